This is an optimization exercise on Yosys and OpenROAD, whose aim is small area, not a production implementation. At most, simulation tests tie the RTL to the original design; equivalence was not proved. Order is by start time. A run may have started before the one above it ended, and the first run may already hold edits. Not every run is shown, and edits may drop behaviour that the tests do not exercise. Function not checked in runs 7, 9 and 12: the RTL went through the layout flow alone. The clock port is modelled as an ideal driver, which makes a skipped or thinned clock tree look cheaper than it is; a real chip needs a root buffer or a tree. Power and IR drop assume default switching activity.

--- flow/run.sh ---
#!/bin/bash
# synth_recipe.tcl (not shown) runs the flow's synth.tcl, then flattens the netlist and writes it again
# the make line also repeats each setting of config.mk as NAME=value (left out here)
make -C /OpenROAD-flow-scripts/flow DESIGN_CONFIG=/design/flow/config.mk WORK_HOME=/design/flow/orfs CLKGATE_MAP_FILE= SYNTH_SCRIPT=/design/flow/synth_recipe.tcl finish
--- flow/config.mk ---
export PLATFORM = sky130hd
export DESIGN_NAME = top
export DESIGN_NICKNAME = top
export VERILOG_FILES = /design/flow/design.v
export SDC_FILE = /design/flow/constraint.sdc
export NUM_CORES = 4
export LEC_CHECK = 0
export ABC_AREA = 1
export CAP_MARGIN = 20
export CORE_MARGIN = 2
export CORE_UTILIZATION = 40
export SLEW_MARGIN = 20
--- flow/constraint.sdc ---
create_clock -name core_clock -period 5.0 [get_ports {pclk}]
set_input_delay 1.0000 -clock core_clock [delete_from_list [all_inputs] [get_ports {pclk}]]
set_output_delay 1.0000 -clock core_clock [all_outputs]
set_load 0.01 [all_outputs]
--- flow/design.v ---
module top
  (
    input               pclk,
    input               presetn,
    input   [31:0]      paddr,
    input   [31:0]      pwdata,
    input               psel,
    input               pwrite,
    input               penable,
    output  [31:0]      prdata
  );
  localparam [31:0] RV1 = 32'h5A5A_5555;
  localparam [31:0] RV2 = 32'h1234_9876;
  localparam [31:0] RV3 = 32'hA5A5_0000;
  localparam [31:0] RV4 = 32'h0000_FFFF;
  reg [3:0]  cntrl;
  reg [31:0] reg1, reg2, reg3, reg4;
  reg        rst1, rst2, rst3, rst4;
  reg [4:0]  sel;
  wire base_ok = ~|paddr[31:5] & ~|paddr[1:0];
  wire [4:0] hit;
  assign hit[0] = base_ok & (paddr[4:2] == 3'd0);
  assign hit[1] = base_ok & (paddr[4:2] == 3'd1);
  assign hit[2] = base_ok & (paddr[4:2] == 3'd2);
  assign hit[3] = base_ok & (paddr[4:2] == 3'd3);
  assign hit[4] = base_ok & (paddr[4:2] == 3'd4);
  wire wr = psel & penable & pwrite;
  always @(posedge pclk) begin
    sel <= hit;
    if (!presetn)
      cntrl <= 4'h0;
    else if (wr & hit[0])
      cntrl <= pwdata[3:0];
    if (wr & hit[1]) reg1 <= pwdata;
    if (wr & hit[2]) reg2 <= pwdata;
    if (wr & hit[3]) reg3 <= pwdata;
    if (wr & hit[4]) reg4 <= pwdata;
    if (!presetn) begin
      rst1 <= 1'b1; rst2 <= 1'b1; rst3 <= 1'b1; rst4 <= 1'b1;
    end else begin
      if (wr & hit[1]) rst1 <= 1'b0;
      if (wr & hit[2]) rst2 <= 1'b0;
      if (wr & hit[3]) rst3 <= 1'b0;
      if (wr & hit[4]) rst4 <= 1'b0;
    end
  end
  wire [31:0] v1 = rst1 ? RV1 : reg1;
  wire [31:0] v2 = rst2 ? RV2 : reg2;
  wire [31:0] v3 = rst3 ? RV3 : reg3;
  wire [31:0] v4 = rst4 ? RV4 : reg4;
  assign prdata = ({32{sel[0]}} & {28'h0, cntrl})
                | ({32{sel[1]}} & v1)
                | ({32{sel[2]}} & v2)
                | ({32{sel[3]}} & v3)
                | ({32{sel[4]}} & v4);
endmodule
==> flow_summary.toml, run 1 <==
[yosys]
synth_fa_ha_area_frac = 0
yosys.area.top_type = "edfxtp_1"
synthXorXnorAreaFrac = 0
synth_area_leaders = "edfxtp_1 (71%), nand2_1 (7.0%), dfxtp_1 (4.8%)"
yosys.area_share.simple = 0.155
synth-compound-area-share = 0.0522
synthCells = 423
synth.avg_cell_area_um2 = 12.8
seq_area_frac_synth = 0.760
synthesis.nets = 492
ys_types = 23
synth-seq-cells = 141
yosysWarningCount = 1
synth.cell_area_um2 = 5400
async_flop_share = 0
synth.mux.area_fraction = 0
synth_edf_count = 128
synth_top_family_by_area = "simple AND/OR/NAND/NOR gates"
yosys_most_used_dff = "edfxtp_1"
yosysTopAreaCellShare = 0.712

[critical_path]
cp_slowest_cell = "nor2_2"
path_class = "reg -> out"
critPathBufInv = 2
cp.arrival_ns = 2.75
r2r_end = "rst4$_SDFFE_PN1P_"
crit_required_ns = 4.00
cp-endpoint = "prdata[3]"
cp_top_family = "simple AND/OR/NAND/NOR gates"
critPathLaunchType = "register"
critPathMaxFanout = 19
cp-end-kind = "primary output"
startpoint = "sel[2]$_DFF_P_"
crit_chain = "inv_2 > nor2_2 > a221oi_1 > nand3_1 > clkdlybuf4s50_1"
crit_cells = 5
regToRegStartpoint = "rst4$_SDFFE_PN1P_"
reg2reg_depth = 2
ff2ff_setup_slack_ns = 3.92
cpPeakStageDelay_ns = 0.74

[route]
avgRoutedWirePerCell_um = 17.3
wl_um = 12500
final_antenna_net_count = 0
drt_iter0_drc = 286
vias = 3599
post-route-drc-count = 0
dr.pass1.iters = 4
vias_per_cell = 4.98
wl_met2_um = 6410
met1_length_um = 5330
top_layer = "met4"
wl_met3_um = 666

[timing]
hold_viol_final = 0
setup-tns-final_ns = 0
setup_viol = 0
fmax_mhz = 266
period_share = 0.751
rsz0062_at_grt = "no"
period_minus_slack_ns = 3.75
worst_slew_pin_slew_ns = 0.968
drv_slew = 0
slew-limit-headroom = 0.354
skew_ns = 0

[layout]
final_common_cell = "edfxtp_1"
layout-drive-gt1-share = 0.0969
mostFrequentLayoutCells = "edfxtp_1 (128), nand2_1 (100), clkdlybuf4s50_1 (100)"
antenna_cells = 0
fin_nets = 603
fill_cells = 1096
fin_cells = 723
synthToLayoutAreaGrowth_pct = 33.7

[pwr]
p_seq_frac = 0.491
p_comb_frac = 0.030
power_density_nw_per_um2 = 363
power.leakage_nw = 2.46
internal-power_mw = 2.12
swShare = 0.189
netSwitchingPower_mw = 0.496
power_frac_clock = 0.479
irDropWorstVdd_uv = 226

[placed_design]
port_buffers = 100
dp.cells = 691
gp_congestion = 0.777
dpl.hpwl_um = 8230

[floorplanning]
die_w_um = 120
die_y_um = 120
core_um2 = 13200
start_util = 0.409
die-area_um2 = 14400
ios = 101
rows = 42

[global_route]
grtUsageTotal = 0.181
grt_max_degree = 23
overflow = 0
grt_pass1_vias = 3602
grt_pass1_wl_um = 19500
antenna_found_initial = 0

[cts]
cts_tree = "built"
clock_latency_ns = 0.40
cts_buffers = 17
clockRootBuffer = "clkbuf_16"
post_cts_resized = 0
clk_pin_slew_ns = 0.06
ctsHoldBuffers = 0
h-tree-depth = 4
cts_setup_buffers = 0
cts.sinks = 141
clock_path_buffers = 2

[hold_path]
worstHoldStart = "cntrl[1]$_SDFFE_PN0P_"
min_path_type = "reg -> reg"

[job]
max_cap_violations = 0

[run_status]
status = "timing/DRC/antenna clean"
==> power groups by stage <==
| stage | clock [mW] | combinational [mW] | sequential, mW |
|---|---|---|---|
| 2_1_floorplan | 0 | 0.00982 | 1.31 |
| 3_3_place_gp | 0 | 0.0780 | 1.31 |
| 3_5_place_dp | 0 | 0.0796 | 1.31 |
| 4_1_cts | 1.27 | 0.0799 | 1.28 |
| 5_1_grt | 1.32 | 0.0853 | 1.28 |
| 6_report | 1.25 | 0.0795 | 1.28 |
==> sequential cells by signal (all words and copies together) (netlist names), 4 cells and up <==
| name | cells |
|---|---|
| reg1 | 32 |
| reg3 | 32 |
| reg4 | 32 |
| sel | 5 |
| reg2 | 32 |
| cntrl | 4 |
==> logic make-up after synthesis <==
kind of cell	after synthesis
buf+inv	42
simple gates	186
flops	141
compound gates	54
==> synthesized netlist by cell type (3+ instances only) <==
| master | instances |
|---|---|
| edfxtp_1 | 128 |
| nand2_1 | 100 |
| o21ai_0 | 38 |
| nand4_1 | 34 |
| nor2_1 | 34 |
| inv_1 | 20 |
| dfxtp_1 | 13 |
| o21ai_1 | 12 |
| clkbuf_1 | 9 |
| buf_2 | 6 |
| nand3_1 | 6 |
| inv_2 | 5 |
| a221oi_1 | 3 |
| nor2_2 | 3 |
| nor3_1 | 3 |
==> final cells by class <==
cell class / instances / area, um2 / share of cell area
Sequential cell: 141 / 4100 / 0.569
Tap cell: 176 / 220 / 0.0305
Clock inverter: 13 / 166 / 0.0231
Inverter: 26 / 97.6 / 0.0135
Multi-Input combinational cell: 240 / 1130 / 0.157
Timing Repair Buffer: 108 / 1060 / 0.147
Clock buffer: 19 / 433 / 0.0600
==> worst reg2reg max path, cell delays in order (launching register included) <==
cell and delay [ns]:
dfxtp_1 0.82, nand2_1 0.11, nand2_1 0.09
==> worst min path at each step <==
stage,to,cells past startpoint
floorplan,cntrl[3]$_SDFFE_PN0P_,4
global placement,cntrl[1]$_SDFFE_PN0P_,4
detailed placement,cntrl[0]$_SDFFE_PN0P_,4
CTS,cntrl[0]$_SDFFE_PN0P_,4
global route,cntrl[1]$_SDFFE_PN0P_,4
finish,cntrl[1]$_SDFFE_PN0P_,4
==> metrics by stage <==
| stage | hold WS, ns | setup WS, ns | total power [mW] | area (um2) | util |
|---|---|---|---|---|---|
| CTS | 0.516 | 1.14 | 2.64 | 7210 | 0.547 |
| global placement | 0.500 | 1.51 | 1.39 | 6620 | 0.502 |
| global route | 0.553 | 1.04 | 2.69 | 7210 | 0.547 |
| floorplan | 0.486 | 0.683 | 1.32 | 5400 | - |
| finish | 0.514 | 1.25 | 2.62 | 7210 | 0.547 |
| detailed placement | 0.504 | 1.48 | 1.39 | 6620 | 0.502 |
==> layer usage <==
metal / vias up / GRT usage
met5: - / 0
met4: 0 / 0.0522
met3: 12 / 0.0452
met2: 91 / 0.306
met1: 1754 / 0.232
li1: 1742 / -
==> run 2, diff against run 1 <==
==> flow/flow/run.sh (new file) <==
#!/bin/bash
# Standard ORFS layout, with two changes: ports are buffered with the
# smallest buffer, and CTS inserts no dummy loads and uses small buffers.
set -euo pipefail
export BUFFER_PORTS_ARGS="-buffer_cell sky130_fd_sc_hd__buf_1"
export CTS_ARGS="-sink_clustering_enable -repair_clock_nets -dont_use_dummy_load -buf_list sky130_fd_sc_hd__clkbuf_4"
bash standard.sh "BUFFER_PORTS_ARGS=$BUFFER_PORTS_ARGS" "CTS_ARGS=$CTS_ARGS" finish > standard_flow.log 2>&1
==> flow/standard.sh (new file) <==
#!/bin/bash
# synth_recipe.tcl (not shown) runs the flow's synth.tcl, then flattens the netlist and writes it again
# the make line also repeats each setting of config.mk as NAME=value (left out here)
make -C /OpenROAD-flow-scripts/flow DESIGN_CONFIG=/design/flow/config.mk WORK_HOME=/design/flow/orfs CLKGATE_MAP_FILE= SYNTH_SCRIPT=/design/flow/synth_recipe.tcl "${@:-finish}"
removed: flow/run.sh
==> run 2 against run 1 <==
Combinational power down 46%. First-iteration DRC count increased by 0.70%. Cell count shrank 2.4%. Die area did not move. Largest cell class unchanged. Fmax grew 4.5%. Critical path depth is 1 higher. Still clean. Non-clock buffer count fell by 2. Register-to-register slack better by 0.02 ns. Via count down 1.8%. Routed wire length decreased by 5.2%. Critical path type unchanged. Power fell by 31%. Critical endpoint is now prdata[17].
==> flow_summary.toml, run 2 <==
[run_status]
status = "timing/DRC/antenna clean"

[yosys]
synth_edf_count = 128
synth.avg_cell_area_um2 = 12.8
yosysWarningCount = 1
synth.cell_area_um2 = 5400
yosys-top-cells-count = "edfxtp_1 (128), nand2_1 (100), o21ai_0 (38)"
synthesis.nets = 492
synth_area_leaders = "edfxtp_1 (71%), nand2_1 (7.0%), dfxtp_1 (4.8%)"
yosys_most_used_dff = "edfxtp_1"
synth-seq-cells = 141
seq_area_frac_synth = 0.760
synthCells = 423
ys_types = 23
async_flop_share = 0
yosysMostFrequentCell = "edfxtp_1"
yosys.area.top_type = "edfxtp_1"
yosysTopAreaCellShare = 0.712

[cts]
h-tree-depth = 4
cts.sinks = 141
clock_path_buffers = 2
cts_tree = "built"
cts_buffers = 17
cts_setup_buffers = 0
clockRootBuffer = "clkbuf_4"
clock_latency_ns = 0.50
ctsHoldBuffers = 0
post_cts_resized = 0
clk_pin_slew_ns = 0.10

[critical_path]
cp-end-kind = "primary output"
path_class = "reg -> out"
cp.arrival_ns = 2.59
critPathMaxFanout = 15
critPathLaunchType = "register"
crit_required_ns = 4.00

[route]
dr.pass1.iters = 5
wl_um = 11900
vias = 3534
post-route-drc-count = 0
vias_per_cell = 5.01
final_antenna_net_count = 0
drt_iter0_drc = 288
avgRoutedWirePerCell_um = 16.8

[global_route]
overflow = 0
grt_pass1_vias = 3587
grt_pass1_wl_um = 18700
antenna_found_initial = 0
grtUsageTotal = 0.173
grt_max_degree = 33

[timing]
skew_ns = 0
hold_viol_final = 0
worst_slew_pin_slew_ns = 0.900
hold_slack_ns = 0.521
rsz0062_at_grt = "no"
fmax_mhz = 278
setup_viol = 0
slew-limit-headroom = 0.399
setup-tns-final_ns = 0
drv_slew = 0
period_share = 0.719
period_minus_slack_ns = 3.59

[floorplanning]
ios = 101
die_w_um = 120
core_um2 = 13200
die-area_um2 = 14400
die_y_um = 120
start_util = 0.409
rows = 42

[pwr]
power_frac_clock = 0.266
power_density_nw_per_um2 = 295
internal-power_mw = 1.45
irDropWorstVdd_uv = 133
p_comb_frac = 0.024
power_mw = 1.80
p_seq_frac = 0.710
power.leakage_nw = 2.00
netSwitchingPower_mw = 0.352
swShare = 0.195

[layout]
layout-drive-gt1-share = 0.0717
synthToLayoutAreaGrowth_pct = 13.2
design_area_um2 = 6110
fin_nets = 601
final_common_cell = "edfxtp_1"
antenna_cells = 0
fill_cells = 1250
multi_input_area_um2 = 1140
mostFrequentLayoutCells = "edfxtp_1 (128), nand2_1 (100), buf_1 (100)"
seq_area_um2 = 4100

[placed_design]
port_buffers = 100
dpl_cell_area_um2 = 5980
gp_congestion = 0.826
dpl.hpwl_um = 7410

[job]
max_cap_violations = 0

[hold_path]
min_path_type = "reg -> reg"
-- run 2: cell counts after synthesis --
No cell type changed its count.
-- run 2: final timing paths --
kind / startpoint / endpoint / slack, ns / cells past startpoint
worst max-delay path: sel[4]$_DFF_P_ / prdata[17] / 1.41 / 6
worst min-delay path: cntrl[3]$_SDFFE_PN0P_ / cntrl[3]$_SDFFE_PN0P_ / 0.52 / 4
worst max register to register: rst4$_SDFFE_PN1P_ / rst4$_SDFFE_PN1P_ / 3.94 / 2
worst min register to register: cntrl[3]$_SDFFE_PN0P_ / cntrl[3]$_SDFFE_PN0P_ / 0.52 / 4
-- run 2: kinds of logic (layout without fill, tap and decap cells) --
family | after synthesis | in the layout | synth area share
AOI/OAI and AO/OA | 54 | 54 | 0.0522
DFF | 141 | 141 | 0.760
and+or+nand+nor | 186 | 186 | 0.155
buffers and inverters | 42 | 149 | 0.0320
-- run 2: worst max-delay path: stages, from the launching register on --
cell and delay [ns]:
dfxtp_1 0.76, inv_2 0.09, nor2_1 0.62, buf_4 0.31
nand2_1 0.07, nand4_1 0.09, buf_1 0.16
-- run 2: layout make-up --
| cell class | count | area share |
|---|---|---|
| Sequential cell | 141 | 0.672 |
| Multi-Input combinational cell | 240 | 0.186 |
| Timing Repair Buffer | 106 | 0.0688 |
| Tap cell | 176 | 0.0361 |
| Clock buffer | 17 | 0.0209 |
| Inverter | 26 | 0.0160 |
-- run 2: power groups by stage --
stage / sequential (mW) / combinational [mW] / clock, mW
6_report: 1.28 / 0.0431 / 0.479
2_1_floorplan: 1.31 / 0.00982 / 0
3_3_place_gp: 1.31 / 0.0408 / 0
3_5_place_dp: 1.31 / 0.0432 / 0
5_1_grt: 1.28 / 0.0491 / 0.541
4_1_cts: 1.28 / 0.0434 / 0.493
-- run 2: per-layer routing --
layer	track usage	wire (um)	share of wire	vias up
met5	0	0	0	-
met4	0.0537	37	0.0031	0
met3	0.0437	732	0.062	2
met2	0.281	5800	0.49	103
met1	0.231	5290	0.45	1703
li1	-	-	-	1726
-- run 2: per-stage QoR --
step                setup slack (ns)  instances   util
floorplan                      0.683        423      -
global placement                1.95        689  0.453
detailed placement              1.94        689  0.453
CTS                             1.41        706  0.463
global route                    1.19        706  0.463
finish                          1.41        706  0.463
==> run 3, diff against run 2 <==
==> flow/flow/run.sh (replaced) <==
#!/bin/bash
# Standard ORFS layout with three changes: ABC maps for area with flow/area.abc
# (registers untouched), ports are buffered with the smallest buffer, and CTS
# inserts no dummy loads and uses small buffers.
set -euo pipefail
export AREA_ABC_SCRIPT="$PWD/flow/area.abc"
export BUFFER_PORTS_ARGS="-buffer_cell sky130_fd_sc_hd__buf_1"
export CTS_ARGS="-sink_clustering_enable -repair_clock_nets -dont_use_dummy_load -buf_list sky130_fd_sc_hd__clkbuf_4"
bash standard.sh "SYNTH_SCRIPT=$PWD/flow/synth.tcl" "BUFFER_PORTS_ARGS=$BUFFER_PORTS_ARGS" "CTS_ARGS=$CTS_ARGS" finish > standard_flow.log 2>&1
==> flow/flow/area.abc (new file) <==
strash
&get -n
&dch
&nf -R 1000
&put
mfs2
strash
&get -n
&dch
&nf -R 1000
&put
==> flow/flow/synth.tcl (new file) <==
proc synth {args} { yosys synth -nofsm -noshare {*}$args }
# Same as synth_recipe.tcl, except that ABC maps with flow/area.abc.
proc abc {args} {
  set i [lsearch -exact $args -script]
  if { $i >= 0 } {
    set args [lreplace $args [expr {$i + 1}] [expr {$i + 1}] $::env(AREA_ABC_SCRIPT)]
  }
  yosys abc {*}$args
}
source $::env(SCRIPTS_DIR)/synth.tcl
# left out here: clear keep_hierarchy, flatten, clean up, hide names made inside functions, write 1_2_yosys.v
==> run 3 against run 2 <==
Clock skew unchanged. Count of clock-buffer cells in the layout did not move. Clock power barely moved. Routed wire length fell by 2.8%. Final area fell by 3.1%. Hold slack better by 0.030 ns. Flip-flop and latch count unchanged. Utilization rose by 0.97 points. Cell count decreased by 12%. Synthesized cell count decreased by 24%. Area after synthesis shrank 5.9%. Non-clock buffer count rose by 4. Critical path type unchanged.
==> flow_summary.toml, run 3 <==
[cts]
clk_pin_slew_ns = 0.09
h-tree-depth = 4
cts_setup_buffers = 0
ctsHoldBuffers = 0
post_cts_resized = 0
cts_tree = "built"
clock_latency_ns = 0.50
clock_path_buffers = 2
clockRootBuffer = "clkbuf_4"
cts.sinks = 141
cts_buffers = 17

[floorplanning]
die_y_um = 117
die-area_um2 = 13600
ios = 101
core_um2 = 12500
start_util = 0.406
die_w_um = 117
rows = 41

[yosys]
synth.cell_area_um2 = 5080
async_flop_share = 0
yosysMostFrequentCell = "edfxtp_1"
yosysWarningCount = 1
synth-seq-cells = 141
seq_area_frac_synth = 0.808
yosys.area.top_type = "edfxtp_1"
synthesis.nets = 392
yosys-top-cells-count = "edfxtp_1 (128), o21ai_0 (61), nand2_1 (32)"
yosys_most_used_dff = "edfxtp_1"
yosysTopAreaCellShare = 0.757
ys_types = 16
synth_area_leaders = "edfxtp_1 (76%), o21ai_0 (6.0%), dfxtp_1 (5.1%)"
synth.avg_cell_area_um2 = 15.7
synthCells = 323
synth_edf_count = 128

[critical_path]
cp_slowest_cell = "nor2b_2"
critPathMaxFanout = 19
crit_chain = "nor2b_2 > a222oi_1 > nand2_1 > buf_1"
cpPeakStageDelay_ns = 0.92
crit_required_ns = 4.00
critPathLaunchType = "register"
reg2reg_depth = 2
cp_top_family = "simple AND/OR/NAND/NOR gates"
path_class = "reg -> out"
regToRegStartpoint = "rst4$_SDFFE_PN1P_"
critPathBufInv = 1
cp-end-kind = "primary output"
r2r_end = "rst4$_SDFFE_PN1P_"
ff2ff_setup_slack_ns = 3.85
cp.arrival_ns = 2.66

[timing]
drv_slew = 0
period_minus_slack_ns = 3.66
period_share = 0.732
hold_viol_final = 0
fmax_mhz = 273
setup_slack_ns = 1.34
worst_slew_pin_slew_ns = 1.01
setup_viol = 0
slew-limit-headroom = 0.324
rsz0062_at_grt = "no"
skew_ns = 0
setup-tns-final_ns = 0

[global_route]
grt_pass1_vias = 3385
grt_max_degree = 23
grtUsageTotal = 0.182
overflow = 0
antenna_found_initial = 0
grt_pass1_wl_um = 17900

[placed_design]
dp.cells = 605
dpl_cell_area_um2 = 5790
gp_congestion = 0.777
dpl.hpwl_um = 7260
post-place-ws_ns = 1.46
port_buffers = 100

[layout]
mostFrequentLayoutCells = "edfxtp_1 (128), buf_1 (100), o21ai_0 (61)"
layout-drive-gt1-share = 0.0733
fin_nets = 521
synthToLayoutAreaGrowth_pct = 16.6
final_common_cell = "edfxtp_1"
antenna_cells = 0
fill_cells = 1156
design_area_um2 = 5920
fin_cells = 622

[pwr]
internal-power_mw = 1.45
p_seq_frac = 0.714
irDropWorstVdd_uv = 108
p_comb_frac = 0.020
netSwitchingPower_mw = 0.344
power.leakage_nw = 1.85
swShare = 0.192
power_density_nw_per_um2 = 303
power_mw = 1.79
power_frac_clock = 0.266

[route]
wl_um = 11500
drt_iter0_drc = 214
post-route-drc-count = 0
avgRoutedWirePerCell_um = 18.5
vias = 3275
final_antenna_net_count = 0
dr.pass1.iters = 5
vias_per_cell = 5.27

[hold_path]
min_delay_path_depth = 2
min_path_type = "reg -> reg"
min_to = "cntrl[2]$_SDFFE_PN0P_"
worstHoldStart = "cntrl[2]$_SDFFE_PN0P_"

[run_status]
status = "timing/DRC/antenna clean"

[job]
max_cap_violations = 0
run 3: cell count changes after synthesis, moves of 11 or more:
cell,change
inv_1,-20
nand4_1,-25
nand3_1,+11
a22oi_1,+15
nor2_1,-31
nand2_1,-68
o21ai_1,-12
o21ai_0,+23
run 3: logic make-up (layout without fill, tap and decap cells):
group                  count (synthesis)  after routing  synth area share
DFF                                  141            141             0.808
AOI/OAI and AO/OA                     91             91             0.107
and+or+nand+nor                       81             81            0.0774
buffers and inverters                 10            137           0.00740
run 3: worst reg2reg max path: stages (launching register included):
cell,delay [ns]
dfxtp_1,0.78
clkinv_1,0.13
o21ai_0,0.17
run 3: how the worst max path moves through the flow:
stage / startpoint / endpoint / slack, ns / cells after the start
after CTS: sel[2]$_DFF_P_ / prdata[17] / 1.23 / 4
after global routing: sel[2]$_DFF_P_ / prdata[17] / 1.10 / 4
after detailed placement: paddr[18] / reg4[29]$_DFFE_PP_ / 1.46 / 7
after floorplan: paddr[26] / reg3[0]$_DFFE_PP_ / 0.31 / 5
final: sel[2]$_DFF_P_ / prdata[17] / 1.34 / 4
after global placement: paddr[25] / reg4[3]$_DFFE_PP_ / 1.52 / 7
run 3: final cells by class:
type | instances | area [um2] | area share
Sequential cell | 141 | 4100 | 0.694
Multi-Input combinational cell | 172 | 982 | 0.166
Timing Repair Buffer | 110 | 450 | 0.0761
Tap cell | 172 | 215 | 0.0364
Clock buffer | 17 | 128 | 0.0216
Inverter | 10 | 37.5 | 0.00634
run 3: power groups by stage:
| stage | sequential, mW | clock, mW | combinational (mW) |
|---|---|---|---|
| floorplan | 1.31 | 0 | 0.00332 |
| global placement | 1.31 | 0 | 0.0348 |
| detailed placement | 1.31 | 0 | 0.0368 |
| CTS | 1.28 | 0.499 | 0.0369 |
| global route | 1.28 | 0.536 | 0.0419 |
| finish | 1.28 | 0.477 | 0.0366 |
run 3: metal layers:
| layer | up-vias | wire length (um) | track usage |
|---|---|---|---|
| li1 | 1547 | - | - |
| met1 | 1607 | 4920 | 0.226 |
| met2 | 115 | 5910 | 0.308 |
| met3 | 6 | 607 | 0.0488 |
| met4 | 0 | 88 | 0.0675 |
| met5 | - | 0 | 0 |
run 3: per-stage QoR:
stage / hold slack [ns] / utilization
6_report: 0.552 / 0.473
5_1_grt: 0.607 / 0.473
4_1_cts: 0.557 / 0.473
3_5_place_dp: 0.527 / 0.463
2_1_floorplan: 0.504 / -
3_3_place_gp: 0.520 / 0.463
==> run 4, diff against run 3 <==
--- a/flow/flow/run.sh
+++ b/flow/flow/run.sh
@@ -5,5 +5,5 @@
 set -euo pipefail
 export AREA_ABC_SCRIPT="$PWD/flow/area.abc"
 export BUFFER_PORTS_ARGS="-buffer_cell sky130_fd_sc_hd__buf_1"
-export CTS_ARGS="-sink_clustering_enable -repair_clock_nets -dont_use_dummy_load -buf_list sky130_fd_sc_hd__clkbuf_4"
+export CTS_ARGS="-sink_clustering_enable -repair_clock_nets -dont_use_dummy_load -buf_list sky130_fd_sc_hd__clkbuf_8 -sink_clustering_size 40 -sink_clustering_max_diameter 300"
 bash standard.sh "SYNTH_SCRIPT=$PWD/flow/synth.tcl" "BUFFER_PORTS_ARGS=$BUFFER_PORTS_ARGS" "CTS_ARGS=$CTS_ARGS" finish > standard_flow.log 2>&1
==> run 4 against run 3 <==
Global-route usage decreased by 0.10 points. Sequential power about the same. Worst setup slack got worse by 0.024 ns. Clock power increased by 35%. Highest routed layer unchanged. Area after synthesis unchanged. Hold slack got worse by 0.0047 ns. Count of clock-buffer cells in the layout unchanged. Final area increased by 1.8%. Combinational power about the same. Sequential share of layout area decreased by 1.2 points. Synthesized cell count unchanged. Utilization increased by 0.85 points.
==> flow_summary.toml, run 4 <==
[timing]
drv_slew = 0
hold_viol_final = 0
period_share = 0.736
fmax_mhz = 272
setup_viol = 0
rsz0062_at_grt = "no"
skew_ns = 0
worst_slew_pin_slew_ns = 1.12
setup-tns-final_ns = 0
period_minus_slack_ns = 3.68
setup_slack_ns = 1.32
hold_slack_ns = 0.547
slew-limit-headroom = 0.250

[route]
post-route-drc-count = 0
vias_per_cell = 5.31
drt_iter0_drc = 238
wl_um = 11700
dr.pass1.iters = 4
vias = 3304
avgRoutedWirePerCell_um = 18.8
final_antenna_net_count = 0

[global_route]
grt_max_degree = 23
grtUsageTotal = 0.181
grt_pass1_wl_um = 17800
grt_pass1_vias = 3387
antenna_found_initial = 0
overflow = 0

[floorplanning]
die_w_um = 117
die-area_um2 = 13600
core_um2 = 12500
die_y_um = 117
start_util = 0.406
ios = 101
rows = 41

[cts]
cts_setup_buffers = 0
post_cts_resized = 0
clock_latency_ns = 0.43
cts_tree = "built"
clockRootBuffer = "clkbuf_8"
ctsHoldBuffers = 0
clk_pin_slew_ns = 0.07
cts.sinks = 141
h-tree-depth = 4
clock_path_buffers = 2
cts_buffers = 17

[layout]
synthToLayoutAreaGrowth_pct = 18.7
fin_cells = 622
mostFrequentLayoutCells = "edfxtp_1 (128), buf_1 (100), o21ai_0 (61)"
design_area_um2 = 6020
post-route-util = 0.481
antenna_cells = 0
layout-drive-gt1-share = 0.0733
final_common_cell = "edfxtp_1"
fill_cells = 1138
fin_nets = 521

[hold_path]
min_path_type = "reg -> reg"

[placed_design]
dpl.hpwl_um = 7260
gp_congestion = 0.777
dpl_cell_area_um2 = 5790
port_buffers = 100
post-place-ws_ns = 1.46
dp.cells = 605

[run_status]
status = "timing/DRC/antenna clean"

[critical_path]
crit_required_ns = 4.00
path_class = "reg -> out"
cp-end-kind = "primary output"
critPathLaunchType = "register"
cpPeakStageDelay_ns = 0.99
crit_chain = "nor2b_2 > a222oi_1 > nand2_1 > buf_1"
cp_slowest_cell = "nor2b_2"
cp.arrival_ns = 2.68
critPathMaxFanout = 19

[yosys]
synthCells = 323
yosysMostFrequentCell = "edfxtp_1"
yosys-top-cells-count = "edfxtp_1 (128), o21ai_0 (61), nand2_1 (32)"
yosysWarningCount = 1
synthesis.nets = 392
yosys_most_used_dff = "edfxtp_1"
yosys.area.top_type = "edfxtp_1"
seq_area_frac_synth = 0.808
async_flop_share = 0
synth_edf_count = 128
synth.avg_cell_area_um2 = 15.7
synth_area_leaders = "edfxtp_1 (76%), o21ai_0 (6.0%), dfxtp_1 (5.1%)"
ys_types = 16
synth.cell_area_um2 = 5080
yosysTopAreaCellShare = 0.757
synth-seq-cells = 141

[pwr]
power.leakage_nw = 1.90
power_mw = 1.96
irDropWorstVdd_uv = 117
power_density_nw_per_um2 = 326

[job]
max_cap_violations = 0
[run 4: report_power, final]
part            switching, mW  internal, mW
clock network           0.344         0.299
registers      0.000000000139          1.28
logic                  0.0234        0.0134
total                   0.368          1.60
[run 4: path summary, 6_finish.rpt]
kind / slack, ns / cells after the start / startpoint / endpoint
worst min register to register: 0.55 / 2 / cntrl[0]$_SDFFE_PN0P_ / cntrl[0]$_SDFFE_PN0P_
worst min-delay path: 0.55 / 2 / cntrl[0]$_SDFFE_PN0P_ / cntrl[0]$_SDFFE_PN0P_
worst max-delay path: 1.32 / 4 / sel[2]$_DFF_P_ / prdata[17]
worst max register to register: 3.86 / 2 / rst1$_SDFFE_PN1P_ / rst1$_SDFFE_PN1P_
[run 4: worst max-delay path: cells and delay by family, from the launching register on]
kind / cells / cell delay (ns)
buffers and inverters: 1 / 0.16
flip-flops: 1 / 0.67
AND/OR/NAND/NOR: 2 / 1.13
AO/OA/AOI/OAI: 1 / 0.28
[run 4: routing by layer]
layer,vias up,share of wire,track usage
met5,-,0,0
met4,0,0.015,0.0682
met3,17,0.060,0.0472
met2,119,0.50,0.307
met1,1624,0.43,0.224
li1,1544,-,-
[run 4: final cells by class]
class                           instances  area, um2  area share
Multi-Input combinational cell        172        982       0.163
Clock buffer                           17        234      0.0388
Timing Repair Buffer                  110        450      0.0748
Inverter                               10       37.5     0.00623
Sequential cell                       141       4100       0.681
Tap cell                              172        215      0.0357
[run 4: cells by family (layout without fill, tap and decap cells)]
| kind of cell | after synthesis | after routing | share of synthesized area |
|---|---|---|---|
| and+or+nand+nor | 81 | 81 | 0.0774 |
| AOI/OAI and AO/OA | 91 | 91 | 0.107 |
| DFF | 141 | 141 | 0.808 |
| buffers and inverters | 10 | 137 | 0.00740 |
==> run 5, diff against run 4 <==
==> flow/flow/run.sh (replaced) <==
#!/bin/bash
# Standard ORFS layout with three changes: ABC maps for area with flow/area.abc
# (registers untouched), ports are buffered with the smallest buffer, and CTS
# inserts no dummy loads and uses small buffers.
set -euo pipefail
export AREA_ABC_SCRIPT="$PWD/flow/area.abc"
export BUFFER_PORTS_ARGS="-buffer_cell sky130_fd_sc_hd__buf_1"
export CTS_ARGS="-sink_clustering_enable -repair_clock_nets -dont_use_dummy_load -buf_list sky130_fd_sc_hd__clkbuf_4"
bash standard.sh "SYNTH_SCRIPT=$PWD/flow/synth.tcl" "BUFFER_PORTS_ARGS=$BUFFER_PORTS_ARGS" "CTS_ARGS=$CTS_ARGS" finish > standard_flow.log 2>&1
--- a/flow/config.mk
+++ b/flow/config.mk
@@ -8,5 +8,5 @@
 export ABC_AREA = 1
 export CAP_MARGIN = 20
 export CORE_MARGIN = 2
-export CORE_UTILIZATION = 40
+export CORE_UTILIZATION = 70
 export SLEW_MARGIN = 20
==> run 5 against run 4 <==
Sequential share of layout area rose by 2.2 points. Critical endpoint is now prdata[18]. Clock power down 27%. Clock skew did not move. Power decreased by 8.9%. Flip-flop and latch count unchanged. Highest routed layer unchanged. Critical path depth rose by 1. Fmax is 1.6% higher. Combinational power increased by 2%. Synthesized cell count did not move. Still clean on timing, DRC and antenna. Worst setup slack improved by 0.056 ns. Utilization grew 34 points.
==> flow_summary.toml, run 5 <==
[cts]
cts_setup_buffers = 0
clockRootBuffer = "clkbuf_4"
h-tree-depth = 4
cts.sinks = 141
post_cts_resized = 0
ctsHoldBuffers = 0
clock_path_buffers = 2
cts_buffers = 17
clk_pin_slew_ns = 0.08
cts_tree = "built"
clock_latency_ns = 0.47

[timing]
hold_viol_final = 0
period_minus_slack_ns = 3.63
setup_viol = 0
worst_slew_pin_slew_ns = 1.05
drv_slew = 0
setup-tns-final_ns = 0
setup_slack_ns = 1.37
slew-limit-headroom = 0.301
fmax_mhz = 276
skew_ns = 0
period_share = 0.725
rsz0062_at_grt = "no"

[critical_path]
crit_chain = "nor2b_1 > buf_4 > a22oi_1 > nand3_1 > buf_1"
reg2reg_depth = 2
ff2ff_setup_slack_ns = 3.87
cpPeakStageDelay_ns = 0.75
cp_slowest_cell = "nor2b_1"
crit_required_ns = 4.00
regToRegStartpoint = "rst4$_SDFFE_PN1P_"
cp-end-kind = "primary output"
critPathLaunchType = "register"
critPathMaxFanout = 17
cp.arrival_ns = 2.63
r2r_end = "rst4$_SDFFE_PN1P_"
path_class = "reg -> out"
cp-endpoint = "prdata[18]"
startpoint = "sel[4]$_DFF_P_"

[route]
wl_um = 10700
vias_per_cell = 6.19
post-route-drc-count = 0
vias = 3376
final_antenna_net_count = 0
dr.pass1.iters = 5
drt_iter0_drc = 373
avgRoutedWirePerCell_um = 19.6

[floorplanning]
start_util = 0.711
ios = 101
die-area_um2 = 7950
die_y_um = 89.2
die_w_um = 89.2
rows = 31
core_um2 = 7140

[layout]
mostFrequentLayoutCells = "edfxtp_1 (128), buf_1 (100), o21ai_0 (61)"
synthToLayoutAreaGrowth_pct = 15.0
final_common_cell = "edfxtp_1"
fill_cells = 397
post-route-util = 0.818
fin_nets = 517
antenna_cells = 0
layout-drive-gt1-share = 0.0628

[yosys]
synth.cell_area_um2 = 5080
yosys-top-cells-count = "edfxtp_1 (128), o21ai_0 (61), nand2_1 (32)"
synth-seq-cells = 141
synth_edf_count = 128
yosys.area.top_type = "edfxtp_1"
yosysMostFrequentCell = "edfxtp_1"
yosysTopAreaCellShare = 0.757
yosysWarningCount = 1
ys_types = 16
synthCells = 323
yosys_most_used_dff = "edfxtp_1"
synthesis.nets = 392
async_flop_share = 0
synth_area_leaders = "edfxtp_1 (76%), o21ai_0 (6.0%), dfxtp_1 (5.1%)"
synth.avg_cell_area_um2 = 15.7
seq_area_frac_synth = 0.808

[pwr]
power_density_nw_per_um2 = 307
power.leakage_nw = 1.84
irDropWorstVdd_uv = 201

[placed_design]
post-place-ws_ns = 1.36
gp_congestion = 0.830
port_buffers = 100
dpl.hpwl_um = 6800

[job]
max_cap_violations = 0

[global_route]
grt_pass1_vias = 3188
overflow = 0
antenna_found_initial = 0
grtUsageTotal = 0.284
grt_pass1_wl_um = 15800
grt_max_degree = 34

[hold_path]
min_path_type = "reg -> reg"

[run_status]
status = "timing/DRC/antenna clean"
[run 5: cell counts after synthesis]
No cell type changed its count.
[run 5: how the worst min path moves through the flow]
stage / start / to / slack, ns / depth (start not counted)
final: cntrl[3]$_SDFFE_PN0P_ / cntrl[3]$_SDFFE_PN0P_ / 0.55 / 2
after global routing: cntrl[3]$_SDFFE_PN0P_ / cntrl[3]$_SDFFE_PN0P_ / 0.59 / 2
after CTS: cntrl[3]$_SDFFE_PN0P_ / cntrl[3]$_SDFFE_PN0P_ / 0.55 / 2
after detailed placement: cntrl[3]$_SDFFE_PN0P_ / cntrl[3]$_SDFFE_PN0P_ / 0.54 / 2
after global placement: cntrl[0]$_SDFFE_PN0P_ / cntrl[0]$_SDFFE_PN0P_ / 0.52 / 2
after floorplan: cntrl[0]$_SDFFE_PN0P_ / cntrl[0]$_SDFFE_PN0P_ / 0.50 / 2
[run 5: where the power goes]
group | internal, mW | switching [mW] | leakage, nW
registers | 1.28 | 0.000000000132 | 1.25
clock network | 0.155 | 0.315 | 0.0782
logic | 0.0134 | 0.0240 | 0.506
[run 5: critical path: cells and delay by family, from the launching register on]
family                 cells  cell delay (ns)
and+or+nand+nor            2             0.86
DFF                        1             0.71
buffers and inverters      2             0.47
AOI/OAI and AO/OA          1             0.10
[run 5: through the flow]
step / hold slack [ns] / total power, mW / area [um2] / std cells
final: 0.552 / 1.79 / 5840 / 545
after global routing: 0.589 / 1.83 / 5840 / 545
after CTS: 0.551 / 1.80 / 5830 / 545
after detailed placement: 0.542 / 1.35 / 5700 / 528
after global placement: 0.521 / 1.34 / 5700 / 528
after floorplan: 0.504 / 1.31 / 5090 / 323
[run 5: cell families (layout without fill, tap and decap cells)]
| kind of cell | count (synthesis) | count (layout) | share of synthesized area |
|---|---|---|---|
| flops | 141 | 141 | 0.808 |
| simple gates | 81 | 81 | 0.0774 |
| compound gates | 91 | 91 | 0.107 |
| buf+inv | 10 | 133 | 0.00740 |
[run 5: area by class of cell]
type	instances	area [um2]	area share
inverter	10	37.5	0.00643
tap	99	124	0.0212
clock buffer	17	128	0.0219
timing repair buffer	106	458	0.0785
multi-input combinational	172	985	0.169
sequential	141	4100	0.703
[run 5: metal layers]
metal  share of wire  up-vias  global-route usage
met2            0.52      166               0.473
met3           0.073       14              0.0674
met4           0.012        0              0.0936
li1                -     1540                   -
met5               0        -                   0
met1            0.40     1656               0.375
==> run 6, diff against run 5 <==
--- a/flow/design.v
+++ b/flow/design.v
@@ -1,3 +1,39 @@
+module apb_rsel
+  (
+    input       [4:1]  sel,
+    input       [4:1]  rst,
+    output      [4:1]  a,
+    output      [15:0] pm
+  );
+  wire [4:1] b = sel & rst;
+  assign a = sel & ~rst;
+  genvar m;
+  generate
+    for (m = 0; m < 16; m = m + 1) begin : g_pm
+      assign pm[m] = |(b & m[3:0]);
+    end
+  endgenerate
+endmodule
+module apb_rbit
+  (
+    input  [4:1] a,
+    input  [4:1] r,
+    input        p,
+    output       y
+  );
+  assign y = |(a & r) | p;
+endmodule
+module apb_rbitc
+  (
+    input  [4:1] a,
+    input  [4:1] r,
+    input        p,
+    input        c,
+    input        cv,
+    output       y
+  );
+  assign y = |(a & r) | p | (c & cv);
+endmodule
 module top
   (
     input               pclk,
@@ -9,10 +45,6 @@
     input               penable,
     output  [31:0]      prdata
   );
-  localparam [31:0] RV1 = 32'h5A5A_5555;
-  localparam [31:0] RV2 = 32'h1234_9876;
-  localparam [31:0] RV3 = 32'hA5A5_0000;
-  localparam [31:0] RV4 = 32'h0000_FFFF;
   reg [3:0]  cntrl;
   reg [31:0] reg1, reg2, reg3, reg4;
   reg        rst1, rst2, rst3, rst4;
@@ -44,13 +76,25 @@
       if (wr & hit[4]) rst4 <= 1'b0;
     end
   end
-  wire [31:0] v1 = rst1 ? RV1 : reg1;
-  wire [31:0] v2 = rst2 ? RV2 : reg2;
-  wire [31:0] v3 = rst3 ? RV3 : reg3;
-  wire [31:0] v4 = rst4 ? RV4 : reg4;
-  assign prdata = ({32{sel[0]}} & {28'h0, cntrl})
-                | ({32{sel[1]}} & v1)
-                | ({32{sel[2]}} & v2)
-                | ({32{sel[3]}} & v3)
-                | ({32{sel[4]}} & v4);
+  localparam [31:0] RV1 = 32'h5A5A_5555;
+  localparam [31:0] RV2 = 32'h1234_9876;
+  localparam [31:0] RV3 = 32'hA5A5_0000;
+  localparam [31:0] RV4 = 32'h0000_FFFF;
+  wire [4:1]  a;
+  wire [15:0] pm;
+  apb_rsel u_rsel (.sel(sel[4:1]), .rst({rst4, rst3, rst2, rst1}), .a(a), .pm(pm));
+  wire [31:0] p;
+  genvar i;
+  generate
+    for (i = 0; i < 32; i = i + 1) begin : g_rd
+      assign p[i] = pm[{RV4[i], RV3[i], RV2[i], RV1[i]}];
+      if (i < 4) begin : g_c
+        apb_rbitc u_bit (.a(a), .r({reg4[i], reg3[i], reg2[i], reg1[i]}), .p(p[i]),
+                         .c(sel[0]), .cv(cntrl[i]), .y(prdata[i]));
+      end else begin : g_r
+        apb_rbit u_bit (.a(a), .r({reg4[i], reg3[i], reg2[i], reg1[i]}), .p(p[i]),
+                        .y(prdata[i]));
+      end
+    end
+  endgenerate
 endmodule
==> flow/flow/run.sh (replaced) <==
#!/bin/bash
# Standard ORFS layout with these changes: ABC maps for area with
# flow/area.abc (registers untouched), ports are buffered with the smallest
# buffer, CTS inserts no dummy loads and uses small buffers, and after CTS a
# clock buffer with slow sink slews is upsized (flow/post_cts.tcl).
set -euo pipefail
export AREA_ABC_SCRIPT="$PWD/flow/area.abc"
export BUFFER_PORTS_ARGS="-buffer_cell sky130_fd_sc_hd__buf_1"
export CTS_ARGS="-sink_clustering_enable -repair_clock_nets -dont_use_dummy_load -buf_list sky130_fd_sc_hd__clkbuf_4"
export POST_CTS_TCL="$PWD/flow/post_cts.tcl"
bash standard.sh "SYNTH_SCRIPT=$PWD/flow/synth.tcl" "BUFFER_PORTS_ARGS=$BUFFER_PORTS_ARGS" \
  "CTS_ARGS=$CTS_ARGS" "POST_CTS_TCL=$POST_CTS_TCL" finish > standard_flow.log 2>&1
==> flow/flow/post_cts.tcl (new file) <==
set_propagated_clock [all_clocks]
estimate_parasitics -placement
set n_up 0
foreach inst [get_cells clkbuf_*] {
  if { [get_property $inst ref_name] ne "sky130_fd_sc_hd__clkbuf_4" } { continue }
  set worst 0
  foreach out [get_pins -of_objects $inst -filter "direction==output"] {
    foreach p [get_pins -of_objects [get_nets -of_objects $out] -filter "direction==input"] {
      set s [get_property $p slew_max]
      if { $s > $worst } { set worst $s }
    }
  }
  if { $worst > 0.095 } {
    puts "post_cts: [get_full_name $inst] sink slew $worst, using clkbuf_8"
    replace_cell $inst sky130_fd_sc_hd__clkbuf_8
    incr n_up
  }
}
puts "post_cts: upsized $n_up clock buffers"
if { $n_up > 0 } {
  detailed_placement
  check_placement -verbose
}
--- a/flow/config.mk
+++ b/flow/config.mk
@@ -6,7 +6,9 @@
 export NUM_CORES = 4
 export LEC_CHECK = 0
 export ABC_AREA = 1
-export CAP_MARGIN = 20
+export CAP_MARGIN = 5
 export CORE_MARGIN = 2
-export CORE_UTILIZATION = 70
-export SLEW_MARGIN = 20
+export CORE_UTILIZATION = 40
+export GPL_TIMING_DRIVEN = 0
+export SLEW_MARGIN = 5
+export SYNTH_HIERARCHICAL = 1
==> run 6 against run 5 <==
Largest power group unchanged. Worst setup slack gained 0.36 ns. Clock skew did not move. Hold slack got worse by 0.041 ns. Die area grew 70%. Critical endpoint is now reg3[30]$_DFFE_PP_. Final area rose by 4.0%.
==> flow_summary.toml, run 6 <==
[timing]
skew_ns = 0
worst_slew_pin_slew_ns = 0.898
fmax_mhz = 306
drv_slew = 0
setup-tns-final_ns = 0
setup_slack_ns = 1.74
hold_viol_final = 0
period_share = 0.653
hold_slack_ns = 0.511
period_minus_slack_ns = 3.26
rsz0062_at_grt = "no"
slew-limit-headroom = 0.400
setup_viol = 0

[cts]
cts.sinks = 141
cts_tree = "built"
clock_latency_ns = 0.40
clk_pin_slew_ns = 0.07

[critical_path]
critPathLaunchType = "input port"
critPathBufInv = 3
cpPeakStageDelay_ns = 0.74
path_class = "in -> reg"
cp_top_family = "simple AND/OR/NAND/NOR gates"
cp.arrival_ns = 3.35
critPathMaxFanout = 10
crit_required_ns = 5.09
cp-end-kind = "register"
crit_chain = "buf_1 > nor4_1 > nand3_1 > nor4_1 > nand2_1 > nor3_2 > buf_6 > buf_6"
cp_slowest_cell = "nor3_2"

[floorplanning]
core_um2 = 12200
start_util = 0.414
die-area_um2 = 13500
ios = 101
die_w_um = 116
die_y_um = 116
rows = 40

[pwr]
internal-power_mw = 1.50
p_comb_frac = 0.019
swShare = 0.184
netSwitchingPower_mw = 0.340
p_seq_frac = 0.695
power.leakage_nw = 1.97
irDropWorstVdd_uv = 117
power_density_nw_per_um2 = 304
power_frac_clock = 0.285

[placed_design]
dpl_cell_area_um2 = 5900
gp_congestion = 0.727
dpl.hpwl_um = 7330
dp.cells = 586
port_buffers = 100
post-place-ws_ns = 1.28

[global_route]
grt_pass1_wl_um = 17100
overflow = 0
grt_pass1_vias = 3246
grt_max_degree = 33
grtUsageTotal = 0.176
antenna_found_initial = 0

[route]
wl_um = 11200
vias = 3225
final_antenna_net_count = 0
vias_per_cell = 5.35
dr.pass1.iters = 4
post-route-drc-count = 0
avgRoutedWirePerCell_um = 18.6
drt_iter0_drc = 250

[layout]
fill_cells = 1072
fin_cells = 603
antenna_cells = 0
layout-drive-gt1-share = 0.0874
synthToLayoutAreaGrowth_pct = 20.5
final_common_cell = "edfxtp_1"
design_area_um2 = 6070
mostFrequentLayoutCells = "edfxtp_1 (128), buf_1 (100), nand2_1 (37)"
fin_nets = 506

[yosys]
synth.cell_area_um2 = 5040
synthCells = 305
yosysWarningCount = 7
synthesis.nets = 374
synth.avg_cell_area_um2 = 16.5

[hold_path]
min_path_type = "reg -> reg"

[run_status]
status = "timing/DRC/antenna clean"

[job]
max_cap_violations = 0
## run 6: final timing paths
| kind | startpoint | to | slack [ns] | depth (start not counted) |
|---|---|---|---|---|
| setup / recovery | paddr[22] | reg3[30]$_DFFE_PP_ | 1.74 | 8 |
| hold / removal | rst1$_SDFFE_PN1P_ | rst1$_SDFFE_PN1P_ | 0.51 | 2 |
| setup reg to reg | rst2$_SDFFE_PN1P_ | rst2$_SDFFE_PN1P_ | 4.27 | 2 |
| hold reg to reg | rst1$_SDFFE_PN1P_ | rst1$_SDFFE_PN1P_ | 0.51 | 2 |
## run 6: worst register-to-register path, stage by stage (launching register included)
cell      delay [ns]
dfxtp_1         0.42
clkinv_1        0.08
o21ai_0         0.15
## run 6: final cells by class
cell class                 count  area, um2  area share
sequential                   141       4100       0.676
multi-input combinational    149        948       0.156
timing repair buffer         113        583      0.0961
tap                          168        210      0.0346
clock buffer                  17        165      0.0272
inverter                      15       56.3     0.00928
## run 6: through the flow
| step | util | power (mW) |
|---|---|---|
| after floorplan | - | 1.31 |
| after global placement | 0.463 | 1.34 |
| after detailed placement | 0.485 | 1.34 |
| after global routing | 0.499 | 1.92 |
| final | 0.499 | 1.84 |
## run 6: power by group through the flow
stage / Clock, mW / Combinational [mW] / Sequential [mW]
floorplan: 0 / 0.00332 / 1.31
global route: 0.595 / 0.0405 / 1.28
global placement: 0 / 0.0325 / 1.31
detailed placement: 0 / 0.0360 / 1.31
finish: 0.526 / 0.0358 / 1.28
## run 6: metal layers
layer | vias up | routed length (um) | GRT usage
li1 | 1509 | - | -
met1 | 1568 | 4770 | 0.229
met2 | 135 | 5560 | 0.285
met3 | 13 | 796 | 0.0545
met4 | 0 | 114 | 0.0532
met5 | - | 0 | 0
==> run 7, diff against run 6 <==
--- a/flow/design.v
+++ b/flow/design.v
@@ -2,17 +2,24 @@
   (
     input       [4:1]  sel,
     input       [4:1]  rst,
-    output      [4:1]  a,
+    output      [4:1]  an,
     output      [15:0] pm
   );
   wire [4:1] b = sel & rst;
-  assign a = sel & ~rst;
+  assign an = ~(sel & ~rst);
   genvar m;
   generate
     for (m = 0; m < 16; m = m + 1) begin : g_pm
       assign pm[m] = |(b & m[3:0]);
     end
   endgenerate
+endmodule
+module apb_inv
+  (
+    input  a,
+    output y
+  );
+  assign y = ~a;
 endmodule
 module apb_rbit
   (
@@ -57,32 +64,42 @@
   assign hit[3] = base_ok & (paddr[4:2] == 3'd3);
   assign hit[4] = base_ok & (paddr[4:2] == 3'd4);
   wire wr = psel & penable & pwrite;
+  wire [4:1] wen_n = ~({4{wr}} & hit[4:1]);
+  wire [4:1] we;
+  apb_inv u_we1 (.a(wen_n[1]), .y(we[1]));
+  apb_inv u_we2 (.a(wen_n[2]), .y(we[2]));
+  apb_inv u_we3 (.a(wen_n[3]), .y(we[3]));
+  apb_inv u_we4 (.a(wen_n[4]), .y(we[4]));
   always @(posedge pclk) begin
     sel <= hit;
     if (!presetn)
       cntrl <= 4'h0;
     else if (wr & hit[0])
       cntrl <= pwdata[3:0];
-    if (wr & hit[1]) reg1 <= pwdata;
-    if (wr & hit[2]) reg2 <= pwdata;
-    if (wr & hit[3]) reg3 <= pwdata;
-    if (wr & hit[4]) reg4 <= pwdata;
+    if (we[1]) reg1 <= pwdata;
+    if (we[2]) reg2 <= pwdata;
+    if (we[3]) reg3 <= pwdata;
+    if (we[4]) reg4 <= pwdata;
     if (!presetn) begin
       rst1 <= 1'b1; rst2 <= 1'b1; rst3 <= 1'b1; rst4 <= 1'b1;
     end else begin
-      if (wr & hit[1]) rst1 <= 1'b0;
-      if (wr & hit[2]) rst2 <= 1'b0;
-      if (wr & hit[3]) rst3 <= 1'b0;
-      if (wr & hit[4]) rst4 <= 1'b0;
+      if (we[1]) rst1 <= 1'b0;
+      if (we[2]) rst2 <= 1'b0;
+      if (we[3]) rst3 <= 1'b0;
+      if (we[4]) rst4 <= 1'b0;
     end
   end
   localparam [31:0] RV1 = 32'h5A5A_5555;
   localparam [31:0] RV2 = 32'h1234_9876;
   localparam [31:0] RV3 = 32'hA5A5_0000;
   localparam [31:0] RV4 = 32'h0000_FFFF;
-  wire [4:1]  a;
+  wire [4:1]  an, a;
   wire [15:0] pm;
-  apb_rsel u_rsel (.sel(sel[4:1]), .rst({rst4, rst3, rst2, rst1}), .a(a), .pm(pm));
+  apb_rsel u_rsel (.sel(sel[4:1]), .rst({rst4, rst3, rst2, rst1}), .an(an), .pm(pm));
+  apb_inv u_a1 (.a(an[1]), .y(a[1]));
+  apb_inv u_a2 (.a(an[2]), .y(a[2]));
+  apb_inv u_a3 (.a(an[3]), .y(a[3]));
+  apb_inv u_a4 (.a(an[4]), .y(a[4]));
   wire [31:0] p;
   genvar i;
   generate
--- a/flow/flow/post_cts.tcl
+++ b/flow/flow/post_cts.tcl
@@ -6,11 +6,12 @@
   set worst 0
   foreach out [get_pins -of_objects $inst -filter "direction==output"] {
     foreach p [get_pins -of_objects [get_nets -of_objects $out] -filter "direction==input"] {
+      if { [get_property $p is_register_clock] ne "1" } { continue }
       set s [get_property $p slew_max]
       if { $s > $worst } { set worst $s }
     }
   }
-  if { $worst > 0.095 } {
+  if { $worst > 0.108 } {
     puts "post_cts: [get_full_name $inst] sink slew $worst, using clkbuf_8"
     replace_cell $inst sky130_fd_sc_hd__clkbuf_8
     incr n_up
--- a/flow/config.mk
+++ b/flow/config.mk
@@ -6,9 +6,8 @@
 export NUM_CORES = 4
 export LEC_CHECK = 0
 export ABC_AREA = 1
-export CAP_MARGIN = 5
+export CAP_MARGIN = 20
 export CORE_MARGIN = 2
 export CORE_UTILIZATION = 40
-export GPL_TIMING_DRIVEN = 0
-export SLEW_MARGIN = 5
+export SLEW_MARGIN = 20
 export SYNTH_HIERARCHICAL = 1
==> run 7 against run 6 <==
Synthesized cell count rose by 2.3%. Count of clock-buffer cells in the layout did not move. Still clean on timing, DRC and antenna. Flip-flop and latch count did not move. Global-route usage fell by 0.43 points. Clock skew did not move. Routed wire length fell by 2.4%. Largest cell class unchanged. Clock power fell by 8.0%. Sequential power barely moved. Die area rose by 0.43%.
==> flow_summary.toml, run 7 <==
[critical_path]
crit_required_ns = 4.00
cpPeakStageDelay_ns = 0.52
cp-end-kind = "primary output"
cp_slowest_cell = "clkinv_1"
regToRegStartpoint = "cntrl[0]$_SDFFE_PN0P_"
startpoint = "rst1$_SDFFE_PN1P_"
cp.arrival_ns = 2.49
path_class = "reg -> out"
reg2reg_depth = 2
cp-endpoint = "prdata[25]"
ff2ff_setup_slack_ns = 4.33
critPathLaunchType = "register"
critPathMaxFanout = 17
r2r_end = "cntrl[0]$_SDFFE_PN0P_"
crit_chain = "nand2b_1 > clkinv_1 > buf_16 > a222oi_1 > nand2_1 > buf_1"

[layout]
mostFrequentLayoutCells = "edfxtp_1 (128), buf_1 (100), nand2_1 (42)"
fin_nets = 508
layout-drive-gt1-share = 0.0572
seq_area_um2 = 4100
synthToLayoutAreaGrowth_pct = 16.4
final_common_cell = "edfxtp_1"
antenna_cells = 0
fin_cells = 609
fill_cells = 1113
multi_input_area_um2 = 891

[timing]
setup-tns-final_ns = 0
hold_viol_final = 0
rsz0062_at_grt = "no"
drv_slew = 0
worst_slew_pin_slew_ns = 0.957
period_minus_slack_ns = 3.49
period_share = 0.698
skew_ns = 0
slew-limit-headroom = 0.358
fmax_mhz = 286
setup_viol = 0

[cts]
clk_pin_slew_ns = 0.08
cts.sinks = 141
cts_tree = "built"
clock_latency_ns = 0.50

[yosys]
synthCells = 312
synth.cell_area_um2 = 5060
synth.avg_cell_area_um2 = 16.2
yosysWarningCount = 7
synthesis.nets = 381

[placed_design]
dpl.hpwl_um = 6940
port_buffers = 100
gp_congestion = 0.703
dp.cells = 592

[run_status]
status = "timing/DRC/antenna clean"

[route]
vias_per_cell = 5.29
post-route-drc-count = 0
vias = 3224
avgRoutedWirePerCell_um = 18.0
final_antenna_net_count = 0
drt_iter0_drc = 297
dr.pass1.iters = 5
wl_um = 11000

[pwr]
p_seq_frac = 0.712
netSwitchingPower_mw = 0.332
internal-power_mw = 1.47
irDropWorstVdd_uv = 101
power_frac_clock = 0.269
power_density_nw_per_um2 = 305
p_comb_frac = 0.019
swShare = 0.185
power.leakage_nw = 1.97

[global_route]
grt_pass1_vias = 3286
grt_max_degree = 34
antenna_found_initial = 0
overflow = 0
grtUsageTotal = 0.171
grt_pass1_wl_um = 17100

[job]
max_cap_violations = 0

[floorplanning]
die_w_um = 116
rows = 41
start_util = 0.406
die_y_um = 116
ios = 101
core_um2 = 12500
die-area_um2 = 13600

[hold_path]
min_path_type = "reg -> reg"
[run 7: worst min path at each step]
stage | cells after the start | start | end | slack (ns)
3_5_place_dp | 2 | rst1$_SDFFE_PN1P_ | rst1$_SDFFE_PN1P_ | 0.47
5_1_grt | 2 | rst1$_SDFFE_PN1P_ | rst1$_SDFFE_PN1P_ | 0.53
3_3_place_gp | 2 | rst4$_SDFFE_PN1P_ | rst4$_SDFFE_PN1P_ | 0.46
6_report | 2 | rst1$_SDFFE_PN1P_ | rst1$_SDFFE_PN1P_ | 0.48
2_1_floorplan | 2 | rst1$_SDFFE_PN1P_ | rst1$_SDFFE_PN1P_ | 0.45
[run 7: final cells by class]
| class | instances | area share |
|---|---|---|
| flip-flops and latches | 141 | 0.697 |
| clock buffers | 17 | 0.0238 |
| inverters | 17 | 0.0108 |
| repair buffers | 108 | 0.0807 |
| well taps | 172 | 0.0365 |
| multi-input cells | 154 | 0.151 |
[run 7: per-stage QoR]
| step | setup WS, ns | hold WS [ns] | utilization | cell area [um2] | total power [mW] |
|---|---|---|---|---|---|
| after floorplan | 2.11 | 0.450 | - | 5060 | 1.31 |
| after global placement | 1.64 | 0.461 | 0.457 | 5690 | 1.34 |
| after detailed placement | 1.50 | 0.473 | 0.461 | 5750 | 1.34 |
| after global routing | 1.28 | 0.531 | 0.472 | 5890 | 1.88 |
| final | 1.51 | 0.480 | 0.472 | 5890 | 1.80 |
[run 7: layer usage]
metal	part of all wire	wire length, um	vias up	GRT usage
met3	0.066	726	6	0.0612
met1	0.45	4950	1586	0.228
met4	0.0071	78	0	0.0437
li1	-	-	1505	-
met2	0.48	5220	127	0.270
met5	0	0	-	0
[run 7: critical path, delay by kind of cell, from the launching register on]
family	cells	cell delay [ns]
buf+inv	3	1.05
flops	1	0.35
compound gates	1	0.35
simple gates	2	0.24
[run 7: power groups by stage]
stage | clock network, mW | registers (mW) | logic [mW]
after floorplan | 0 | 1.31 | 0.00213
after global placement | 0 | 1.31 | 0.0325
after detailed placement | 0 | 1.31 | 0.0339
after global routing | 0.557 | 1.28 | 0.0381
final | 0.484 | 1.28 | 0.0334
==> run 8, diff against run 7 <==
--- a/flow/design.v
+++ b/flow/design.v
@@ -2,24 +2,17 @@
   (
     input       [4:1]  sel,
     input       [4:1]  rst,
-    output      [4:1]  an,
+    output      [4:1]  a,
     output      [15:0] pm
   );
   wire [4:1] b = sel & rst;
-  assign an = ~(sel & ~rst);
+  assign a = sel & ~rst;
   genvar m;
   generate
     for (m = 0; m < 16; m = m + 1) begin : g_pm
       assign pm[m] = |(b & m[3:0]);
     end
   endgenerate
-endmodule
-module apb_inv
-  (
-    input  a,
-    output y
-  );
-  assign y = ~a;
 endmodule
 module apb_rbit
   (
@@ -64,42 +57,32 @@
   assign hit[3] = base_ok & (paddr[4:2] == 3'd3);
   assign hit[4] = base_ok & (paddr[4:2] == 3'd4);
   wire wr = psel & penable & pwrite;
-  wire [4:1] wen_n = ~({4{wr}} & hit[4:1]);
-  wire [4:1] we;
-  apb_inv u_we1 (.a(wen_n[1]), .y(we[1]));
-  apb_inv u_we2 (.a(wen_n[2]), .y(we[2]));
-  apb_inv u_we3 (.a(wen_n[3]), .y(we[3]));
-  apb_inv u_we4 (.a(wen_n[4]), .y(we[4]));
   always @(posedge pclk) begin
     sel <= hit;
     if (!presetn)
       cntrl <= 4'h0;
     else if (wr & hit[0])
       cntrl <= pwdata[3:0];
-    if (we[1]) reg1 <= pwdata;
-    if (we[2]) reg2 <= pwdata;
-    if (we[3]) reg3 <= pwdata;
-    if (we[4]) reg4 <= pwdata;
+    if (wr & hit[1]) reg1 <= pwdata;
+    if (wr & hit[2]) reg2 <= pwdata;
+    if (wr & hit[3]) reg3 <= pwdata;
+    if (wr & hit[4]) reg4 <= pwdata;
     if (!presetn) begin
       rst1 <= 1'b1; rst2 <= 1'b1; rst3 <= 1'b1; rst4 <= 1'b1;
     end else begin
-      if (we[1]) rst1 <= 1'b0;
-      if (we[2]) rst2 <= 1'b0;
-      if (we[3]) rst3 <= 1'b0;
-      if (we[4]) rst4 <= 1'b0;
+      if (wr & hit[1]) rst1 <= 1'b0;
+      if (wr & hit[2]) rst2 <= 1'b0;
+      if (wr & hit[3]) rst3 <= 1'b0;
+      if (wr & hit[4]) rst4 <= 1'b0;
     end
   end
   localparam [31:0] RV1 = 32'h5A5A_5555;
   localparam [31:0] RV2 = 32'h1234_9876;
   localparam [31:0] RV3 = 32'hA5A5_0000;
   localparam [31:0] RV4 = 32'h0000_FFFF;
-  wire [4:1]  an, a;
+  wire [4:1]  a;
   wire [15:0] pm;
-  apb_rsel u_rsel (.sel(sel[4:1]), .rst({rst4, rst3, rst2, rst1}), .an(an), .pm(pm));
-  apb_inv u_a1 (.a(an[1]), .y(a[1]));
-  apb_inv u_a2 (.a(an[2]), .y(a[2]));
-  apb_inv u_a3 (.a(an[3]), .y(a[3]));
-  apb_inv u_a4 (.a(an[4]), .y(a[4]));
+  apb_rsel u_rsel (.sel(sel[4:1]), .rst({rst4, rst3, rst2, rst1}), .a(a), .pm(pm));
   wire [31:0] p;
   genvar i;
   generate
--- a/flow/flow/post_cts.tcl
+++ b/flow/flow/post_cts.tcl
@@ -6,12 +6,11 @@
   set worst 0
   foreach out [get_pins -of_objects $inst -filter "direction==output"] {
     foreach p [get_pins -of_objects [get_nets -of_objects $out] -filter "direction==input"] {
-      if { [get_property $p is_register_clock] ne "1" } { continue }
       set s [get_property $p slew_max]
       if { $s > $worst } { set worst $s }
     }
   }
-  if { $worst > 0.108 } {
+  if { $worst > 0.095 } {
     puts "post_cts: [get_full_name $inst] sink slew $worst, using clkbuf_8"
     replace_cell $inst sky130_fd_sc_hd__clkbuf_8
     incr n_up
==> run 8 against run 7 <==
Non-clock buffer count unchanged. Register-to-register slack lost 0.02 ns. First-iteration DRC count is 8.1% lower. Utilization increased by 1.5 points. Count of clock-buffer cells in the layout unchanged. Flip-flop and latch count stayed put. Combinational power increased by about 10%. Cell count decreased by 1.8%. Power up 3.8%. Largest cell class unchanged. Sequential share of layout area shrank 0.41 points.
==> flow_summary.toml, run 8 <==
[floorplanning]
die_w_um = 116
core_um2 = 12200
ios = 101
rows = 40
start_util = 0.414
die-area_um2 = 13500
die_y_um = 116

[cts]
clock_latency_ns = 0.41
clk_pin_slew_ns = 0.09
cts.sinks = 141
cts_tree = "built"

[layout]
synthToLayoutAreaGrowth_pct = 17.6
final_common_cell = "edfxtp_1"
fill_cells = 1090
layout-drive-gt1-share = 0.0767
antenna_cells = 0
mostFrequentLayoutCells = "edfxtp_1 (128), buf_1 (100), nand2_1 (37)"
post-route-util = 0.487
fin_nets = 501

[route]
vias_per_cell = 5.27
wl_um = 10800
post-route-drc-count = 0
avgRoutedWirePerCell_um = 18.1
drt_iter0_drc = 273
final_antenna_net_count = 0
vias = 3154
dr.pass1.iters = 8

[yosys]
synth.cell_area_um2 = 5040
yosysWarningCount = 7
synthesis.nets = 374
synth.avg_cell_area_um2 = 16.5
synthCells = 305

[pwr]
p_comb_frac = 0.020
swShare = 0.186
power.leakage_nw = 1.92
power_frac_clock = 0.294
internal-power_mw = 1.52
p_seq_frac = 0.687
netSwitchingPower_mw = 0.346
power_density_nw_per_um2 = 315
irDropWorstVdd_uv = 132

[timing]
hold_viol_final = 0
period_share = 0.644
setup_viol = 0
drv_slew = 0
fmax_mhz = 311
rsz0062_at_grt = "no"
setup-tns-final_ns = 0
worst_slew_pin_slew_ns = 0.896
slew-limit-headroom = 0.398
period_minus_slack_ns = 3.22
setup_slack_ns = 1.78
skew_ns = 0

[critical_path]
regToRegStartpoint = "cntrl[2]$_SDFFE_PN0P_"
path_class = "reg -> out"
cp.arrival_ns = 2.22
critPathMaxFanout = 17
critPathLaunchType = "register"
crit_required_ns = 4.00
cp-end-kind = "primary output"
startpoint = "sel[2]$_DFF_P_"

[global_route]
grtUsageTotal = 0.171
grt_pass1_vias = 3171
grtUsageMet3 = 0.0524
use_met1 = 0.223
antenna_found_initial = 0
grt_pass1_wl_um = 16700
overflow = 0
grt_util_met2 = 0.274
grt_busiest_layer = "met2"
grt_max_degree = 34

[run_status]
status = "timing/DRC/antenna clean"

[placed_design]
post-place-ws_ns = 1.44
gp_congestion = 0.708
port_buffers = 100
dpl.hpwl_um = 6950

[job]
max_cap_violations = 0

[hold_path]
worstHoldStart = "rst3$_SDFFE_PN1P_"
min_path_type = "reg -> reg"
-- run 8: cell count changes in the layout (fill, tap and decap cells not counted), sizes merged, moves of 4 or more --
cell and delta:
nand2 -5, a21oi +4, nor2b +4, nor2 -7
and3 -4
-- run 8: final timing paths --
check	to	slack, ns	cells past startpoint
max	prdata[27]	1.78	5
min	rst3$_SDFFE_PN1P_	0.50	2
max reg2reg	cntrl[2]$_SDFFE_PN0P_	4.31	2
min reg2reg	rst3$_SDFFE_PN1P_	0.50	2
-- run 8: power by group through the flow --
| stage | sequential (mW) | clock [mW] | combinational (mW) |
|---|---|---|---|
| after detailed placement | 1.31 | 0 | 0.0375 |
| final | 1.28 | 0.548 | 0.0369 |
| after global placement | 1.31 | 0 | 0.0358 |
| after global routing | 1.28 | 0.616 | 0.0423 |
| after floorplan | 1.31 | 0 | 0.00332 |
-- run 8: stage by stage --
stage / hold slack, ns / cell area, um2 / std cells / total power, mW
floorplan: 0.455 / 5050 / 305 / 1.31
global placement: 0.475 / 5750 / 581 / 1.34
detailed placement: 0.484 / 5750 / 581 / 1.35
global route: 0.517 / 5920 / 598 / 1.94
finish: 0.498 / 5920 / 598 / 1.87
-- run 8: layout make-up --
class	instances	area (um2)	area share
tap	168	210	0.0355
timing repair buffer	108	448	0.0756
inverter	15	56.3	0.00950
multi-input combinational	149	928	0.157
sequential	141	4100	0.693
clock buffer	17	178	0.0300
-- run 8: layer usage --
metal	wire length [um]	part of all wire	up-vias
met5	0	0	-
met4	121	0.011	0
met3	918	0.085	11
met2	5240	0.49	152
met1	4520	0.42	1495
li1	-	-	1496
-- run 8: critical path, cell delays in order (launching register included) --
cell      delay, ns
dfxtp_1        0.33
nor2b_2        0.71
buf_4          0.37
a222oi_1       0.10
nand2_1        0.14
buf_1          0.16
==> run 9, diff against run 8 <==
--- a/flow/design.v
+++ b/flow/design.v
@@ -2,17 +2,24 @@
   (
     input       [4:1]  sel,
     input       [4:1]  rst,
-    output      [4:1]  a,
+    output      [4:1]  an,
     output      [15:0] pm
   );
   wire [4:1] b = sel & rst;
-  assign a = sel & ~rst;
+  assign an = ~(sel & ~rst);
   genvar m;
   generate
     for (m = 0; m < 16; m = m + 1) begin : g_pm
       assign pm[m] = |(b & m[3:0]);
     end
   endgenerate
+endmodule
+module apb_inv
+  (
+    input  a,
+    output y
+  );
+  assign y = ~a;
 endmodule
 module apb_rbit
   (
@@ -57,32 +64,42 @@
   assign hit[3] = base_ok & (paddr[4:2] == 3'd3);
   assign hit[4] = base_ok & (paddr[4:2] == 3'd4);
   wire wr = psel & penable & pwrite;
+  wire [4:1] wen_n = ~({4{wr}} & hit[4:1]);
+  wire [4:1] we;
+  apb_inv u_we1 (.a(wen_n[1]), .y(we[1]));
+  apb_inv u_we2 (.a(wen_n[2]), .y(we[2]));
+  apb_inv u_we3 (.a(wen_n[3]), .y(we[3]));
+  apb_inv u_we4 (.a(wen_n[4]), .y(we[4]));
   always @(posedge pclk) begin
     sel <= hit;
     if (!presetn)
       cntrl <= 4'h0;
     else if (wr & hit[0])
       cntrl <= pwdata[3:0];
-    if (wr & hit[1]) reg1 <= pwdata;
-    if (wr & hit[2]) reg2 <= pwdata;
-    if (wr & hit[3]) reg3 <= pwdata;
-    if (wr & hit[4]) reg4 <= pwdata;
+    if (we[1]) reg1 <= pwdata;
+    if (we[2]) reg2 <= pwdata;
+    if (we[3]) reg3 <= pwdata;
+    if (we[4]) reg4 <= pwdata;
     if (!presetn) begin
       rst1 <= 1'b1; rst2 <= 1'b1; rst3 <= 1'b1; rst4 <= 1'b1;
     end else begin
-      if (wr & hit[1]) rst1 <= 1'b0;
-      if (wr & hit[2]) rst2 <= 1'b0;
-      if (wr & hit[3]) rst3 <= 1'b0;
-      if (wr & hit[4]) rst4 <= 1'b0;
+      if (we[1]) rst1 <= 1'b0;
+      if (we[2]) rst2 <= 1'b0;
+      if (we[3]) rst3 <= 1'b0;
+      if (we[4]) rst4 <= 1'b0;
     end
   end
   localparam [31:0] RV1 = 32'h5A5A_5555;
   localparam [31:0] RV2 = 32'h1234_9876;
   localparam [31:0] RV3 = 32'hA5A5_0000;
   localparam [31:0] RV4 = 32'h0000_FFFF;
-  wire [4:1]  a;
+  wire [4:1]  an, a;
   wire [15:0] pm;
-  apb_rsel u_rsel (.sel(sel[4:1]), .rst({rst4, rst3, rst2, rst1}), .a(a), .pm(pm));
+  apb_rsel u_rsel (.sel(sel[4:1]), .rst({rst4, rst3, rst2, rst1}), .an(an), .pm(pm));
+  apb_inv u_a1 (.a(an[1]), .y(a[1]));
+  apb_inv u_a2 (.a(an[2]), .y(a[2]));
+  apb_inv u_a3 (.a(an[3]), .y(a[3]));
+  apb_inv u_a4 (.a(an[4]), .y(a[4]));
   wire [31:0] p;
   genvar i;
   generate
--- a/flow/flow/post_cts.tcl
+++ b/flow/flow/post_cts.tcl
@@ -6,11 +6,12 @@
   set worst 0
   foreach out [get_pins -of_objects $inst -filter "direction==output"] {
     foreach p [get_pins -of_objects [get_nets -of_objects $out] -filter "direction==input"] {
+      if { [get_property $p is_register_clock] ne "1" } { continue }
       set s [get_property $p slew_max]
       if { $s > $worst } { set worst $s }
     }
   }
-  if { $worst > 0.095 } {
+  if { $worst > 0.108 } {
     puts "post_cts: [get_full_name $inst] sink slew $worst, using clkbuf_8"
     replace_cell $inst sky130_fd_sc_hd__clkbuf_8
     incr n_up
==> flow/flow/synth.tcl (replaced) <==
proc synth {args} { yosys synth -nofsm -noshare {*}$args }
# Same as synth_recipe.tcl, except that ABC maps with flow/area.abc, and the
# inverters of apb_inv are sized up (below).
proc abc {args} {
  set i [lsearch -exact $args -script]
  if { $i >= 0 } {
    set args [lreplace $args [expr {$i + 1}] [expr {$i + 1}] $::env(AREA_ABC_SCRIPT)]
  }
  yosys abc {*}$args
}
source $::env(SCRIPTS_DIR)/synth.tcl
# The inverters of apb_inv drive a whole register's enables or read selects:
# give them the double-strength inverter, which has the same area.
chtype -set sky130_fd_sc_hd__inv_2 apb_inv/t:sky130_fd_sc_hd__clkinv_1 apb_inv/t:sky130_fd_sc_hd__inv_1
# left out here: clear keep_hierarchy, flatten, clean up, hide names made inside functions, write 1_2_yosys.v
==> run 9 against run 8 <==
Clock skew unchanged. Routed wire length up 1.3%. Sequential power about the same. Critical endpoint is now prdata[25]. Count of clock-buffer cells in the layout unchanged. Register-to-register slack about the same. Power down 3.2%. Critical path type unchanged. Flip-flop and latch count unchanged.
==> flow_summary.toml, run 9 <==
[critical_path]
cp.arrival_ns = 2.08
r2r_end = "cntrl[1]$_SDFFE_PN0P_"
ff2ff_setup_slack_ns = 4.30
startpoint = "rst1$_SDFFE_PN1P_"
cp-end-kind = "primary output"
path_class = "reg -> out"
crit_required_ns = 4.00
critPathMaxFanout = 32
regToRegStartpoint = "cntrl[1]$_SDFFE_PN0P_"
critPathLaunchType = "register"
reg2reg_depth = 2
cp-endpoint = "prdata[25]"

[floorplanning]
core_um2 = 12500
die_y_um = 116
rows = 41
die_w_um = 116
ios = 101
die-area_um2 = 13600
start_util = 0.406

[timing]
worst_slew_pin_slew_ns = 0.859
period_share = 0.617
setup_slack_ns = 1.92
setup_viol = 0
slew-limit-headroom = 0.426
drv_slew = 0
rsz0062_at_grt = "no"
period_minus_slack_ns = 3.08
hold_viol_final = 0
fmax_mhz = 324
setup-tns-final_ns = 0
skew_ns = 0

[yosys]
synth.cell_area_um2 = 5060
synthCells = 312
synthesis.nets = 381
synth.avg_cell_area_um2 = 16.2
yosysWarningCount = 7

[layout]
antenna_cells = 0
mostFrequentLayoutCells = "edfxtp_1 (128), buf_1 (100), nand2_1 (42)"
fin_cells = 601
fin_nets = 500
fill_cells = 1156
final_common_cell = "edfxtp_1"
synthToLayoutAreaGrowth_pct = 14.4
layout-drive-gt1-share = 0.0583

[route]
wl_um = 10900
vias = 3206
drt_iter0_drc = 239
avgRoutedWirePerCell_um = 18.2
post-route-drc-count = 0
vias_per_cell = 5.33
dr.pass1.iters = 5
final_antenna_net_count = 0

[cts]
cts_tree = "built"
cts.sinks = 141
clk_pin_slew_ns = 0.10
clock_latency_ns = 0.51

[global_route]
grt_max_degree = 34
grt_pass1_wl_um = 16700
overflow = 0
antenna_found_initial = 0
grt_pass1_vias = 3305
grtUsageTotal = 0.170

[pwr]
power.leakage_nw = 1.95
power_mw = 1.81
irDropWorstVdd_uv = 141
power_density_nw_per_um2 = 312

[placed_design]
gp_congestion = 0.703
post-place-ws_ns = 1.54
dpl.hpwl_um = 6400
port_buffers = 100
dp.cells = 584

[job]
max_cap_violations = 0

[hold_path]
min_path_type = "reg -> reg"

[run_status]
status = "timing/DRC/antenna clean"
[run 9: power by group]
| part | switching, mW | total, mW | internal (mW) |
|---|---|---|---|
| sequential | 0.0000000000483 | 1.28 | 1.28 |
| clock | 0.319 | 0.491 | 0.172 |
| combinational | 0.0206 | 0.0336 | 0.0130 |
| total | 0.340 | 1.81 | 1.47 |
[run 9: per-layer routing]
metal  global-route usage  vias to the layer above  routed length, um
met5                    0                        -                  0
met4               0.0500                        0                 68
met3               0.0550                        6                816
met2                0.282                      131               5350
met1                0.215                     1577               4700
li1                     -                     1492                  -
[run 9: critical path, stage by stage (launching register included)]
cell and delay, ns:
dfxtp_1 0.33, nand2b_1 0.15, inv_2 0.52, a222oi_1 0.24, nand2_1 0.15, buf_1 0.17
[run 9: area by class of cell]
class | count | area [um2] | share of cell area
repair buffers | 100 | 375 | 0.0648
multi-input cells | 154 | 891 | 0.154
flip-flops and latches | 141 | 4100 | 0.709
clock buffers | 17 | 140 | 0.0242
inverters | 17 | 63.8 | 0.0110
well taps | 172 | 215 | 0.0372
[run 9: worst min path at each step]
stage | end | startpoint | depth (start not counted)
detailed placement | rst1$_SDFFE_PN1P_ | rst1$_SDFFE_PN1P_ | 2
global placement | rst3$_SDFFE_PN1P_ | rst3$_SDFFE_PN1P_ | 2
finish | rst1$_SDFFE_PN1P_ | rst1$_SDFFE_PN1P_ | 2
global route | rst1$_SDFFE_PN1P_ | rst1$_SDFFE_PN1P_ | 2
floorplan | rst1$_SDFFE_PN1P_ | rst1$_SDFFE_PN1P_ | 2
[run 9: through the flow]
step	util	cell area, um2	hold slack [ns]
floorplan	-	5060	0.450
global placement	0.453	5650	0.459
detailed placement	0.453	5650	0.467
global route	0.464	5790	0.510
finish	0.464	5790	0.483
==> run 10, diff against run 9 <==
--- a/flow/design.v
+++ b/flow/design.v
@@ -20,6 +20,16 @@
     output y
   );
   assign y = ~a;
+endmodule
+module apb_hold
+  (
+    input  en,
+    input  en_n,
+    input  d,
+    input  q,
+    output y
+  );
+  assign y = (en & d) | (en_n & q);
 endmodule
 module apb_rbit
   (
@@ -70,16 +80,31 @@
   apb_inv u_we2 (.a(wen_n[2]), .y(we[2]));
   apb_inv u_we3 (.a(wen_n[3]), .y(we[3]));
   apb_inv u_we4 (.a(wen_n[4]), .y(we[4]));
+  wire [4:1] wn;
+  apb_inv u_wn1 (.a(we[1]), .y(wn[1]));
+  apb_inv u_wn2 (.a(we[2]), .y(wn[2]));
+  apb_inv u_wn3 (.a(we[3]), .y(wn[3]));
+  apb_inv u_wn4 (.a(we[4]), .y(wn[4]));
+  wire [31:0] nx1, nx2, nx3, nx4;
+  genvar j;
+  generate
+    for (j = 0; j < 32; j = j + 1) begin : g_wr
+      apb_hold u_h1 (.en(we[1]), .en_n(wn[1]), .d(pwdata[j]), .q(reg1[j]), .y(nx1[j]));
+      apb_hold u_h2 (.en(we[2]), .en_n(wn[2]), .d(pwdata[j]), .q(reg2[j]), .y(nx2[j]));
+      apb_hold u_h3 (.en(we[3]), .en_n(wn[3]), .d(pwdata[j]), .q(reg3[j]), .y(nx3[j]));
+      apb_hold u_h4 (.en(we[4]), .en_n(wn[4]), .d(pwdata[j]), .q(reg4[j]), .y(nx4[j]));
+    end
+  endgenerate
   always @(posedge pclk) begin
     sel <= hit;
     if (!presetn)
       cntrl <= 4'h0;
     else if (wr & hit[0])
       cntrl <= pwdata[3:0];
-    if (we[1]) reg1 <= pwdata;
-    if (we[2]) reg2 <= pwdata;
-    if (we[3]) reg3 <= pwdata;
-    if (we[4]) reg4 <= pwdata;
+    reg1 <= nx1;
+    reg2 <= nx2;
+    reg3 <= nx3;
+    reg4 <= nx4;
     if (!presetn) begin
       rst1 <= 1'b1; rst2 <= 1'b1; rst3 <= 1'b1; rst4 <= 1'b1;
     end else begin
==> run 10 against run 9 <==
Combinational power is 13% higher. Non-clock buffer count is 4 higher. Clock skew stayed put. Die area is 2.8% lower. Worst setup slack worse by 0.0033 ns. Routed wire length is 28% higher. First-iteration DRC count is 100% higher. Count of clock-buffer cells in the layout stayed put. Final area is 2.4% lower. Via count is 33% higher. Critical path type unchanged. Largest cell class unchanged.
==> flow_summary.toml, run 10 <==
[run_status]
status = "timing/DRC/antenna clean"

[layout]
fin_nets = 636
design_area_um2 = 5650
final_common_cell = "dfxtp_1"
layout-drive-gt1-share = 0.0584
post-route-util = 0.470
fill_cells = 1183
fin_cells = 712
antenna_cells = 0
synthToLayoutAreaGrowth_pct = 15.0
mostFrequentLayoutCells = "dfxtp_1 (141), a22o_1 (128), buf_1 (100)"

[global_route]
grt_max_degree = 35
grt_pass1_vias = 4194
grt_pass1_wl_um = 21900
overflow = 0
antenna_found_initial = 0
grtUsageTotal = 0.215

[critical_path]
critPathLaunchType = "register"
cp.arrival_ns = 2.09
reg2reg_depth = 2
crit_required_ns = 4.00
path_class = "reg -> out"
ff2ff_setup_slack_ns = 4.36
cp-end-kind = "primary output"
r2r_end = "cntrl[3]$_SDFFE_PN0P_"
critPathMaxFanout = 32
regToRegStartpoint = "cntrl[3]$_SDFFE_PN0P_"

[pwr]
power_mw = 1.68
power.leakage_nw = 2.26
power_density_nw_per_um2 = 297
irDropWorstVdd_uv = 108

[route]
vias_per_cell = 5.99
dr.pass1.iters = 5
drt_iter0_drc = 482
final_antenna_net_count = 0
vias = 4262
post-route-drc-count = 0
avgRoutedWirePerCell_um = 19.6
wl_um = 14000

[placed_design]
dp.cells = 695
dpl.hpwl_um = 8010
post-place-ws_ns = 1.48
gp_congestion = 0.717
dpl_cell_area_um2 = 5500
port_buffers = 100

[timing]
setup-tns-final_ns = 0
worst_slew_pin_slew_ns = 0.743
setup_viol = 0
slew-limit-headroom = 0.504
setup_slack_ns = 1.91
fmax_mhz = 324
hold_slack_ns = 0.476
skew_ns = 0
rsz0062_at_grt = "no"
hold_viol_final = 0
period_share = 0.617
period_minus_slack_ns = 3.09
drv_slew = 0

[hold_path]
worstHoldStart = "reg3[1]$_DFF_P_"
min_delay_path_depth = 1
min_path_type = "reg -> reg"
min_to = "reg3[1]$_DFF_P_"

[yosys]
yosysWarningCount = 7
synth.avg_cell_area_um2 = 11.1
synthesis.nets = 513
synthCells = 444
synth.cell_area_um2 = 4910

[cts]
cts.sinks = 141
cts_tree = "built"
clk_pin_slew_ns = 0.08
clock_latency_ns = 0.52

[floorplanning]
core_um2 = 12000
die_y_um = 115
ios = 101
die-area_um2 = 13200
rows = 40
die_w_um = 115
start_util = 0.409

[job]
max_cap_violations = 0
run 10: how the worst max path moves through the flow:
| stage | start | end |
|---|---|---|
| final | rst1$_SDFFE_PN1P_ | prdata[5] |
| after global routing | rst1$_SDFFE_PN1P_ | prdata[5] |
| after detailed placement | paddr[13] | reg3[8]$_DFF_P_ |
| after global placement | paddr[26] | reg3[23]$_DFF_P_ |
| after floorplan | paddr[26] | reg1[0]$_DFF_P_ |
run 10: cell type report:
cell class	instances	area, um2	area share
inverters	21	78.8	0.0140
well taps	147	184	0.0326
clock buffers	17	146	0.0259
repair buffers	104	405	0.0718
multi-input cells	282	2010	0.356
flip-flops and latches	141	2820	0.500
run 10: per-layer routing:
layer,vias up,track usage,share of wire
li1,2021,-,-
met1,2041,0.294,0.46
met2,189,0.341,0.46
met3,11,0.0559,0.072
met4,0,0.0562,0.010
met5,-,0,0
run 10: report_power, final:
part / leakage [nW] / internal [mW] / switching (mW)
sequential: 1.14 / 1.12 / 0.00000000114
combinational: 1.04 / 0.0143 / 0.0235
clock: 0.0860 / 0.180 / 0.337
total: 2.26 / 1.32 / 0.360
run 10: critical path, cell delays in order, from the launching register on:
cell and delay (ns):
dfxtp_1 0.33, nand2b_1 0.16, inv_2 0.53, a222oi_1 0.23, nand2_1 0.14, buf_1 0.17
==> run 11, diff against run 10 <==
--- a/flow/config.mk
+++ b/flow/config.mk
@@ -9,5 +9,6 @@
 export CAP_MARGIN = 20
 export CORE_MARGIN = 2
 export CORE_UTILIZATION = 40
+export GPL_TIMING_DRIVEN = 0
 export SLEW_MARGIN = 20
 export SYNTH_HIERARCHICAL = 1
==> run 11 against run 10 <==
Still clean on timing, DRC and antenna. Register-to-register slack about the same. Synthesized cell count unchanged. Sequential share of layout area increased by 0.38 points. Routed wire length increased by 5.1%. Largest power group unchanged. Highest routed layer unchanged.
==> flow_summary.toml, run 11 <==
[pwr]
swShare = 0.214
internal-power_mw = 1.30
power_frac_clock = 0.300
irDropWorstVdd_uv = 110
power_density_nw_per_um2 = 295
p_seq_frac = 0.678
netSwitchingPower_mw = 0.355
p_comb_frac = 0.022
power.leakage_nw = 2.23

[placed_design]
port_buffers = 100
gp_congestion = 0.732
dpl.hpwl_um = 8090
dp.cells = 691

[hold_path]
min_path_type = "reg -> reg"
min_delay_path_depth = 1

[layout]
fin_cells = 708
mostFrequentLayoutCells = "dfxtp_1 (141), a22o_1 (128), buf_1 (100)"
layout-drive-gt1-share = 0.0517
synthToLayoutAreaGrowth_pct = 14.1
fin_nets = 632
antenna_cells = 0
final_common_cell = "dfxtp_1"

[critical_path]
crit_chain = "buf_1 > nor4_1 > nand4_1 > nor4_1 > nor2b_1 > and3b_1 > nand2_1 > inv_2 > inv_2 > a22o_1"
cp_top_family = "simple AND/OR/NAND/NOR gates"
critPathLaunchType = "input port"
cp-end-kind = "register"
critPathMaxFanout = 34
cp.arrival_ns = 3.85
crit_required_ns = 5.38
critPathBufInv = 3
cpPeakStageDelay_ns = 0.59
crit_cells = 10
path_class = "in -> reg"
cp_slowest_cell = "inv_2"
reg2reg_depth = 2

[route]
avgRoutedWirePerCell_um = 20.7
drt_iter0_drc = 541
final_antenna_net_count = 0
post-route-drc-count = 0
vias = 4336
dr.pass1.iters = 8
vias_per_cell = 6.12
wl_um = 14700

[timing]
setup_viol = 0
worst_slew_pin_slew_ns = 0.811
hold_viol_final = 0
period_share = 0.693
rsz0062_at_grt = "no"
period_minus_slack_ns = 3.47
skew_ns = 0
slew-limit-headroom = 0.459
hold_slack_ns = 0.477
drv_slew = 0
setup-tns-final_ns = 0
fmax_mhz = 288

[cts]
cts.sinks = 141
clock_latency_ns = 0.51
clk_pin_slew_ns = 0.09
cts_tree = "built"

[yosys]
synthCells = 444
synth.avg_cell_area_um2 = 11.1
synth.cell_area_um2 = 4910
yosysWarningCount = 7
synthesis.nets = 513

[job]
max_cap_violations = 0

[floorplanning]
core_um2 = 12000
die_y_um = 115
die_w_um = 115
rows = 40
die-area_um2 = 13200
start_util = 0.409
ios = 101

[run_status]
status = "timing/DRC/antenna clean"

[global_route]
antenna_found_initial = 0
grt_max_degree = 35
grtUsageTotal = 0.228
overflow = 0
grt_pass1_wl_um = 22700
grt_pass1_vias = 4332
==> run 11: cell type report <==
class	instances	area, um2
repair buffers	100	375
clock buffers	17	134
inverters	21	78.8
multi-input cells	282	2010
well taps	147	184
fillers	1167	6400
flip-flops and latches	141	2820
==> run 11: layer usage <==
metal  GRT usage  share of wire
met1       0.296           0.45
met3      0.0611          0.075
met4      0.0578         0.0082
met2       0.379           0.46
met5           0              0
==> run 11: power by group through the flow <==
| stage | clock [mW] | sequential, mW | combinational [mW] |
|---|---|---|---|
| after floorplan | 0 | 1.15 | 0.00344 |
| after global placement | 0 | 1.15 | 0.0350 |
| after detailed placement | 0 | 1.15 | 0.0362 |
| after global routing | 0.564 | 1.12 | 0.0400 |
| final | 0.496 | 1.12 | 0.0366 |
==> run 11: through the flow <==
stage               instance area [um2]  power (mW)  utilization  setup WS (ns)
floorplan                          4910        1.15            -           2.02
finish                             5610        1.65        0.467           1.53
global route                       5610        1.73        0.467           1.33
global placement                   5470        1.18        0.456           1.08
detailed placement                 5470        1.18        0.456           1.02
==> run 11: final timing paths <==
path,startpoint,to,slack (ns)
hold / removal,reg4[21]$_DFF_P_,reg4[21]$_DFF_P_,0.48
hold reg to reg,reg4[21]$_DFF_P_,reg4[21]$_DFF_P_,0.48
setup reg to reg,cntrl[1]$_SDFFE_PN0P_,cntrl[1]$_SDFFE_PN0P_,4.37
setup / recovery,paddr[6],reg1[2]$_DFF_P_,1.53
==> run 11: worst register-to-register path: cells and delay by family (launching register included) <==
| kind | cells | cell delay, ns |
|---|---|---|
| compound gates | 1 | 0.16 |
| simple gates | 1 | 0.06 |
| flops | 1 | 0.31 |
==> run 12, diff against run 11 <==
--- a/flow/design.v
+++ b/flow/design.v
@@ -1,12 +1,12 @@
 module apb_rsel
   (
     input       [4:1]  sel,
-    input       [4:1]  rst,
+    input       [4:1]  vld,
     output      [4:1]  an,
     output      [15:0] pm
   );
-  wire [4:1] b = sel & rst;
-  assign an = ~(sel & ~rst);
+  wire [4:1] b = sel & ~vld;
+  assign an = ~(sel & vld);
   genvar m;
   generate
     for (m = 0; m < 16; m = m + 1) begin : g_pm
@@ -40,6 +40,33 @@
   );
   assign y = |(a & r) | p;
 endmodule
+module apb_aoi3
+  (
+    input  [3:1] a,
+    input  [3:1] r,
+    output yn
+  );
+  assign yn = ~|(a & r);
+endmodule
+module apb_aoi221
+  (
+    input  a4,
+    input  r4,
+    input  c,
+    input  cv,
+    input  p,
+    output yn
+  );
+  assign yn = ~((a4 & r4) | (c & cv) | p);
+endmodule
+module apb_nand2
+  (
+    input  a,
+    input  b,
+    output y
+  );
+  assign y = ~(a & b);
+endmodule
 module apb_rbitc
   (
     input  [4:1] a,
@@ -49,7 +76,10 @@
     input        cv,
     output       y
   );
-  assign y = |(a & r) | p | (c & cv);
+  wire n0, n1;
+  apb_aoi3   u_l (.a(a[3:1]), .r(r[3:1]), .yn(n0));
+  apb_aoi221 u_h (.a4(a[4]), .r4(r[4]), .c(c), .cv(cv), .p(p), .yn(n1));
+  apb_nand2  u_y (.a(n0), .b(n1), .y(y));
 endmodule
 module top
   (
@@ -64,7 +94,7 @@
   );
   reg [3:0]  cntrl;
   reg [31:0] reg1, reg2, reg3, reg4;
-  reg        rst1, rst2, rst3, rst4;
+  reg        vld1, vld2, vld3, vld4;
   reg [4:0]  sel;
   wire base_ok = ~|paddr[31:5] & ~|paddr[1:0];
   wire [4:0] hit;
@@ -85,6 +115,15 @@
   apb_inv u_wn2 (.a(we[2]), .y(wn[2]));
   apb_inv u_wn3 (.a(we[3]), .y(wn[3]));
   apb_inv u_wn4 (.a(we[4]), .y(wn[4]));
+  wire ce   = presetn & wr & hit[0];
+  wire ce_n = presetn & ~(wr & hit[0]);
+  wire [3:0] nxc;
+  genvar c;
+  generate
+    for (c = 0; c < 4; c = c + 1) begin : g_c
+      apb_hold u_hc (.en(ce), .en_n(ce_n), .d(pwdata[c]), .q(cntrl[c]), .y(nxc[c]));
+    end
+  endgenerate
   wire [31:0] nx1, nx2, nx3, nx4;
   genvar j;
   generate
@@ -97,22 +136,15 @@
   endgenerate
   always @(posedge pclk) begin
     sel <= hit;
-    if (!presetn)
-      cntrl <= 4'h0;
-    else if (wr & hit[0])
-      cntrl <= pwdata[3:0];
+    cntrl <= nxc;
     reg1 <= nx1;
     reg2 <= nx2;
     reg3 <= nx3;
     reg4 <= nx4;
-    if (!presetn) begin
-      rst1 <= 1'b1; rst2 <= 1'b1; rst3 <= 1'b1; rst4 <= 1'b1;
-    end else begin
-      if (we[1]) rst1 <= 1'b0;
-      if (we[2]) rst2 <= 1'b0;
-      if (we[3]) rst3 <= 1'b0;
-      if (we[4]) rst4 <= 1'b0;
-    end
+    vld1 <= presetn & (vld1 | we[1]);
+    vld2 <= presetn & (vld2 | we[2]);
+    vld3 <= presetn & (vld3 | we[3]);
+    vld4 <= presetn & (vld4 | we[4]);
   end
   localparam [31:0] RV1 = 32'h5A5A_5555;
   localparam [31:0] RV2 = 32'h1234_9876;
@@ -120,7 +152,7 @@
   localparam [31:0] RV4 = 32'h0000_FFFF;
   wire [4:1]  an, a;
   wire [15:0] pm;
-  apb_rsel u_rsel (.sel(sel[4:1]), .rst({rst4, rst3, rst2, rst1}), .an(an), .pm(pm));
+  apb_rsel u_rsel (.sel(sel[4:1]), .vld({vld4, vld3, vld2, vld1}), .an(an), .pm(pm));
   apb_inv u_a1 (.a(an[1]), .y(a[1]));
   apb_inv u_a2 (.a(an[2]), .y(a[2]));
   apb_inv u_a3 (.a(an[3]), .y(a[3]));
--- a/flow/config.mk
+++ b/flow/config.mk
@@ -8,7 +8,7 @@
 export ABC_AREA = 1
 export CAP_MARGIN = 20
 export CORE_MARGIN = 2
-export CORE_UTILIZATION = 40
+export CORE_UTILIZATION = 60
 export GPL_TIMING_DRIVEN = 0
 export SLEW_MARGIN = 20
 export SYNTH_HIERARCHICAL = 1
==> run 12 against run 11 <==
Clock power increased by 3%. Area after synthesis fell by 0.53%. Sequential share of layout area rose by 0.64 points. Worst setup slack better by 0.13 ns. Global-route usage increased by 7.9 points. Largest cell class unchanged. Largest power group unchanged. Highest routed layer unchanged.
==> flow_summary.toml, run 12 <==
[timing]
period_minus_slack_ns = 3.34
setup-tns-final_ns = 0
hold_viol_final = 0
fmax_mhz = 300
drv_slew = 0
worst_slew_pin_slew_ns = 0.773
skew_ns = 0
slew-limit-headroom = 0.484
setup_viol = 0
period_share = 0.668
rsz0062_at_grt = "no"

[route]
avgRoutedWirePerCell_um = 20.6
final_antenna_net_count = 0
post-route-drc-count = 0
vias = 4405
drt_iter0_drc = 472
dr.pass1.iters = 6
vias_per_cell = 6.76
wl_um = 13400

[pwr]
power.leakage_nw = 2.23
p_seq_frac = 0.672
power_density_nw_per_um2 = 301
internal-power_mw = 1.32
netSwitchingPower_mw = 0.353
power_frac_clock = 0.306
swShare = 0.211
p_comb_frac = 0.022
irDropWorstVdd_uv = 191

[cts]
cts_tree = "built"
clock_latency_ns = 0.52
clk_pin_slew_ns = 0.08
cts.sinks = 141

[global_route]
antenna_found_initial = 0
grtUsageTotal = 0.307
grt_pass1_wl_um = 21100
overflow = 0
grt_pass1_vias = 4316
grt_max_degree = 35

[run_status]
status = "timing/DRC/antenna clean"

[yosys]
synthesis.nets = 502
synth.avg_cell_area_um2 = 11.3
synth.cell_area_um2 = 4890
yosysWarningCount = 7
synthCells = 433

[floorplanning]
start_util = 0.626
die_y_um = 94.3
die_w_um = 94.3
core_um2 = 7810
die-area_um2 = 8880
rows = 32
ios = 101

[critical_path]
path_class = "in -> reg"
startpoint = "paddr[26]"
cp.arrival_ns = 3.73
crit_chain = "buf_1 > nor4_1 > nand3_1 > nor4_1 > nor2b_1 > and3b_1 > nand2_1 > inv_2 > inv_2 > a22o_1"
critPathMaxFanout = 34
regToRegStartpoint = "cntrl[1]$_DFF_P_"
cpPeakStageDelay_ns = 0.57
crit_required_ns = 5.39
critPathLaunchType = "input port"
critPathBufInv = 3
cp-end-kind = "register"
cp_top_family = "simple AND/OR/NAND/NOR gates"
cp_slowest_cell = "inv_2"

[layout]
fin_nets = 621
antenna_cells = 0
synthToLayoutAreaGrowth_pct = 13.3
layout-drive-gt1-share = 0.0527
mostFrequentLayoutCells = "dfxtp_1 (141), a22o_1 (132), buf_1 (100)"
post-route-util = 0.709
final_common_cell = "dfxtp_1"

[job]
max_cap_violations = 0

[placed_design]
port_buffers = 100
gp_congestion = 0.769
dpl.hpwl_um = 7500

[hold_path]
worstHoldStart = "reg2[7]$_DFF_P_"
min_path_type = "reg -> reg"
==> run 12: final cells by class <==
cell class                      instances  area (um2)
Multi-Input combinational cell        274        2000
Timing Repair Buffer                  100         375
Fill cell                             633        2270
Inverter                               18        67.6
Clock buffer                           17         146
Sequential cell                       141        2820
Tap cell                              102         128
==> run 12: layer usage <==
layer,GRT usage,part of all wire,vias to the layer above
li1,-,-,1987
met1,0.399,0.42,2153
met2,0.513,0.48,249
met3,0.0730,0.095,16
met4,0.0833,0.0085,0
met5,0,0,-
==> run 12: final timing paths <==
kind	endpoint	slack [ns]	cells past startpoint
max	reg1[31]$_DFF_P_	1.66	10
min	reg2[7]$_DFF_P_	0.47	1
max reg2reg	cntrl[1]$_DFF_P_	4.36	1
min reg2reg	reg2[7]$_DFF_P_	0.47	1
==> run 12: power groups by stage <==
| stage | Sequential (mW) | Clock [mW] | Combinational [mW] |
|---|---|---|---|
| floorplan | 1.15 | 0 | 0.00413 |
| global placement | 1.15 | 0 | 0.0339 |
| detailed placement | 1.15 | 0 | 0.0355 |
| global route | 1.12 | 0.561 | 0.0409 |
| finish | 1.12 | 0.511 | 0.0362 |
==> run 12: stage by stage <==
stage / setup WS (ns) / std cells / area (um2) / hold WS [ns] / power (mW)
2_1_floorplan: 2.04 / 433 / 4890 / 0.438 / 1.15
3_3_place_gp: 1.27 / 635 / 5390 / 0.451 / 1.18
3_5_place_dp: 1.19 / 635 / 5390 / 0.452 / 1.18
5_1_grt: 1.37 / 652 / 5540 / 0.486 / 1.72
6_report: 1.66 / 652 / 5540 / 0.475 / 1.67
==> run 13, diff against run 12 <==
==> flow/design.v (replaced) <==
module apb_inv (input a, output y);
  assign y = ~a;
endmodule
module apb_nand2 (input a, input b, output y);
  assign y = ~(a & b);
endmodule
module apb_aoi2 (input [1:0] a, input [1:0] r, output y);
  assign y = ~|(a & r);
endmodule
module apb_aoi3 (input [2:0] a, input [2:0] r, output y);
  assign y = ~|(a & r);
endmodule
module apb_o21ai (input a1, input a2, input b, output y);
  assign y = ~((a1 | a2) & b);
endmodule
module apb_o221ai (input a1, input a2, input b1, input b2, input c, output y);
  assign y = ~((a1 | a2) & (b1 | b2) & c);
endmodule
module apb_o22a (input a1, input a2, input b1, input b2, output y);
  assign y = (a1 | a2) & (b1 | b2);
endmodule
module apb_o211ai (input a1, input a2, input b, input c, output y);
  assign y = ~((a1 | a2) & b & c);
endmodule
module apb_hold (input en, input en_n, input d, input q, output y);
  assign y = (en & d) | (en_n & q);
endmodule
module apb_holdn (input en_b, input en_n, input d, input q, output y);
  assign y = (~en_b & ~d) | (en_n & q);
endmodule
module top
  (
    input               pclk,
    input               presetn,
    input   [31:0]      paddr,
    input   [31:0]      pwdata,
    input               psel,
    input               pwrite,
    input               penable,
    output  [31:0]      prdata
  );
  localparam [31:0] RV1 = 32'h5A5A_5555;
  localparam [31:0] RV2 = 32'h1234_9876;
  localparam [31:0] RV3 = 32'hA5A5_0000;
  localparam [31:0] RV4 = 32'h0000_FFFF;
  reg [3:0]  cntrl;
  reg [31:0] s1, s2, s3, s4;    
  reg [4:0]  selq_n;
  wire base_ok = ~|paddr[31:5] & ~|paddr[1:0];
  wire [4:0] hit;
  assign hit[0] = base_ok & (paddr[4:2] == 3'd0);
  assign hit[1] = base_ok & (paddr[4:2] == 3'd1);
  assign hit[2] = base_ok & (paddr[4:2] == 3'd2);
  assign hit[3] = base_ok & (paddr[4:2] == 3'd3);
  assign hit[4] = base_ok & (paddr[4:2] == 3'd4);
  wire wr = psel & penable & pwrite;
  wire [4:1] x_n = ~({4{wr & presetn}} & hit[4:1]);
  wire [4:1] h_n = ~({4{presetn}} & ~({4{wr}} & hit[4:1]));
  wire [4:1] en, en_b, en_n;
  wire [4:0] a, an;
  assign a[0] = ~selq_n[0];
  wire ce   = presetn & wr & hit[0];
  wire ce_n = presetn & ~(wr & hit[0]);
  wire [3:0]  nxc;
  wire [31:0] nx1, nx2, nx3, nx4;
  always @(posedge pclk) begin
    selq_n <= ~hit;
    cntrl  <= nxc;
    s1 <= nx1;
    s2 <= nx2;
    s3 <= nx3;
    s4 <= nx4;
  end
  apb_inv u_en1  (.a(x_n[1]), .y(en[1]));
  apb_inv u_enb1 (.a(en[1]), .y(en_b[1]));
  apb_inv u_enn1 (.a(h_n[1]), .y(en_n[1]));
  apb_inv u_a1   (.a(selq_n[1]), .y(a[1]));
  apb_inv u_an1  (.a(a[1]), .y(an[1]));
  apb_inv u_en2  (.a(x_n[2]), .y(en[2]));
  apb_inv u_enb2 (.a(en[2]), .y(en_b[2]));
  apb_inv u_enn2 (.a(h_n[2]), .y(en_n[2]));
  apb_inv u_a2   (.a(selq_n[2]), .y(a[2]));
  apb_inv u_an2  (.a(a[2]), .y(an[2]));
  apb_inv u_en3  (.a(x_n[3]), .y(en[3]));
  apb_inv u_enb3 (.a(en[3]), .y(en_b[3]));
  apb_inv u_enn3 (.a(h_n[3]), .y(en_n[3]));
  apb_inv u_a3   (.a(selq_n[3]), .y(a[3]));
  apb_inv u_an3  (.a(a[3]), .y(an[3]));
  apb_inv u_en4  (.a(x_n[4]), .y(en[4]));
  apb_inv u_enb4 (.a(en[4]), .y(en_b[4]));
  apb_inv u_enn4 (.a(h_n[4]), .y(en_n[4]));
  apb_inv u_a4   (.a(selq_n[4]), .y(a[4]));
  apb_inv u_an4  (.a(a[4]), .y(an[4]));
  assign an[0] = selq_n[0];
  apb_hold u_hc0 (.en(ce), .en_n(ce_n), .d(pwdata[0]), .q(cntrl[0]), .y(nxc[0]));
  apb_hold u_hc1 (.en(ce), .en_n(ce_n), .d(pwdata[1]), .q(cntrl[1]), .y(nxc[1]));
  apb_hold u_hc2 (.en(ce), .en_n(ce_n), .d(pwdata[2]), .q(cntrl[2]), .y(nxc[2]));
  apb_hold u_hc3 (.en(ce), .en_n(ce_n), .d(pwdata[3]), .q(cntrl[3]), .y(nxc[3]));
  apb_holdn u_h1_0 (.en_b(en_b[1]), .en_n(en_n[1]), .d(pwdata[0]), .q(s1[0]), .y(nx1[0]));
  apb_hold  u_h1_1 (.en(en[1]), .en_n(en_n[1]), .d(pwdata[1]), .q(s1[1]), .y(nx1[1]));
  apb_holdn u_h1_2 (.en_b(en_b[1]), .en_n(en_n[1]), .d(pwdata[2]), .q(s1[2]), .y(nx1[2]));
  apb_hold  u_h1_3 (.en(en[1]), .en_n(en_n[1]), .d(pwdata[3]), .q(s1[3]), .y(nx1[3]));
  apb_holdn u_h1_4 (.en_b(en_b[1]), .en_n(en_n[1]), .d(pwdata[4]), .q(s1[4]), .y(nx1[4]));
  apb_hold  u_h1_5 (.en(en[1]), .en_n(en_n[1]), .d(pwdata[5]), .q(s1[5]), .y(nx1[5]));
  apb_holdn u_h1_6 (.en_b(en_b[1]), .en_n(en_n[1]), .d(pwdata[6]), .q(s1[6]), .y(nx1[6]));
  apb_hold  u_h1_7 (.en(en[1]), .en_n(en_n[1]), .d(pwdata[7]), .q(s1[7]), .y(nx1[7]));
  apb_holdn u_h1_8 (.en_b(en_b[1]), .en_n(en_n[1]), .d(pwdata[8]), .q(s1[8]), .y(nx1[8]));
  apb_hold  u_h1_9 (.en(en[1]), .en_n(en_n[1]), .d(pwdata[9]), .q(s1[9]), .y(nx1[9]));
  apb_holdn u_h1_10 (.en_b(en_b[1]), .en_n(en_n[1]), .d(pwdata[10]), .q(s1[10]), .y(nx1[10]));
  apb_hold  u_h1_11 (.en(en[1]), .en_n(en_n[1]), .d(pwdata[11]), .q(s1[11]), .y(nx1[11]));
  apb_holdn u_h1_12 (.en_b(en_b[1]), .en_n(en_n[1]), .d(pwdata[12]), .q(s1[12]), .y(nx1[12]));
  apb_hold  u_h1_13 (.en(en[1]), .en_n(en_n[1]), .d(pwdata[13]), .q(s1[13]), .y(nx1[13]));
  apb_holdn u_h1_14 (.en_b(en_b[1]), .en_n(en_n[1]), .d(pwdata[14]), .q(s1[14]), .y(nx1[14]));
  apb_hold  u_h1_15 (.en(en[1]), .en_n(en_n[1]), .d(pwdata[15]), .q(s1[15]), .y(nx1[15]));
  apb_hold  u_h1_16 (.en(en[1]), .en_n(en_n[1]), .d(pwdata[16]), .q(s1[16]), .y(nx1[16]));
  apb_holdn u_h1_17 (.en_b(en_b[1]), .en_n(en_n[1]), .d(pwdata[17]), .q(s1[17]), .y(nx1[17]));
  apb_hold  u_h1_18 (.en(en[1]), .en_n(en_n[1]), .d(pwdata[18]), .q(s1[18]), .y(nx1[18]));
  apb_holdn u_h1_19 (.en_b(en_b[1]), .en_n(en_n[1]), .d(pwdata[19]), .q(s1[19]), .y(nx1[19]));
  apb_holdn u_h1_20 (.en_b(en_b[1]), .en_n(en_n[1]), .d(pwdata[20]), .q(s1[20]), .y(nx1[20]));
  apb_hold  u_h1_21 (.en(en[1]), .en_n(en_n[1]), .d(pwdata[21]), .q(s1[21]), .y(nx1[21]));
  apb_holdn u_h1_22 (.en_b(en_b[1]), .en_n(en_n[1]), .d(pwdata[22]), .q(s1[22]), .y(nx1[22]));
  apb_hold  u_h1_23 (.en(en[1]), .en_n(en_n[1]), .d(pwdata[23]), .q(s1[23]), .y(nx1[23]));
  apb_hold  u_h1_24 (.en(en[1]), .en_n(en_n[1]), .d(pwdata[24]), .q(s1[24]), .y(nx1[24]));
  apb_holdn u_h1_25 (.en_b(en_b[1]), .en_n(en_n[1]), .d(pwdata[25]), .q(s1[25]), .y(nx1[25]));
  apb_hold  u_h1_26 (.en(en[1]), .en_n(en_n[1]), .d(pwdata[26]), .q(s1[26]), .y(nx1[26]));
  apb_holdn u_h1_27 (.en_b(en_b[1]), .en_n(en_n[1]), .d(pwdata[27]), .q(s1[27]), .y(nx1[27]));
  apb_holdn u_h1_28 (.en_b(en_b[1]), .en_n(en_n[1]), .d(pwdata[28]), .q(s1[28]), .y(nx1[28]));
  apb_hold  u_h1_29 (.en(en[1]), .en_n(en_n[1]), .d(pwdata[29]), .q(s1[29]), .y(nx1[29]));
  apb_holdn u_h1_30 (.en_b(en_b[1]), .en_n(en_n[1]), .d(pwdata[30]), .q(s1[30]), .y(nx1[30]));
  apb_hold  u_h1_31 (.en(en[1]), .en_n(en_n[1]), .d(pwdata[31]), .q(s1[31]), .y(nx1[31]));
  apb_hold  u_h2_0 (.en(en[2]), .en_n(en_n[2]), .d(pwdata[0]), .q(s2[0]), .y(nx2[0]));
  apb_holdn u_h2_1 (.en_b(en_b[2]), .en_n(en_n[2]), .d(pwdata[1]), .q(s2[1]), .y(nx2[1]));
  apb_holdn u_h2_2 (.en_b(en_b[2]), .en_n(en_n[2]), .d(pwdata[2]), .q(s2[2]), .y(nx2[2]));
  apb_hold  u_h2_3 (.en(en[2]), .en_n(en_n[2]), .d(pwdata[3]), .q(s2[3]), .y(nx2[3]));
  apb_holdn u_h2_4 (.en_b(en_b[2]), .en_n(en_n[2]), .d(pwdata[4]), .q(s2[4]), .y(nx2[4]));
  apb_holdn u_h2_5 (.en_b(en_b[2]), .en_n(en_n[2]), .d(pwdata[5]), .q(s2[5]), .y(nx2[5]));
  apb_holdn u_h2_6 (.en_b(en_b[2]), .en_n(en_n[2]), .d(pwdata[6]), .q(s2[6]), .y(nx2[6]));
  apb_hold  u_h2_7 (.en(en[2]), .en_n(en_n[2]), .d(pwdata[7]), .q(s2[7]), .y(nx2[7]));
  apb_hold  u_h2_8 (.en(en[2]), .en_n(en_n[2]), .d(pwdata[8]), .q(s2[8]), .y(nx2[8]));
  apb_hold  u_h2_9 (.en(en[2]), .en_n(en_n[2]), .d(pwdata[9]), .q(s2[9]), .y(nx2[9]));
  apb_hold  u_h2_10 (.en(en[2]), .en_n(en_n[2]), .d(pwdata[10]), .q(s2[10]), .y(nx2[10]));
  apb_holdn u_h2_11 (.en_b(en_b[2]), .en_n(en_n[2]), .d(pwdata[11]), .q(s2[11]), .y(nx2[11]));
  apb_holdn u_h2_12 (.en_b(en_b[2]), .en_n(en_n[2]), .d(pwdata[12]), .q(s2[12]), .y(nx2[12]));
  apb_hold  u_h2_13 (.en(en[2]), .en_n(en_n[2]), .d(pwdata[13]), .q(s2[13]), .y(nx2[13]));
  apb_hold  u_h2_14 (.en(en[2]), .en_n(en_n[2]), .d(pwdata[14]), .q(s2[14]), .y(nx2[14]));
  apb_holdn u_h2_15 (.en_b(en_b[2]), .en_n(en_n[2]), .d(pwdata[15]), .q(s2[15]), .y(nx2[15]));
  apb_hold  u_h2_16 (.en(en[2]), .en_n(en_n[2]), .d(pwdata[16]), .q(s2[16]), .y(nx2[16]));
  apb_hold  u_h2_17 (.en(en[2]), .en_n(en_n[2]), .d(pwdata[17]), .q(s2[17]), .y(nx2[17]));
  apb_holdn u_h2_18 (.en_b(en_b[2]), .en_n(en_n[2]), .d(pwdata[18]), .q(s2[18]), .y(nx2[18]));
  apb_hold  u_h2_19 (.en(en[2]), .en_n(en_n[2]), .d(pwdata[19]), .q(s2[19]), .y(nx2[19]));
  apb_holdn u_h2_20 (.en_b(en_b[2]), .en_n(en_n[2]), .d(pwdata[20]), .q(s2[20]), .y(nx2[20]));
  apb_holdn u_h2_21 (.en_b(en_b[2]), .en_n(en_n[2]), .d(pwdata[21]), .q(s2[21]), .y(nx2[21]));
  apb_hold  u_h2_22 (.en(en[2]), .en_n(en_n[2]), .d(pwdata[22]), .q(s2[22]), .y(nx2[22]));
  apb_hold  u_h2_23 (.en(en[2]), .en_n(en_n[2]), .d(pwdata[23]), .q(s2[23]), .y(nx2[23]));
  apb_hold  u_h2_24 (.en(en[2]), .en_n(en_n[2]), .d(pwdata[24]), .q(s2[24]), .y(nx2[24]));
  apb_holdn u_h2_25 (.en_b(en_b[2]), .en_n(en_n[2]), .d(pwdata[25]), .q(s2[25]), .y(nx2[25]));
  apb_hold  u_h2_26 (.en(en[2]), .en_n(en_n[2]), .d(pwdata[26]), .q(s2[26]), .y(nx2[26]));
  apb_hold  u_h2_27 (.en(en[2]), .en_n(en_n[2]), .d(pwdata[27]), .q(s2[27]), .y(nx2[27]));
  apb_holdn u_h2_28 (.en_b(en_b[2]), .en_n(en_n[2]), .d(pwdata[28]), .q(s2[28]), .y(nx2[28]));
  apb_hold  u_h2_29 (.en(en[2]), .en_n(en_n[2]), .d(pwdata[29]), .q(s2[29]), .y(nx2[29]));
  apb_hold  u_h2_30 (.en(en[2]), .en_n(en_n[2]), .d(pwdata[30]), .q(s2[30]), .y(nx2[30]));
  apb_hold  u_h2_31 (.en(en[2]), .en_n(en_n[2]), .d(pwdata[31]), .q(s2[31]), .y(nx2[31]));
  apb_hold  u_h3_0 (.en(en[3]), .en_n(en_n[3]), .d(pwdata[0]), .q(s3[0]), .y(nx3[0]));
  apb_hold  u_h3_1 (.en(en[3]), .en_n(en_n[3]), .d(pwdata[1]), .q(s3[1]), .y(nx3[1]));
  apb_hold  u_h3_2 (.en(en[3]), .en_n(en_n[3]), .d(pwdata[2]), .q(s3[2]), .y(nx3[2]));
  apb_hold  u_h3_3 (.en(en[3]), .en_n(en_n[3]), .d(pwdata[3]), .q(s3[3]), .y(nx3[3]));
  apb_hold  u_h3_4 (.en(en[3]), .en_n(en_n[3]), .d(pwdata[4]), .q(s3[4]), .y(nx3[4]));
  apb_hold  u_h3_5 (.en(en[3]), .en_n(en_n[3]), .d(pwdata[5]), .q(s3[5]), .y(nx3[5]));
  apb_hold  u_h3_6 (.en(en[3]), .en_n(en_n[3]), .d(pwdata[6]), .q(s3[6]), .y(nx3[6]));
  apb_hold  u_h3_7 (.en(en[3]), .en_n(en_n[3]), .d(pwdata[7]), .q(s3[7]), .y(nx3[7]));
  apb_hold  u_h3_8 (.en(en[3]), .en_n(en_n[3]), .d(pwdata[8]), .q(s3[8]), .y(nx3[8]));
  apb_hold  u_h3_9 (.en(en[3]), .en_n(en_n[3]), .d(pwdata[9]), .q(s3[9]), .y(nx3[9]));
  apb_hold  u_h3_10 (.en(en[3]), .en_n(en_n[3]), .d(pwdata[10]), .q(s3[10]), .y(nx3[10]));
  apb_hold  u_h3_11 (.en(en[3]), .en_n(en_n[3]), .d(pwdata[11]), .q(s3[11]), .y(nx3[11]));
  apb_hold  u_h3_12 (.en(en[3]), .en_n(en_n[3]), .d(pwdata[12]), .q(s3[12]), .y(nx3[12]));
  apb_hold  u_h3_13 (.en(en[3]), .en_n(en_n[3]), .d(pwdata[13]), .q(s3[13]), .y(nx3[13]));
  apb_hold  u_h3_14 (.en(en[3]), .en_n(en_n[3]), .d(pwdata[14]), .q(s3[14]), .y(nx3[14]));
  apb_hold  u_h3_15 (.en(en[3]), .en_n(en_n[3]), .d(pwdata[15]), .q(s3[15]), .y(nx3[15]));
  apb_holdn u_h3_16 (.en_b(en_b[3]), .en_n(en_n[3]), .d(pwdata[16]), .q(s3[16]), .y(nx3[16]));
  apb_hold  u_h3_17 (.en(en[3]), .en_n(en_n[3]), .d(pwdata[17]), .q(s3[17]), .y(nx3[17]));
  apb_holdn u_h3_18 (.en_b(en_b[3]), .en_n(en_n[3]), .d(pwdata[18]), .q(s3[18]), .y(nx3[18]));
  apb_hold  u_h3_19 (.en(en[3]), .en_n(en_n[3]), .d(pwdata[19]), .q(s3[19]), .y(nx3[19]));
  apb_hold  u_h3_20 (.en(en[3]), .en_n(en_n[3]), .d(pwdata[20]), .q(s3[20]), .y(nx3[20]));
  apb_holdn u_h3_21 (.en_b(en_b[3]), .en_n(en_n[3]), .d(pwdata[21]), .q(s3[21]), .y(nx3[21]));
  apb_hold  u_h3_22 (.en(en[3]), .en_n(en_n[3]), .d(pwdata[22]), .q(s3[22]), .y(nx3[22]));
  apb_holdn u_h3_23 (.en_b(en_b[3]), .en_n(en_n[3]), .d(pwdata[23]), .q(s3[23]), .y(nx3[23]));
  apb_holdn u_h3_24 (.en_b(en_b[3]), .en_n(en_n[3]), .d(pwdata[24]), .q(s3[24]), .y(nx3[24]));
  apb_hold  u_h3_25 (.en(en[3]), .en_n(en_n[3]), .d(pwdata[25]), .q(s3[25]), .y(nx3[25]));
  apb_holdn u_h3_26 (.en_b(en_b[3]), .en_n(en_n[3]), .d(pwdata[26]), .q(s3[26]), .y(nx3[26]));
  apb_hold  u_h3_27 (.en(en[3]), .en_n(en_n[3]), .d(pwdata[27]), .q(s3[27]), .y(nx3[27]));
  apb_hold  u_h3_28 (.en(en[3]), .en_n(en_n[3]), .d(pwdata[28]), .q(s3[28]), .y(nx3[28]));
  apb_holdn u_h3_29 (.en_b(en_b[3]), .en_n(en_n[3]), .d(pwdata[29]), .q(s3[29]), .y(nx3[29]));
  apb_hold  u_h3_30 (.en(en[3]), .en_n(en_n[3]), .d(pwdata[30]), .q(s3[30]), .y(nx3[30]));
  apb_holdn u_h3_31 (.en_b(en_b[3]), .en_n(en_n[3]), .d(pwdata[31]), .q(s3[31]), .y(nx3[31]));
  apb_holdn u_h4_0 (.en_b(en_b[4]), .en_n(en_n[4]), .d(pwdata[0]), .q(s4[0]), .y(nx4[0]));
  apb_holdn u_h4_1 (.en_b(en_b[4]), .en_n(en_n[4]), .d(pwdata[1]), .q(s4[1]), .y(nx4[1]));
  apb_holdn u_h4_2 (.en_b(en_b[4]), .en_n(en_n[4]), .d(pwdata[2]), .q(s4[2]), .y(nx4[2]));
  apb_holdn u_h4_3 (.en_b(en_b[4]), .en_n(en_n[4]), .d(pwdata[3]), .q(s4[3]), .y(nx4[3]));
  apb_holdn u_h4_4 (.en_b(en_b[4]), .en_n(en_n[4]), .d(pwdata[4]), .q(s4[4]), .y(nx4[4]));
  apb_holdn u_h4_5 (.en_b(en_b[4]), .en_n(en_n[4]), .d(pwdata[5]), .q(s4[5]), .y(nx4[5]));
  apb_holdn u_h4_6 (.en_b(en_b[4]), .en_n(en_n[4]), .d(pwdata[6]), .q(s4[6]), .y(nx4[6]));
  apb_holdn u_h4_7 (.en_b(en_b[4]), .en_n(en_n[4]), .d(pwdata[7]), .q(s4[7]), .y(nx4[7]));
  apb_holdn u_h4_8 (.en_b(en_b[4]), .en_n(en_n[4]), .d(pwdata[8]), .q(s4[8]), .y(nx4[8]));
  apb_holdn u_h4_9 (.en_b(en_b[4]), .en_n(en_n[4]), .d(pwdata[9]), .q(s4[9]), .y(nx4[9]));
  apb_holdn u_h4_10 (.en_b(en_b[4]), .en_n(en_n[4]), .d(pwdata[10]), .q(s4[10]), .y(nx4[10]));
  apb_holdn u_h4_11 (.en_b(en_b[4]), .en_n(en_n[4]), .d(pwdata[11]), .q(s4[11]), .y(nx4[11]));
  apb_holdn u_h4_12 (.en_b(en_b[4]), .en_n(en_n[4]), .d(pwdata[12]), .q(s4[12]), .y(nx4[12]));
  apb_holdn u_h4_13 (.en_b(en_b[4]), .en_n(en_n[4]), .d(pwdata[13]), .q(s4[13]), .y(nx4[13]));
  apb_holdn u_h4_14 (.en_b(en_b[4]), .en_n(en_n[4]), .d(pwdata[14]), .q(s4[14]), .y(nx4[14]));
  apb_holdn u_h4_15 (.en_b(en_b[4]), .en_n(en_n[4]), .d(pwdata[15]), .q(s4[15]), .y(nx4[15]));
  apb_hold  u_h4_16 (.en(en[4]), .en_n(en_n[4]), .d(pwdata[16]), .q(s4[16]), .y(nx4[16]));
  apb_hold  u_h4_17 (.en(en[4]), .en_n(en_n[4]), .d(pwdata[17]), .q(s4[17]), .y(nx4[17]));
  apb_hold  u_h4_18 (.en(en[4]), .en_n(en_n[4]), .d(pwdata[18]), .q(s4[18]), .y(nx4[18]));
  apb_hold  u_h4_19 (.en(en[4]), .en_n(en_n[4]), .d(pwdata[19]), .q(s4[19]), .y(nx4[19]));
  apb_hold  u_h4_20 (.en(en[4]), .en_n(en_n[4]), .d(pwdata[20]), .q(s4[20]), .y(nx4[20]));
  apb_hold  u_h4_21 (.en(en[4]), .en_n(en_n[4]), .d(pwdata[21]), .q(s4[21]), .y(nx4[21]));
  apb_hold  u_h4_22 (.en(en[4]), .en_n(en_n[4]), .d(pwdata[22]), .q(s4[22]), .y(nx4[22]));
  apb_hold  u_h4_23 (.en(en[4]), .en_n(en_n[4]), .d(pwdata[23]), .q(s4[23]), .y(nx4[23]));
  apb_hold  u_h4_24 (.en(en[4]), .en_n(en_n[4]), .d(pwdata[24]), .q(s4[24]), .y(nx4[24]));
  apb_hold  u_h4_25 (.en(en[4]), .en_n(en_n[4]), .d(pwdata[25]), .q(s4[25]), .y(nx4[25]));
  apb_hold  u_h4_26 (.en(en[4]), .en_n(en_n[4]), .d(pwdata[26]), .q(s4[26]), .y(nx4[26]));
  apb_hold  u_h4_27 (.en(en[4]), .en_n(en_n[4]), .d(pwdata[27]), .q(s4[27]), .y(nx4[27]));
  apb_hold  u_h4_28 (.en(en[4]), .en_n(en_n[4]), .d(pwdata[28]), .q(s4[28]), .y(nx4[28]));
  apb_hold  u_h4_29 (.en(en[4]), .en_n(en_n[4]), .d(pwdata[29]), .q(s4[29]), .y(nx4[29]));
  apb_hold  u_h4_30 (.en(en[4]), .en_n(en_n[4]), .d(pwdata[30]), .q(s4[30]), .y(nx4[30]));
  apb_hold  u_h4_31 (.en(en[4]), .en_n(en_n[4]), .d(pwdata[31]), .q(s4[31]), .y(nx4[31]));
  wire r0p;
  apb_aoi3  u_r0p (.a({a[0], a[2], a[3]}), .r({cntrl[0], s2[0], s3[0]}), .y(r0p));
  apb_o221ai u_r0 (.a1(an[1]), .a2(s1[0]), .b1(an[4]), .b2(s4[0]), .c(r0p), .y(prdata[0]));
  wire r1p;
  apb_aoi3  u_r1p (.a({a[0], a[1], a[3]}), .r({cntrl[1], s1[1], s3[1]}), .y(r1p));
  apb_o221ai u_r1 (.a1(an[2]), .a2(s2[1]), .b1(an[4]), .b2(s4[1]), .c(r1p), .y(prdata[1]));
  wire r2p, r2m;
  apb_aoi2  u_r2p (.a({a[0], a[3]}), .r({cntrl[2], s3[2]}), .y(r2p));
  apb_o22a u_r2m (.a1(an[1]), .a2(s1[2]), .b1(an[2]), .b2(s2[2]), .y(r2m));
  apb_o211ai u_r2 (.a1(an[4]), .a2(s4[2]), .b(r2p), .c(r2m), .y(prdata[2]));
  wire r3p, r3q;
  apb_aoi3  u_r3p (.a({a[0], a[1], a[2]}), .r({cntrl[3], s1[3], s2[3]}), .y(r3p));
  apb_nand2 u_r3q (.a(a[3]), .b(s3[3]), .y(r3q));
  apb_o211ai u_r3 (.a1(an[4]), .a2(s4[3]), .b(r3p), .c(r3q), .y(prdata[3]));
  wire r4p, r4m;
  apb_nand2 u_r4p (.a(a[3]), .b(s3[4]), .y(r4p));
  apb_o22a u_r4m (.a1(an[1]), .a2(s1[4]), .b1(an[2]), .b2(s2[4]), .y(r4m));
  apb_o211ai u_r4 (.a1(an[4]), .a2(s4[4]), .b(r4p), .c(r4m), .y(prdata[4]));
  wire r5p;
  apb_aoi2  u_r5p (.a({a[1], a[3]}), .r({s1[5], s3[5]}), .y(r5p));
  apb_o221ai u_r5 (.a1(an[2]), .a2(s2[5]), .b1(an[4]), .b2(s4[5]), .c(r5p), .y(prdata[5]));
  wire r6p, r6m;
  apb_nand2 u_r6p (.a(a[3]), .b(s3[6]), .y(r6p));
  apb_o22a u_r6m (.a1(an[1]), .a2(s1[6]), .b1(an[2]), .b2(s2[6]), .y(r6m));
  apb_o211ai u_r6 (.a1(an[4]), .a2(s4[6]), .b(r6p), .c(r6m), .y(prdata[6]));
  wire r7p;
  apb_aoi3  u_r7p (.a({a[1], a[2], a[3]}), .r({s1[7], s2[7], s3[7]}), .y(r7p));
  apb_o21ai u_r7 (.a1(an[4]), .a2(s4[7]), .b(r7p), .y(prdata[7]));
  wire r8p;
  apb_aoi2  u_r8p (.a({a[2], a[3]}), .r({s2[8], s3[8]}), .y(r8p));
  apb_o221ai u_r8 (.a1(an[1]), .a2(s1[8]), .b1(an[4]), .b2(s4[8]), .c(r8p), .y(prdata[8]));
  wire r9p;
  apb_aoi3  u_r9p (.a({a[1], a[2], a[3]}), .r({s1[9], s2[9], s3[9]}), .y(r9p));
  apb_o21ai u_r9 (.a1(an[4]), .a2(s4[9]), .b(r9p), .y(prdata[9]));
  wire r10p;
  apb_aoi2  u_r10p (.a({a[2], a[3]}), .r({s2[10], s3[10]}), .y(r10p));
  apb_o221ai u_r10 (.a1(an[1]), .a2(s1[10]), .b1(an[4]), .b2(s4[10]), .c(r10p), .y(prdata[10]));
  wire r11p;
  apb_aoi2  u_r11p (.a({a[1], a[3]}), .r({s1[11], s3[11]}), .y(r11p));
  apb_o221ai u_r11 (.a1(an[2]), .a2(s2[11]), .b1(an[4]), .b2(s4[11]), .c(r11p), .y(prdata[11]));
  wire r12p, r12m;
  apb_nand2 u_r12p (.a(a[3]), .b(s3[12]), .y(r12p));
  apb_o22a u_r12m (.a1(an[1]), .a2(s1[12]), .b1(an[2]), .b2(s2[12]), .y(r12m));
  apb_o211ai u_r12 (.a1(an[4]), .a2(s4[12]), .b(r12p), .c(r12m), .y(prdata[12]));
  wire r13p;
  apb_aoi3  u_r13p (.a({a[1], a[2], a[3]}), .r({s1[13], s2[13], s3[13]}), .y(r13p));
  apb_o21ai u_r13 (.a1(an[4]), .a2(s4[13]), .b(r13p), .y(prdata[13]));
  wire r14p;
  apb_aoi2  u_r14p (.a({a[2], a[3]}), .r({s2[14], s3[14]}), .y(r14p));
  apb_o221ai u_r14 (.a1(an[1]), .a2(s1[14]), .b1(an[4]), .b2(s4[14]), .c(r14p), .y(prdata[14]));
  wire r15p;
  apb_aoi2  u_r15p (.a({a[1], a[3]}), .r({s1[15], s3[15]}), .y(r15p));
  apb_o221ai u_r15 (.a1(an[2]), .a2(s2[15]), .b1(an[4]), .b2(s4[15]), .c(r15p), .y(prdata[15]));
  wire r16p;
  apb_aoi3  u_r16p (.a({a[1], a[2], a[4]}), .r({s1[16], s2[16], s4[16]}), .y(r16p));
  apb_o21ai u_r16 (.a1(an[3]), .a2(s3[16]), .b(r16p), .y(prdata[16]));
  wire r17p;
  apb_aoi3  u_r17p (.a({a[2], a[3], a[4]}), .r({s2[17], s3[17], s4[17]}), .y(r17p));
  apb_o21ai u_r17 (.a1(an[1]), .a2(s1[17]), .b(r17p), .y(prdata[17]));
  wire r18p;
  apb_aoi2  u_r18p (.a({a[1], a[4]}), .r({s1[18], s4[18]}), .y(r18p));
  apb_o221ai u_r18 (.a1(an[2]), .a2(s2[18]), .b1(an[3]), .b2(s3[18]), .c(r18p), .y(prdata[18]));
  wire r19p;
  apb_aoi3  u_r19p (.a({a[2], a[3], a[4]}), .r({s2[19], s3[19], s4[19]}), .y(r19p));
  apb_o21ai u_r19 (.a1(an[1]), .a2(s1[19]), .b(r19p), .y(prdata[19]));
  wire r20p;
  apb_aoi2  u_r20p (.a({a[3], a[4]}), .r({s3[20], s4[20]}), .y(r20p));
  apb_o221ai u_r20 (.a1(an[1]), .a2(s1[20]), .b1(an[2]), .b2(s2[20]), .c(r20p), .y(prdata[20]));
  wire r21p;
  apb_aoi2  u_r21p (.a({a[1], a[4]}), .r({s1[21], s4[21]}), .y(r21p));
  apb_o221ai u_r21 (.a1(an[2]), .a2(s2[21]), .b1(an[3]), .b2(s3[21]), .c(r21p), .y(prdata[21]));
  wire r22p;
  apb_aoi3  u_r22p (.a({a[2], a[3], a[4]}), .r({s2[22], s3[22], s4[22]}), .y(r22p));
  apb_o21ai u_r22 (.a1(an[1]), .a2(s1[22]), .b(r22p), .y(prdata[22]));
  wire r23p;
  apb_aoi3  u_r23p (.a({a[1], a[2], a[4]}), .r({s1[23], s2[23], s4[23]}), .y(r23p));
  apb_o21ai u_r23 (.a1(an[3]), .a2(s3[23]), .b(r23p), .y(prdata[23]));
  wire r24p;
  apb_aoi3  u_r24p (.a({a[1], a[2], a[4]}), .r({s1[24], s2[24], s4[24]}), .y(r24p));
  apb_o21ai u_r24 (.a1(an[3]), .a2(s3[24]), .b(r24p), .y(prdata[24]));
  wire r25p;
  apb_aoi2  u_r25p (.a({a[3], a[4]}), .r({s3[25], s4[25]}), .y(r25p));
  apb_o221ai u_r25 (.a1(an[1]), .a2(s1[25]), .b1(an[2]), .b2(s2[25]), .c(r25p), .y(prdata[25]));
  wire r26p;
  apb_aoi3  u_r26p (.a({a[1], a[2], a[4]}), .r({s1[26], s2[26], s4[26]}), .y(r26p));
  apb_o21ai u_r26 (.a1(an[3]), .a2(s3[26]), .b(r26p), .y(prdata[26]));
  wire r27p;
  apb_aoi3  u_r27p (.a({a[2], a[3], a[4]}), .r({s2[27], s3[27], s4[27]}), .y(r27p));
  apb_o21ai u_r27 (.a1(an[1]), .a2(s1[27]), .b(r27p), .y(prdata[27]));
  wire r28p;
  apb_aoi2  u_r28p (.a({a[3], a[4]}), .r({s3[28], s4[28]}), .y(r28p));
  apb_o221ai u_r28 (.a1(an[1]), .a2(s1[28]), .b1(an[2]), .b2(s2[28]), .c(r28p), .y(prdata[28]));
  wire r29p;
  apb_aoi3  u_r29p (.a({a[1], a[2], a[4]}), .r({s1[29], s2[29], s4[29]}), .y(r29p));
  apb_o21ai u_r29 (.a1(an[3]), .a2(s3[29]), .b(r29p), .y(prdata[29]));
  wire r30p;
  apb_aoi3  u_r30p (.a({a[2], a[3], a[4]}), .r({s2[30], s3[30], s4[30]}), .y(r30p));
  apb_o21ai u_r30 (.a1(an[1]), .a2(s1[30]), .b(r30p), .y(prdata[30]));
  wire r31p;
  apb_aoi3  u_r31p (.a({a[1], a[2], a[4]}), .r({s1[31], s2[31], s4[31]}), .y(r31p));
  apb_o21ai u_r31 (.a1(an[3]), .a2(s3[31]), .b(r31p), .y(prdata[31]));
endmodule
--- a/flow/config.mk
+++ b/flow/config.mk
@@ -8,7 +8,7 @@
 export ABC_AREA = 1
 export CAP_MARGIN = 20
 export CORE_MARGIN = 2
-export CORE_UTILIZATION = 60
+export CORE_UTILIZATION = 40
 export GPL_TIMING_DRIVEN = 0
 export SLEW_MARGIN = 20
 export SYNTH_HIERARCHICAL = 1
==> run 13 against run 12 <==
Still clean on timing, DRC and antenna. Sequential power about the same. Critical path depth up 1. Non-clock buffer count did not move. Sequential share of layout area rose by 0.12 points. Hold slack worse by 0.024 ns. Die area up 41%. Fmax is 8.5% higher. Routed wire length is 0.59% lower. Highest routed layer unchanged.
==> flow_summary.toml, run 13 <==
[run_status]
status = "timing/DRC/antenna clean"

[pwr]
irDropWorstVdd_uv = 167
power.leakage_nw = 1.94
power_density_nw_per_um2 = 325

[yosys]
synthXorXnorAreaFrac = 0
synthCells = 441
yosys.area.top_type = "dfxtp_1"
seq_area_frac_synth = 0.587
yosys-top-cells-count = "dfxtp_1 (137), a22o_1 (79), o21ai_0 (71)"
yosysWarningCount = 7
yosys_most_used_dff = "dfxtp_1"
synth.cell_area_um2 = 4670
async_flop_share = 0
synth-seq-cells = 137
synthesis.nets = 510
synth-compound-area-share = 0.322
synth.avg_cell_area_um2 = 10.6
yosys.area_share.simple = 0.0734
yosysTopAreaCellShare = 0.587
yosysMostFrequentCell = "dfxtp_1"
ys_types = 19
synth_top_family_by_area = "compound AO/OA/AOI/OAI gates"
synth_edf_count = 0
synth.mux.area_fraction = 0
synth_area_leaders = "dfxtp_1 (59%), a22o_1 (15%), o21ai_0 (7.6%)"
synth_fa_ha_area_frac = 0

[route]
drt_iter0_drc = 424
dr.pass1.iters = 6
vias_per_cell = 5.86
final_antenna_net_count = 0
post-route-drc-count = 0
vias = 4115
avgRoutedWirePerCell_um = 19.0
wl_um = 13300

[layout]
layout-drive-gt1-share = 0.0663
multi_input_area_um2 = 1840
synthToLayoutAreaGrowth_pct = 14.9
mostFrequentLayoutCells = "dfxtp_1 (137), buf_1 (100), a22o_1 (79)"
seq_area_um2 = 2740
fin_nets = 629
fill_cells = 1103
final_common_cell = "dfxtp_1"

[floorplanning]
core_um2 = 11400
start_util = 0.409
die_w_um = 112
die-area_um2 = 12600
rows = 39
die_y_um = 112
ios = 101

[cts]
clk_pin_slew_ns = 0.08
cts_tree = "built"
cts.sinks = 137
clock_latency_ns = 0.49

[global_route]
overflow = 0
grt_max_degree = 33
grtUsageTotal = 0.217
grt_pass1_vias = 3997
grt_util_met2 = 0.346
grtUsageMet3 = 0.0529
grt_busiest_layer = "met2"
use_met1 = 0.301
antenna_found_initial = 1
grt_pass1_wl_um = 21100

[critical_path]
path_class = "in -> reg"
critPathLaunchType = "input port"
cp-end-kind = "register"
cp.arrival_ns = 3.48
crit_required_ns = 5.40
critPathMaxFanout = 20

[placed_design]
gp_congestion = 0.722
post-place-ws_ns = 1.42
port_buffers = 100
dpl.hpwl_um = 7760

[timing]
period_minus_slack_ns = 3.08
period_share = 0.615
hold_viol_final = 0
setup_slack_ns = 1.92
fmax_mhz = 325
hold_slack_ns = 0.451
setup_viol = 0
slew-limit-headroom = 0.511
skew_ns = 0
worst_slew_pin_slew_ns = 0.732
setup-tns-final_ns = 0
drv_slew = 0
rsz0062_at_grt = "no"

[job]
max_cap_violations = 0

[hold_path]
min_path_type = "reg -> reg"
run 13: cell type report:
class,count,share of cell area
sequential,137,0.511
multi-input combinational,282,0.344
timing repair buffer,100,0.0699
tap,143,0.0333
clock buffer,17,0.0261
inverter,22,0.0154
antenna,1,0.000466
run 13: worst max-delay path: stages:
cell and delay, ns:
buf_1 0.07, nor4_1 0.29, nand4_1 0.14, nor4_1 0.30, nor2b_1 0.28, nand3b_1 0.13
o21ai_0 0.27, nand2_1 0.10, inv_2 0.41, inv_2 0.25, o21ai_0 0.22
run 13: cell families after synthesis:
family | count (synthesis)
AO/OA/AOI/OAI | 202
buffers and inverters | 22
flip-flops | 137
AND/OR/NAND/NOR | 80
run 13: final timing paths:
kind	start	endpoint	cells after the start	slack, ns
hold reg to reg	s4[9]$_DFF_P_	s4[9]$_DFF_P_	2	0.45
hold / removal	s4[9]$_DFF_P_	s4[9]$_DFF_P_	2	0.45
setup reg to reg	s1[26]$_DFF_P_	s1[26]$_DFF_P_	1	4.39
setup / recovery	paddr[10]	s2[1]$_DFF_P_	11	1.92
run 13: metal layers:
metal  routed length, um  share of wire
met2                6280           0.47
met5                   0              0
met4                 106         0.0079
met3                 909          0.068
met1                6050           0.45
run 13: modules after synthesis (local to each module, per instance):
module | times used | cells inside | cell area, um2 | flops+latches
apb_o221ai | 13 | 1 | 8.76 | 0
apb_nand2 | 4 | 1 | 3.75 | 0
apb_o211ai | 5 | 1 | 7.51 | 0
apb_aoi3 | 17 | 1 | 10.0 | 0
apb_o21ai | 14 | 1 | 5.00 | 0
apb_hold | 79 | 1 | 8.76 | 0
apb_o22a | 4 | 1 | 8.76 | 0
apb_aoi2 | 12 | 1 | 7.51 | 0
apb_holdn | 53 | 2 | 8.76 | 0
apb_inv | 20 | 1 | 3.75 | 0
top | 1 | 167 | 2910 | 137
run 13: stage by stage:
step / power (mW) / std cells / area (um2) / utilization
finish: 1.74 / 702 / 5370 / 0.470
global route: 1.82 / 702 / 5370 / 0.470
detailed placement: 1.28 / 684 / 5220 / 0.457
global placement: 1.27 / 684 / 5220 / 0.457
floorplan: 1.22 / 441 / 4670 / -
run 13: where the power goes:
part / switching, mW / total [mW] / internal (mW)
logic: 0.0651 / 0.102 / 0.0369
registers: 0.0208 / 1.15 / 1.13
clock network: 0.315 / 0.487 / 0.172
total: 0.401 / 1.74 / 1.34
==> run 14, diff against run 13 <==
--- a/flow/design.v
+++ b/flow/design.v
@@ -25,6 +25,9 @@
 module apb_hold (input en, input en_n, input d, input q, output y);
   assign y = (en & d) | (en_n & q);
 endmodule
+module apb_holds (input en, input en_n, input rst, input d, input q, output y);
+  assign y = (en & d) | (en_n & q) | rst;
+endmodule
 module apb_holdn (input en_b, input en_n, input d, input q, output y);
   assign y = (~en_b & ~d) | (en_n & q);
 endmodule
@@ -54,9 +57,10 @@
   assign hit[3] = base_ok & (paddr[4:2] == 3'd3);
   assign hit[4] = base_ok & (paddr[4:2] == 3'd4);
   wire wr = psel & penable & pwrite;
-  wire [4:1] x_n = ~({4{wr & presetn}} & hit[4:1]);
+  wire [4:1] en_b = ~({4{wr & presetn}} & hit[4:1]);
+  wire rst = ~presetn;
   wire [4:1] h_n = ~({4{presetn}} & ~({4{wr}} & hit[4:1]));
-  wire [4:1] en, en_b, en_n;
+  wire [4:1] en, en_n;
   wire [4:0] a, an;
   assign a[0] = ~selq_n[0];
   wire ce   = presetn & wr & hit[0];
@@ -71,27 +75,19 @@
     s3 <= nx3;
     s4 <= nx4;
   end
-  apb_inv u_en1  (.a(x_n[1]), .y(en[1]));
-  apb_inv u_enb1 (.a(en[1]), .y(en_b[1]));
+  apb_inv u_en1  (.a(en_b[1]), .y(en[1]));
   apb_inv u_enn1 (.a(h_n[1]), .y(en_n[1]));
   apb_inv u_a1   (.a(selq_n[1]), .y(a[1]));
-  apb_inv u_an1  (.a(a[1]), .y(an[1]));
-  apb_inv u_en2  (.a(x_n[2]), .y(en[2]));
-  apb_inv u_enb2 (.a(en[2]), .y(en_b[2]));
+  apb_inv u_en2  (.a(en_b[2]), .y(en[2]));
   apb_inv u_enn2 (.a(h_n[2]), .y(en_n[2]));
   apb_inv u_a2   (.a(selq_n[2]), .y(a[2]));
-  apb_inv u_an2  (.a(a[2]), .y(an[2]));
-  apb_inv u_en3  (.a(x_n[3]), .y(en[3]));
-  apb_inv u_enb3 (.a(en[3]), .y(en_b[3]));
+  apb_inv u_en3  (.a(en_b[3]), .y(en[3]));
   apb_inv u_enn3 (.a(h_n[3]), .y(en_n[3]));
   apb_inv u_a3   (.a(selq_n[3]), .y(a[3]));
-  apb_inv u_an3  (.a(a[3]), .y(an[3]));
-  apb_inv u_en4  (.a(x_n[4]), .y(en[4]));
-  apb_inv u_enb4 (.a(en[4]), .y(en_b[4]));
+  apb_inv u_en4  (.a(en_b[4]), .y(en[4]));
   apb_inv u_enn4 (.a(h_n[4]), .y(en_n[4]));
   apb_inv u_a4   (.a(selq_n[4]), .y(a[4]));
-  apb_inv u_an4  (.a(a[4]), .y(an[4]));
-  assign an[0] = selq_n[0];
+  assign an = selq_n;
   apb_hold u_hc0 (.en(ce), .en_n(ce_n), .d(pwdata[0]), .q(cntrl[0]), .y(nxc[0]));
   apb_hold u_hc1 (.en(ce), .en_n(ce_n), .d(pwdata[1]), .q(cntrl[1]), .y(nxc[1]));
   apb_hold u_hc2 (.en(ce), .en_n(ce_n), .d(pwdata[2]), .q(cntrl[2]), .y(nxc[2]));
@@ -194,17 +190,17 @@
   apb_holdn u_h3_31 (.en_b(en_b[3]), .en_n(en_n[3]), .d(pwdata[31]), .q(s3[31]), .y(nx3[31]));
   apb_holdn u_h4_0 (.en_b(en_b[4]), .en_n(en_n[4]), .d(pwdata[0]), .q(s4[0]), .y(nx4[0]));
   apb_holdn u_h4_1 (.en_b(en_b[4]), .en_n(en_n[4]), .d(pwdata[1]), .q(s4[1]), .y(nx4[1]));
-  apb_holdn u_h4_2 (.en_b(en_b[4]), .en_n(en_n[4]), .d(pwdata[2]), .q(s4[2]), .y(nx4[2]));
+  apb_holds u_h4_2 (.en(en[4]), .en_n(en_n[4]), .rst(rst), .d(pwdata[2]), .q(s4[2]), .y(nx4[2]));
   apb_holdn u_h4_3 (.en_b(en_b[4]), .en_n(en_n[4]), .d(pwdata[3]), .q(s4[3]), .y(nx4[3]));
-  apb_holdn u_h4_4 (.en_b(en_b[4]), .en_n(en_n[4]), .d(pwdata[4]), .q(s4[4]), .y(nx4[4]));
+  apb_holds u_h4_4 (.en(en[4]), .en_n(en_n[4]), .rst(rst), .d(pwdata[4]), .q(s4[4]), .y(nx4[4]));
   apb_holdn u_h4_5 (.en_b(en_b[4]), .en_n(en_n[4]), .d(pwdata[5]), .q(s4[5]), .y(nx4[5]));
-  apb_holdn u_h4_6 (.en_b(en_b[4]), .en_n(en_n[4]), .d(pwdata[6]), .q(s4[6]), .y(nx4[6]));
+  apb_holds u_h4_6 (.en(en[4]), .en_n(en_n[4]), .rst(rst), .d(pwdata[6]), .q(s4[6]), .y(nx4[6]));
   apb_holdn u_h4_7 (.en_b(en_b[4]), .en_n(en_n[4]), .d(pwdata[7]), .q(s4[7]), .y(nx4[7]));
   apb_holdn u_h4_8 (.en_b(en_b[4]), .en_n(en_n[4]), .d(pwdata[8]), .q(s4[8]), .y(nx4[8]));
   apb_holdn u_h4_9 (.en_b(en_b[4]), .en_n(en_n[4]), .d(pwdata[9]), .q(s4[9]), .y(nx4[9]));
   apb_holdn u_h4_10 (.en_b(en_b[4]), .en_n(en_n[4]), .d(pwdata[10]), .q(s4[10]), .y(nx4[10]));
   apb_holdn u_h4_11 (.en_b(en_b[4]), .en_n(en_n[4]), .d(pwdata[11]), .q(s4[11]), .y(nx4[11]));
-  apb_holdn u_h4_12 (.en_b(en_b[4]), .en_n(en_n[4]), .d(pwdata[12]), .q(s4[12]), .y(nx4[12]));
+  apb_holds u_h4_12 (.en(en[4]), .en_n(en_n[4]), .rst(rst), .d(pwdata[12]), .q(s4[12]), .y(nx4[12]));
   apb_holdn u_h4_13 (.en_b(en_b[4]), .en_n(en_n[4]), .d(pwdata[13]), .q(s4[13]), .y(nx4[13]));
   apb_holdn u_h4_14 (.en_b(en_b[4]), .en_n(en_n[4]), .d(pwdata[14]), .q(s4[14]), .y(nx4[14]));
   apb_holdn u_h4_15 (.en_b(en_b[4]), .en_n(en_n[4]), .d(pwdata[15]), .q(s4[15]), .y(nx4[15]));
@@ -230,25 +226,22 @@
   wire r1p;
   apb_aoi3  u_r1p (.a({a[0], a[1], a[3]}), .r({cntrl[1], s1[1], s3[1]}), .y(r1p));
   apb_o221ai u_r1 (.a1(an[2]), .a2(s2[1]), .b1(an[4]), .b2(s4[1]), .c(r1p), .y(prdata[1]));
-  wire r2p, r2m;
-  apb_aoi2  u_r2p (.a({a[0], a[3]}), .r({cntrl[2], s3[2]}), .y(r2p));
-  apb_o22a u_r2m (.a1(an[1]), .a2(s1[2]), .b1(an[2]), .b2(s2[2]), .y(r2m));
-  apb_o211ai u_r2 (.a1(an[4]), .a2(s4[2]), .b(r2p), .c(r2m), .y(prdata[2]));
+  wire r2p;
+  apb_aoi3  u_r2p (.a({a[0], a[3], a[4]}), .r({cntrl[2], s3[2], s4[2]}), .y(r2p));
+  apb_o221ai u_r2 (.a1(an[1]), .a2(s1[2]), .b1(an[2]), .b2(s2[2]), .c(r2p), .y(prdata[2]));
   wire r3p, r3q;
   apb_aoi3  u_r3p (.a({a[0], a[1], a[2]}), .r({cntrl[3], s1[3], s2[3]}), .y(r3p));
   apb_nand2 u_r3q (.a(a[3]), .b(s3[3]), .y(r3q));
   apb_o211ai u_r3 (.a1(an[4]), .a2(s4[3]), .b(r3p), .c(r3q), .y(prdata[3]));
-  wire r4p, r4m;
-  apb_nand2 u_r4p (.a(a[3]), .b(s3[4]), .y(r4p));
-  apb_o22a u_r4m (.a1(an[1]), .a2(s1[4]), .b1(an[2]), .b2(s2[4]), .y(r4m));
-  apb_o211ai u_r4 (.a1(an[4]), .a2(s4[4]), .b(r4p), .c(r4m), .y(prdata[4]));
+  wire r4p;
+  apb_aoi2  u_r4p (.a({a[3], a[4]}), .r({s3[4], s4[4]}), .y(r4p));
+  apb_o221ai u_r4 (.a1(an[1]), .a2(s1[4]), .b1(an[2]), .b2(s2[4]), .c(r4p), .y(prdata[4]));
   wire r5p;
   apb_aoi2  u_r5p (.a({a[1], a[3]}), .r({s1[5], s3[5]}), .y(r5p));
   apb_o221ai u_r5 (.a1(an[2]), .a2(s2[5]), .b1(an[4]), .b2(s4[5]), .c(r5p), .y(prdata[5]));
-  wire r6p, r6m;
-  apb_nand2 u_r6p (.a(a[3]), .b(s3[6]), .y(r6p));
-  apb_o22a u_r6m (.a1(an[1]), .a2(s1[6]), .b1(an[2]), .b2(s2[6]), .y(r6m));
-  apb_o211ai u_r6 (.a1(an[4]), .a2(s4[6]), .b(r6p), .c(r6m), .y(prdata[6]));
+  wire r6p;
+  apb_aoi2  u_r6p (.a({a[3], a[4]}), .r({s3[6], s4[6]}), .y(r6p));
+  apb_o221ai u_r6 (.a1(an[1]), .a2(s1[6]), .b1(an[2]), .b2(s2[6]), .c(r6p), .y(prdata[6]));
   wire r7p;
   apb_aoi3  u_r7p (.a({a[1], a[2], a[3]}), .r({s1[7], s2[7], s3[7]}), .y(r7p));
   apb_o21ai u_r7 (.a1(an[4]), .a2(s4[7]), .b(r7p), .y(prdata[7]));
@@ -264,10 +257,9 @@
   wire r11p;
   apb_aoi2  u_r11p (.a({a[1], a[3]}), .r({s1[11], s3[11]}), .y(r11p));
   apb_o221ai u_r11 (.a1(an[2]), .a2(s2[11]), .b1(an[4]), .b2(s4[11]), .c(r11p), .y(prdata[11]));
-  wire r12p, r12m;
-  apb_nand2 u_r12p (.a(a[3]), .b(s3[12]), .y(r12p));
-  apb_o22a u_r12m (.a1(an[1]), .a2(s1[12]), .b1(an[2]), .b2(s2[12]), .y(r12m));
-  apb_o211ai u_r12 (.a1(an[4]), .a2(s4[12]), .b(r12p), .c(r12m), .y(prdata[12]));
+  wire r12p;
+  apb_aoi2  u_r12p (.a({a[3], a[4]}), .r({s3[12], s4[12]}), .y(r12p));
+  apb_o221ai u_r12 (.a1(an[1]), .a2(s1[12]), .b1(an[2]), .b2(s2[12]), .c(r12p), .y(prdata[12]));
   wire r13p;
   apb_aoi3  u_r13p (.a({a[1], a[2], a[3]}), .r({s1[13], s2[13], s3[13]}), .y(r13p));
   apb_o21ai u_r13 (.a1(an[4]), .a2(s4[13]), .b(r13p), .y(prdata[13]));
==> run 14 against run 13 <==
Still clean on timing, DRC and antenna. Area after synthesis decreased by 0.86%. Flip-flop and latch count unchanged. Hold slack got worse by 0.0012 ns. First-iteration DRC count decreased by 14%. Via count decreased by 0.51%. Combinational power decreased by 41%. Global-route usage decreased by 0.11 points. Largest power group unchanged.
==> flow_summary.toml, run 14 <==
[run_status]
status = "timing/DRC/antenna clean"

[cts]
cts.sinks = 137
clk_pin_slew_ns = 0.09
cts_tree = "built"
clock_latency_ns = 0.49

[yosys]
async_flop_share = 0
synthCells = 425
synth.cell_area_um2 = 4630
yosysWarningCount = 7
synth_edf_count = 0
yosysMostFrequentCell = "dfxtp_1"
yosysTopAreaCellShare = 0.592
synth.avg_cell_area_um2 = 10.9
synth-seq-cells = 137
synthesis.nets = 494
yosys.area.top_type = "dfxtp_1"
ys_types = 18
seq_area_frac_synth = 0.592
yosys-top-cells-count = "dfxtp_1 (137), a22o_1 (79), o21ai_0 (67)"
yosys_most_used_dff = "dfxtp_1"
synth_area_leaders = "dfxtp_1 (59%), a22o_1 (15%), o21ai_0 (7.2%)"

[route]
dr.pass1.iters = 8
post-route-drc-count = 0
vias = 4094
final_antenna_net_count = 0
vias_per_cell = 5.97
wl_um = 13400
drt_iter0_drc = 365
avgRoutedWirePerCell_um = 19.6

[floorplanning]
die-area_um2 = 12500
rows = 39
die_y_um = 112
start_util = 0.407
core_um2 = 11400
ios = 101
die_w_um = 112

[critical_path]
crit_chain = "inv_2 > a222oi_1 > o21ai_0 > buf_1"
r2r_end = "s4[2]$_DFF_P_"
cp.arrival_ns = 2.51
path_class = "reg -> out"
cp-end-kind = "primary output"
crit_required_ns = 4.00
cp_slowest_cell = "dfxtp_1"
cpPeakStageDelay_ns = 0.83
ff2ff_setup_slack_ns = 4.28
critPathLaunchType = "register"
reg2reg_depth = 1
regToRegStartpoint = "s4[2]$_DFF_P_"
critPathMaxFanout = 19

[timing]
rsz0062_at_grt = "no"
setup_viol = 0
hold_viol_final = 0
skew_ns = 0
period_share = 0.702
fmax_mhz = 285
period_minus_slack_ns = 3.51
slew-limit-headroom = 0.466
worst_slew_pin_slew_ns = 0.800
drv_slew = 0
setup-tns-final_ns = 0

[layout]
final_common_cell = "dfxtp_1"
layout-drive-gt1-share = 0.0535
mostFrequentLayoutCells = "dfxtp_1 (137), buf_1 (100), a22o_1 (79)"
fin_cells = 686
synthToLayoutAreaGrowth_pct = 15.2
post-route-util = 0.469
fin_nets = 613

[global_route]
overflow = 0
grt_pass1_wl_um = 21100
grtUsageTotal = 0.216
antenna_found_initial = 1
grt_pass1_vias = 3921
grt_max_degree = 33

[placed_design]
dp.cells = 668
gp_congestion = 0.741
port_buffers = 100
dpl.hpwl_um = 7990

[job]
max_cap_violations = 0

[hold_path]
min_path_type = "reg -> reg"
worstHoldStart = "s4[7]$_DFF_P_"
min_to = "s4[7]$_DFF_P_"
min_delay_path_depth = 2

[pwr]
power_mw = 1.66
irDropWorstVdd_uv = 131
power.leakage_nw = 1.89
power_density_nw_per_um2 = 312
## run 14: cell count changes in the layout (fill, tap and decap cells not counted), moves of 4 or more
cell,previous run,this run
nand2_1,60,51
o211ai_1,5,1
o221ai_1,13,17
a221o_1,0,4
o21ai_0,71,67
o22a_1,4,0
inv_2,20,12
## run 14: cell type report
| cell class | instances | area, um2 |
|---|---|---|
| Fill cell | 1093 | 6040 |
| Sequential cell | 137 | 2740 |
| Multi-Input combinational cell | 274 | 1830 |
| Timing Repair Buffer | 100 | 375 |
| Tap cell | 143 | 179 |
| Clock buffer | 17 | 146 |
| Inverter | 14 | 52.6 |
| Antenna cell | 1 | 2.50 |
## run 14: worst max path at each step
stage | startpoint | end | slack (ns) | depth (start not counted)
floorplan | paddr[14] | s2[0]$_DFF_P_ | 2.06 | 8
global placement | paddr[10] | s2[13]$_DFF_P_ | 1.21 | 9
detailed placement | paddr[18] | s2[0]$_DFF_P_ | 1.13 | 9
global route | selq_n[2]$_DFF_P_ | prdata[30] | 1.22 | 4
finish | selq_n[2]$_DFF_P_ | prdata[17] | 1.49 | 4
## run 14: kinds of logic after synthesis
| logic type | after synthesis | synth area share |
|---|---|---|
| compound gates | 200 | 0.326 |
| flops | 137 | 0.592 |
| buf+inv | 14 | 0.0114 |
| simple gates | 74 | 0.0703 |
## run 14: report_power, final
part           internal [mW]  switching [mW]  leakage [nW]
combinational         0.0162          0.0444         0.696
sequential              1.09         0.00135          1.10
clock                  0.181           0.330        0.0860
## run 14: per-stage QoR
step	instance area, um2	hold slack (ns)	setup slack, ns
5_1_grt	5330	0.487	1.22
2_1_floorplan	4630	0.420	2.06
6_report	5330	0.449	1.49
3_3_place_gp	5180	0.428	1.21
3_5_place_dp	5180	0.437	1.13
## run 14: modules after synthesis (local to each module, per instance)
| module | times used | cells inside |
|---|---|---|
| apb_hold | 79 | 1 |
| apb_aoi2 | 14 | 1 |
| apb_holds | 4 | 1 |
| apb_nand2 | 1 | 1 |
| apb_inv | 12 | 1 |
| apb_o211ai | 1 | 1 |
| apb_o21ai | 14 | 1 |
| apb_holdn | 49 | 2 |
| apb_o221ai | 17 | 1 |
| apb_aoi3 | 18 | 1 |
| top | 1 | 167 |
## run 14: critical path, delay by kind of cell (launching register included)
kind	cells	cell delay, ns
AO/OA/AOI/OAI	2	0.59
buffers and inverters	2	0.57
flip-flops	1	0.83
## run 14: routing by layer
metal,GRT usage,share of wire,up-vias
met4,0.0543,0.0082,0
met5,0,0,-
met2,0.340,0.47,185
met1,0.294,0.45,1968
li1,-,-,1935
met3,0.0626,0.076,6
==> run 15, diff against run 14 <==
--- a/flow/flow/run.sh
+++ b/flow/flow/run.sh
@@ -2,7 +2,7 @@
 # Standard ORFS layout with these changes: ABC maps for area with
 # flow/area.abc (registers untouched), ports are buffered with the smallest
 # buffer, CTS inserts no dummy loads and uses small buffers, and after CTS a
-# clock buffer with slow sink slews is upsized (flow/post_cts.tcl).
+# clock tree is rebuilt as a root and eight leaf buffers (flow/post_cts.tcl).
 set -euo pipefail
 export AREA_ABC_SCRIPT="$PWD/flow/area.abc"
 export BUFFER_PORTS_ARGS="-buffer_cell sky130_fd_sc_hd__buf_1"
==> flow/flow/clock_tree.tcl (new file) <==
# Replace the clock tree by a two-level tree: one root buffer fed by the
# clock port, driving NB leaf buffers, each driving the flops of one region.
proc rebuild_clock_tree { nc nr leaf_cell root_cell } {
  set block [ord::get_db_block]
  set clk_port_net [$block findNet pclk]
  # 1. Tear down the existing tree: every sink back onto the port net.
  set bufs {}
  foreach inst [$block getInsts] {
    if { [string match "sky130_fd_sc_hd__clkbuf_*" [[$inst getMaster] getName]] } { lappend bufs $inst }
  }
  foreach inst $bufs {
    set onet [[$inst findITerm X] getNet]
    foreach it [$onet getITerms] {
      if { [$it getInst] == $inst } continue
      $it disconnect
      $it connect $clk_port_net
    }
    odb::dbInst_destroy $inst
    odb::dbNet_destroy $onet
  }
  # 2. Sinks with their locations.
  set sinks {}
  foreach it [$clk_port_net getITerms] {
    set inst [$it getInst]
    set bb [$inst getBBox]
    lappend sinks [list [$inst getName]/[[$it getMTerm] getName] [expr {([$bb xMin]+[$bb xMax])/2}] [expr {([$bb yMin]+[$bb yMax])/2}]]
  }
  # 3. Regions: nc columns by x, each split into nr rows by y, equal counts.
  set groups {}
  set s [lsort -integer -index 1 $sinks]
  set L [llength $s]
  for {set c 0} {$c < $nc} {incr c} {
    set col [lsort -integer -index 2 [lrange $s [expr {$c*$L/$nc}] [expr {($c+1)*$L/$nc - 1}]]]
    set M [llength $col]
    for {set r 0} {$r < $nr} {incr r} {
      lappend groups [lrange $col [expr {$r*$M/$nr}] [expr {($r+1)*$M/$nr - 1}]]
    }
  }
  # 4. Leaf buffers at the centroid of their region.
  set i 0
  set leaves {}
  foreach g $groups {
    set sx 0; set sy 0; set pl {}
    foreach e $g { lassign $e p x y; set sx [expr {$sx+$x}]; set sy [expr {$sy+$y}]; lappend pl [get_pins $p] }
    set n [llength $g]
    set cx [expr {$sx/$n/1000.0}]; set cy [expr {$sy/$n/1000.0}]
    insert_buffer -buffer_cell $leaf_cell -net pclk -load_pins $pl -location [list $cx $cy] -buffer_name clkbuf_leaf_$i -net_name clknet_leaf_$i
    incr i
  }
  # 5. Root buffer at the centroid of the leaves, fed by the port.
  set sx 0; set sy 0
  foreach it [$clk_port_net getITerms] {
    set inst [$it getInst]
    lappend leaves [get_pins [$inst getName]/[[$it getMTerm] getName]]
    set bb [$inst getBBox]
    set sx [expr {$sx + ([$bb xMin]+[$bb xMax])/2}]; set sy [expr {$sy + ([$bb yMin]+[$bb yMax])/2}]
  }
  set n [llength $leaves]
  insert_buffer -buffer_cell $root_cell -net pclk -load_pins $leaves -location [list [expr {$sx/$n/1000.0}] [expr {$sy/$n/1000.0}]] -buffer_name clkbuf_root -net_name clknet_root
  foreach net [$block getNets] {
    if { [string match clknet_* [$net getName]] } { $net setSigType CLOCK }
  }
  $clk_port_net setSigType CLOCK
}
==> flow/flow/post_cts.tcl (replaced) <==
# After CTS: the clock tree is rebuilt as two levels, one root buffer fed by
# the clock port driving eight leaf buffers, each of which drives the
# flip-flops of one region of the core (flow/clock_tree.tcl). A leaf whose
# flip-flops see a slow clock edge is then swapped for a larger buffer.
source [file join [file dirname [info script]] clock_tree.tcl]
rebuild_clock_tree 2 4 sky130_fd_sc_hd__clkbuf_8 sky130_fd_sc_hd__clkbuf_4
detailed_placement
set_propagated_clock [all_clocks]
estimate_parasitics -placement
set n_up 0
foreach inst [get_cells clkbuf_leaf_*] {
  set worst 0
  foreach out [get_pins -of_objects $inst -filter "direction==output"] {
    foreach p [get_pins -of_objects [get_nets -of_objects $out] -filter "direction==input"] {
      if { [get_property $p is_register_clock] ne "1" } { continue }
      set s [get_property $p slew_max]
      if { $s > $worst } { set worst $s }
    }
  }
  puts "post_cts: [get_full_name $inst] sink slew $worst"
  if { $worst > 0.112 } {
    puts "post_cts: [get_full_name $inst] using clkbuf_16"
    replace_cell $inst sky130_fd_sc_hd__clkbuf_16
    incr n_up
  }
}
puts "post_cts: upsized $n_up clock buffers"
if { $n_up > 0 } {
  detailed_placement
  estimate_parasitics -placement
}
check_placement -verbose
report_clock_skew
==> run 15 against run 14 <==
Sequential power hardly changed. Critical path type unchanged. Final area is 0.54% lower. Via count is 3.8% higher. Flip-flop and latch count stayed put. Routed wire length is 1.6% higher. Synthesized cell count stayed put. Power is 2.6% lower. Global-route usage is 2.8 points higher. Sequential share of layout area is 0.28 points higher. Register-to-register slack worse by 0.02 ns. Die area stayed put. First-iteration DRC count is 85% higher.
==> flow_summary.toml, run 15 <==
[run_status]
status = "timing/DRC/antenna clean"

[route]
vias = 4249
avgRoutedWirePerCell_um = 20.1
vias_per_cell = 6.27
final_antenna_net_count = 0
wl_um = 13700
post-route-drc-count = 0
dr.pass1.iters = 12
drt_iter0_drc = 677

[timing]
setup_slack_ns = 1.49
slew-limit-headroom = 0.465
setup_viol = 0
setup-tns-final_ns = 0
drv_slew = 0
period_minus_slack_ns = 3.51
fmax_mhz = 285
hold_viol_final = 0
skew_ns = 0
period_share = 0.701
rsz0062_at_grt = "no"
worst_slew_pin_slew_ns = 0.801

[hold_path]
min_delay_path_depth = 2
min_path_type = "reg -> reg"

[cts]
clock_latency_ns = 0.47
cts.sinks = 137
clk_pin_slew_ns = 0.10

[pwr]
power_mw = 1.62
internal-power_mw = 1.26
power.leakage_nw = 1.86
netSwitchingPower_mw = 0.360
irDropWorstVdd_uv = 119
power_density_nw_per_um2 = 306
swShare = 0.222
p_comb_frac = 0.038
power_frac_clock = 0.288
p_seq_frac = 0.675

[critical_path]
cp-end-kind = "primary output"
path_class = "reg -> out"
critPathBufInv = 2
cpPeakStageDelay_ns = 0.85
crit_cells = 4
cp_top_family = "flip-flops"
cp.arrival_ns = 2.51
cp_slowest_cell = "dfxtp_1"
critPathLaunchType = "register"
crit_chain = "inv_2 > a222oi_1 > o21ai_0 > buf_1"
critPathMaxFanout = 19
crit_required_ns = 4.00
reg2reg_depth = 1

[global_route]
antenna_found_initial = 1
grt_pass1_wl_um = 20700
overflow = 0
grt_pass1_vias = 3878
grtUsageTotal = 0.244
grt_max_degree = 33

[yosys]
yosysMostFrequentCell = "dfxtp_1"
seq_area_frac_synth = 0.592
synth_edf_count = 0
synthCells = 425
yosys.area.top_type = "dfxtp_1"
synthesis.nets = 494
synth-seq-cells = 137
yosysWarningCount = 7
yosys_most_used_dff = "dfxtp_1"
ys_types = 18
yosys-top-cells-count = "dfxtp_1 (137), a22o_1 (79), o21ai_0 (67)"
yosysTopAreaCellShare = 0.592
synth.avg_cell_area_um2 = 10.9
synth.cell_area_um2 = 4630
async_flop_share = 0
synth_area_leaders = "dfxtp_1 (59%), a22o_1 (15%), o21ai_0 (7.2%)"

[placed_design]
post-place-ws_ns = 1.13
port_buffers = 100
dpl.hpwl_um = 7990
gp_congestion = 0.741
dp.cells = 668

[layout]
mostFrequentLayoutCells = "dfxtp_1 (137), buf_1 (100), a22o_1 (79)"
layout-drive-gt1-share = 0.0393
fin_nets = 605
final_common_cell = "dfxtp_1"
synthToLayoutAreaGrowth_pct = 14.6
fin_cells = 678

[floorplanning]
start_util = 0.407
die_y_um = 112
core_um2 = 11400
die_w_um = 112
ios = 101
die-area_um2 = 12500
rows = 39

[job]
max_cap_violations = 0
## run 15: logic make-up after synthesis
group | synth area share
AND/OR/NAND/NOR | 0.0703
AO/OA/AOI/OAI | 0.326
buffers and inverters | 0.0114
flip-flops | 0.592
## run 15: per-layer routing
| layer | track usage | part of all wire | wire (um) |
|---|---|---|---|
| met5 | 0 | 0 | 0 |
| met4 | 0.0922 | 0.018 | 252 |
| met3 | 0.0397 | 0.12 | 1630 |
| met2 | 0.365 | 0.46 | 6220 |
| met1 | 0.354 | 0.41 | 5550 |
## run 15: layout make-up, clock buffers not listed
class	instances	area, um2
inverter	14	52.6
antenna	1	2.50
sequential	137	2740
tap	143	179
multi-input combinational	274	1830
timing repair buffer	100	375
fill	1102	6070
## run 15: modules after synthesis (local to each module, per instance)
| module | times used | flops+latches | area (um2) |
|---|---|---|---|
| apb_o211ai | 1 | 0 | 7.51 |
| apb_inv | 12 | 0 | 3.75 |
| apb_holdn | 49 | 0 | 8.76 |
| apb_o221ai | 17 | 0 | 8.76 |
| apb_holds | 4 | 0 | 10.0 |
| apb_hold | 79 | 0 | 8.76 |
| apb_o21ai | 14 | 0 | 5.00 |
| apb_aoi2 | 14 | 0 | 7.51 |
| apb_aoi3 | 18 | 0 | 10.0 |
| top | 1 | 137 | 2910 |
| apb_nand2 | 1 | 0 | 3.75 |
## run 15: final timing paths
path	end	start	slack (ns)
max	prdata[30]	selq_n[2]$_DFF_P_	1.49
min	s4[7]$_DFF_P_	s4[7]$_DFF_P_	0.46
max reg2reg	s4[12]$_DFF_P_	s4[12]$_DFF_P_	4.26
min reg2reg	s4[7]$_DFF_P_	s4[7]$_DFF_P_	0.46
## run 15: per-stage QoR
step / utilization / cell area [um2] / hold WS, ns
2_1_floorplan: - / 4630 / 0.420
3_3_place_gp: 0.456 / 5180 / 0.428
3_5_place_dp: 0.456 / 5180 / 0.437
5_1_grt: 0.466 / 5300 / 0.490
6_report: 0.466 / 5300 / 0.459
## run 15: power by group through the flow
stage | Combinational, mW | Clock (mW) | Sequential, mW
after global placement | 0.0586 | 0 | 1.12
after detailed placement | 0.0603 | 0 | 1.12
after floorplan | 0.0175 | 0 | 1.12
final | 0.0609 | 0.466 | 1.09
after global routing | 0.0660 | 0.524 | 1.09
==> run 16, diff against run 15 <==
--- a/flow/flow/run.sh
+++ b/flow/flow/run.sh
@@ -1,8 +1,9 @@
 #!/bin/bash
 # Standard ORFS layout with these changes: ABC maps for area with
 # flow/area.abc (registers untouched), ports are buffered with the smallest
-# buffer, CTS inserts no dummy loads and uses small buffers, and after CTS a
-# clock tree is rebuilt as a root and eight leaf buffers (flow/post_cts.tcl).
+# buffer, and after CTS the clock tree is rebuilt as one root and eight leaf
+# buffers (flow/post_cts.tcl, flow/clock_tree.tcl). Each tool's output goes
+# to standard_flow.log here and to ORFS's own logs under orfs/logs.
 set -euo pipefail
 export AREA_ABC_SCRIPT="$PWD/flow/area.abc"
 export BUFFER_PORTS_ARGS="-buffer_cell sky130_fd_sc_hd__buf_1"
--- a/flow/config.mk
+++ b/flow/config.mk
@@ -7,6 +7,8 @@
 export LEC_CHECK = 0
 export ABC_AREA = 1
 export CAP_MARGIN = 20
+export CELL_PAD_IN_SITES_DETAIL_PLACEMENT = 1
+export CELL_PAD_IN_SITES_GLOBAL_PLACEMENT = 1
 export CORE_MARGIN = 2
 export CORE_UTILIZATION = 40
 export GPL_TIMING_DRIVEN = 0
==> run 16 against run 15 <==
Still clean. Fmax fell by 0.78%. Critical path depth unchanged. Routed wire length is 11% higher. Area after synthesis unchanged. Sequential power is essentially flat. Critical path type unchanged. Critical endpoint is now prdata[0]. Largest power group unchanged.
==> flow_summary.toml, run 16 <==
[run_status]
status = "timing/DRC/antenna clean"

[route]
avgRoutedWirePerCell_um = 22.3
wl_um = 15100
drt_iter0_drc = 666
final_antenna_net_count = 0
post-route-drc-count = 0
dr.pass1.iters = 8
vias_per_cell = 6.35
vias = 4299

[yosys]
yosysWarningCount = 7
synth.mux.area_fraction = 0
yosys.area_share.simple = 0.0703
synth-compound-area-share = 0.326
yosysMostFrequentCell = "dfxtp_1"
synth.avg_cell_area_um2 = 10.9
synth_edf_count = 0
synth_top_family_by_area = "compound AO/OA/AOI/OAI gates"
yosys-top-cells-count = "dfxtp_1 (137), a22o_1 (79), o21ai_0 (67)"
synth_fa_ha_area_frac = 0
yosysTopAreaCellShare = 0.592
yosys_most_used_dff = "dfxtp_1"
async_flop_share = 0
synthXorXnorAreaFrac = 0
synthCells = 425
seq_area_frac_synth = 0.592
synth-seq-cells = 137
synth_area_leaders = "dfxtp_1 (59%), a22o_1 (15%), o21ai_0 (7.2%)"
synth.cell_area_um2 = 4630
synthesis.nets = 494
yosys.area.top_type = "dfxtp_1"
ys_types = 18

[critical_path]
crit_required_ns = 4.00
startpoint = "selq_n[2]$_DFF_P_"
critPathLaunchType = "register"
regToRegStartpoint = "s4[4]$_DFF_P_"
cp.arrival_ns = 2.53
r2r_end = "s4[4]$_DFF_P_"
critPathMaxFanout = 19
cpPeakStageDelay_ns = 0.86
cp-endpoint = "prdata[0]"
ff2ff_setup_slack_ns = 4.29
path_class = "reg -> out"
reg2reg_depth = 1
cp-end-kind = "primary output"
crit_chain = "inv_2 > a222oi_1 > o221ai_1 > buf_1"
cp_slowest_cell = "dfxtp_1"

[global_route]
use_met1 = 0.383
grt_pass1_vias = 4466
grtUsageMet3 = 0.0370
grt_util_met2 = 0.448
grt_pass1_wl_um = 23800
antenna_found_initial = 0
grt_max_degree = 33
grtUsageTotal = 0.277
overflow = 0
grt_busiest_layer = "met2"

[layout]
layout-drive-gt1-share = 0.0393
synthToLayoutAreaGrowth_pct = 14.8
fin_nets = 605
fin_cells = 677
antenna_cells = 0
final_common_cell = "dfxtp_1"
mostFrequentLayoutCells = "dfxtp_1 (137), buf_1 (100), a22o_1 (79)"

[pwr]
netSwitchingPower_mw = 0.366
power_frac_clock = 0.297
p_seq_frac = 0.665
internal-power_mw = 1.28
swShare = 0.223
irDropWorstVdd_uv = 221
p_comb_frac = 0.038
power.leakage_nw = 1.87
power_density_nw_per_um2 = 310

[timing]
period_share = 0.707
worst_slew_pin_slew_ns = 0.813
setup-tns-final_ns = 0
hold_slack_ns = 0.463
rsz0062_at_grt = "no"
skew_ns = 0
drv_slew = 0
fmax_mhz = 283
hold_viol_final = 0
setup_viol = 0
slew-limit-headroom = 0.457
period_minus_slack_ns = 3.53

[floorplanning]
start_util = 0.407
rows = 39
core_um2 = 11400
die-area_um2 = 12500
die_w_um = 112
ios = 101
die_y_um = 112

[cts]
clock_latency_ns = 0.48
clk_pin_slew_ns = 0.10
cts.sinks = 137

[placed_design]
dp.cells = 668
gp_congestion = 0.726
dpl.hpwl_um = 8930
port_buffers = 100

[hold_path]
min_path_type = "reg -> reg"
worstHoldStart = "s4[3]$_DFF_P_"

[job]
max_cap_violations = 0
-- run 16: logic make-up after synthesis --
family          Yosys count
compound gates          200
flops                   137
simple gates             74
buf+inv                  14
-- run 16: how the worst min path moves through the flow --
stage                           endpoint  slack (ns)  depth (start not counted)
final                      s4[3]$_DFF_P_        0.46                          2
after global placement    s3[23]$_DFF_P_        0.43                          2
after detailed placement  s1[17]$_DFF_P_        0.44                          2
after global routing      s1[19]$_DFF_P_        0.49                          2
after floorplan           s1[17]$_DFF_P_        0.42                          2
-- run 16: per-stage QoR --
stage	power, mW	worst slack (ns)	utilization	cell area, um2
after detailed placement	1.18	1.14	0.456	5180
after global placement	1.18	1.25	0.456	5180
after floorplan	1.14	2.06	-	4630
final	1.64	1.47	0.467	5310
after global routing	1.71	1.26	0.467	5310
-- run 16: modules after synthesis, one instance, submodules excluded, excerpt --
module / cells inside / area (um2)
top: 167 / 2910
apb_aoi3: 1 / 10.0
apb_holds: 1 / 10.0
apb_holdn: 2 / 8.76
apb_hold: 1 / 8.76
apb_o211ai: 1 / 7.51
apb_o21ai: 1 / 5.00
apb_inv: 1 / 3.75
-- run 16: critical path: cells and delay by family (launching register included) --
| kind | cells | cell delay, ns |
|---|---|---|
| DFF | 1 | 0.86 |
| buffers and inverters | 2 | 0.60 |
| AOI/OAI and AO/OA | 2 | 0.58 |
-- run 16: final cells by class, clock buffers not listed --
cell class	count	area, um2
Sequential cell	137	2740
Multi-Input combinational cell	274	1830
Fill cell	1323	6060
Tap cell	143	179
Timing Repair Buffer	100	375
Inverter	14	52.6
-- run 16: power groups by stage --
stage / sequential [mW] / combinational, mW / clock (mW)
finish: 1.09 / 0.0622 / 0.489
global route: 1.09 / 0.0690 / 0.546
detailed placement: 1.12 / 0.0623 / 0
global placement: 1.12 / 0.0602 / 0
floorplan: 1.12 / 0.0175 / 0
-- run 16: per-layer routing --
layer	vias up	part of all wire
li1	1916	-
met1	2122	0.42
met2	237	0.48
met3	24	0.080
met4	0	0.021
met5	-	0
==> run 17, diff against run 16 <==
--- a/flow/config.mk
+++ b/flow/config.mk
@@ -7,8 +7,6 @@
 export LEC_CHECK = 0
 export ABC_AREA = 1
 export CAP_MARGIN = 20
-export CELL_PAD_IN_SITES_DETAIL_PLACEMENT = 1
-export CELL_PAD_IN_SITES_GLOBAL_PLACEMENT = 1
 export CORE_MARGIN = 2
 export CORE_UTILIZATION = 40
 export GPL_TIMING_DRIVEN = 0
==> run 17 against run 16 <==
Fmax is 0.79% higher. Global-route usage down 3.3 points. Hold slack got worse by 0.0039 ns. Synthesized cell count stayed put. Register-to-register slack got worse by 0.03 ns. Routed wire length is 9.5% lower. Clock power is 4.7% lower. Power shrank 1.4%. Highest routed layer unchanged.
==> flow_summary.toml, run 17 <==
[yosys]
async_flop_share = 0
synth_area_leaders = "dfxtp_1 (59%), a22o_1 (15%), o21ai_0 (7.2%)"
synth-seq-cells = 137
synth.mux.area_fraction = 0
synthesis.nets = 494
synth.cell_area_um2 = 4630
yosys-top-cells-count = "dfxtp_1 (137), a22o_1 (79), o21ai_0 (67)"
seq_area_frac_synth = 0.592
synth.avg_cell_area_um2 = 10.9
yosysWarningCount = 7
yosys.area_share.simple = 0.0703
yosys_most_used_dff = "dfxtp_1"
synth_top_family_by_area = "compound AO/OA/AOI/OAI gates"
synth_fa_ha_area_frac = 0
synth-compound-area-share = 0.326
yosysMostFrequentCell = "dfxtp_1"
ys_types = 18
synthCells = 425
yosysTopAreaCellShare = 0.592
yosys.area.top_type = "dfxtp_1"
synthXorXnorAreaFrac = 0
synth_edf_count = 0

[placed_design]
gp_congestion = 0.741
port_buffers = 100
dp.cells = 668
dpl_cell_area_um2 = 5180
dpl.hpwl_um = 7990

[timing]
hold_slack_ns = 0.459
fmax_mhz = 285
hold_viol_final = 0
skew_ns = 0
drv_slew = 0
setup_viol = 0
setup-tns-final_ns = 0
slew-limit-headroom = 0.465
period_minus_slack_ns = 3.51
worst_slew_pin_slew_ns = 0.801
period_share = 0.701
rsz0062_at_grt = "no"

[pwr]
power.leakage_nw = 1.86
power_mw = 1.62
power_density_nw_per_um2 = 306
irDropWorstVdd_uv = 119

[floorplanning]
start_util = 0.407
die-area_um2 = 12500
die_w_um = 112
ios = 101
die_y_um = 112
rows = 39
core_um2 = 11400

[layout]
mostFrequentLayoutCells = "dfxtp_1 (137), buf_1 (100), a22o_1 (79)"
fin_cells = 678
synthToLayoutAreaGrowth_pct = 14.6
final_common_cell = "dfxtp_1"
design_area_um2 = 5300
layout-drive-gt1-share = 0.0393
fin_nets = 605
fill_cells = 1102

[hold_path]
min_path_type = "reg -> reg"

[route]
wl_um = 13700
post-route-drc-count = 0
dr.pass1.iters = 12
final_antenna_net_count = 0
vias = 4249
vias_per_cell = 6.27
avgRoutedWirePerCell_um = 20.1
drt_iter0_drc = 677

[cts]
clk_pin_slew_ns = 0.10
clock_latency_ns = 0.47
cts.sinks = 137

[critical_path]
critPathBufInv = 2
cp_slowest_cell = "dfxtp_1"
crit_chain = "inv_2 > a222oi_1 > o21ai_0 > buf_1"
critPathMaxFanout = 19
cp_top_family = "flip-flops"
crit_required_ns = 4.00
cp-end-kind = "primary output"
cp.arrival_ns = 2.51
critPathLaunchType = "register"
cpPeakStageDelay_ns = 0.85
path_class = "reg -> out"

[global_route]
grtUsageTotal = 0.244
overflow = 0
grt_pass1_vias = 3878
grt_pass1_wl_um = 20700
antenna_found_initial = 1
grt_max_degree = 33

[job]
max_cap_violations = 0

[run_status]
status = "timing/DRC/antenna clean"
-- run 17: cell families after synthesis --
group,after synthesis
AO/OA/AOI/OAI,200
flip-flops,137
buffers and inverters,14
AND/OR/NAND/NOR,74
-- run 17: tightest hold or removal path, cell delays in order, from the launching register on --
cell and delay, ns:
dfxtp_1 0.33, nand2_1 0.04, o21ai_0 0.06
-- run 17: power by group --
| group | switching, mW | leakage, nW | internal (mW) |
|---|---|---|---|
| Combinational | 0.0447 | 0.696 | 0.0162 |
| Clock | 0.313 | 0.0621 | 0.153 |
| Sequential | 0.00135 | 1.10 | 1.09 |
-- run 17: worst paths after layout --
check | to | startpoint | slack [ns] | depth (start not counted)
setup / recovery | prdata[30] | selq_n[2]$_DFF_P_ | 1.49 | 4
hold / removal | s4[7]$_DFF_P_ | s4[7]$_DFF_P_ | 0.46 | 2
setup reg to reg | s4[12]$_DFF_P_ | s4[12]$_DFF_P_ | 4.26 | 1
hold reg to reg | s4[7]$_DFF_P_ | s4[7]$_DFF_P_ | 0.46 | 2
-- run 17: cell type report, clock buffers not listed --
type	instances	area [um2]	area share
repair buffers	100	375	0.0708
multi-input cells	274	1830	0.346
flip-flops and latches	137	2740	0.517
well taps	143	179	0.0337
diodes	1	2.50	0.000472
inverters	14	52.6	0.00991
-- run 17: modules after synthesis (local to each module, per instance) --
module	copies in the design	cell area (um2)
apb_o221ai	17	8.76
apb_nand2	1	3.75
apb_o21ai	14	5.00
apb_aoi2	14	7.51
top	1	2910
apb_aoi3	18	10.0
apb_holdn	49	8.76
apb_hold	79	8.76
apb_inv	12	3.75
apb_holds	4	10.0
apb_o211ai	1	7.51
-- run 17: per-layer routing --
layer	global-route usage	share of wire	vias up
li1	-	-	1906
met1	0.354	0.41	2006
met2	0.365	0.46	313
met3	0.0397	0.12	24
met4	0.0922	0.018	0
met5	0	0	-
-- run 17: through the flow --
step                utilization  setup WS, ns
floorplan                     -          2.06
global placement          0.456          1.21
detailed placement        0.456          1.13
global route              0.466          1.31
finish                    0.466          1.49

port drivers added, routing unchanged:
The flow's constraints put no driver on any port. The routed layouts listed below were extracted and timed again, unchanged, in two steps.
Step 1 assumes that a clkbuf_16 drives the clock port and a buf_2 every other input.
Step 2 also shifts input and output timing later by t, the mid clock arrival at the registers, as if the neighbouring blocks saw the same clock.
a / b / c = ideal ports / drivers / drivers and shift; a / b = the first two.
| run | shift t [ns] | slack for setup (ns) | worst setup path after step 2 | clock arrival spread, ns |
|---|---|---|---|---|
| run 1 | 0.443 | 1.246 / 1.206 / 1.484 | input to register | 0.012 / 0.012 |
| run 2 | 0.520 | 1.406 / 1.376 / 1.897 | register to output | 0.041 / 0.041 |
| run 3 | 0.524 | 1.342 / 1.312 / 1.460 | input to register | 0.037 / 0.037 |
| run 4 | 0.451 | 1.319 / 1.287 / 1.464 | input to register | 0.019 / 0.020 |
| run 5 | 0.522 | 1.375 / 1.345 / 1.364 | input to register | 0.050 / 0.050 |
| run 6 | 0.417 | 1.737 / 1.749 / 1.332 | input to register | 0.029 / 0.028 |
| run 7 | 0.523 | 1.509 / 1.477 / 1.514 | input to register | 0.030 / 0.030 |
| run 8 | 0.431 | 1.780 / 1.747 / 1.485 | input to register | 0.031 / 0.031 |
| run 9 | 0.530 | 1.917 / 1.886 / 1.550 | input to register | 0.034 / 0.033 |
| run 10 | 0.540 | 1.913 / 1.880 / 1.454 | input to register | 0.028 / 0.027 |
| run 11 | 0.539 | 1.534 / 1.547 / 1.008 | input to register | 0.033 / 0.034 |
| run 12 | 0.536 | 1.662 / 1.669 / 1.133 | input to register | 0.034 / 0.033 |
| run 13 | 0.520 | 1.924 / 1.943 / 1.423 | input to register | 0.029 / 0.029 |
| run 14 | 0.536 | 1.488 / 1.453 / 1.112 | input to register | 0.033 / 0.033 |
| run 15 | 0.504 | 1.494 / 1.458 / 1.121 | input to register | 0.015 / 0.015 |
| run 16 | 0.506 | 1.466 / 1.433 / 1.155 | input to register | 0.022 / 0.021 |
| run 17 | 0.504 | 1.494 / 1.458 / 1.121 | input to register | 0.015 / 0.015 |
After both steps every run listed still meets setup and hold. For run 12, which loses most, drivers alone change the setup slack by +0.007 ns; drivers and shift together by -0.529 ns.
